This is an optimization exercise on Yosys and OpenROAD, whose aim is small area, a short achievable clock period and few clock cycles, not a production implementation. RTL that was checked went through simulation tests only; none was proved equivalent to the original. Order is by start time. A run may have started before the one above it ended, and the first run may already hold edits. Some runs may be left out. An edit can pass the tests and still lose a function that they never use. Function not checked in run 2: the RTL went through the layout flow alone.

File: flow/run.sh
#!/bin/bash
# synth_recipe.tcl (not shown) runs the flow's synth.tcl, then flattens the netlist and writes it again
# the make line also repeats each setting of config.mk as NAME=value (left out here)
make -C /OpenROAD-flow-scripts/flow DESIGN_CONFIG=/design/flow/config.mk WORK_HOME=/design/flow/orfs CLKGATE_MAP_FILE= SYNTH_SCRIPT=/design/flow/synth_recipe.tcl finish
File: flow/config.mk
export PLATFORM = sky130hd
export DESIGN_NAME = rv32im_core
export DESIGN_NICKNAME = rv32im_core
export VERILOG_FILES = /design/flow/design.v
export SDC_FILE = /design/flow/constraint.sdc
export NUM_CORES = 8
export LEC_CHECK = 0
export CAP_MARGIN = 20
export CORE_MARGIN = 2
export CORE_UTILIZATION = 40
export SLEW_MARGIN = 20
File: flow/constraint.sdc
create_clock -name core_clock -period 20.0 [get_ports {clk}]
set_input_delay 4.0000 -clock core_clock [delete_from_list [all_inputs] [get_ports {clk}]]
set_output_delay 4.0000 -clock core_clock [all_outputs]
set_load 0.01 [all_outputs]
File: flow/design.v
module alu #(parameter WIDTH = 32)(
    input  logic [WIDTH-1:0] inA,
    input  logic [WIDTH-1:0] inB,
    input  logic [3:0]       alu_op,
    output logic             zero,
    output logic [WIDTH-1:0] result
);
    always @(*) begin
        case(alu_op)
            4'b0000: result = inA + inB;
            4'b1000: result = inA - inB;
            4'b0001: result = inA << inB[4:0];  
            4'b0010: result = ($signed(inA) < $signed(inB)) ? {{(WIDTH-1){1'b0}},{1'b1}} : {(WIDTH){1'b0}};    
            4'b0011: result = (inA < inB) ? {{(WIDTH-1){1'b0}},{1'b1}} : {(WIDTH){1'b0}};  
            4'b0100: result = inA ^ inB;
            4'b0101: result = inA >> inB[4:0];  
            4'b1101: result = $signed(inA) >>> inB[4:0];  
            4'b0110: result = inA | inB;
            4'b0111: result = inA & inB;
            4'b1010: result = inA * inB;                                           
            4'b1011: result = 32'((64'(($signed(inA))) * 64'(($signed(inB)))) >> 32);   
            4'b1100: result = 32'((64'(($signed(inA))) * 64'(inB)) >> 32);              
            4'b1001: result = 32'((64'(inA) * 64'(inB)) >> 32);
            default: result = {WIDTH{1'b0}};
        endcase
    end
    assign zero = ~(| result[WIDTH-1:0]);
endmodule
module alu_decoder(
    input  logic [1:0] aluOp,
    input  logic [2:0] funct3,
    input  logic       funct7_5,
    input  logic [6:0] opcode,        
    output logic [3:0] aluControl
);
    always_comb begin
        case (aluOp)
            2'b00: aluControl = 4'b0000;   
            2'b01: begin   
                case (funct3)
                    3'b000, 3'b001: aluControl = 4'b1000;   
                    3'b100, 3'b101: aluControl = 4'b0010;   
                    3'b110, 3'b111: aluControl = 4'b0011;   
                    default: aluControl = 4'b0000;
                endcase
            end
            2'b10: begin   
                case (funct3)
                    3'b000: begin
                        if (opcode == 7'b0110011 && funct7_5)
                            aluControl = 4'b1000;   
                        else
                            aluControl = 4'b0000;   
                    end
                    3'b001: aluControl = 4'b0001;   
                    3'b010: aluControl = 4'b0010;   
                    3'b011: aluControl = 4'b0011;   
                    3'b100: aluControl = 4'b0100;   
                    3'b101: begin
                        if (funct7_5)
                            aluControl = 4'b1101;   
                        else
                            aluControl = 4'b0101;   
                    end
                    3'b110: aluControl = 4'b0110;   
                    3'b111: aluControl = 4'b0111;   
                    default: aluControl = 4'b0000;
                endcase
            end
            2'b11:begin
                case (funct3)
                    3'b000: aluControl = 4'b1010;  
                    3'b001: aluControl = 4'b1011;  
                    3'b010: aluControl = 4'b1100;  
                    3'b011: aluControl = 4'b1001;  
                    3'b100: aluControl = 4'b1110;  
                    3'b101: aluControl = 4'b1111;  
                    3'b110: aluControl = 4'b0110;  
                    3'b111: aluControl = 4'b0111;  
                    default: aluControl = 4'b0000;
                endcase
            end
            default: aluControl = 4'b0000;
        endcase
    end
endmodule
module branch_comparator (
    input  logic        zero,           
    input  logic        alu_result_0,   
    input  logic [2:0]  branchType,
    input  logic        Branch,
    output logic        branch_taken
);
    typedef enum logic [2:0] {
        BEQ  = 3'b000,
        BNE  = 3'b001,
        BLT  = 3'b100,
        BGE  = 3'b101,
        BLTU = 3'b110,
        BGEU = 3'b111
    } branch_t;
    always_comb begin
        branch_taken = 1'b0;
        if (Branch) begin
            case (branchType)
                BEQ:  branch_taken = zero;            
                BNE:  branch_taken = ~zero;           
                BLT:  branch_taken = ~zero;           
                BGE:  branch_taken = zero;            
                BLTU: branch_taken = ~zero;           
                BGEU: branch_taken = zero;            
                default: branch_taken = 1'b0;
            endcase
        end
    end
endmodule
/*verilator lint_off UNUSED*/
module control_unit (
    input  logic [31:0] instr,
    output logic [3:0]  ALUControl,
    output logic        ALUSrcB,
    output logic        ALUSrcA,
    output logic        MemWrite,     
    output logic        RegWrite,     
    output logic [1:0]  ResultSrc,  
    output logic [2:0]  ImmSrc,
    output logic [1:0]  memSize,       
    output logic        mem_signed,    
    output logic        PCTargetSrc,   
    output logic        Branch,      
    output logic        Jump,        
    output logic [2:0]  branchType,   
    output logic        is_div
);
    logic [6:0] opcode;
    logic [2:0] funct3;
    logic       funct7_5;   
    assign opcode   = instr[6:0];
    assign funct3   = instr[14:12];
    assign funct7_5 = instr[30];
    logic [1:0] aluOp;
    logic branch_taken;
    always_comb begin
        RegWrite    = 1'b0;     
        ResultSrc   = 2'b00;    
        ALUSrcA     = 1'b0;      
        ALUSrcB     = 1'b0;     
        MemWrite    = 1'b0;     
        memSize     = 2'b10;    
        mem_signed  = 1'b0;     
        ImmSrc      = 3'b000;   
        Branch      = 1'b0;     
        Jump        = 1'b0;     
        branchType  = 3'b000;   
        aluOp       = 2'b00;    
        PCTargetSrc = 1'b0;     
        is_div      = 1'b0;
        case (opcode)
            7'b0110011: begin   
                RegWrite  = 1'b1;
                ResultSrc = 2'b00;   
                ALUSrcB   = 1'b0;    
                aluOp     = 2'b10;
                if (instr[31:25] == 7'b0000001) begin  
                    aluOp = 2'b11;
                    case (funct3)
                        3'b100, 3'b101, 3'b110, 3'b111: begin
                            is_div = 1'b1;
                        end
                        default: begin
                            is_div = 1'b0;
                        end
                    endcase
                end
            end
            7'b1100011: begin   
                Branch     = 1'b1;       
                ALUSrcB    = 1'b0;      
                ImmSrc     = 3'b010;     
                aluOp      = 2'b01;
                branchType = funct3;     
            end
            7'b0000011: begin  
                RegWrite  = 1'b1;
                ResultSrc = 2'b01;
                ALUSrcB   = 1'b1;
                case(funct3)
                    3'b000: begin
                        memSize    = 2'b00;
                        mem_signed = 1'b1;
                    end
                    3'b001: begin 
                        memSize    = 2'b01;
                        mem_signed = 1'b1;
                    end
                    3'b010: memSize = 2'b10;
                    3'b100: begin  
                        memSize     = 2'b00;
                    end
                    3'b101: begin  
                        memSize     = 2'b01;
                    end
                    default: ;  
                endcase
            end
            7'b0010011: begin  
                RegWrite  = 1'b1;
                ResultSrc = 2'b00;
                ALUSrcB   = 1'b1;
                ImmSrc    = 3'b000;
                aluOp     = 2'b10;
            end
            7'b0100011: begin  
                ImmSrc    = 3'b001;
                MemWrite  = 1'b1;
                ALUSrcB   = 1'b1;
                case(funct3)
                    3'b000: memSize = 2'b00;
                    3'b001: memSize = 2'b01;
                    3'b010: memSize = 2'b10;
                    default: ;  
                endcase
            end
            7'b0010111: begin  
                ImmSrc    = 3'b011;
                RegWrite  = 1'b1;
                ALUSrcA   = 1'b1;
                ALUSrcB   = 1'b1;
            end
            7'b0110111: begin  
                RegWrite  = 1'b1;    
                ResultSrc = 2'b00;   
                ALUSrcB   = 1'b1;    
                ImmSrc    = 3'b011;  
                aluOp     = 2'b00;
            end
            7'b1100111: begin  
                RegWrite    = 1'b1;
                ResultSrc   = 2'b10;
                ALUSrcB     = 1'b1;     
                Jump        = 1'b1;
                PCTargetSrc = 1'b1;  
            end
            7'b1101111: begin  
                RegWrite  = 1'b1;     
                ResultSrc = 2'b10;    
                ImmSrc    = 3'b100;   
                Jump      = 1'b1;   
            end
            default: ;  
        endcase
    end
    alu_decoder alu_dec (
        .aluOp(aluOp),
        .funct3(funct3),
        .funct7_5(funct7_5),
        .opcode(opcode),
        .aluControl(ALUControl)
    );
endmodule
module sign_extend (
    input logic [2:0] immSrc,
    /*verilator lint_off UNUSED*/
    input logic [31:0] instr,
    /*verilator lint_on UNUSED*/
    output logic [31:0] imm_ext
);
always_comb begin
    case (immSrc)
        3'b000: imm_ext = {{20{instr[31]}}, instr[31:20]};        
        3'b001: imm_ext = {{20{instr[31]}}, instr[31:25], instr[11:7]};                                  
        3'b010: imm_ext = {{19{instr[31]}}, instr[31], instr[7], instr[30:25], instr[11:8], 1'b0};                           
        3'b011: imm_ext = {instr[31:12], 12'b0};                        
        3'b100: imm_ext = {{11{instr[31]}}, instr[31], instr[19:12], instr[20], instr[30:21], 1'b0};                           
        default: imm_ext = 32'b0;
    endcase
end
endmodule
module regfile(
    input clk,
    input write_en,
    input rst,
    input logic [4:0] a1,
    input logic [4:0] a2,
    input logic [4:0] a3,
    input logic [31:0] din,
    output logic [31:0] rout1,
    output logic [31:0] rout2,
   output logic [31:0] a0
);
logic [31:0] register [31:0];
assign register[0] = 32'b0;
for (genvar g = 1; g < 32; g++) begin : entry
    always_ff @(posedge clk) begin
        if(rst) begin
            register[g] <= 32'b0;
        end
        else if(write_en && a3 == g) begin
            register[g] <= din;
        end
    end
end
assign rout1 = (a1 == 5'b0) ? 32'b0 : (write_en && a3 == a1) ? din : register[a1];
assign rout2 = (a2 == 5'b0) ? 32'b0 : (write_en && a3 == a2) ? din : register[a2];
assign a0 = register[10];
endmodule
module decode #(
    parameter DATA_WIDTH = 32
) (
    input  logic                   clk,
    input  logic                   rst,
    input  logic [DATA_WIDTH-1:0]  instr,
    input  logic [DATA_WIDTH-1:0]  data_in,
    input  logic                   wb_write_en,
    input  logic [4:0]             wb_rd,
    output logic                   PCTargetSrc,
    output logic                   RegWrite,
    output logic [1:0]             result_src,
    output logic                   mem_write,
    output logic [3:0]             alu_control,
    output logic                   alu_srcA,
    output logic                   alu_srcB,
    output logic                   sign_ext_flag,
    output logic                   Branch,
    output logic                   Jump,
    output logic [2:0]             branchType,
    output logic [DATA_WIDTH-1:0]  imm_ext,
    output logic [DATA_WIDTH-1:0]  r_out1,
    output logic [DATA_WIDTH-1:0]  r_out2,
    output logic [1:0]             type_control,
    output logic [4:0]             rs1,
    output logic [4:0]             rs2,
    output logic [4:0]             rd,
    output logic [6:0]             opcode,
    output logic [DATA_WIDTH-1:0]  a0,
    output logic                   is_div
);
    logic [2:0] imm_src;
    assign rs1 = instr[19:15];
    assign rs2 = instr[24:20];
    assign rd  = instr[11:7];
    assign opcode = instr[6:0];
    control_unit control_unit(
        .instr(instr),
        .ALUControl(alu_control),
        .ALUSrcB(alu_srcB),
        .ALUSrcA(alu_srcA),
        .MemWrite(mem_write),     
        .RegWrite(RegWrite),
        .ResultSrc(result_src),  
        .ImmSrc(imm_src),
        .memSize(type_control),    
        .mem_signed(sign_ext_flag),
        .Branch(Branch),
        .Jump(Jump),
        .branchType(branchType),
        .PCTargetSrc(PCTargetSrc),
        .is_div(is_div)
    );
    logic [4:0] rf_a1;
    assign rf_a1 = (opcode == 7'b0110111) ? 5'b0 : rs1;
    regfile regfile(
        .clk(clk),
        .write_en(wb_write_en),
        .rst(rst),
        .a1(rf_a1),
        .a2(rs2),
        .a3(wb_rd),
        .din(data_in),
        .rout1(r_out1),
        .rout2(r_out2),
        .a0(a0)
    );
    sign_extend sign_extend(
        .immSrc(imm_src),
        .instr(instr),
        .imm_ext(imm_ext)
    );
endmodule
module div #(
    parameter DATA_WIDTH = 32
)(
    input  logic clk,
    input  logic rst,
    input  logic [DATA_WIDTH-1:0] dividend,
    input  logic [DATA_WIDTH-1:0] divisor,
    output logic [DATA_WIDTH-1:0] quotient,
    output logic [DATA_WIDTH-1:0] remainder,
    output logic is_finished,
    input  logic is_unsigned,
    input  logic triggered
);
    logic                     is_running;
    logic [5:0]               cycle;
    logic [DATA_WIDTH-1:0]    dividend_register;
    logic [DATA_WIDTH-1:0]    divider_register;
    logic [DATA_WIDTH-1:0]    quotient_reg;
    logic [DATA_WIDTH-1:0]    remainder_reg;
    logic                     signed_result;
    logic                     signed_remainder;
    logic [DATA_WIDTH-1:0]    possible_remainder;
    assign possible_remainder = {remainder_reg[DATA_WIDTH-2:0], dividend_register[DATA_WIDTH-1]};
    always_ff @(posedge clk) begin
        if (rst) begin
            is_running  <= 0;
            is_finished <= 0;
        end
        else if (triggered && !is_running && !is_finished) begin
            if (divisor == 0) begin
                is_finished     <= 1;
                is_running   <= 0;
                quotient  <= 32'hFFFFFFFF;
                remainder <= dividend;
            end 
            else begin
                is_running <= 1;
                is_finished   <= 0;
                cycle <= 0;
                if (!is_unsigned) begin
                    signed_remainder    <= dividend[DATA_WIDTH-1];
                    signed_result <= dividend[DATA_WIDTH-1] ^ divisor[DATA_WIDTH-1];
                    dividend_register <= dividend[DATA_WIDTH-1] ? -dividend : dividend;
                    divider_register  <= divisor[DATA_WIDTH-1]  ? -divisor  : divisor;
                end 
                else begin
                    dividend_register <= dividend;
                    divider_register  <= divisor;
                    signed_remainder       <= 0;
                    signed_result    <= 0;
                end
                quotient_reg <= '0;
                remainder_reg <= '0;
            end
        end
        else if (is_running) begin
            if (cycle < 32) begin
                dividend_register <= {dividend_register[DATA_WIDTH-2:0], 1'b0};
                if (possible_remainder >= divider_register) begin
                    remainder_reg <= possible_remainder - divider_register;
                    quotient_reg <= {quotient_reg[DATA_WIDTH-2:0], 1'b1};
                end
                else begin
                    remainder_reg <= possible_remainder;
                    quotient_reg <= {quotient_reg[DATA_WIDTH-2:0], 1'b0};
                end
                cycle <= cycle + 1;
            end
            else begin
                is_running <= 0;
                is_finished   <= 1;
                if (!is_unsigned) begin
                    quotient  <= signed_result ? -quotient_reg : quotient_reg;
                    remainder <= signed_remainder    ? -remainder_reg : remainder_reg;
                end 
                else begin
                    quotient  <= quotient_reg;
                    remainder <= remainder_reg;
                end
            end
        end
        else if (is_finished) begin
            is_finished <= 0;
        end
    end
endmodule
module execute #(
    parameter DATA_WIDTH = 32
) (
    input  logic clk,
    input  logic rst,
    input  logic [3:0]            alu_control,
    input  logic                  ALUSrcA,
    input  logic                  ALUSrcB,
    input  logic                  PCTargetSrc,
    input  logic                  Branch,
    input  logic [2:0]            branchType,
    input  logic [DATA_WIDTH-1:0] PC,
    input  logic [DATA_WIDTH-1:0] rs1,
    input  logic [DATA_WIDTH-1:0] rs2,
    input  logic [DATA_WIDTH-1:0] imm_ext,
    input  logic                  is_div,
    output logic [DATA_WIDTH-1:0] ALUResult,
    output logic [DATA_WIDTH-1:0] PCTarget,
    output logic                  branch_taken,
    output logic                  div_stall_flag
);
    logic [DATA_WIDTH-1:0] op1;
    logic [DATA_WIDTH-1:0] op2;
    logic [DATA_WIDTH-1:0] PCoperand;
    logic                  ALUlsb;
    logic                  zero;
    logic [DATA_WIDTH-1:0] alu_out;
    logic [DATA_WIDTH-1:0] quotient;
    logic [DATA_WIDTH-1:0] remainder; 
    logic div_done;
    logic div_unsigned;
    always_comb begin : ALU_Operand_select
        op1 = ALUSrcA ? PC : rs1;
        op2 = ALUSrcB ? imm_ext : rs2;    
    end 
    alu alu(
        .inA(op1),
        .inB(op2),
        .alu_op(alu_control),
        .zero(zero),
        .result(alu_out)
    );
    assign ALUlsb = ALUResult[0];
    assign div_unsigned = alu_control[0];
    div div(
        .clk(clk),
        .rst(rst),
        .triggered(is_div),
        .dividend(op1),
        .divisor(op2),
        .is_unsigned(div_unsigned),
        .quotient(quotient),
        .remainder(remainder),
        .is_finished(div_done)
    );
    assign div_stall_flag = (is_div) && !div_done;
    always_comb begin
        ALUResult = alu_out;
        if (is_div) begin
            if (div_done) begin
                if (alu_control[3] == 1'b0) 
                    ALUResult = remainder;
                else
                    ALUResult = quotient;
            end
        end
    end
    branch_comparator branchComparator (
        .zero(zero),
        .alu_result_0(ALUlsb),
        .branchType(branchType),
        .Branch(Branch),
        .branch_taken(branch_taken)
    );
    always_comb begin : PC_target_adder
        PCoperand = PCTargetSrc ? rs1 : PC;
        PCTarget  = PCoperand + imm_ext;
    end
endmodule
module pc_reg #(
    parameter DATA_WIDTH = 32
) (
    input logic clk,
    input logic rst,
    input logic PC_en,
    input logic [DATA_WIDTH-1: 0] pc_next,
    output logic [DATA_WIDTH-1: 0] pc_out
);
    logic [DATA_WIDTH-1:0] PC; 
    always_ff @(posedge clk) begin
        if (rst) begin
            PC <= 32'b0;
        end
        else if(PC_en)begin
            PC <= pc_next;
        end
    end
    assign pc_out = PC;
endmodule
module fetch #(
    parameter DATA_WIDTH = 32
) (
    input logic clk,
    /*verilator lint_off UNUSED*/
    input logic rst,
    /*verilator lint_on UNUSED*/
    input logic                  PCSrc,
    input logic                  PC_en,
    input logic                  predict_taken,
    input logic [DATA_WIDTH-1:0] predict_target,
    input logic                  predict_valid,
    input logic [DATA_WIDTH-1:0] Hazard_target,
    input logic [DATA_WIDTH-1:0] imem_rdata,
    output logic [DATA_WIDTH-1:0] Instr,
    output logic [DATA_WIDTH-1:0] pc_out4,
    output logic [DATA_WIDTH-1:0] pc_out
);
    logic [DATA_WIDTH-1:0] PC_next;
    pc_reg PC_REG(
        .clk(clk),
        .rst(rst),
        .PC_en(PC_en),
        .pc_next(PC_next),
        .pc_out(pc_out)
    );
    always_comb begin
        pc_out4 = pc_out + 32'b100;
    end
    always_comb begin
        if (PCSrc)
            PC_next = Hazard_target;
        else if (predict_taken && predict_valid)
            PC_next = predict_target;
        else
            PC_next = pc_out4;
    end
    assign Instr = imem_rdata;
endmodule
module F_D_reg #(
    parameter DATA_WIDTH = 32
) (
    input  logic clk,
    input  logic rst,
    input  logic F_D_en,
    input  logic CTRL_Flush,
    input  logic [DATA_WIDTH-1:0] F_instr,
    input  logic [DATA_WIDTH-1:0] F_pc_out,
    input  logic [DATA_WIDTH-1:0] F_pc_out4,
    output logic [DATA_WIDTH-1:0] D_instr,
    output logic [DATA_WIDTH-1:0] D_pc_out,
    output logic [DATA_WIDTH-1:0] D_pc_out4,
    input   logic                  F_prediction_made,
    input   logic                  F_predicted_taken,
    input   logic [DATA_WIDTH-1:0] F_btb_PCtarget,
    output  logic                  D_prediction_made,
    output  logic                  D_predicted_taken,
    output  logic [DATA_WIDTH-1:0] D_btb_PCtarget
);
    always_ff @(posedge clk) begin
        if (rst || CTRL_Flush) begin
            D_instr <= 32'b0;
            D_pc_out <= 32'b0;
            D_pc_out4 <= 32'b0;
            D_predicted_taken <= 1'b0;
            D_prediction_made <= 1'b0;
            D_btb_PCtarget <= 32'b0;
        end else if (F_D_en) begin
            D_instr <= F_instr;
            D_pc_out <= F_pc_out;
            D_pc_out4 <= F_pc_out4;
            D_predicted_taken <= F_predicted_taken;
            D_prediction_made <= F_prediction_made;
            D_btb_PCtarget <= F_btb_PCtarget;
        end
    end
endmodule
module D_E_reg #(
    parameter DATA_WIDTH = 32
) (
    input  logic clk,
    input  logic rst,
    input  logic no_op,
    input  logic CTRL_Flush,
    input  logic D_E_en,
    input  logic D_RegWrite,
    input  logic D_PCTargetSrc,
    input  logic [1:0] D_result_src,
    input  logic D_mem_write,
    input  logic [3:0] D_alu_control,
    input  logic D_alu_srcA,
    input  logic D_alu_srcB,
    input  logic D_sign_ext_flag,
    input  logic D_Branch,
    input  logic D_Jump,
    input  logic [2:0] D_branchType,
    input  logic [DATA_WIDTH-1:0] D_pc_out,
    input  logic [DATA_WIDTH-1:0] D_pc_out4,
    input  logic [DATA_WIDTH-1:0] D_imm_ext,
    input  logic [DATA_WIDTH-1:0] D_r_out1,
    input  logic [DATA_WIDTH-1:0] D_r_out2,
    input  logic [1:0] D_type_control,
    input  logic [6:0] D_opcode,
    input  logic [4:0] D_rd,
    input  logic D_is_div,
    input  logic [4:0] D_ra,
    input  logic [4:0] D_rb,
    output logic E_RegWrite,
    output logic E_PCTargetSrc,
    output logic [1:0] E_result_src,
    output logic E_mem_write,
    output logic [3:0] E_alu_control,
    output logic E_alu_srcA,
    output logic E_alu_srcB,
    output logic E_sign_ext_flag,
    output logic E_Branch,
    output logic E_Jump,
    output logic [2:0] E_branchType,
    output logic [DATA_WIDTH-1:0] E_pc_out,
    output logic [DATA_WIDTH-1:0] E_pc_out4,
    output logic [DATA_WIDTH-1:0] E_imm_ext,
    output logic [DATA_WIDTH-1:0] E_r_out1,
    output logic [DATA_WIDTH-1:0] E_r_out2,
    output logic [1:0] E_type_control,
    output logic [6:0] E_opcode,
    output logic [4:0] E_rd,
    output logic E_is_div,
    output logic [4:0] E_ra,
    output logic [4:0] E_rb,
    input  logic                  D_prediction_made,
    input  logic                  D_predicted_taken,
    input  logic [DATA_WIDTH-1:0] D_btb_PCtarget,
    output logic                  E_prediction_made,
    output logic                  E_predicted_taken,
    output logic [DATA_WIDTH-1:0] E_btb_PCtarget
);
    always_ff @(posedge clk) begin
        if (rst) begin
            E_RegWrite <= 0;
            E_PCTargetSrc <= 0;
            E_result_src <= 0;
            E_mem_write <= 0;
            E_alu_control <= 0;
            E_alu_srcA <= 0;
            E_alu_srcB <= 0;
            E_sign_ext_flag <= 0;
            E_Branch <= 0;
            E_Jump <= 0;
            E_branchType <= 0;
            E_pc_out <= 0;
            E_pc_out4 <= 0;
            E_imm_ext <= 0;
            E_r_out1 <= 0;
            E_r_out2 <= 0;
            E_type_control <= 0;
            E_rd <= 0;
            E_ra <= 0;
            E_rb <= 0;
            E_opcode <= 0;
            E_predicted_taken <= 0;
            E_prediction_made <= 0;
            E_btb_PCtarget <= 0;
            E_is_div <= 0;
        end 
        else if (CTRL_Flush || no_op) begin
            E_RegWrite <= 0;
            E_PCTargetSrc <= 0;
            E_result_src <= 0;
            E_mem_write <= 0;
            E_alu_control <= 0;
            E_alu_srcA <= 0;
            E_alu_srcB <= 0;
            E_sign_ext_flag <= 0;
            E_Branch <= 0;
            E_Jump <= 0;
            E_branchType <= 0;
            E_pc_out <= 0;
            E_pc_out4 <= 0;
            E_imm_ext <= 0;
            E_r_out1 <= 0;
            E_r_out2 <= 0;
            E_type_control <= 0;
            E_rd <= 0;
            E_ra <= 0;
            E_rb <= 0;
            E_opcode <= 0;
            E_predicted_taken <= 0;
            E_prediction_made <= 0;
            E_btb_PCtarget <= 0;
            E_is_div <= 0;
        end
        else if (D_E_en)
        begin
            E_RegWrite <= D_RegWrite;
            E_PCTargetSrc <= D_PCTargetSrc;
            E_result_src <= D_result_src;
            E_mem_write <= D_mem_write;
            E_alu_control <= D_alu_control;
            E_alu_srcA <= D_alu_srcA;
            E_alu_srcB <= D_alu_srcB;
            E_sign_ext_flag <= D_sign_ext_flag;
            E_Branch <= D_Branch;
            E_Jump <= D_Jump;
            E_branchType <= D_branchType;
            E_pc_out <= D_pc_out;
            E_pc_out4 <= D_pc_out4;
            E_imm_ext <= D_imm_ext;
            E_r_out1 <= D_r_out1;
            E_r_out2 <= D_r_out2;
            E_type_control <= D_type_control;
            E_rd <= D_rd;
            E_ra <= D_ra;
            E_rb <= D_rb;
            E_opcode <= D_opcode;
            E_predicted_taken <= D_predicted_taken;
            E_prediction_made <= D_prediction_made;
            E_btb_PCtarget <= D_btb_PCtarget;
            E_is_div <= D_is_div;
        end
    end
endmodule
module E_M_reg #(
    parameter DATA_WIDTH = 32
) (
    input  logic clk,
    input  logic rst,
    input  logic E_M_en,
    input  logic E_RegWrite,
    input  logic E_mem_write,
    input  logic [1:0] E_type_control,
    input  logic E_sign_ext_flag,
    input  logic [1:0] E_result_src,
    input  logic [DATA_WIDTH-1:0] E_alu_result,
    input  logic [DATA_WIDTH-1:0] E_r_out2,
    input  logic [DATA_WIDTH-1:0] E_pc_out4,
    input  logic [4:0] E_rd,
    input  logic [6:0] E_opcode,
    output logic M_RegWrite,
    output logic M_mem_write,
    output logic [1:0] M_type_control,
    output logic M_sign_ext_flag,
    output logic [1:0] M_result_src,
    output logic [DATA_WIDTH-1:0] M_alu_result,
    output logic [DATA_WIDTH-1:0] M_write_data,
    output logic [DATA_WIDTH-1:0] M_pc_out4,
    output logic [4:0] M_rd,
    output logic [6:0] M_opcode
);
    always_ff @(posedge clk) begin
        if (rst) begin
            M_RegWrite <= 0;
            M_mem_write <= 0;
            M_type_control <= 0;
            M_sign_ext_flag <= 0;
            M_result_src <= 0;
            M_alu_result <= 0;
            M_write_data <= 0;
            M_pc_out4 <= 0;
            M_rd <= 0;
            M_opcode <= 0;
        end
        else if (E_M_en)
        begin
            M_RegWrite <= E_RegWrite;
            M_mem_write <= E_mem_write;
            M_type_control <= E_type_control;
            M_sign_ext_flag <= E_sign_ext_flag;
            M_result_src <= E_result_src;
            M_alu_result <= E_alu_result;
            M_write_data <= E_r_out2;
            M_pc_out4 <= E_pc_out4;
            M_rd <= E_rd;
            M_opcode <= E_opcode;
        end
    end
endmodule
module M_W_reg #(
    parameter DATA_WIDTH = 32
) (
    input  logic clk,
    input  logic rst,
    input  logic M_W_en,
    input  logic M_RegWrite,
    input  logic [1:0] M_result_src,
    input  logic [DATA_WIDTH-1:0] M_alu_result,
    input  logic [DATA_WIDTH-1:0] M_mem_data,
    input  logic [DATA_WIDTH-1:0] M_pc_out4,
    input  logic [4:0] M_rd,
    input  logic [6:0] M_opcode,
    output logic W_RegWrite,
    output logic [1:0] W_result_src,
    output logic [DATA_WIDTH-1:0] W_alu_result,
    output logic [DATA_WIDTH-1:0] W_mem_data,
    output logic [DATA_WIDTH-1:0] W_pc_out4,
    output logic [4:0] W_rd,
    output logic [6:0] W_opcode
);
    always_ff @(posedge clk) begin
        if (rst) begin
            W_RegWrite <= 0;
            W_result_src <= 0;
            W_alu_result <= 0;
            W_mem_data <= 0;
            W_pc_out4 <= 0;
            W_rd <= 0;
            W_opcode <= 0;
        end
        else if (M_W_en)
        begin
            W_RegWrite <= M_RegWrite;
            W_result_src <= M_result_src;
            W_alu_result <= M_alu_result;
            W_mem_data <= M_mem_data;
            W_pc_out4 <= M_pc_out4;
            W_rd <= M_rd;
            W_opcode <= M_opcode;
        end
    end
endmodule
typedef enum logic [1:0]{
    none = 2'b00,
    mem  = 2'b01,
    writeback = 2'b10
} forward_type;
module hazard_unit(
    input  logic    [4:0] d_reg_a,
    input  logic    [4:0] d_reg_b,
    input  logic    [6:0] d_opcode,
    input   logic   [4:0] ex_reg_a,
    input   logic   [4:0] ex_reg_b,
    input   logic   [4:0] ex_reg_d,
    input   logic   [6:0] E_opcode,
    input   logic   datamem_reg_write_enable,
    input   logic   [4:0] datamem_reg_write_addr,
    input   logic   [6:0] M_opcode,
    input   logic   wb_reg_write_enable,
    input   logic   [4:0] wb_reg_write_addr,
    input   logic   [6:0] W_opcode,
    input   logic   div_stall,    
    input   logic   cache_stall,  
    output  forward_type    reg_a,
    output  forward_type    reg_b,
    output logic            PC_en,
    output logic            F_D_en,
    output logic            D_E_en,
    output logic            E_M_en,
    output logic            M_W_en,
    output logic            no_op,
    input  logic            Branch,
    input  logic            branch_taken,
    input  logic            Jump,
    output logic            PCSrc,
    output logic            Flush,
    input  logic            E_prediction_made,
    input  logic            E_predicted_taken,
    input  logic   [31:0]   E_btb_PCtarget,
    input  logic   [31:0]   PCTarget,
    input  logic   [31:0]   E_pc_out4,
    output logic   [31:0]   Hazard_target
);
logic E_reg_1_valid;
logic E_reg_2_valid;
logic M_reg_c_valid;
logic W_reg_c_valid;
logic d_reg_1_valid;
logic d_reg_2_valid;
logic reg_en;
logic branch_mispredict;
logic target_mismatch;
logic M_rd_nz;
logic W_rd_nz;
assign M_rd_nz = (datamem_reg_write_addr != 5'b0);
assign W_rd_nz = (wb_reg_write_addr != 5'b0);
assign target_mismatch = (E_btb_PCtarget != PCTarget);
always_comb begin : opcode_check
    d_reg_1_valid = ~(d_opcode == 7'b0010111 | d_opcode == 7'b0110111 | d_opcode == 7'b1101111);
    d_reg_2_valid = ~(d_opcode == 7'b0010111 | d_opcode == 7'b0110111 | d_opcode == 7'b1100111 | d_opcode == 7'b1101111 | d_opcode == 7'b0000011 | d_opcode == 7'b0010011);
    E_reg_1_valid = ~(E_opcode == 7'b0010111 | E_opcode == 7'b0110111 | E_opcode == 7'b1101111 | E_opcode == 7'b0000000);
    E_reg_2_valid = ~(E_opcode == 7'b0010111 | E_opcode == 7'b0110111 | E_opcode == 7'b1100111 | E_opcode == 7'b1101111 | E_opcode == 7'b0000011 | E_opcode == 7'b0010011 | E_opcode == 7'b0000000);
    W_reg_c_valid = ~(W_opcode == 7'b0100011 | W_opcode == 7'b1100011 | ~wb_reg_write_enable);
    M_reg_c_valid = ~(M_opcode == 7'b0100011 | M_opcode == 7'b1100011 | ~datamem_reg_write_enable);
end
always_comb begin : reg_enables
    if (cache_stall) begin
        PC_en  = 1'b0;
        F_D_en = 1'b0;
        D_E_en = 1'b0;
        E_M_en = 1'b1;   
        M_W_en = 1'b1;   
        no_op  = 1'b1;
    end else if (branch_mispredict) begin
        PC_en  = 1'b1;
        F_D_en = 1'b1;
        D_E_en = 1'b1;
        E_M_en = 1'b1;
        M_W_en = 1'b1;
        no_op  = 1'b0;
    end else begin
        PC_en  = reg_en && !div_stall;
        F_D_en = reg_en && !div_stall;
        D_E_en = reg_en && !div_stall;
        E_M_en = 1'b1;
        M_W_en = 1'b1;
        no_op  = ~reg_en;
    end
end
logic A_L_haz;
assign A_L_haz = (E_opcode == 7'b0000011 && (((d_reg_a == ex_reg_d) && d_reg_1_valid) || ((d_reg_b == ex_reg_d) && d_reg_2_valid)));
assign reg_en = ~(A_L_haz || cache_stall);
always_comb begin
    reg_a = none;
    reg_b = none;
    if((ex_reg_a == datamem_reg_write_addr) && datamem_reg_write_enable && M_rd_nz && E_reg_1_valid && M_reg_c_valid && (M_opcode != 7'b0000011)) begin
        reg_a = mem;
    end
    else if((ex_reg_a == wb_reg_write_addr) && wb_reg_write_enable && W_rd_nz && E_reg_1_valid && W_reg_c_valid) begin
        reg_a = writeback;
    end
    if((ex_reg_b == datamem_reg_write_addr) && datamem_reg_write_enable && M_rd_nz && E_reg_2_valid && M_reg_c_valid && (M_opcode != 7'b0000011)) begin
        reg_b = mem;
    end
    else if((ex_reg_b == wb_reg_write_addr) && wb_reg_write_enable && W_rd_nz && E_reg_2_valid && W_reg_c_valid) begin
        reg_b = writeback;
    end
end
logic mispred_take;
logic mispred_not_take;
always_comb begin
    if (Branch) begin
        if (E_prediction_made) begin
            if (branch_taken) begin
                branch_mispredict = (~E_predicted_taken) || target_mismatch;
            end else begin
                branch_mispredict = E_predicted_taken;
            end
        end else begin
            branch_mispredict = branch_taken;
        end
    end
    else if (Jump) begin
        if (E_opcode == 7'b1100111) begin
            branch_mispredict = 1'b1;
        end else begin
            if (E_prediction_made) begin
                if (E_predicted_taken) begin
                    branch_mispredict = target_mismatch;
                end else begin
                    branch_mispredict = 1'b1;
                end
            end else begin
                branch_mispredict = 1'b1;
            end
        end
    end
    else begin
        branch_mispredict = 1'b0;
    end
    mispred_take     = Branch && branch_taken && !E_predicted_taken;
    mispred_not_take = Branch && !branch_taken && E_predicted_taken;
    if (Jump)
        Hazard_target = PCTarget;
    else if (mispred_take)
        Hazard_target = PCTarget;
    else if (mispred_not_take)
        Hazard_target = E_pc_out4;
    else if (Branch && branch_taken)
        Hazard_target = PCTarget;     
    else
        Hazard_target = E_pc_out4;
    PCSrc = Jump || mispred_take || mispred_not_take || (Branch && branch_taken && ~E_prediction_made);
    Flush = PCSrc;
end
endmodule
module writeback #(
    parameter DATA_WIDTH = 32
) (
    input  logic [1:0]            result_src,
    input  logic [DATA_WIDTH-1:0] alu_result,
    input  logic [DATA_WIDTH-1:0] mem_data,
    input  logic [DATA_WIDTH-1:0] pc4,
    output logic [DATA_WIDTH-1:0] result
);
    always_comb begin
        case(result_src)
            2'b00: result = alu_result;
            2'b01: result = mem_data;
            2'b10: result = pc4;
            default: result = alu_result;
        endcase
    end
endmodule
module rv32im_core #(
    parameter DATA_WIDTH = 32
) (
    input   logic clk,
    input   logic rst,
    output  logic [DATA_WIDTH-1:0] imem_addr,
    input   logic [DATA_WIDTH-1:0] imem_rdata,
    output  logic [DATA_WIDTH-1:0] dmem_addr,
    output  logic                  dmem_we,
    output  logic [1:0]            dmem_size,
    output  logic [DATA_WIDTH-1:0] dmem_wdata,
    input   logic [DATA_WIDTH-1:0] dmem_rdata,
    output  logic [DATA_WIDTH-1:0] a0
);
    logic PCSrc;
    logic [DATA_WIDTH-1:0] PCTarget;
    logic [DATA_WIDTH-1:0] F_instr;
    logic [DATA_WIDTH-1:0] F_pc_out;
    logic [DATA_WIDTH-1:0] F_pc_out4;
    logic [DATA_WIDTH-1:0] D_instr;
    logic [DATA_WIDTH-1:0] D_pc_out;
    logic [DATA_WIDTH-1:0] D_pc_out4;
    logic D_PCTargetSrc;
    logic D_RegWrite;
    logic [1:0] D_result_src;
    logic D_mem_write;
    logic [3:0] D_alu_control;
    logic D_alu_srcA;
    logic D_alu_srcB;
    logic D_sign_ext_flag;
    logic D_Branch;
    logic D_Jump;
    logic [2:0] D_branchType;
    logic [DATA_WIDTH-1:0] D_imm_ext;
    logic [DATA_WIDTH-1:0] D_r_out1;
    logic [DATA_WIDTH-1:0] D_r_out2;
    logic [1:0] D_type_control;
    logic [4:0] D_rs1;
    logic [4:0] D_rs2;
    logic [4:0] D_rd;
    logic D_is_div;
    logic E_PCTargetSrc;
    logic E_RegWrite;
    logic [1:0] E_result_src;
    logic E_mem_write;
    logic [3:0] E_alu_control;
    logic E_alu_srcA;
    logic E_alu_srcB;
    logic E_sign_ext_flag;
    logic E_Branch;
    logic E_Jump;
    logic [2:0] E_branchType;
    logic [DATA_WIDTH-1:0] E_pc_out;
    logic [DATA_WIDTH-1:0] E_pc_out4;
    logic [DATA_WIDTH-1:0] E_imm_ext;
    logic [DATA_WIDTH-1:0] E_r_out1;
    logic [DATA_WIDTH-1:0] E_r_out2;
    logic [DATA_WIDTH-1:0] E_forwarded_1;
    logic [DATA_WIDTH-1:0] E_forwarded_2;
    logic [1:0] E_type_control;
    logic [4:0] E_rd;
    logic [4:0] E_ra;
    logic [4:0] E_rb;
    logic E_is_div;
    logic [DATA_WIDTH-1:0] E_ALUResult;
    logic M_mem_write;
    logic M_RegWrite;
    logic [1:0] M_type_control;
    logic M_sign_ext_flag;
    logic [1:0] M_result_src;
    logic [DATA_WIDTH-1:0] M_alu_result;
    logic [DATA_WIDTH-1:0] M_write_data;
    logic [DATA_WIDTH-1:0] M_pc_out4;
    logic [4:0] M_rd;
    logic [DATA_WIDTH-1:0] M_mem_read_data;
    logic [DATA_WIDTH-1:0] M_alu_result_out;
    logic cache_stall;
    logic W_RegWrite;
    logic [1:0] W_result_src;
    logic [DATA_WIDTH-1:0] W_alu_result;
    logic [DATA_WIDTH-1:0] W_mem_data;
    logic [DATA_WIDTH-1:0] W_pc_out4;
    logic [4:0] W_rd;
    logic [DATA_WIDTH-1:0] W_result;
    logic [1:0] forwarding_sel_a;
    logic [1:0] forwarding_sel_b;
    logic [6:0] D_opcode;
    logic [6:0] E_opcode;
    logic [6:0] M_opcode;
    logic [6:0] W_opcode;
    logic F_D_en;
    logic D_E_en;
    logic E_M_en;
    logic M_W_en;
    logic PC_en;
    logic no_op;
    logic CTRL_Flush;
    logic branch_taken;
    logic div_stall_flag;
    logic bp_predict_taken;
    logic [DATA_WIDTH-1:0] bp_predict_target;
    logic bp_predict_valid;
    logic F_prediction_made;
    logic F_predicted_taken;
    logic D_prediction_made;
    logic D_predicted_taken;
    logic E_prediction_made;
    logic E_predicted_taken;
    logic [DATA_WIDTH-1:0] F_btb_PCtarget;
    logic [DATA_WIDTH-1:0] D_btb_PCtarget;
    logic [DATA_WIDTH-1:0] E_btb_PCtarget;
    assign F_prediction_made = bp_predict_valid;
    assign F_predicted_taken = bp_predict_taken;
    assign F_btb_PCtarget    = bp_predict_target;
    logic [DATA_WIDTH-1:0] Hazard_target;
    assign bp_predict_taken  = 1'b0;
    assign bp_predict_target = '0;
    assign bp_predict_valid  = 1'b0;
    fetch fetch_stage (
        .clk(clk),
        .rst(rst),
        .PCSrc(PCSrc),
        .imem_rdata(imem_rdata),
        .Instr(F_instr),
        .pc_out4(F_pc_out4),
        .pc_out(F_pc_out),
        .PC_en(PC_en),
        .predict_taken(bp_predict_taken),
        .predict_target(bp_predict_target),
        .predict_valid(bp_predict_valid),
        .Hazard_target(Hazard_target)
    );
    F_D_reg F_D (
        .clk(clk),
        .rst(rst),
        .CTRL_Flush(CTRL_Flush),
        .F_D_en(F_D_en),
        .F_instr(F_instr),
        .F_pc_out(F_pc_out),
        .F_pc_out4(F_pc_out4),
        .D_instr(D_instr),
        .D_pc_out(D_pc_out),
        .D_pc_out4(D_pc_out4),
        .F_prediction_made(F_prediction_made),
        .F_predicted_taken(F_predicted_taken),
        .D_prediction_made(D_prediction_made),
        .D_predicted_taken(D_predicted_taken),
        .F_btb_PCtarget(F_btb_PCtarget),
        .D_btb_PCtarget(D_btb_PCtarget)
    );
    decode decode_stage (
        .clk(clk),
        .rst(rst),
        .instr(D_instr),
        .data_in(W_result),
        .wb_write_en(W_RegWrite),
        .wb_rd(W_rd),
        .PCTargetSrc(D_PCTargetSrc),
        .RegWrite(D_RegWrite),
        .result_src(D_result_src),
        .mem_write(D_mem_write),
        .alu_control(D_alu_control),
        .alu_srcA(D_alu_srcA),
        .alu_srcB(D_alu_srcB),
        .sign_ext_flag(D_sign_ext_flag),
        .Branch(D_Branch),
        .Jump(D_Jump),
        .branchType(D_branchType),
        .imm_ext(D_imm_ext),
        .r_out1(D_r_out1),
        .r_out2(D_r_out2),
        .type_control(D_type_control),
        .rs1(D_rs1),
        .rs2(D_rs2),
        .rd(D_rd),
        .a0(a0),
        .opcode(D_opcode),
        .is_div(D_is_div)
    );
    D_E_reg D_E (
        .clk(clk),
        .rst(rst),
        .no_op(no_op),
        .D_E_en(D_E_en),
        .CTRL_Flush(CTRL_Flush),
        .D_RegWrite(D_RegWrite),
        .D_PCTargetSrc(D_PCTargetSrc),
        .D_result_src(D_result_src),
        .D_mem_write(D_mem_write),
        .D_alu_control(D_alu_control),
        .D_alu_srcA(D_alu_srcA),
        .D_alu_srcB(D_alu_srcB),
        .D_sign_ext_flag(D_sign_ext_flag),
        .D_Branch(D_Branch),
        .D_Jump(D_Jump),
        .D_branchType(D_branchType),
        .D_pc_out(D_pc_out),
        .D_pc_out4(D_pc_out4),
        .D_imm_ext(D_imm_ext),
        .D_r_out1(D_r_out1),
        .D_r_out2(D_r_out2),
        .D_type_control(D_type_control),
        .D_rd(D_rd),
        .D_ra(D_rs1),
        .D_rb(D_rs2),
        .D_opcode(D_opcode),
        .D_prediction_made(D_prediction_made),
        .D_predicted_taken(D_predicted_taken),
        .D_is_div(D_is_div),
        .E_RegWrite(E_RegWrite),
        .E_PCTargetSrc(E_PCTargetSrc),
        .E_result_src(E_result_src),
        .E_mem_write(E_mem_write),
        .E_alu_control(E_alu_control),
        .E_alu_srcA(E_alu_srcA),
        .E_alu_srcB(E_alu_srcB),
        .E_sign_ext_flag(E_sign_ext_flag),
        .E_Branch(E_Branch),
        .E_Jump(E_Jump),
        .E_branchType(E_branchType),
        .E_pc_out(E_pc_out),
        .E_pc_out4(E_pc_out4),
        .E_imm_ext(E_imm_ext),
        .E_r_out1(E_r_out1),
        .E_r_out2(E_r_out2),
        .E_type_control(E_type_control),
        .E_rd(E_rd),
        .E_ra(E_ra),
        .E_rb(E_rb),
        .E_opcode(E_opcode),
        .E_is_div(E_is_div),
        .E_prediction_made(E_prediction_made),
        .E_predicted_taken(E_predicted_taken),
        .D_btb_PCtarget(D_btb_PCtarget),
        .E_btb_PCtarget(E_btb_PCtarget)
    );
    always_comb begin
        case (forwarding_sel_a)
            2'b00: E_forwarded_1 = E_r_out1;
            2'b01: E_forwarded_1 = M_alu_result;
            2'b10: E_forwarded_1 = W_result;
            default: E_forwarded_1 = 32'b0;        
        endcase
        case (forwarding_sel_b)
            2'b00: E_forwarded_2 = E_r_out2;
            2'b01: E_forwarded_2 = M_alu_result;
            2'b10: E_forwarded_2 = W_result;
            default: E_forwarded_2 = 32'b0;        
        endcase
    end
    execute execute_stage (
        .clk(clk),
        .rst(rst),
        .is_div(E_is_div),
        .alu_control(E_alu_control),
        .ALUSrcA(E_alu_srcA),
        .ALUSrcB(E_alu_srcB),
        .PCTargetSrc(E_PCTargetSrc),
        .Branch(E_Branch),
        .branch_taken(branch_taken),
        .branchType(E_branchType),
        .PC(E_pc_out),
        .rs1(E_forwarded_1),
        .rs2(E_forwarded_2),
        .imm_ext(E_imm_ext),
        .ALUResult(E_ALUResult),
        .PCTarget(PCTarget),
        .div_stall_flag(div_stall_flag)
    );
    E_M_reg E_M (
        .clk(clk),
        .rst(rst),
        .E_M_en(E_M_en),
        .E_RegWrite(div_stall_flag ? 1'b0 : E_RegWrite),
        .E_mem_write(div_stall_flag ? 1'b0 : E_mem_write),
        .E_type_control(E_type_control),
        .E_sign_ext_flag(E_sign_ext_flag),
        .E_result_src(E_result_src),
        .E_alu_result(E_ALUResult),
        .E_r_out2(E_forwarded_2),
        .E_pc_out4(E_pc_out4),
        .E_rd(E_rd),
        .E_opcode(E_opcode),
        .M_RegWrite(M_RegWrite),
        .M_mem_write(M_mem_write),
        .M_type_control(M_type_control),
        .M_sign_ext_flag(M_sign_ext_flag),
        .M_result_src(M_result_src),
        .M_alu_result(M_alu_result),
        .M_write_data(M_write_data),
        .M_pc_out4(M_pc_out4),
        .M_rd(M_rd),
        .M_opcode(M_opcode)
    );
    assign imem_addr        = F_pc_out;
    assign dmem_addr        = M_alu_result;
    assign dmem_we          = M_mem_write;
    assign dmem_size        = M_type_control;
    assign dmem_wdata       = M_write_data;
    assign M_alu_result_out = M_alu_result;
    assign cache_stall      = 1'b0;
    always_comb begin
        case (M_type_control)
            2'b00:   M_mem_read_data = {{24{M_sign_ext_flag & dmem_rdata[7]}}, dmem_rdata[7:0]};
            2'b01:   M_mem_read_data = {{16{M_sign_ext_flag & dmem_rdata[15]}}, dmem_rdata[15:0]};
            2'b10:   M_mem_read_data = dmem_rdata;
            default: M_mem_read_data = 32'b0;
        endcase
    end
    M_W_reg M_W (
        .clk(clk),
        .rst(rst),
        .M_W_en(M_W_en),
        .M_RegWrite(M_RegWrite),
        .M_result_src(M_result_src),
        .M_alu_result(M_alu_result_out),
        .M_mem_data(M_mem_read_data),
        .M_pc_out4(M_pc_out4),
        .M_rd(M_rd),
        .M_opcode(M_opcode),
        .W_RegWrite(W_RegWrite),
        .W_result_src(W_result_src),
        .W_alu_result(W_alu_result),
        .W_mem_data(W_mem_data),
        .W_pc_out4(W_pc_out4),
        .W_rd(W_rd),
        .W_opcode(W_opcode)
    );
    writeback writeback_stage (
        .result_src(W_result_src),
        .alu_result(W_alu_result),
        .mem_data(W_mem_data),
        .pc4(W_pc_out4),
        .result(W_result)
    );
    hazard_unit h_u(
        .PC_en(PC_en),
        .F_D_en(F_D_en),
        .D_E_en(D_E_en),
        .E_M_en(E_M_en),
        .M_W_en(M_W_en),
        .E_opcode(E_opcode),
        .M_opcode(M_opcode),
        .W_opcode(W_opcode),
        .d_reg_a(D_rs1),
        .d_reg_b(D_rs2),
        .d_opcode(D_opcode),
        .ex_reg_a(E_ra),
        .ex_reg_b(E_rb),
        .ex_reg_d(E_rd),
        .datamem_reg_write_enable(M_RegWrite),
        .datamem_reg_write_addr(M_rd),
        .wb_reg_write_enable(W_RegWrite),
        .wb_reg_write_addr(W_rd),
        .reg_a(forwarding_sel_a),
        .reg_b(forwarding_sel_b),
        .no_op(no_op),
        .Branch(E_Branch),
        .Jump(E_Jump),
        .branch_taken(branch_taken),
        .Flush(CTRL_Flush),
        .E_prediction_made(E_prediction_made),
        .E_predicted_taken(E_predicted_taken),
        .PCSrc(PCSrc),
        .E_btb_PCtarget(E_btb_PCtarget),
        .PCTarget(PCTarget),
        .E_pc_out4(E_pc_out4),
        .Hazard_target(Hazard_target),
        .div_stall(div_stall_flag),
        .cache_stall(cache_stall)
    );
endmodule
==> flow_summary.toml, run 1 <==
[global_routing]
grt_usage_pct = 39.11
grt_antenna_before_repair = 74
total_global_routing_overflow = 0
largest_net_degree_at_the_start_of_global_routing = 156
first_pass_grt_wire_length_um = 1177000
number_of_global_route_vias_before_repair = 152700

[setup_path]
critPathCaptureType = "flip-flop"
worst_ep_arrival_time_ns = 19.58
worstReg2RegEnd = "D_E.E_imm_ext[17]"
timing.reg2reg.worst_path_depth = 46
reg2reg_setup_slack_ns = 1.22
peak_fanout_along_the_critical_path = 116
timing.critical_path.slowest_cell_delay_ns = 1.01
timing.critical_path.from = "M_W.W_rd[0]"
cp.required_ns = 20.80
cpMostUsedCell = "sky130_fd_sc_hd__fa_1"
critical_path_class = "flip-flop to flip-flop"
r2r_startpoint = "M_W.W_rd[0]"
start_kind = "flip-flop"
cp_slowest_cell = "sky130_fd_sc_hd__dfxtp_1"

[hold_path]
worstHoldPathType = "flip-flop to flip-flop"
worst_hold_path.endpoint = "M_W.W_rd[0]"
hold_crit_start = "E_M.M_rd[0]"
min_delay_path_depth = 1

[clocking]
cts_num_sinks = 1749
cts_root_buf = "sky130_fd_sc_hd__clkbuf_16"
clkSlewWorstSetupHoldPaths_ns = 0.06
worst_skew_pair.late_latency_ns = 1.07
cts_hold_repair.buffers = 0
cts_setup_buffers = 0
tritoncts = "done"
ctsLongestPathBuffers = 4
cts-resized-gates = 0
cts.htree.levels = 4
cts-buffers-inserted = 194

[place]
hpwl_um = 593800
globalplace.congestion = 1.073
io_buffer_count = 196
postPlaceCellArea_sq_um = 176900
place_ws_ns = 1.974

[final_layout]
layout_common_cells = "3006 x sky130_fd_sc_hd__nand2_1, 2972 x sky130_fd_sc_hd__inv_1, 2283 x sky130_fd_sc_hd__fa_1, 1543 x sky130_fd_sc_hd__dfxtp_1, 1451 x sky130_fd_sc_hd__a21oi_1"
layout.cell_area.non_filler_sq_um = 184000
layout_stage_area_growth_over_the_synthesis_result_pct = 9.912
largest_register_ff_count = 992
final_common_cell = "sky130_fd_sc_hd__nand2_1"
layout.nets = 22390
post_route_cells_drive_above_1_share_pct = 5.968

[timing]
tns_ns = 0
final-hold-violation-count = 0
hold-worst-slack_ns = 0.3732
worst_slack_ns = 1.218
unrepaired_setup_endpoints_after_global_routing = "false"
min_period_over_period_pct = 93.91
worst-slew-pin-transition_ns = 1.435
worst_clock_skew_ns = 0.2028
shortest_period_the_worst_path_allows_ns = 18.78
slew_headroom_pct = 3.569
maxSlewViolCount = 0
timing.fmax_ghz = 0.05324
setup_viol_count_final = 0

[logic_synthesis]
synth_async_sr_flop_share_pct = 0
synth_mux_area_share_pct = 2.482
simple_gate_portion_of_the_synthesized_area_pct = 14.57
synth-compound-area-share_pct = 15.82
synth_area_per_cell_sq_um = 8.534
post_synth_fa_ha_maj_area_fraction_pct = 33.44
syn_inst = 19620
yosysSeqAreaShare_pct = 22.11
yosys.cell_types.count = 99
synth-seq-cells = 1749
synth_top_family_by_area = "adder cells"
synth_edf_count = 200
post_synth_xor_area_fraction_pct = 1.904
synth_top_flop_cell = "sky130_fd_sc_hd__dfxtp_1"
synthesis.area_sq_um = 167400
synth.yosys.warnings = 18

[drt]
route.detailed.drc = 0
wirelength_um = 851500
wl_per_cell_um = 34.10
initialDrtViolationCount = 26200
num_vias = 157600
vias_per_cell = 6.313
drt-pass1-iter-count = 12
number_of_nets_with_antenna_violations_after_detailed_routing = 0

[status]
status = "complete, no violations"

[job]
maxCapViolations = 0

[die]
placementRows = 237
chipHeight_um = 650.9
die-area_sq_um = 423700
die_span_x_um = 650.9
pin_count = 197
starting_density_of_the_core_pct = 40.18
floorplan.core_area_sq_um = 416600
## worst max-delay path: cells and delay by family, from the launching register on
family | cells | cell delay (ns)
flops | 1 | 1.01
fa+ha+maj | 9 | 4.45
compound gates | 15 | 5.86
simple gates | 12 | 5.04
buf+inv | 9 | 1.48
mux | 1 | 0.50
## cell usage after synthesis (all sizes together) (117+ instances only)
cell type / count / area, sq um
a211oi: 192 / 1451
a21o: 131 / 983.4
a21oi: 1454 / 7277
a221oi: 277 / 2426
a22o: 206 / 1804
a22oi: 508 / 3814
buf: 213 / 917.1
clkbuf: 1062 / 3986
dfxtp: 1549 / 31010
edfxtp: 200 / 6006
fa: 2284 / 45720
ha: 820 / 10260
inv: 2994 / 11240
mux2i: 384 / 3847
nand2: 3029 / 11370
nand3: 269 / 1359
nand4: 184 / 1151
nor2: 1373 / 5156
nor2b: 187 / 1170
nor3: 192 / 970.9
o21ai: 458 / 2292
xnor2: 247 / 2163
xor2: 117 / 1025
## stage by stage
stage,instances,util (%)
after global placement,24510,42.43
final,24970,44.17
after CTS,24860,44.09
after floorplan,19620,-
after global routing,24900,44.12
after detailed placement,24510,42.46
## kinds of logic (layout without fill, tap and decap cells)
kind of cell    after synthesis  after routing
fa+ha+maj                  3104           3104
other cells                   0            105
flops                      1749           1749
xor+xnor                    364            364
simple gates               5699           5699
mux                         407            407
compound gates             4009           4009
buf+inv                    4286           4039
## per-layer routing
layer / track usage, % / wire [um] / vias up / share of wire [%]
met5: 1.868 / 1424 / - / 0.17
met2: 55.32 / 342700 / 12680 / 40
met1: 47.38 / 301300 / 77250 / 35
met3: 15.26 / 121200 / 3868 / 14
met4: 30.23 / 84870 / 82 / 10
li1: - / - / 63770 / -
## worst max-delay path by stage
stage	to	slack, ns	cells past startpoint
6_report	D_E.E_imm_ext[17]	1.22	46
5_1_grt	D_E.E_imm_ext[2]	1.01	43
4_1_cts	D_E.E_imm_ext[17]	1.91	43
3_5_place_dp	D_E.E_imm_ext[2]	1.97	45
3_3_place_gp	D_E.E_imm_ext[15]	0.94	44
2_1_floorplan	D_E.E_pc_out[10]	6.37	47
## layout make-up
| cell class | instances | area (sq um) |
|---|---|---|
| Tap cell | 5497 | 6878 |
| Inverter | 3011 | 11300 |
| Clock buffer | 265 | 5573 |
| Antenna cell | 105 | 262.8 |
| Timing Repair Buffer | 677 | 5756 |
| Fill cell | 40780 | 232600 |
| Clock inverter | 86 | 1212 |
| Multi-Input combinational cell | 13580 | 116000 |
| Sequential cell | 1749 | 37030 |
Testbench counts, summed over its fixed seeds: cycles 53,399.
Power of run 1 is not shown: the default activity estimate is doubtful for this run.
==> run 2: changes to the inputs <==
==> flow/design.v (replaced) <==
module regfile (
    input  logic        clk,
    input  logic        rst,
    input  logic        we,       
    input  logic [4:0]  wa,
    input  logic [31:0] wd,
    input  logic [4:0]  ra1,
    input  logic [4:0]  ra2,
    output logic [31:0] rd1,
    output logic [31:0] rd2,
    output logic [31:0] x10
);
    logic [31:0] r [0:31];
    logic [31:0] v;
    assign r[0] = 32'b0;
    for (genvar g = 1; g < 32; g++) begin : entry
        always_ff @(posedge clk) begin
            if (we && wa == g) r[g] <= wd;
        end
        always_ff @(posedge clk) begin
            if (rst) v[g] <= 1'b0;
            else if (we && wa == g) v[g] <= 1'b1;
        end
    end
    assign v[0] = 1'b0;
    assign rd1 = (we && wa == ra1) ? wd : (v[ra1] ? r[ra1] : 32'b0);
    assign rd2 = (we && wa == ra2) ? wd : (v[ra2] ? r[ra2] : 32'b0);
    assign x10 = v[10] ? r[10] : 32'b0;
endmodule
module muldiv (
    input  logic        clk,
    input  logic        rst,
    input  logic        start,
    input  logic [2:0]  f3,
    input  logic [31:0] a,
    input  logic [31:0] b,
    input  logic [4:0]  rd,
    input  logic        ack,      
    output logic        busy,
    output logic        done,
    output logic [4:0]  prd,
    output logic [31:0] result
);
    localparam logic [1:0] IDLE = 2'd0, NORM = 2'd1, RUN = 2'd2, DONE = 2'd3;
    logic [1:0]  state;
    logic [31:0] r1, r2, r3;    
    logic [4:0]  cnt;
    logic        is_div, sel_hi, neg;
    assign busy = (state != IDLE);
    assign done = (state == DONE);
    logic sa, sb;
    assign sa = a[31] & ((f3 == 3'd1) | (f3 == 3'd2) | (f3 == 3'd4) | (f3 == 3'd6));
    assign sb = b[31] & ((f3 == 3'd1) | (f3 == 3'd4) | (f3 == 3'd6));
    logic [31:0] ma, mb;
    assign ma = sa ? -a : a;
    assign mb = sb ? -b : b;
    function automatic logic [5:0] clz32(input logic [31:0] x);
        clz32 = 6'd32;
        for (int i = 0; i < 32; i++) if (x[i]) clz32 = 6'd31 - i[5:0];
    endfunction
    logic [5:0] z1, z3;
    logic [5:0] kdiff;
    assign z1 = clz32(r1);
    assign z3 = clz32(r3);
    assign kdiff = z3 - z1;
    logic [39:0] msum;
    assign msum = {8'b0, r1} + r3 * r2[7:0];
    logic [32:0] dsub;
    assign dsub = {1'b0, r1} - {1'b0, r3};
    logic [31:0] x;
    logic        cin;
    assign x = sel_hi ? r1 : r2;
    assign cin = (sel_hi & ~is_div) ? (r2 == 32'b0) : 1'b1;
    assign result = neg ? (~x + {31'b0, cin}) : x;
    always_ff @(posedge clk) begin
        if (rst) begin
            state <= IDLE;
        end else begin
            case (state)
                IDLE: if (start) begin
                    prd    <= rd;
                    is_div <= f3[2];
                    if (f3[2]) begin
                        r1     <= ma;
                        r2     <= 32'b0;
                        r3     <= mb;
                        sel_hi <= f3[1];
                        neg    <= f3[1] ? sa : (sa ^ sb);
                        state  <= NORM;
                    end else begin
                        r1     <= 32'b0;
                        r2     <= mb;
                        r3     <= ma;
                        sel_hi <= (f3[1:0] != 2'd0);
                        neg    <= sa ^ sb;
                        cnt    <= 5'd3;
                        state  <= RUN;
                    end
                end
                NORM: begin
                    if (r3 == 32'b0) begin
                        r2    <= 32'hFFFF_FFFF;
                        neg   <= neg & sel_hi;
                        state <= DONE;
                    end else if (z3 < z1) begin
                        state <= DONE;
                    end else begin
                        r3    <= r3 << kdiff[4:0];
                        cnt   <= kdiff[4:0];
                        state <= RUN;
                    end
                end
                RUN: begin
                    if (is_div) begin
                        if (!dsub[32]) r1 <= dsub[31:0];
                        r2 <= {r2[30:0], ~dsub[32]};
                        r3 <= {1'b0, r3[31:1]};
                    end else begin
                        r1 <= msum[39:8];
                        r2 <= {msum[7:0], r2[31:8]};
                    end
                    cnt <= cnt - 5'd1;
                    if (cnt == 5'd0) state <= DONE;
                end
                DONE: if (ack) state <= IDLE;
            endcase
        end
    end
endmodule
module rv32im_core #(
    parameter DATA_WIDTH = 32
) (
    input   logic clk,
    input   logic rst,
    output  logic [DATA_WIDTH-1:0] imem_addr,
    input   logic [DATA_WIDTH-1:0] imem_rdata,
    output  logic [DATA_WIDTH-1:0] dmem_addr,
    output  logic                  dmem_we,
    output  logic [1:0]            dmem_size,
    output  logic [DATA_WIDTH-1:0] dmem_wdata,
    input   logic [DATA_WIDTH-1:0] dmem_rdata,
    output  logic [DATA_WIDTH-1:0] a0
);
    logic [9:0]  pc_f;
    logic [31:0] ins_d;
    logic [9:0]  pc_d;
    logic        v_d;
    logic        we_e, ld_e, st_e, br_e, jalr_e, md_e, pred_e;
    logic [31:0] rv1_e, rv2_e, imm_e;
    logic [10:0] alt_e;
    logic [2:0]  f3_e;
    logic [4:0]  rd_e;
    logic        useimm_e, sub_e, sadd_e, sslt_e, ssltu_e, sxor_e, sor_e, sand_e, ssh_e, slink_e;
    logic        shl_e, sha_e;
    logic        fm1_e, fw1_e, fm2_e, fw2_e;
    logic        we_m, ld_m, st_m;
    logic [31:0] res_m, sd_m;
    logic [4:0]  rd_m;
    logic [2:0]  f3_m;
    logic        we_w, ld_w;
    logic [31:0] res_w;
    logic [4:0]  rd_w;
    logic [2:0]  f3_w;
    logic [31:0] wd_w;
    logic        redir_e;
    logic [9:0]  tgt_e;
    logic        stall_d;
    logic        u_busy, u_done;
    logic [4:0]  u_rd;
    logic [31:0] u_res;
    assign imem_addr = {20'b0, pc_f, 2'b00};
    logic [4:0] op;
    logic [2:0] f3;
    logic is_lui, is_auipc, is_jal, is_jalr, is_br, is_ld, is_st, is_opi, is_op;
    assign op  = ins_d[6:2];
    assign f3  = ins_d[14:12];
    assign is_lui   = (op == 5'b01101);
    assign is_auipc = (op == 5'b00101);
    assign is_jal   = (op == 5'b11011);
    assign is_jalr  = (op == 5'b11001);
    assign is_br    = (op == 5'b11000);
    assign is_ld    = (op == 5'b00000);
    assign is_st    = (op == 5'b01000);
    assign is_opi   = (op == 5'b00100);
    assign is_op    = (op == 5'b01100);
    logic [4:0] rs1, rs2, rd;
    assign rs1 = (is_lui | is_auipc | is_jal) ? 5'd0 : ins_d[19:15];
    assign rs2 = ins_d[24:20];
    assign rd  = ins_d[11:7];
    logic rd_nz, use2, wr_d, ld_d, md_d;
    assign rd_nz = (rd != 5'd0);
    assign use2  = is_br | is_st | is_op;
    assign md_d  = is_op & ins_d[25] & rd_nz;
    assign ld_d  = is_ld & rd_nz;
    assign wr_d  = (is_lui | is_auipc | is_jal | is_jalr | is_ld | is_opi | (is_op & ~ins_d[25])) & rd_nz;
    logic [31:0] rv1, rv2;
    regfile rf (
        .clk(clk), .rst(rst),
        .we(we_w), .wa(rd_w), .wd(wd_w),
        .ra1(rs1), .ra2(rs2),
        .rd1(rv1), .rd2(rv2),
        .x10(a0)
    );
    logic [10:0] pc1_d;
    logic [9:0]  off_d, tgt_d;
    logic        pred_d;
    assign pc1_d  = {1'b0, pc_d} + 11'd1;
    assign off_d  = is_jal ? {ins_d[20], ins_d[30:22]} : {ins_d[7], ins_d[30:25], ins_d[11:9]};
    assign tgt_d  = pc_d + off_d;
    assign pred_d = is_jal | (is_br & ins_d[31]);
    logic hz_late, hz_waw, hz_unit, hz_busy;
    assign hz_late = (ld_e | md_e) & ((rs1 == rd_e) | (use2 & (rs2 == rd_e)));
    assign hz_waw  = md_e & (wr_d | md_d) & (rd == rd_e);
    logic u_wait;     
    assign u_wait  = u_busy & ~(u_done & ~we_m);
    assign hz_busy = u_wait & ((rs1 == u_rd) | (use2 & (rs2 == u_rd)) | ((wr_d | md_d) & (rd == u_rd)));
    assign hz_unit = md_d & (u_wait | md_e);
    assign stall_d = v_d & (hz_late | hz_waw | hz_busy | hz_unit);
    logic go_d;       
    assign go_d = v_d & ~stall_d & ~redir_e;
    logic [31:0] imm_d;
    always_comb begin
        if (is_st)         imm_d = {{20{ins_d[31]}}, ins_d[31:25], ins_d[11:7]};
        else if (is_lui)   imm_d = {ins_d[31:12], 12'b0};
        else if (is_auipc) imm_d = {ins_d[31:12], pc_d, 2'b00};
        else if (is_jal)   imm_d = {19'b0, pc1_d, 2'b00};
        else               imm_d = {{20{ins_d[31]}}, ins_d[31:20]};
    end
    logic alu_rr, alu_ri;
    assign alu_rr = is_op & ~ins_d[25];
    assign alu_ri = is_opi;
    always_ff @(posedge clk) begin
        if (rst) begin
            pc_f <= 10'd0;
        end else if (redir_e) begin
            pc_f <= tgt_e;
        end else if (!stall_d) begin
            pc_f <= (v_d & pred_d) ? tgt_d : pc_f + 10'd1;
        end
    end
    always_ff @(posedge clk) begin
        if (rst | redir_e) v_d <= 1'b0;
        else if (!stall_d) v_d <= ~(v_d & pred_d);
        if (!stall_d) begin
            ins_d <= imem_rdata;
            pc_d  <= pc_f;
        end
    end
    always_ff @(posedge clk) begin
        if (rst | ~go_d) begin
            we_e <= 1'b0; ld_e <= 1'b0; st_e <= 1'b0; br_e <= 1'b0; jalr_e <= 1'b0; md_e <= 1'b0;
        end else begin
            we_e   <= wr_d;
            ld_e   <= ld_d;
            st_e   <= is_st;
            br_e   <= is_br;
            jalr_e <= is_jalr;
            md_e   <= md_d;
        end
        pred_e   <= pred_d;
        rv1_e    <= rv1;
        rv2_e    <= rv2;
        imm_e    <= imm_d;
        alt_e    <= (is_jalr | pred_d) ? pc1_d : {1'b0, tgt_d};
        f3_e     <= f3;
        rd_e     <= rd;
        useimm_e <= ~(is_op | is_br);
        sub_e    <= is_br | ((alu_rr | alu_ri) & ((f3 == 3'd2) | (f3 == 3'd3))) | (alu_rr & (f3 == 3'd0) & ins_d[30]);
        sadd_e   <= ~(alu_rr | alu_ri | is_jalr) | ((alu_rr | alu_ri) & (f3 == 3'd0));
        sslt_e   <= (alu_rr | alu_ri) & (f3 == 3'd2);
        ssltu_e  <= (alu_rr | alu_ri) & (f3 == 3'd3);
        sxor_e   <= (alu_rr | alu_ri) & (f3 == 3'd4);
        sor_e    <= (alu_rr | alu_ri) & (f3 == 3'd6);
        sand_e   <= (alu_rr | alu_ri) & (f3 == 3'd7);
        ssh_e    <= (alu_rr | alu_ri) & ((f3 == 3'd1) | (f3 == 3'd5));
        slink_e  <= is_jalr;
        shl_e    <= ~f3[2];
        sha_e    <= ins_d[30];
        fm1_e    <= we_e & (rs1 == rd_e);
        fw1_e    <= (we_m & (rs1 == rd_m)) | (u_done & ~we_m & (rs1 == u_rd));
        fm2_e    <= we_e & (rs2 == rd_e);
        fw2_e    <= (we_m & (rs2 == rd_m)) | (u_done & ~we_m & (rs2 == u_rd));
    end
    logic [31:0] a, b2, b;
    assign a  = fm1_e ? res_m : (fw1_e ? wd_w : rv1_e);
    assign b2 = fm2_e ? res_m : (fw2_e ? wd_w : rv2_e);
    assign b  = useimm_e ? imm_e : b2;
    logic [32:0] sum;
    assign sum = {1'b0, a} + {1'b0, sub_e ? ~b : b} + {32'b0, sub_e};
    logic eq, lt, ltu;
    assign eq  = (a == b2);
    assign ltu = ~sum[32];
    assign lt  = (a[31] ^ b[31]) ? a[31] : sum[31];
    logic [31:0] sh_in, sh_out, sh_rev;
    logic [4:0]  shamt;
    assign shamt = b[4:0];
    always_comb begin
        for (int i = 0; i < 32; i++) sh_in[i] = shl_e ? a[31 - i] : a[i];
    end
    assign sh_out = 32'($signed({sha_e & ~shl_e & a[31], sh_in}) >>> shamt);
    always_comb begin
        for (int i = 0; i < 32; i++) sh_rev[i] = shl_e ? sh_out[31 - i] : sh_out[i];
    end
    logic [31:0] res_e;
    assign res_e = ({32{sadd_e}}  & sum[31:0])
                 | ({32{sslt_e}}  & {31'b0, lt})
                 | ({32{ssltu_e}} & {31'b0, ltu})
                 | ({32{sxor_e}}  & (a ^ b))
                 | ({32{sor_e}}   & (a | b))
                 | ({32{sand_e}}  & (a & b))
                 | ({32{ssh_e}}   & sh_rev)
                 | ({32{slink_e}} & {19'b0, alt_e, 2'b00});
    logic taken;
    assign taken   = (f3_e[2] ? (f3_e[1] ? ltu : lt) : eq) ^ f3_e[0];
    assign redir_e = (br_e & (taken ^ pred_e)) | jalr_e;
    assign tgt_e   = jalr_e ? sum[11:2] : alt_e[9:0];
    muldiv mdu (
        .clk(clk), .rst(rst),
        .start(md_e), .f3(f3_e), .a(a), .b(b2), .rd(rd_e),
        .ack(u_done & ~we_m),
        .busy(u_busy), .done(u_done), .prd(u_rd), .result(u_res)
    );
    always_ff @(posedge clk) begin
        if (rst) begin
            we_m <= 1'b0; ld_m <= 1'b0; st_m <= 1'b0;
        end else begin
            we_m <= we_e; ld_m <= ld_e; st_m <= st_e;
        end
        res_m <= res_e;
        sd_m  <= b2;
        rd_m  <= rd_e;
        f3_m  <= f3_e;
    end
    assign dmem_addr  = res_m;
    assign dmem_we    = st_m;
    assign dmem_size  = f3_m[1:0];
    assign dmem_wdata = sd_m;
    logic inj;
    assign inj = u_done & ~we_m;
    always_ff @(posedge clk) begin
        if (rst) begin
            we_w <= 1'b0;
        end else begin
            we_w <= we_m | inj;
        end
        ld_w  <= ld_m & ~inj;
        res_w <= inj ? u_res : (ld_m ? dmem_rdata : res_m);
        rd_w  <= inj ? u_rd : rd_m;
        f3_w  <= f3_m;
    end
    always_comb begin
        wd_w = res_w;
        if (ld_w) begin
            case (f3_w)
                3'd0: wd_w = {{24{res_w[7]}}, res_w[7:0]};
                3'd1: wd_w = {{16{res_w[15]}}, res_w[15:0]};
                3'd4: wd_w = {24'b0, res_w[7:0]};
                3'd5: wd_w = {16'b0, res_w[15:0]};
                default: wd_w = res_w;
            endcase
        end
    end
endmodule
==> run 2 against run 1 <==
  * Routed wire length decreased by 53%
  * Fmax rose to 2.5 times the previous value
  * Sequential cell count decreased by 309
  * Die area shrank 50%
  * Worst setup slack better by 11 ns
  * Via count is 53% lower
  * Hold slack worse by 0.047 ns
  * Largest cell class is now flip-flops and latches
  * Highest routed layer unchanged
==> flow_summary.toml, run 2 <==
[timing]
shortest_period_the_worst_path_allows_ns = 7.368
unrepaired_setup_endpoints_after_global_routing = "false"
final-hold-violation-count = 0
timing.fmax_ghz = 0.1357
min_period_over_period_pct = 36.84
worst_slack_ns = 12.63
worst_clock_skew_ns = 0.05623
setup_viol_count_final = 0
tns_ns = 0
slew_headroom_pct = 10.09
worst-slew-pin-transition_ns = 1.338
maxSlewViolCount = 0

[logic_synthesis]
yosys.cell_types.count = 107
synth.yosys.warnings = 5
syn_inst = 7557
synth_area_per_cell_sq_um = 10.95
synthDominantAreaCellType = "sky130_fd_sc_hd__edfxtp_1"
ys_top_cells_by_count = "1141 x sky130_fd_sc_hd__edfxtp_1, 644 x sky130_fd_sc_hd__nand2_1, 477 x sky130_fd_sc_hd__nor2_1, 442 x sky130_fd_sc_hd__clkbuf_1, 406 x sky130_fd_sc_hd__inv_1"
synthesis.area_sq_um = 82710
synth_area_leaders = "sky130_fd_sc_hd__edfxtp_1 41%, sky130_fd_sc_hd__dfxtp_1 7.2%, sky130_fd_sc_hd__fa_1 5.2%"
yosysSeqAreaShare_pct = 48.66
synth.most_common_cell = "sky130_fd_sc_hd__edfxtp_1"
synth_edf_count = 1141
synth_top_flop_cell = "sky130_fd_sc_hd__edfxtp_1"
synth_async_sr_flop_share_pct = 0
synth.top_cell.area_share_pct = 41.42
synth-seq-cells = 1440

[clocking]
cts_setup_buffers = 0
cts_num_sinks = 1440
cts_hold_repair.buffers = 0
ctsLongestPathBuffers = 3
cts-resized-gates = 0
cts_root_buf = "sky130_fd_sc_hd__clkbuf_16"
cts-buffers-inserted = 155
cts.htree.levels = 4
clkSlewWorstSetupHoldPaths_ns = 0.07
tritoncts = "done"
worst_skew_pair.late_latency_ns = 0.85

[final_layout]
final_common_cell = "sky130_fd_sc_hd__edfxtp_1"
top_reg_by_flops = "rf.r"
fillCellCount = 18850
layout_common_cells = "1141 x sky130_fd_sc_hd__edfxtp_1, 643 x sky130_fd_sc_hd__nand2_1, 406 x sky130_fd_sc_hd__inv_1, 382 x sky130_fd_sc_hd__nor2_1, 354 x sky130_fd_sc_hd__a22oi_1"
layout_stage_area_growth_over_the_synthesis_result_pct = 13.45
largest_register_ff_count = 992
post_route_cells_drive_above_1_share_pct = 10.24
multiInputGateArea_sq_um = 39550
regArea_sq_um = 40250
layout.nets = 8141

[global_routing]
grt.busiest_layer = "met2"
total_global_routing_overflow = 0
first_pass_grt_wire_length_um = 551900
gr-usage-met2_pct = 54.51
grt_antenna_before_repair = 25
use_met3_pct = 13.85
grt_use_met1_pct = 44.52
number_of_global_route_vias_before_repair = 69770
grt_usage_pct = 37.09
largest_net_degree_at_the_start_of_global_routing = 71

[job]
maxCapViolations = 0

[die]
starting_density_of_the_core_pct = 40.35
floorplan.core_area_sq_um = 205000
chipHeight_um = 458.7
pin_count = 197
die-area_sq_um = 210400
die_span_x_um = 458.7
placementRows = 166

[drt]
initialDrtViolationCount = 14240
route.detailed.drc = 0
number_of_nets_with_antenna_violations_after_detailed_routing = 0
wl_per_cell_um = 38.42
wirelength_um = 402700
vias_per_cell = 7.013
drt-pass1-iter-count = 13
num_vias = 73510

[place]
io_buffer_count = 172
hpwl_um = 258000
place_ws_ns = 12.71
globalplace.congestion = 1.001

[setup_path]
peak_fanout_along_the_critical_path = 20
critPathCaptureType = "flip-flop"
start_kind = "flip-flop"
worst_ep_arrival_time_ns = 7.96
cp.required_ns = 20.59
critical_path_class = "flip-flop to flip-flop"

[hold_path]
worstHoldPathType = "flip-flop to flip-flop"

[status]
status = "complete, no violations"
[run 2: cell count changes after synthesis, moves of 149 or more]
| cell | previous run | this run |
|---|---|---|
| sky130_fd_sc_hd__a211oi_1 | 190 | 34 |
| sky130_fd_sc_hd__a21oi_1 | 1454 | 310 |
| sky130_fd_sc_hd__a22oi_1 | 508 | 354 |
| sky130_fd_sc_hd__clkbuf_1 | 1062 | 442 |
| sky130_fd_sc_hd__dfxtp_1 | 1549 | 299 |
| sky130_fd_sc_hd__edfxtp_1 | 200 | 1141 |
| sky130_fd_sc_hd__fa_1 | 2284 | 216 |
| sky130_fd_sc_hd__ha_1 | 820 | 214 |
| sky130_fd_sc_hd__inv_1 | 2985 | 406 |
| sky130_fd_sc_hd__mux2i_1 | 383 | 198 |
| sky130_fd_sc_hd__nand2_1 | 3029 | 644 |
| sky130_fd_sc_hd__nor2_1 | 1372 | 477 |
| sky130_fd_sc_hd__nor2b_1 | 187 | 38 |
[run 2: critical path, cell delays in order (launching register included)]
cell                        delay (ns)
sky130_fd_sc_hd__edfxtp_1         1.06
sky130_fd_sc_hd__buf_4            0.43
sky130_fd_sc_hd__nand2_1          0.12
sky130_fd_sc_hd__fa_1             0.58
sky130_fd_sc_hd__fa_1             0.45
sky130_fd_sc_hd__fa_1             0.50
sky130_fd_sc_hd__inv_1            0.05
sky130_fd_sc_hd__fa_1             0.44
sky130_fd_sc_hd__ha_1             0.36
sky130_fd_sc_hd__a21o_1           0.19
sky130_fd_sc_hd__a21o_1           0.18
sky130_fd_sc_hd__a21oi_1          0.13
sky130_fd_sc_hd__o31ai_1          0.08
sky130_fd_sc_hd__buf_4            0.17
sky130_fd_sc_hd__a2111oi_1        1.03
sky130_fd_sc_hd__o41a_1           0.40
sky130_fd_sc_hd__o31a_1           0.23
sky130_fd_sc_hd__o2111ai_1        0.18
sky130_fd_sc_hd__mux2i_1          0.18
sky130_fd_sc_hd__nor2_1           0.05
sky130_fd_sc_hd__a211o_1          0.29
[run 2: cells by family after synthesis]
group / count (synthesis) / share of synthesized area (%)
other: 1 / 0.004534
buffers and inverters: 963 / 4.615
muxes: 294 / 4.556
xor gates and xnor gates: 287 / 3.039
DFF: 1440 / 48.66
and+or+nand+nor: 1877 / 10.64
adders and majority gates: 430 / 8.465
AOI/OAI and AO/OA: 2265 / 20.01
[run 2: final cells by class]
type                       count  area share, %
timing repair buffer         454          4.151
multi-input combinational   5175          42.15
tap                         2688          3.584
inverter                     419          1.679
antenna                       23        0.06133
clock inverter                90         0.9867
clock buffer                 194          4.493
sequential                  1440          42.90
[run 2: final timing paths]
| kind | startpoint | endpoint | slack [ns] | cells past startpoint |
|---|---|---|---|---|
| worst max-delay path | mdu.r2[5] | mdu.r1[29] | 12.63 | 20 |
| worst max register to register | mdu.r2[5] | mdu.r1[29] | 12.63 | 20 |
| worst min-delay path | f3_m[2] | f3_w[2] | 0.33 | 0 |
| worst min register to register | f3_m[2] | f3_w[2] | 0.33 | 0 |
[run 2: metal layers]
metal  vias up  share of wire, %
met4        20               9.1
met5         -             0.076
met1     35780                34
li1      29050                 -
met2      6776                42
met3      1886                15
[run 2: stage by stage]
step / cells / hold WS (ns) / util, % / instance area (sq um)
finish: 10480 / 0.3267 / 45.77 / 93840
global route: 10460 / 0.3279 / 45.75 / 93780
CTS: 10460 / 0.3260 / 45.70 / 93690
detailed placement: 10170 / 0.3121 / 43.19 / 88540
global placement: 10170 / 0.3121 / 43.17 / 88500
floorplan: 7578 / 0.3096 / - / 82790
Power of run 2 is not shown: the default activity estimate is doubtful for this run.
==> run 3: changes to the inputs <==
==> flow/design.v (replaced) <==
module regfile (
    input  logic        clk,
    input  logic        rst,
    input  logic        we,       
    input  logic [4:0]  wa,
    input  logic [31:0] wd,
    input  logic [4:0]  ra1,
    input  logic [4:0]  ra2,
    output logic [31:0] rd1,
    output logic [31:0] rd2,
    output logic [31:0] x10
);
    logic [31:0] r [0:31];
    logic [31:0] v;
    assign r[0] = 32'b0;
    assign v[0] = 1'b0;
    assign v[10] = 1'b1;
    for (genvar g = 1; g < 32; g++) begin : entry
        if (g == 10) begin : a0reg
            always_ff @(posedge clk) begin
                if (rst) r[g] <= 32'b0;
                else if (we && wa == g) r[g] <= wd;
            end
        end else begin : plain
            always_ff @(posedge clk) begin
                if (we && wa == g) r[g] <= wd;
            end
            always_ff @(posedge clk) begin
                if (rst) v[g] <= 1'b0;
                else if (we && wa == g) v[g] <= 1'b1;
            end
        end
    end
    logic [31:0] o1, o2;
    always_comb begin
        o1 = 32'b0;
        o2 = 32'b0;
        for (int i = 1; i < 32; i++) begin
            o1 = o1 | (r[i] & {32{ra1 == i && v[i]}});
            o2 = o2 | (r[i] & {32{ra2 == i && v[i]}});
        end
    end
    assign rd1 = o1;
    assign rd2 = o2;
    assign x10 = r[10];
endmodule
module muldiv (
    input  logic        clk,
    input  logic        rst,
    input  logic        start,
    input  logic [2:0]  f3,
    input  logic [31:0] a,
    input  logic [31:0] b,
    input  logic [4:0]  rd,
    input  logic        slot,     
    output logic        busy,
    output logic        inj,      
    output logic        inj_r,    
    output logic [4:0]  prd,
    output logic [31:0] result
);
    localparam logic [1:0] IDLE = 2'd0, NORM = 2'd1, RUN = 2'd2, DONE = 2'd3;
    logic [1:0]  state;
    logic [31:0] r1;    
    logic [31:0] r4;    
    logic        ci;    
    logic [31:0] r2;    
    logic [31:0] r3;    
    logic [4:0]  cnt;
    logic        is_div, sel_hi, neg;
    assign busy = (state != IDLE);
    logic sa, sb;
    assign sa = a[31] & ((f3 == 3'd1) | (f3 == 3'd2) | (f3 == 3'd4) | (f3 == 3'd6));
    assign sb = b[31] & ((f3 == 3'd1) | (f3 == 3'd4) | (f3 == 3'd6));
    logic [32:0] ma_x, mb_x;
    assign ma_x = {a ^ {32{sa}}, 1'b1} + {32'b0, sa};
    assign mb_x = {b ^ {32{sb}}, 1'b1} + {32'b0, sb};
    logic [31:0] ma, mb;
    assign ma = ma_x[32:1];
    assign mb = mb_x[32:1];
    logic [5:0] za, zb, z1, z3;
    logic [5:0] kdiff;
    lzc32 lza (.x(ma), .z(za));
    lzc32 lzb (.x(mb), .z(zb));
    assign kdiff = z3 - z1;
    logic [39:0] pp [0:9];
    assign pp[0] = {8'b0, r1};
    assign pp[1] = {8'b0, r4};
    for (genvar i = 0; i < 8; i++) begin : g_pp
        assign pp[i + 2] = {8'b0, r3 & {32{r2[i]}}} << i;
    end
    function automatic logic [39:0] fa_s(input logic [39:0] x, input logic [39:0] y, input logic [39:0] z);
        fa_s = x ^ y ^ z;
    endfunction
    function automatic logic [39:0] fa_c(input logic [39:0] x, input logic [39:0] y, input logic [39:0] z);
        fa_c = {(x[38:0] & y[38:0]) | (x[38:0] & z[38:0]) | (y[38:0] & z[38:0]), 1'b0};
    endfunction
    logic [39:0] s1a, c1a, s1b, c1b, s1c, c1c, s2a, c2a, s2b, c2b, s3a, c3a, s4a, c4a, cx, cy;
    assign s1a = fa_s(pp[2], pp[3], pp[4]);  assign c1a = fa_c(pp[2], pp[3], pp[4]);
    assign s1b = fa_s(pp[5], pp[6], pp[7]);  assign c1b = fa_c(pp[5], pp[6], pp[7]);
    assign s1c = fa_s(pp[8], pp[9], pp[0]);  assign c1c = fa_c(pp[8], pp[9], pp[0]);
    assign s2a = fa_s(s1a, c1a, s1b);        assign c2a = fa_c(s1a, c1a, s1b);
    assign s2b = fa_s(c1b, s1c, c1c);        assign c2b = fa_c(c1b, s1c, c1c);
    assign s3a = fa_s(s2a, c2a, s2b);        assign c3a = fa_c(s2a, c2a, s2b);
    assign s4a = fa_s(s3a, c3a, c2b);        assign c4a = fa_c(s3a, c3a, c2b);
    assign cx  = fa_s(s4a, c4a, pp[1]);      assign cy  = fa_c(s4a, c4a, pp[1]);
    logic [9:0] lsum;       
    assign lsum = {1'b0, cx[7:0], 1'b1} + {1'b0, cy[7:0], ci};
    logic [33:0] dsub;
    assign dsub = {1'b0, r1, 1'b1} + {1'b0, ~r3, 1'b1};
    logic ge;               
    assign ge = dsub[33];
    logic direct, early;
    assign direct = (state == RUN) & ~is_div & ~sel_hi & (cnt == 5'd0);    
    assign early  = (state == NORM) & (z3[5] | (z3 < z1));                  
    assign inj    = slot & ((state == DONE) | direct | early);
    assign inj_r  = slot & ((state == DONE) | direct);      
    logic        mhi;
    logic [31:0] nmask, ra, rb;
    logic [1:0]  rk;
    assign mhi   = sel_hi & ~is_div;
    assign nmask = {32{neg}};
    assign ra    = (mhi ? r1 : (sel_hi ? r1 : r2)) ^ nmask;
    assign rb    = mhi ? (r4 ^ nmask) : 32'b0;
    assign rk    = mhi ? (neg ? {1'b0, ~ci} + {1'b0, r2 == 32'b0} : {1'b0, ci}) : {1'b0, neg};
    logic [31:0] rsum;
    assign rsum  = ra + rb + {30'b0, rk};
    always_comb begin
        if (state == DONE)      result = rsum;
        else if (state == NORM) result = sel_hi ? rsum : {32{z3[5]}};
        else                    result = {lsum[8:1], r2[31:8]};
    end
    always_ff @(posedge clk) begin
        if (rst) begin
            state <= IDLE;
        end else begin
            case (state)
                IDLE: if (start) begin
                    prd    <= rd;
                    is_div <= f3[2];
                    if (f3[2]) begin
                        r1     <= ma;
                        r2     <= 32'b0;
                        r3     <= mb;
                        z1     <= za;
                        z3     <= zb;
                        sel_hi <= f3[1];
                        neg    <= f3[1] ? sa : (sa ^ sb);
                        state  <= NORM;
                    end else begin
                        r1     <= 32'b0;
                        r4     <= 32'b0;
                        ci     <= 1'b0;
                        r2     <= mb;
                        r3     <= ma;
                        sel_hi <= (f3[1:0] != 2'd0);
                        neg    <= sa ^ sb;
                        cnt    <= 5'd3;
                        state  <= RUN;
                    end
                end
                NORM: begin
                    if (z3[5]) begin
                        r2    <= 32'hFFFF_FFFF;
                        neg   <= neg & sel_hi;
                        state <= slot ? IDLE : DONE;
                    end else if (z3 < z1) begin
                        state <= slot ? IDLE : DONE;
                    end else begin
                        r3    <= r3 << kdiff[4:0];
                        cnt   <= kdiff[4:0];
                        state <= RUN;
                    end
                end
                RUN: begin
                    if (is_div) begin
                        if (ge) r1 <= dsub[32:1];
                        r2 <= {r2[30:0], ge};
                        r3 <= {1'b0, r3[31:1]};
                    end else begin
                        r1 <= cx[39:8];
                        r4 <= cy[39:8];
                        ci <= lsum[9];
                        r2 <= {lsum[8:1], r2[31:8]};
                    end
                    cnt <= cnt - 5'd1;
                    if (cnt == 5'd0) state <= (direct & slot) ? IDLE : DONE;
                end
                DONE: if (slot) state <= IDLE;
            endcase
        end
    end
endmodule
module lzc32 (
    input  logic [31:0] x,
    output logic [5:0]  z
);
    logic [15:0] v1;  logic [0:0] c1 [0:15];
    logic [7:0]  v2;  logic [1:0] c2 [0:7];
    logic [3:0]  v3;  logic [2:0] c3 [0:3];
    logic [1:0]  v4;  logic [3:0] c4 [0:1];
    for (genvar i = 0; i < 16; i++) begin : l1
        assign v1[i] = x[2*i+1] | x[2*i];
        assign c1[i] = ~x[2*i+1];
    end
    for (genvar i = 0; i < 8; i++) begin : l2
        assign v2[i] = v1[2*i+1] | v1[2*i];
        assign c2[i] = v1[2*i+1] ? {1'b0, c1[2*i+1]} : {1'b1, c1[2*i]};
    end
    for (genvar i = 0; i < 4; i++) begin : l3
        assign v3[i] = v2[2*i+1] | v2[2*i];
        assign c3[i] = v2[2*i+1] ? {1'b0, c2[2*i+1]} : {1'b1, c2[2*i]};
    end
    for (genvar i = 0; i < 2; i++) begin : l4
        assign v4[i] = v3[2*i+1] | v3[2*i];
        assign c4[i] = v3[2*i+1] ? {1'b0, c3[2*i+1]} : {1'b1, c3[2*i]};
    end
    assign z = (v4[1] | v4[0]) ? {1'b0, v4[1] ? {1'b0, c4[1]} : {1'b1, c4[0]}} : 6'd32;
endmodule
module rv32im_core #(
    parameter DATA_WIDTH = 32
) (
    input   logic clk,
    input   logic rst,
    output  logic [DATA_WIDTH-1:0] imem_addr,
    input   logic [DATA_WIDTH-1:0] imem_rdata,
    output  logic [DATA_WIDTH-1:0] dmem_addr,
    output  logic                  dmem_we,
    output  logic [1:0]            dmem_size,
    output  logic [DATA_WIDTH-1:0] dmem_wdata,
    input   logic [DATA_WIDTH-1:0] dmem_rdata,
    output  logic [DATA_WIDTH-1:0] a0
);
    logic [9:0]  pc_f;
    logic [31:0] ins_d;
    logic [9:0]  pc_d;
    logic        v_d, pred_d;
    logic        v_e, we_e, ld_e, st_e, br_e, jalr_e, md_e;
    logic        c_eq_e, c_lt_e, c_ltu_e, c_inv_e;
    logic [4:0]  shamt_e;
    logic        we_ev, ld_ev, md_ev;       
    logic [31:0] rv1_e, rv2_e, bop_e;
    logic [10:0] alt_e;
    logic [2:0]  f3_e;
    logic [4:0]  rd_e;
    logic        sub_e, sadd_e, sslt_e, ssltu_e, sxor_e, sor_e, sand_e, ssh_e, slink_e;
    logic        shl_e, sha_e;
    logic        we_m, ld_m, st_m;
    logic [31:0] res_m, sd_m;
    logic [4:0]  rd_m;
    logic [2:0]  f3_m;
    logic [1:0]  sz_m;
    logic        we_rf;
    logic [31:0] wd_rf;
    logic [4:0]  wa_rf;
    logic        redir_e;
    logic [9:0]  tgt_e;
    logic        stall_d;
    logic [31:0] res_e, mres;
    logic        u_busy, u_inj, u_injr;
    logic [4:0]  u_rd;
    logic [31:0] u_res;
    assign imem_addr = {20'b0, pc_f, 2'b00};
    logic       f_jal, f_bb, f_pred;
    logic [9:0] f_tj, f_tb, f_inc, f_next;
    assign f_jal  = (imem_rdata[6:2] == 5'b11011);
    assign f_bb   = (imem_rdata[6:2] == 5'b11000) & imem_rdata[31];
    assign f_pred = f_jal | f_bb;
    add10 f_addj (.a(pc_f), .b({imem_rdata[20], imem_rdata[30:22]}), .s(f_tj));
    add10 f_addb (.a(pc_f), .b({imem_rdata[7], imem_rdata[30:25], imem_rdata[11:9]}), .s(f_tb));
    assign f_inc  = pc_f + 10'd1;
    assign f_next = f_jal ? f_tj : (f_bb ? f_tb : f_inc);
    always_ff @(posedge clk) begin
        if (rst) begin
            pc_f <= 10'd0;
        end else if (redir_e) begin
            pc_f <= tgt_e;
        end else if (!stall_d) begin
            pc_f <= f_next;
        end
    end
    always_ff @(posedge clk) begin
        if (rst | redir_e) v_d <= 1'b0;
        else if (!stall_d) v_d <= 1'b1;
        if (!stall_d) begin
            ins_d  <= imem_rdata;
            pc_d   <= pc_f;
            pred_d <= f_pred;
        end
    end
    logic [4:0] op;
    logic [2:0] f3;
    logic is_lui, is_auipc, is_jal, is_jalr, is_br, is_ld, is_st, is_opi, is_op;
    assign op  = ins_d[6:2];
    assign f3  = ins_d[14:12];
    assign is_lui   = (op == 5'b01101);
    assign is_auipc = (op == 5'b00101);
    assign is_jal   = (op == 5'b11011);
    assign is_jalr  = (op == 5'b11001);
    assign is_br    = (op == 5'b11000);
    assign is_ld    = (op == 5'b00000);
    assign is_st    = (op == 5'b01000);
    assign is_opi   = (op == 5'b00100);
    assign is_op    = (op == 5'b01100);
    logic [4:0] rs1, rs2, rd;
    assign rs1 = (is_lui | is_auipc | is_jal) ? 5'd0 : ins_d[19:15];
    assign rs2 = ins_d[24:20];
    assign rd  = ins_d[11:7];
    logic rd_nz, use2, wr_d, ld_d, md_d;
    assign rd_nz = (rd != 5'd0);
    assign use2  = is_br | is_st | is_op;
    assign md_d  = is_op & ins_d[25] & rd_nz;
    assign ld_d  = is_ld & rd_nz;
    assign wr_d  = (is_lui | is_auipc | is_jal | is_jalr | is_ld | is_opi | (is_op & ~ins_d[25])) & rd_nz;
    logic [31:0] rv1, rv2;
    regfile rf (
        .clk(clk), .rst(rst),
        .we(we_rf), .wa(wa_rf), .wd(wd_rf),
        .ra1(rs1), .ra2(rs2),
        .rd1(rv1), .rd2(rv2),
        .x10(a0)
    );
    logic fe1, fm1, fe2, fm2, fu1, fu2;
    assign we_ev = we_e & v_e;
    assign ld_ev = ld_e & v_e;
    assign md_ev = md_e & v_e;
    assign fe1 = we_ev & (rs1 == rd_e);
    assign fm1 = we_m & (rs1 == rd_m);
    assign fe2 = we_ev & (rs2 == rd_e);
    assign fm2 = we_m & (rs2 == rd_m);
    assign fu1 = u_inj & (rs1 == u_rd);
    assign fu2 = u_inj & (rs2 == u_rd);
    logic [31:0] o1, o2;
    assign o1 = fe1 ? res_e : (fm1 ? mres : (fu1 ? u_res : rv1));
    assign o2 = fe2 ? res_e : (fm2 ? mres : (fu2 ? u_res : rv2));
    logic hz_late, hz_waw, hz_unit, hz_busy;
    assign hz_late = (ld_ev | md_ev) & ((rs1 == rd_e) | (use2 & (rs2 == rd_e)));
    assign hz_waw  = md_ev & (wr_d | md_d) & (rd == rd_e);
    assign hz_busy = u_busy & ~u_injr & ((rs1 == u_rd) | (use2 & (rs2 == u_rd)) | ((wr_d | md_d) & (rd == u_rd)));
    assign hz_unit = md_d & ((u_busy & ~u_injr) | md_ev);
    assign stall_d = v_d & (hz_late | hz_waw | hz_busy | hz_unit);
    logic go_d;       
    assign go_d = v_d & ~stall_d & ~redir_e;
    logic [10:0] pc1_d;
    logic [9:0]  btgt_d;
    assign pc1_d  = {1'b0, pc_d} + 11'd1;
    assign btgt_d = pc_d + {ins_d[7], ins_d[30:25], ins_d[11:9]};
    logic [31:0] imm_d;
    always_comb begin
        if (is_st)         imm_d = {{20{ins_d[31]}}, ins_d[31:25], ins_d[11:7]};
        else if (is_lui)   imm_d = {ins_d[31:12], 12'b0};
        else if (is_auipc) imm_d = {ins_d[31:12], pc_d, 2'b00};
        else if (is_jal)   imm_d = {19'b0, pc1_d, 2'b00};
        else               imm_d = {{20{ins_d[31]}}, ins_d[31:20]};
    end
    logic alu_rr, alu_ri, alu, sub_d;
    assign alu_rr = is_op & ~ins_d[25];
    assign alu_ri = is_opi;
    assign alu    = alu_rr | alu_ri;
    assign sub_d  = is_br | (alu & ((f3 == 3'd2) | (f3 == 3'd3))) | (alu_rr & (f3 == 3'd0) & ins_d[30]);
    logic [31:0] b_d;
    assign b_d = (is_op | is_br) ? o2 : imm_d;
    always_ff @(posedge clk) begin
        if (rst) v_e <= 1'b0;
        else     v_e <= go_d;
        we_e    <= wr_d;
        ld_e    <= ld_d;
        st_e    <= is_st;
        br_e    <= is_br;
        jalr_e  <= is_jalr;
        md_e    <= md_d;
        c_eq_e  <= ~f3[2];
        c_lt_e  <= f3[2] & ~f3[1];
        c_ltu_e <= f3[2] & f3[1];
        c_inv_e <= f3[0] ^ pred_d;
        shamt_e <= b_d[4:0];
        rv1_e   <= o1;
        rv2_e   <= o2;
        bop_e   <= sub_d ? ~b_d : b_d;
        alt_e   <= (is_jalr | pred_d) ? pc1_d : {1'b0, btgt_d};
        f3_e    <= f3;
        rd_e    <= rd;
        sub_e   <= sub_d;
        sadd_e  <= ~(alu | is_jalr) | (alu & (f3 == 3'd0));
        sslt_e  <= alu & (f3 == 3'd2);
        ssltu_e <= alu & (f3 == 3'd3);
        sxor_e  <= alu & (f3 == 3'd4);
        sor_e   <= alu & (f3 == 3'd6);
        sand_e  <= alu & (f3 == 3'd7);
        ssh_e   <= alu & ((f3 == 3'd1) | (f3 == 3'd5));
        slink_e <= is_jalr;
        shl_e   <= ~f3[2];
        sha_e   <= ins_d[30];
    end
    logic [31:0] a, b;
    assign a = rv1_e;
    assign b = bop_e;
    logic [33:0] sumx;
    logic [32:0] sum;
    assign sumx = {1'b0, a, 1'b1} + {1'b0, b, sub_e};
    assign sum  = sumx[33:1];
    logic eq, lt, ltu;
    assign eq  = (rv1_e == rv2_e);
    assign ltu = ~sum[32];
    assign lt  = (a[31] ^ ~b[31]) ? a[31] : sum[31];
    logic [31:0] sh_in, sh_out, sh_rev;
    logic [4:0]  shamt;
    assign shamt = shamt_e;
    always_comb begin
        for (int i = 0; i < 32; i++) sh_in[i] = shl_e ? a[31 - i] : a[i];
    end
    assign sh_out = 32'($signed({sha_e & ~shl_e & a[31], sh_in}) >>> shamt);
    always_comb begin
        for (int i = 0; i < 32; i++) sh_rev[i] = shl_e ? sh_out[31 - i] : sh_out[i];
    end
    assign res_e = ({32{sadd_e}}  & sum[31:0])
                 | ({32{sslt_e}}  & {31'b0, lt})
                 | ({32{ssltu_e}} & {31'b0, ltu})
                 | ({32{sxor_e}}  & (a ^ b))
                 | ({32{sor_e}}   & (a | b))
                 | ({32{sand_e}}  & (a & b))
                 | ({32{ssh_e}}   & sh_rev)
                 | ({32{slink_e}} & {19'b0, alt_e, 2'b00});
    logic taken;
    assign taken   = (c_eq_e & eq) | (c_lt_e & lt) | (c_ltu_e & ltu);
    assign redir_e = v_e & ((br_e & (taken ^ c_inv_e)) | jalr_e);
    assign tgt_e   = jalr_e ? sum[11:2] : alt_e[9:0];
    muldiv mdu (
        .clk(clk), .rst(rst),
        .start(md_ev), .f3(f3_e), .a(rv1_e), .b(rv2_e), .rd(rd_e),
        .slot(~we_m),
        .busy(u_busy), .inj(u_inj), .inj_r(u_injr), .prd(u_rd), .result(u_res)
    );
    always_ff @(posedge clk) begin
        if (rst) begin
            we_m <= 1'b0; ld_m <= 1'b0; st_m <= 1'b0;
        end else begin
            we_m <= we_ev; ld_m <= ld_ev; st_m <= st_e & v_e;
        end
        res_m <= res_e;
        sd_m  <= rv2_e;
        rd_m  <= rd_e;
        f3_m  <= f3_e;
        sz_m  <= f3_e[1:0];
    end
    assign dmem_addr  = res_m;
    assign dmem_we    = st_m;
    assign dmem_size  = sz_m;
    assign dmem_wdata = sd_m;
    always_comb begin
        mres = res_m;
        if (ld_m) begin
            case (f3_m)
                3'd0: mres = {{24{dmem_rdata[7]}}, dmem_rdata[7:0]};
                3'd1: mres = {{16{dmem_rdata[15]}}, dmem_rdata[15:0]};
                3'd4: mres = {24'b0, dmem_rdata[7:0]};
                3'd5: mres = {16'b0, dmem_rdata[15:0]};
                default: mres = dmem_rdata;
            endcase
        end
    end
    assign we_rf = we_m | u_inj;
    assign wa_rf = u_inj ? u_rd : rd_m;
    assign wd_rf = u_inj ? u_res : mres;
endmodule
module add10 (
    input  logic [9:0] a,
    input  logic [9:0] b,
    output logic [9:0] s
);
    logic [9:0] g0, p0, g1, p1, g2, p2, g3, p3, g4;
    assign g0 = a & b;
    assign p0 = a ^ b;
    assign g1 = g0 | (p0 & {g0[8:0], 1'b0});
    assign p1 = p0 & {p0[8:0], 1'b0};
    assign g2 = g1 | (p1 & {g1[7:0], 2'b0});
    assign p2 = p1 & {p1[7:0], 2'b0};
    assign g3 = g2 | (p2 & {g2[5:0], 4'b0});
    assign p3 = p2 & {p2[5:0], 4'b0};
    assign g4 = g3 | (p3 & {g3[1:0], 8'b0});
    assign s  = p0 ^ {g4[8:0], 1'b0};
endmodule
==> flow/flow/run.sh (new file) <==
#!/bin/bash
# Layout flow: the standard layout (standard.sh, every ORFS step unchanged)
# with two settings changed:
#  * BUFFER_PORTS_ARGS: the buffers that global placement puts on every input
#    and output port are sky130_fd_sc_hd__buf_4 instead of the default choice
#    (a clkdlybuf4s50 delay cell).
# ORFS writes each step's full log under orfs/logs/; make's own output goes to
# standard.log in this folder.
set -euo pipefail
bash standard.sh SETUP_SLACK_MARGIN=14.6 "BUFFER_PORTS_ARGS=-buffer_cell sky130_fd_sc_hd__buf_4" finish > standard.log 2>&1
==> flow/standard.sh (new file) <==
#!/bin/bash
# synth_recipe.tcl (not shown) runs the flow's synth.tcl, then flattens the netlist and writes it again
# the make line also repeats each setting of config.mk as NAME=value (left out here)
make -C /OpenROAD-flow-scripts/flow DESIGN_CONFIG=/design/flow/config.mk WORK_HOME=/design/flow/orfs CLKGATE_MAP_FILE= SYNTH_SCRIPT=/design/flow/synth_recipe.tcl "${@:-finish}"
removed: flow/run.sh
==> run 3 against run 2 <==
  * First-iteration DRC count up 19%
  * Via count increased by 12%
  * Final cell count increased by 12%
  * Critical path type unchanged
  * Sequential share of layout area decreased by 3.3 points
  * Core utilization grew 1.1 points
  * Non-clock buffer count grew 173
  * Design area rose by 9.7%
  * Count of clock-buffer cells in the layout rose by 12
  * Global-route usage increased by 1.3 points
  * Synthesized cell count grew 13%
  * Die area grew 6.7%
  * Hold slack improved by 0.14 ns
==> flow_summary.toml, run 3 <==
[status]
status = "complete, no violations"

[timing]
worst_clock_skew_ns = 0.08727
tns_ns = 0
maxSlewViolCount = 0
slew_headroom_pct = 8.290
unrepaired_setup_endpoints_after_global_routing = "true"
worst-slew-pin-transition_ns = 1.373
timing.fmax_ghz = 0.1747
setup_viol_count_final = 0
final-hold-violation-count = 0
shortest_period_the_worst_path_allows_ns = 5.726
min_period_over_period_pct = 28.63

[drt]
wirelength_um = 447500
initialDrtViolationCount = 16940
route.detailed.drc = 0
num_vias = 82530
number_of_nets_with_antenna_violations_after_detailed_routing = 0
drt-pass1-iter-count = 12
wl_per_cell_um = 38.18
vias_per_cell = 7.041

[die]
chipHeight_um = 473.8
die_span_x_um = 473.8
pin_count = 197
floorplan.core_area_sq_um = 219500
die-area_sq_um = 224500
placementRows = 172
starting_density_of_the_core_pct = 40.22

[final_layout]
top_reg_by_flops = "rf.r"
layout_common_cells = "1155 x sky130_fd_sc_hd__edfxtp_1, 684 x sky130_fd_sc_hd__nand2_1, 601 x sky130_fd_sc_hd__a22oi_1, 600 x sky130_fd_sc_hd__inv_1, 534 x sky130_fd_sc_hd__buf_4"
layout_stage_area_growth_over_the_synthesis_result_pct = 16.61
regArea_sq_um = 40730
fillCellCount = 20160
layout.nets = 9244
final_common_cell = "sky130_fd_sc_hd__edfxtp_1"
post_route_cells_drive_above_1_share_pct = 17.21
multiInputGateArea_sq_um = 45440
largest_register_ff_count = 992

[logic_synthesis]
synth_area_leaders = "sky130_fd_sc_hd__edfxtp_1 39%, sky130_fd_sc_hd__dfxtp_1 6.6%, sky130_fd_sc_hd__fa_1 5.7%"
synthDominantAreaCellType = "sky130_fd_sc_hd__edfxtp_1"
syn_inst = 8546
synth_top_flop_cell = "sky130_fd_sc_hd__edfxtp_1"
synth_area_per_cell_sq_um = 10.33
synth.top_cell.area_share_pct = 39.29
yosysSeqAreaShare_pct = 45.86
yosys.cell_types.count = 101
synth_edf_count = 1155
synth-seq-cells = 1445
synth.yosys.warnings = 10
ys_top_cells_by_count = "1155 x sky130_fd_sc_hd__edfxtp_1, 699 x sky130_fd_sc_hd__nand2_1, 611 x sky130_fd_sc_hd__inv_1, 604 x sky130_fd_sc_hd__a22oi_1, 549 x sky130_fd_sc_hd__nor2_1"
synthesis.area_sq_um = 88280
synth_async_sr_flop_share_pct = 0
synth.most_common_cell = "sky130_fd_sc_hd__edfxtp_1"

[setup_path]
reg2reg_setup_slack_ns = 14.27
r2r_startpoint = "ins_d[19]"
worst_ep_arrival_time_ns = 6.44
critical_path_class = "flip-flop to flip-flop"
timing.reg2reg.worst_path_depth = 12
peak_fanout_along_the_critical_path = 25
worstReg2RegEnd = "rv1_e[2]"
cp.required_ns = 20.71
start_kind = "flip-flop"
critPathCaptureType = "flip-flop"

[global_routing]
grt_antenna_before_repair = 29
total_global_routing_overflow = 0
number_of_global_route_vias_before_repair = 77050
first_pass_grt_wire_length_um = 606300
largest_net_degree_at_the_start_of_global_routing = 60
grt_usage_pct = 38.42

[hold_path]
hold_crit_start = "rd_e[1]"
worst_hold_path.endpoint = "rd_m[1]"
min_delay_path_depth = 0
worstHoldPathType = "flip-flop to flip-flop"

[clocking]
ctsLongestPathBuffers = 3
cts_num_sinks = 1445
clkSlewWorstSetupHoldPaths_ns = 0.06
worst_skew_pair.late_latency_ns = 0.90
cts-buffers-inserted = 158
tritoncts = "done"
cts_root_buf = "sky130_fd_sc_hd__clkbuf_16"
cts.htree.levels = 4

[place]
hpwl_um = 287300
globalplace.congestion = 1.023
io_buffer_count = 172

[job]
maxCapViolations = 0
==> run 3: through the flow <==
step | hold slack (ns) | setup WS [ns] | instances | utilization [%] | area (sq um)
after floorplan | 0.3290 | 14.19 | 8567 | - | 89130
after global placement | 0.4402 | 12.75 | 11230 | 42.90 | 94170
after detailed placement | 0.4396 | 12.73 | 11230 | 42.90 | 94180
after CTS | 0.4615 | 14.46 | 11620 | 46.20 | 101400
after global routing | 0.4698 | 14.45 | 11700 | 46.88 | 102900
final | 0.4669 | 14.27 | 11720 | 46.90 | 102900
==> run 3: worst max-delay path: stages (launching register included) <==
cell and delay [ns]:
sky130_fd_sc_hd__edfxtp_1 0.32, sky130_fd_sc_hd__buf_4 0.39, sky130_fd_sc_hd__clkinv_1 0.82, sky130_fd_sc_hd__nor2_1 0.97, sky130_fd_sc_hd__nor4_2 0.13, sky130_fd_sc_hd__buf_4 0.34, sky130_fd_sc_hd__a221oi_1 0.40, sky130_fd_sc_hd__and3_1 0.21
sky130_fd_sc_hd__nand4_1 0.11, sky130_fd_sc_hd__a2111oi_2 1.20, sky130_fd_sc_hd__o22ai_1 0.27, sky130_fd_sc_hd__nand2_1 0.15, sky130_fd_sc_hd__o21ai_0 0.18
==> run 3: timing repair <==
| item | CTS | global route |
|---|---|---|
| pin swaps | 24 | 37 |
| setup buffers | 85 | 67 |
| setup endpoints to repair | 983 | 760 |
| hold buffers | 0 | 0 |
| gates resized for setup | 258 | 173 |
| cloned | 12 | 3 |
==> run 3: worst max path at each step <==
stage	start	end	slack (ns)	cells after the start
2_1_floorplan	rst	mdu.r3[0]	14.19	3
3_3_place_gp	rv1_e[4]	bop_e[0]	12.75	21
3_5_place_dp	rv1_e[4]	bop_e[0]	12.73	21
4_1_cts	rv1_e[8]	bop_e[0]	14.46	21
5_1_grt	mdu.r2[5]	rf.r[18][31]	14.45	26
6_report	ins_d[19]	rv1_e[2]	14.27	12
==> run 3: logic make-up (layout without fill, tap and decap cells) <==
group	after synthesis	after routing	synth area share, %
other	1	46	0.004248
muxes	266	271	4.075
buffers and inverters	1294	1542	5.629
adders and majority gates	487	487	9.034
DFF	1445	1445	45.86
and+or+nand+nor	2260	2263	12.46
AOI/OAI and AO/OA	2458	2461	19.61
xor gates and xnor gates	335	335	3.323
==> run 3: routing by layer <==
metal	global-route usage (%)	vias to the layer above	routed length [um]
met2	53.96	7812	179500
met1	46.26	40070	152600
li1	-	32340	-
met3	16.53	2277	71580
met4	28.76	31	43040
met5	2.077	-	862
==> run 3: layout make-up <==
class                           count  share of cell area, %
Timing Repair Buffer              627                  5.164
Inverter                          621                  2.296
Clock inverter                     88                  1.022
Sequential cell                  1445                  39.56
Tap cell                         2871                  3.489
Antenna cell                       24                0.05834
Clock buffer                      206                  4.270
Multi-Input combinational cell   5839                  44.14
Testbench counts for the RTL of run 3, summed over its fixed seeds: cycles 39,946.
Power of run 3 is not shown: the default activity estimate is doubtful for this run.
==> run 4: changes to the inputs <==
--- a/flow/design.v
+++ b/flow/design.v
@@ -32,14 +32,8 @@
         end
     end
     logic [31:0] o1, o2;
-    always_comb begin
-        o1 = 32'b0;
-        o2 = 32'b0;
-        for (int i = 1; i < 32; i++) begin
-            o1 = o1 | (r[i] & {32{ra1 == i && v[i]}});
-            o2 = o2 | (r[i] & {32{ra2 == i && v[i]}});
-        end
-    end
+    assign o1 = r[ra1] & {32{v[ra1]}};
+    assign o2 = r[ra2] & {32{v[ra2]}};
     assign rd1 = o1;
     assign rd2 = o2;
     assign x10 = r[10];
@@ -83,6 +77,12 @@
     lzc32 lza (.x(ma), .z(za));
     lzc32 lzb (.x(mb), .z(zb));
     assign kdiff = z3 - z1;
+    logic [6:0] zsum;
+    logic       mfirst, mhe, mnz;
+    assign zsum   = {1'b0, z1} + {1'b0, z3};
+    assign mfirst = (state == RUN) & ~is_div & (cnt == 5'd3);
+    assign mhe    = mfirst & sel_hi & (zsum[6] | zsum[5]);
+    assign mnz    = ~z1[5] & ~z3[5];       
     logic [39:0] pp [0:9];
     assign pp[0] = {8'b0, r1};
     assign pp[1] = {8'b0, r4};
@@ -106,15 +106,11 @@
     assign cx  = fa_s(s4a, c4a, pp[1]);      assign cy  = fa_c(s4a, c4a, pp[1]);
     logic [9:0] lsum;       
     assign lsum = {1'b0, cx[7:0], 1'b1} + {1'b0, cy[7:0], ci};
-    logic [33:0] dsub;
-    assign dsub = {1'b0, r1, 1'b1} + {1'b0, ~r3, 1'b1};
-    logic ge;               
-    assign ge = dsub[33];
     logic direct, early;
-    assign direct = (state == RUN) & ~is_div & ~sel_hi & (cnt == 5'd0);    
+    assign direct = 1'b0;    
     assign early  = (state == NORM) & (z3[5] | (z3 < z1));                  
-    assign inj    = slot & ((state == DONE) | direct | early);
-    assign inj_r  = slot & ((state == DONE) | direct);      
+    assign inj    = slot & ((state == DONE) | direct | early | mhe);
+    assign inj_r  = slot & ((state == DONE) | direct | mhe);      
     logic        mhi;
     logic [31:0] nmask, ra, rb;
     logic [1:0]  rk;
@@ -123,12 +119,16 @@
     assign ra    = (mhi ? r1 : (sel_hi ? r1 : r2)) ^ nmask;
     assign rb    = mhi ? (r4 ^ nmask) : 32'b0;
     assign rk    = mhi ? (neg ? {1'b0, ~ci} + {1'b0, r2 == 32'b0} : {1'b0, ci}) : {1'b0, neg};
-    logic [31:0] rsum;
-    assign rsum  = ra + rb + {30'b0, rk};
+    logic        divrun;
+    logic [32:0] rsum;
+    assign divrun = is_div & (state == RUN);
+    assign rsum   = {1'b0, divrun ? r1 : ra} + {1'b0, divrun ? ~r3 : rb} + {31'b0, divrun ? 2'd1 : rk};
+    logic ge;               
+    assign ge = rsum[32];
     always_comb begin
-        if (state == DONE)      result = rsum;
-        else if (state == NORM) result = sel_hi ? rsum : {32{z3[5]}};
-        else                    result = {lsum[8:1], r2[31:8]};
+        if (state == DONE)      result = rsum[31:0];
+        else if (state == NORM) result = sel_hi ? rsum[31:0] : {32{z3[5]}};
+        else                    result = {32{neg & mnz}};      
     end
     always_ff @(posedge clk) begin
         if (rst) begin
@@ -153,6 +153,8 @@
                         ci     <= 1'b0;
                         r2     <= mb;
                         r3     <= ma;
+                        z1     <= za;
+                        z3     <= zb;
                         sel_hi <= (f3[1:0] != 2'd0);
                         neg    <= sa ^ sb;
                         cnt    <= 5'd3;
@@ -174,9 +176,11 @@
                 end
                 RUN: begin
                     if (is_div) begin
-                        if (ge) r1 <= dsub[32:1];
+                        if (ge) r1 <= rsum[31:0];
                         r2 <= {r2[30:0], ge};
                         r3 <= {1'b0, r3[31:1]};
+                    end else if (mhe) begin
+                        r2 <= {31'b0, mnz};      
                     end else begin
                         r1 <= cx[39:8];
                         r4 <= cy[39:8];
@@ -184,7 +188,8 @@
                         r2 <= {lsum[8:1], r2[31:8]};
                     end
                     cnt <= cnt - 5'd1;
-                    if (cnt == 5'd0) state <= (direct & slot) ? IDLE : DONE;
+                    if (mhe) state <= slot ? IDLE : DONE;
+                    else if (cnt == 5'd0) state <= (direct & slot) ? IDLE : DONE;
                 end
                 DONE: if (slot) state <= IDLE;
             endcase
--- a/flow/flow/run.sh
+++ b/flow/flow/run.sh
@@ -7,4 +7,4 @@
 # ORFS writes each step's full log under orfs/logs/; make's own output goes to
 # standard.log in this folder.
 set -euo pipefail
-bash standard.sh SETUP_SLACK_MARGIN=14.6 "BUFFER_PORTS_ARGS=-buffer_cell sky130_fd_sc_hd__buf_4" finish > standard.log 2>&1
+bash standard.sh SETUP_SLACK_MARGIN=14.8 "BUFFER_PORTS_ARGS=-buffer_cell sky130_fd_sc_hd__buf_4" finish > standard.log 2>&1
--- a/flow/config.mk
+++ b/flow/config.mk
@@ -7,5 +7,7 @@
 export LEC_CHECK = 0
 export CAP_MARGIN = 20
 export CORE_MARGIN = 2
-export CORE_UTILIZATION = 40
+export CORE_UTILIZATION = 50
+export CTS_CLUSTER_DIAMETER = 60
+export CTS_CLUSTER_SIZE = 20
 export SLEW_MARGIN = 20
==> run 4 against run 3 <==
  * Critical path depth down 1
  * Die area down 19%
  * Design area up 0.35%
  * First-iteration DRC count down 3.0%
  * Fmax up 3.1%
  * Final cell count down 4.4%
  * Via count up 2.7%
  * Critical path type unchanged
  * Critical endpoint is now rv1_e[7]
  * Highest routed layer unchanged
==> flow_summary.toml, run 4 <==
[timing]
worst_clock_skew_ns = 0.07563
maxSlewViolCount = 0
slew_headroom_pct = 11.94
timing.fmax_ghz = 0.1801
shortest_period_the_worst_path_allows_ns = 5.551
tns_ns = 0
worst-slew-pin-transition_ns = 1.318
setup_viol_count_final = 0
worst_slack_ns = 14.45
final-hold-violation-count = 0
min_period_over_period_pct = 27.76
unrepaired_setup_endpoints_after_global_routing = "true"
hold-worst-slack_ns = 0.4265

[die]
die_span_x_um = 425.9
floorplan.core_area_sq_um = 176500
die-area_sq_um = 181400
pin_count = 197
starting_density_of_the_core_pct = 50.43
placementRows = 154
chipHeight_um = 425.9

[logic_synthesis]
syn_inst = 8556
synth_async_sr_flop_share_pct = 0
synth-seq-cells = 1445
synthesis.area_sq_um = 89020
synth_area_per_cell_sq_um = 10.40
ys_top_cells_by_count = "1155 x sky130_fd_sc_hd__edfxtp_1, 732 x sky130_fd_sc_hd__nand2_1, 622 x sky130_fd_sc_hd__a22oi_1, 578 x sky130_fd_sc_hd__inv_1, 539 x sky130_fd_sc_hd__clkbuf_1"
synth_top_flop_cell = "sky130_fd_sc_hd__edfxtp_1"
yosysSeqAreaShare_pct = 45.49
yosys.cell_types.count = 114
synth.most_common_cell = "sky130_fd_sc_hd__edfxtp_1"
synthDominantAreaCellType = "sky130_fd_sc_hd__edfxtp_1"
synth.top_cell.area_share_pct = 38.96
synth_edf_count = 1155
synth.yosys.warnings = 10
synth_area_leaders = "sky130_fd_sc_hd__edfxtp_1 39%, sky130_fd_sc_hd__dfxtp_1 6.5%, sky130_fd_sc_hd__fa_1 5.6%"

[job]
maxCapViolations = 0

[hold_path]
worstHoldPathType = "flip-flop to flip-flop"

[global_routing]
grt_usage_pct = 49.63
first_pass_grt_wire_length_um = 625100
number_of_global_route_vias_before_repair = 77850
total_global_routing_overflow = 0
largest_net_degree_at_the_start_of_global_routing = 67
grt_antenna_before_repair = 29

[drt]
route.detailed.drc = 0
vias_per_cell = 7.564
num_vias = 84780
initialDrtViolationCount = 16430
drt-pass1-iter-count = 13
number_of_nets_with_antenna_violations_after_detailed_routing = 0
wirelength_um = 467600
wl_per_cell_um = 41.71

[final_layout]
top_reg_by_flops = "rf.r"
post_route_cells_drive_above_1_share_pct = 18.84
layout_stage_area_growth_over_the_synthesis_result_pct = 16.06
final_common_cell = "sky130_fd_sc_hd__edfxtp_1"
layout_common_cells = "1155 x sky130_fd_sc_hd__edfxtp_1, 721 x sky130_fd_sc_hd__nand2_1, 621 x sky130_fd_sc_hd__a22oi_1, 568 x sky130_fd_sc_hd__inv_1, 529 x sky130_fd_sc_hd__buf_4"
layout.nets = 9270
post-route-util_pct = 58.53
largest_register_ff_count = 992

[clocking]
worst_skew_pair.late_latency_ns = 0.88
cts_num_sinks = 1445
tritoncts = "done"
clkSlewWorstSetupHoldPaths_ns = 0.08
ctsLongestPathBuffers = 3
cts.htree.levels = 3
cts_root_buf = "sky130_fd_sc_hd__clkbuf_16"
cts-buffers-inserted = 118

[setup_path]
worst_ep_arrival_time_ns = 6.32
reg2reg_setup_slack_ns = 14.45
critical_path_class = "flip-flop to flip-flop"
peak_fanout_along_the_critical_path = 20
start_kind = "flip-flop"
cp.required_ns = 20.77
critPathCaptureType = "flip-flop"

[place]
globalplace.congestion = 1.027
io_buffer_count = 172
hpwl_um = 299600
place_ws_ns = 12.76

[status]
status = "complete, no violations"
## run 4: layout make-up
cell class,count,area [sq um]
multi-input combinational,5872,46680
timing repair buffer,719,6556
clock buffer,150,3177
clock inverter,74,904.6
sequential,1445,40780
antenna,24,60.06
fill,14900,73190
tap,2340,2928
inverter,585,2218
## run 4: per-layer routing
| metal | global-route usage (%) | vias to the layer above | wire length (um) |
|---|---|---|---|
| li1 | - | 32770 | - |
| met4 | 41.38 | 32 | 52100 |
| met2 | 70.64 | 8459 | 189700 |
| met5 | 0 | - | 511 |
| met3 | 20.65 | 2684 | 74580 |
| met1 | 58.18 | 40840 | 150700 |
## run 4: logic make-up after synthesis
| group | Yosys count | share of synthesized area (%) |
|---|---|---|
| XOR/XNOR | 293 | 2.907 |
| buffers and inverters | 1284 | 5.632 |
| AO/OA/AOI/OAI | 2514 | 20.17 |
| flip-flops | 1445 | 45.49 |
| other | 1 | 0.004213 |
| adder cells (fa/ha/maj) | 463 | 8.616 |
| AND/OR/NAND/NOR | 2255 | 12.47 |
| multiplexers | 301 | 4.713 |
## run 4: per-stage QoR
step	std cells	instance area [sq um]
after floorplan	8577	89950
after global placement	10720	94480
after detailed placement	10720	94490
after CTS	11090	101500
after global routing	11190	103300
final	11210	103300
## run 4: worst max-delay path: stages (launching register included)
cell and delay (ns):
sky130_fd_sc_hd__edfxtp_1 0.63, sky130_fd_sc_hd__and4b_1 0.32, sky130_fd_sc_hd__o21ai_2 0.26, sky130_fd_sc_hd__buf_4 0.51
sky130_fd_sc_hd__nand3_2 0.72, sky130_fd_sc_hd__nor2_4 0.83, sky130_fd_sc_hd__buf_4 0.56, sky130_fd_sc_hd__a221o_1 0.25
sky130_fd_sc_hd__nor2_1 0.05, sky130_fd_sc_hd__a31oi_1 0.87, sky130_fd_sc_hd__o22ai_1 0.24, sky130_fd_sc_hd__o21ai_0 0.22
## run 4: what timing repair did
item / 4_1_cts / 5_1_grt
pin swaps: 61 / 78
setup endpoints to repair: 1272 / 1245
hold buffers: 0 / 0
buffers inserted: 127 / 85
resized for setup: 445 / 183
gates cloned: 18 / 13
## run 4: path summary, 6_finish.rpt
| check | start | end | cells after the start |
|---|---|---|---|
| max | ins_d[5] | rv1_e[7] | 11 |
| min | st_e | st_m | 1 |
| max reg2reg | ins_d[5] | rv1_e[7] | 11 |
| min reg2reg | st_e | st_m | 1 |
Testbench counts for the RTL of run 4, summed over its fixed seeds: cycles 38,201.
Power of run 4 is not shown: the default activity estimate is doubtful for this run.
==> run 5: changes to the inputs <==
--- a/flow/design.v
+++ b/flow/design.v
@@ -4,8 +4,10 @@
     input  logic        we,       
     input  logic [4:0]  wa,
     input  logic [31:0] wd,
-    input  logic [4:0]  ra1,
-    input  logic [4:0]  ra2,
+    input  logic [3:0]  ra1_lo,
+    input  logic [7:0]  ra1_hi,
+    input  logic [3:0]  ra2_lo,
+    input  logic [7:0]  ra2_hi,
     output logic [31:0] rd1,
     output logic [31:0] rd2,
     output logic [31:0] x10
@@ -32,8 +34,14 @@
         end
     end
     logic [31:0] o1, o2;
-    assign o1 = r[ra1] & {32{v[ra1]}};
-    assign o2 = r[ra2] & {32{v[ra2]}};
+    always_comb begin
+        o1 = 32'b0;
+        o2 = 32'b0;
+        for (int i = 1; i < 32; i++) begin
+            o1 = o1 | (r[i] & {32{ra1_lo[i % 4] & ra1_hi[i / 4] & v[i]}});
+            o2 = o2 | (r[i] & {32{ra2_lo[i % 4] & ra2_hi[i / 4] & v[i]}});
+        end
+    end
     assign rd1 = o1;
     assign rd2 = o2;
     assign x10 = r[10];
@@ -42,6 +50,8 @@
     input  logic        clk,
     input  logic        rst,
     input  logic        start,
+    input  logic        sga,      
+    input  logic        sgb,      
     input  logic [2:0]  f3,
     input  logic [31:0] a,
     input  logic [31:0] b,
@@ -64,8 +74,8 @@
     logic        is_div, sel_hi, neg;
     assign busy = (state != IDLE);
     logic sa, sb;
-    assign sa = a[31] & ((f3 == 3'd1) | (f3 == 3'd2) | (f3 == 3'd4) | (f3 == 3'd6));
-    assign sb = b[31] & ((f3 == 3'd1) | (f3 == 3'd4) | (f3 == 3'd6));
+    assign sa = a[31] & sga;
+    assign sb = b[31] & sgb;
     logic [32:0] ma_x, mb_x;
     assign ma_x = {a ^ {32{sa}}, 1'b1} + {32'b0, sa};
     assign mb_x = {b ^ {32{sb}}, 1'b1} + {32'b0, sb};
@@ -241,6 +251,7 @@
     logic [9:0]  pc_d;
     logic        v_d, pred_d;
     logic        v_e, we_e, ld_e, st_e, br_e, jalr_e, md_e;
+    logic        sga_e, sgb_e;      
     logic        c_eq_e, c_lt_e, c_ltu_e, c_inv_e;
     logic [4:0]  shamt_e;
     logic        we_ev, ld_ev, md_ev;       
@@ -275,15 +286,23 @@
     add10 f_addb (.a(pc_f), .b({imem_rdata[7], imem_rdata[30:25], imem_rdata[11:9]}), .s(f_tb));
     assign f_inc  = pc_f + 10'd1;
     assign f_next = f_jal ? f_tj : (f_bb ? f_tb : f_inc);
+    logic       pc_keep;
+    logic [9:0] pc_alt, next_d;
+    assign pc_keep = rst | redir_e | stall_d;
+    assign pc_alt  = rst ? 10'd0 : (redir_e ? tgt_e : next_d);
     always_ff @(posedge clk) begin
-        if (rst) begin
-            pc_f <= 10'd0;
-        end else if (redir_e) begin
-            pc_f <= tgt_e;
-        end else if (!stall_d) begin
-            pc_f <= f_next;
-        end
+        pc_f <= pc_keep ? pc_alt : f_next;
     end
+    logic       f_nors1;
+    logic [4:0] f_rs1;
+    logic [3:0] f_r1lo, f_r2lo, r1lo_d, r2lo_d;
+    logic [7:0] f_r1hi, f_r2hi, r1hi_d, r2hi_d;
+    assign f_nors1 = (imem_rdata[6:2] == 5'b01101) | (imem_rdata[6:2] == 5'b00101) | (imem_rdata[6:2] == 5'b11011);
+    assign f_rs1   = f_nors1 ? 5'd0 : imem_rdata[19:15];
+    assign f_r1lo  = 4'b0001 << f_rs1[1:0];
+    assign f_r1hi  = 8'b0000_0001 << f_rs1[4:2];
+    assign f_r2lo  = 4'b0001 << imem_rdata[21:20];
+    assign f_r2hi  = 8'b0000_0001 << imem_rdata[24:22];
     always_ff @(posedge clk) begin
         if (rst | redir_e) v_d <= 1'b0;
         else if (!stall_d) v_d <= 1'b1;
@@ -291,6 +310,10 @@
             ins_d  <= imem_rdata;
             pc_d   <= pc_f;
             pred_d <= f_pred;
+            r1lo_d <= f_r1lo;
+            r1hi_d <= f_r1hi;
+            r2lo_d <= f_r2lo;
+            r2hi_d <= f_r2hi;
         end
     end
     logic [4:0] op;
@@ -321,7 +344,7 @@
     regfile rf (
         .clk(clk), .rst(rst),
         .we(we_rf), .wa(wa_rf), .wd(wd_rf),
-        .ra1(rs1), .ra2(rs2),
+        .ra1_lo(r1lo_d), .ra1_hi(r1hi_d), .ra2_lo(r2lo_d), .ra2_hi(r2hi_d),
         .rd1(rv1), .rd2(rv2),
         .x10(a0)
     );
@@ -347,9 +370,11 @@
     logic go_d;       
     assign go_d = v_d & ~stall_d & ~redir_e;
     logic [10:0] pc1_d;
-    logic [9:0]  btgt_d;
+    logic [9:0]  btgt_d, jtgt_d;
     assign pc1_d  = {1'b0, pc_d} + 11'd1;
     assign btgt_d = pc_d + {ins_d[7], ins_d[30:25], ins_d[11:9]};
+    assign jtgt_d = pc_d + {ins_d[20], ins_d[30:22]};
+    assign next_d = pred_d ? (is_jal ? jtgt_d : btgt_d) : pc1_d[9:0];
     logic [31:0] imm_d;
     always_comb begin
         if (is_st)         imm_d = {{20{ins_d[31]}}, ins_d[31:25], ins_d[11:7]};
@@ -374,6 +399,8 @@
         br_e    <= is_br;
         jalr_e  <= is_jalr;
         md_e    <= md_d;
+        sga_e   <= (f3 == 3'd1) | (f3 == 3'd2) | (f3 == 3'd4) | (f3 == 3'd6);
+        sgb_e   <= (f3 == 3'd1) | (f3 == 3'd4) | (f3 == 3'd6);
         c_eq_e  <= ~f3[2];
         c_lt_e  <= f3[2] & ~f3[1];
         c_ltu_e <= f3[2] & f3[1];
@@ -432,7 +459,7 @@
     assign tgt_e   = jalr_e ? sum[11:2] : alt_e[9:0];
     muldiv mdu (
         .clk(clk), .rst(rst),
-        .start(md_ev), .f3(f3_e), .a(rv1_e), .b(rv2_e), .rd(rd_e),
+        .start(md_ev), .sga(sga_e), .sgb(sgb_e), .f3(f3_e), .a(rv1_e), .b(rv2_e), .rd(rd_e),
         .slot(~we_m),
         .busy(u_busy), .inj(u_inj), .inj_r(u_injr), .prd(u_rd), .result(u_res)
     );
@@ -446,7 +473,7 @@
         sd_m  <= rv2_e;
         rd_m  <= rd_e;
         f3_m  <= f3_e;
-        sz_m  <= f3_e[1:0];
+        sz_m  <= f3_e[1:0] & {2{st_e}};     
     end
     assign dmem_addr  = res_m;
     assign dmem_we    = st_m;
--- a/flow/config.mk
+++ b/flow/config.mk
@@ -7,7 +7,7 @@
 export LEC_CHECK = 0
 export CAP_MARGIN = 20
 export CORE_MARGIN = 2
-export CORE_UTILIZATION = 50
+export CORE_UTILIZATION = 55
 export CTS_CLUSTER_DIAMETER = 60
 export CTS_CLUSTER_SIZE = 20
 export SLEW_MARGIN = 20
==> run 5 against run 4 <==
  * Synthesized area down 0.36%
  * Non-clock buffer count shrank 101
  * Fmax is 3.3% higher
  * Still clean
  * Register-to-register slack gained 0.28 ns
  * Worst setup slack improved by 0.17 ns
  * Hold slack better by 0.038 ns
  * Clock skew up 0.026 ns
  * Die area is 9.3% lower
==> flow_summary.toml, run 5 <==
[setup_path]
r2r_startpoint = "rv1_e[31]"
worstReg2RegEnd = "mdu.z1[0]"
worstPathBufferInverterCount = 1
critPathCapture = "a0[28]"
cp_top_family = "flip-flops"
critical_path_class = "flip-flop to output pin"
worst_ep_arrival_time_ns = 1.38
timing.critical_path.slowest_cell_delay_ns = 0.45
crit_path_cell_trace = "buf_6"
critPathCaptureType = "output pin"
timing.reg2reg.worst_path_depth = 13
timing.critical_path.depth = 1
reg2reg_setup_slack_ns = 14.73
cp_slowest_cell = "sky130_fd_sc_hd__dfxtp_4"
cp.required_ns = 16.00
timing.critical_path.from = "rf.r[10][28]"
start_kind = "flip-flop"
peak_fanout_along_the_critical_path = 2

[drt]
wl_per_cell_um = 40.68
vias_per_cell = 7.748
initialDrtViolationCount = 17670
wirelength_um = 435400
drt-pass1-iter-count = 13
number_of_nets_with_antenna_violations_after_detailed_routing = 0
route.detailed.drc = 0
num_vias = 82930

[logic_synthesis]
synth_top_flop_cell = "sky130_fd_sc_hd__edfxtp_1"
synth.yosys.warnings = 10
synth_area_per_cell_sq_um = 10.62
synth_area_leaders = "sky130_fd_sc_hd__edfxtp_1 40%, sky130_fd_sc_hd__dfxtp_1 6.6%, sky130_fd_sc_hd__fa_1 5.7%"
syn_inst = 8351
ys_top_cells_by_count = "1179 x sky130_fd_sc_hd__edfxtp_1, 629 x sky130_fd_sc_hd__nand2_1, 584 x sky130_fd_sc_hd__clkbuf_1, 584 x sky130_fd_sc_hd__inv_1, 454 x sky130_fd_sc_hd__a22oi_1"
synth-seq-cells = 1473
yosysSeqAreaShare_pct = 46.55
synth_async_sr_flop_share_pct = 0
synth_edf_count = 1179
synth.most_common_cell = "sky130_fd_sc_hd__edfxtp_1"
synth.top_cell.area_share_pct = 39.91
synthesis.area_sq_um = 88700
yosys.cell_types.count = 112
synthDominantAreaCellType = "sky130_fd_sc_hd__edfxtp_1"

[final_layout]
layout.nets = 8949
largest_register_ff_count = 992
layout_stage_area_growth_over_the_synthesis_result_pct = 14.98
layout.cells.non_filler = 10700
fillCellCount = 12890
post_route_cells_drive_above_1_share_pct = 18.35
final_common_cell = "sky130_fd_sc_hd__edfxtp_1"
multiInputGateArea_sq_um = 45360
top_reg_by_flops = "rf.r"
layout_common_cells = "1179 x sky130_fd_sc_hd__edfxtp_1, 608 x sky130_fd_sc_hd__nand2_1, 573 x sky130_fd_sc_hd__inv_1, 449 x sky130_fd_sc_hd__a22oi_1, 447 x sky130_fd_sc_hd__buf_4"
regArea_sq_um = 41590

[global_routing]
total_global_routing_overflow = 0
number_of_global_route_vias_before_repair = 75690
first_pass_grt_wire_length_um = 589200
grt_antenna_before_repair = 25
largest_net_degree_at_the_start_of_global_routing = 68
grt_usage_pct = 51.26

[die]
placementRows = 147
die_span_x_um = 405.6
chipHeight_um = 405.6
starting_density_of_the_core_pct = 55.30
floorplan.core_area_sq_um = 160400
pin_count = 197
die-area_sq_um = 164500

[timing]
timing.fmax_ghz = 0.1860
final-hold-violation-count = 0
setup_viol_count_final = 0
slew_headroom_pct = 10.95
min_period_over_period_pct = 26.88
worst_clock_skew_ns = 0.1019
maxSlewViolCount = 0
hold-worst-slack_ns = 0.4648
shortest_period_the_worst_path_allows_ns = 5.376
unrepaired_setup_endpoints_after_global_routing = "true"
worst-slew-pin-transition_ns = 1.319
tns_ns = 0

[hold_path]
worstHoldPathType = "flip-flop to flip-flop"
min_delay_path_depth = 0

[clocking]
cts.htree.levels = 3
clkSlewWorstSetupHoldPaths_ns = 0.08
worst_skew_pair.late_latency_ns = 0.85
cts_num_sinks = 1473
cts-buffers-inserted = 117
ctsLongestPathBuffers = 3
cts_root_buf = "sky130_fd_sc_hd__clkbuf_16"
tritoncts = "done"

[place]
hpwl_um = 272700
numPlacedInstances = 10250
io_buffer_count = 172
globalplace.congestion = 1.024

[status]
status = "complete, no violations"

[job]
maxCapViolations = 0
[run 5: cell count changes in the layout (fill, tap and decap cells not counted), sizes merged, moves of 51 or more]
cell    before  now
a221oi     155  293
a22o       127  241
a22oi      622  454
buf        712  610
nand2      733  630
nand3      181  104
nand4      129  200
o221ai      63   12
[run 5: final cells by class]
class | count | share of cell area [%]
multi-input cells | 5613 | 44.48
flip-flops and latches | 1473 | 40.78
repair buffers | 618 | 5.619
clock buffers | 146 | 3.038
well taps | 2160 | 2.650
inverters | 593 | 2.224
clock inverters | 76 | 1.146
diodes | 25 | 0.06134
[run 5: stage by stage]
step | cell area (sq um) | util, % | worst slack (ns)
final | 102000 | 63.59 | 14.62
after global routing | 101900 | 63.56 | 14.57
after CTS | 100400 | 62.59 | 14.66
after detailed placement | 93120 | 58.06 | 12.65
after global placement | 93090 | 58.04 | 12.81
after floorplan | 89600 | - | 14.27
[run 5: cell families (layout without fill, tap and decap cells)]
| kind of cell | Yosys count | after routing | share of synthesized area, % |
|---|---|---|---|
| AOI/OAI and AO/OA | 2459 | 2471 | 20.05 |
| xor gates and xnor gates | 302 | 302 | 2.982 |
| adders and majority gates | 469 | 469 | 8.735 |
| buffers and inverters | 1305 | 1433 | 5.716 |
| DFF | 1473 | 1473 | 46.55 |
| muxes | 282 | 289 | 4.395 |
| other | 1 | 47 | 0.004228 |
| and+or+nand+nor | 2060 | 2060 | 11.57 |
[run 5: worst min path at each step]
stage / start / end / slack [ns]
finish: rd_e[2] / rd_m[2] / 0.46
global route: rv2_e[13] / sd_m[13] / 0.47
CTS: rv2_e[13] / sd_m[13] / 0.46
detailed placement: v_d / v_e / 0.46
global placement: v_d / v_e / 0.45
floorplan: rv2_e[19] / sd_m[19] / 0.33
[run 5: repair_timing]
item                                    4_1_cts  5_1_grt
hold buffers                                  0        0
setup buffers                               113       68
pin swaps                                    55       73
gates resized for setup                     487      151
endpoints found under the setup margin     1270      828
gates cloned                                 17        8
[run 5: per-layer routing]
layer / routed length [um] / vias up / part of all wire [%] / track usage (%)
met1: 142700 / 39910 / 33 / 61.79
met3: 72540 / 2659 / 17 / 22.16
li1: - / 31800 / - / -
met4: 45260 / 32 / 10 / 39.79
met2: 174300 / 8530 / 40 / 71.66
met5: 642 / - / 0.15 / 1.754
[run 5: worst reg2reg max path: cells and delay by family (launching register included)]
family | cells | cell delay, ns
xor+xnor | 1 | 1.03
buf+inv | 2 | 0.42
fa+ha+maj | 1 | 0.37
flops | 1 | 0.60
simple gates | 3 | 1.32
compound gates | 6 | 1.26
Testbench counts for the RTL of run 5, summed over its fixed seeds: cycles 38,201.
Power of run 5 is not shown: the default activity estimate is doubtful for this run.
==> run 6: changes to the inputs <==
==> flow/config.mk (replaced) <==
export PLATFORM = sky130hd
export DESIGN_NAME = rv32im_core
export DESIGN_NICKNAME = rv32im_core
export VERILOG_FILES = /design/flow/design.v
export SDC_FILE = /design/flow/constraint.sdc
export NUM_CORES = 8
export LEC_CHECK = 0
export CAP_MARGIN = 30
export CORE_MARGIN = 2
export CORE_UTILIZATION = 55
export CTS_CLUSTER_DIAMETER = 80
export CTS_CLUSTER_SIZE = 25
export SLEW_MARGIN = 30
==> run 6 against run 5 <==
  * Still clean on timing, DRC and antenna
  * Sequential share of layout area rose by 0.36 points
  * Synthesized cell count did not move
  * Non-clock buffer count fell by 8
  * Design area fell by 0.89%
  * First-iteration DRC count barely moved
  * Core utilization fell by 0.56 points
  * Routed wire length fell by 0.42%
  * Worst setup slack improved by 0.014 ns
  * Die area did not move
  * Register-to-register slack got worse by 0.05 ns
  * Critical path type is now primary input to flip-flop
  * Critical endpoint is now pc_f[6]
==> flow_summary.toml, run 6 <==
[status]
status = "complete, no violations"

[setup_path]
crit_path_cell_trace = "buf_12 > ha_4 > inv_2 > fa_2 > inv_2 > a21oi_2 > o21bai_2 > buf_4 > a22oi_2 > o21ai_1 > a221o_1 > o21ai_1 > a31o_2"
peak_fanout_along_the_critical_path = 3
timing.critical_path.slowest_cell_delay_ns = 0.41
worstPathBufferInverterCount = 4
critical_path_class = "primary input to flip-flop"
critPathCaptureType = "flip-flop"
cp.required_ns = 20.69
cp_top_family = "compound AO/OA/AOI/OAI gates"
reg2reg_setup_slack_ns = 14.68
start_kind = "primary input"
cp_slowest_cell = "sky130_fd_sc_hd__a221o_1"
worst_ep_arrival_time_ns = 6.05

[logic_synthesis]
synth_edf_count = 1179
synth_async_sr_flop_share_pct = 0
synth_area_per_cell_sq_um = 10.62
yosysSeqAreaShare_pct = 46.55
post_synth_xor_area_fraction_pct = 2.982
synthDominantAreaCellType = "sky130_fd_sc_hd__edfxtp_1"
synth_mux_area_share_pct = 4.395
post_synth_fa_ha_maj_area_fraction_pct = 8.735
simple_gate_portion_of_the_synthesized_area_pct = 11.57
syn_inst = 8351
synthesis.area_sq_um = 88700
yosys.cell_types.count = 112
synth-seq-cells = 1473
synth.most_common_cell = "sky130_fd_sc_hd__edfxtp_1"
ys_top_cells_by_count = "1179 x sky130_fd_sc_hd__edfxtp_1, 629 x sky130_fd_sc_hd__nand2_1, 584 x sky130_fd_sc_hd__clkbuf_1, 584 x sky130_fd_sc_hd__inv_1, 454 x sky130_fd_sc_hd__a22oi_1"
synth-compound-area-share_pct = 20.05
synth_top_flop_cell = "sky130_fd_sc_hd__edfxtp_1"
synth_top_family_by_area = "compound AO/OA/AOI/OAI gates"
synth_area_leaders = "sky130_fd_sc_hd__edfxtp_1 40%, sky130_fd_sc_hd__dfxtp_1 6.6%, sky130_fd_sc_hd__fa_1 5.7%"
synth.top_cell.area_share_pct = 39.91
synth.yosys.warnings = 10

[global_routing]
grt_usage_pct = 51.26
largest_net_degree_at_the_start_of_global_routing = 68
grt_antenna_before_repair = 29
first_pass_grt_wire_length_um = 589000
total_global_routing_overflow = 0
number_of_global_route_vias_before_repair = 75410

[timing]
hold-worst-slack_ns = 0.4734
worst_slack_ns = 14.64
setup_viol_count_final = 0
worst-slew-pin-transition_ns = 1.226
final-hold-violation-count = 0
maxSlewViolCount = 0
tns_ns = 0
unrepaired_setup_endpoints_after_global_routing = "true"
worst_clock_skew_ns = 0.1101
min_period_over_period_pct = 26.81
slew_headroom_pct = 16.98
shortest_period_the_worst_path_allows_ns = 5.362
timing.fmax_ghz = 0.1865

[drt]
route.met3.wl_um = 73150
wl_per_cell_um = 40.75
vias_per_cell = 7.723
num_vias = 82180
initialDrtViolationCount = 17660
wirelength_met1_um = 141300
number_of_nets_with_antenna_violations_after_detailed_routing = 0
wirelength_um = 433600
highest-signal-layer = "met5"
routed-wl-met2_um = 173500
route.detailed.drc = 0
drt-pass1-iter-count = 12

[final_layout]
multiInputGateArea_sq_um = 45550
layout.nets = 8916
layout_common_cells = "1179 x sky130_fd_sc_hd__edfxtp_1, 610 x sky130_fd_sc_hd__nand2_1, 574 x sky130_fd_sc_hd__inv_1, 449 x sky130_fd_sc_hd__a22oi_1, 435 x sky130_fd_sc_hd__buf_4"
layout.cells.non_filler = 10640
top_reg_by_flops = "rf.r"
final_common_cell = "sky130_fd_sc_hd__edfxtp_1"
regArea_sq_um = 41590
largest_register_ff_count = 992
fillCellCount = 12940
post_route_cells_drive_above_1_share_pct = 18.06
layout_stage_area_growth_over_the_synthesis_result_pct = 13.97

[job]
maxCapViolations = 0

[die]
die-area_sq_um = 164500
pin_count = 197
chipHeight_um = 405.6
die_span_x_um = 405.6
starting_density_of_the_core_pct = 55.30
placementRows = 147
floorplan.core_area_sq_um = 160400

[clocking]
cts-buffers-inserted = 92
worst_skew_pair.late_latency_ns = 0.81
ctsLongestPathBuffers = 3
cts_root_buf = "sky130_fd_sc_hd__clkbuf_16"
cts_num_sinks = 1473
cts.htree.levels = 3
clkSlewWorstSetupHoldPaths_ns = 0.10
tritoncts = "done"

[place]
globalplace.congestion = 1.024
hpwl_um = 272800
place_ws_ns = 12.62
io_buffer_count = 172
numPlacedInstances = 10250

[hold_path]
worstHoldPathType = "flip-flop to flip-flop"
run 6: area by class of cell:
cell class              instances  area share, %
diodes                         20        0.04951
clock buffers                 107          2.364
clock inverters                65         0.8206
inverters                     593          2.242
multi-input cells            5613          45.06
flip-flops and latches       1473          41.14
well taps                    2160          2.674
repair buffers                610          5.650
run 6: per-layer routing:
layer / vias to the layer above / GRT usage [%]
li1: 31680 / -
met1: 39360 / 61.64
met2: 8422 / 71.40
met3: 2664 / 22.62
met4: 43 / 39.97
met5: - / 1.695
run 6: worst reg2reg max path: cells and delay by family (launching register included):
family          cells  cell delay (ns)
xor+xnor            1             0.10
compound gates      8             2.61
mux                 1             0.15
fa+ha+maj           3             0.87
flops               1             0.55
simple gates        3             0.75
buf+inv             1             0.19
run 6: kinds of logic (layout without fill, tap and decap cells):
logic type / after synthesis / after routing
DFF: 1473 / 1473
AOI/OAI and AO/OA: 2459 / 2473
other: 1 / 42
muxes: 282 / 286
buffers and inverters: 1305 / 1375
adders and majority gates: 469 / 469
and+or+nand+nor: 2060 / 2061
xor gates and xnor gates: 302 / 302
run 6: worst paths after layout:
path,from,end,depth (start not counted)
worst max-delay path,imem_rdata[22],pc_f[6],13
worst max register to register,mdu.r2[23],rv1_e[10],17
worst min register to register,rd_e[3],rd_m[3],0
worst min-delay path,rd_e[3],rd_m[3],0
run 6: timing repair:
item | 4_1_cts | 5_1_grt
endpoints found under the hold margin | 0 | 0
setup endpoints to repair | 1278 | 750
resized for setup | 488 | 147
setup buffers | 122 | 49
cloned | 19 | 6
pin swaps | 64 | 55
hold buffers | 0 | 0
run 6: per-stage QoR:
stage | utilization, % | cell area [sq um]
2_1_floorplan | - | 89600
3_3_place_gp | 58.04 | 93090
3_5_place_dp | 58.17 | 93300
4_1_cts | 62.14 | 99670
5_1_grt | 63.00 | 101000
6_report | 63.03 | 101100
Power of run 6 is not shown: the default activity estimate is doubtful for this run.
==> run 7: changes to the inputs <==
--- a/flow/config.mk
+++ b/flow/config.mk
@@ -7,7 +7,7 @@
 export LEC_CHECK = 0
 export CAP_MARGIN = 30
 export CORE_MARGIN = 2
-export CORE_UTILIZATION = 55
-export CTS_CLUSTER_DIAMETER = 80
-export CTS_CLUSTER_SIZE = 25
+export CORE_UTILIZATION = 58
+export CTS_CLUSTER_DIAMETER = 60
+export CTS_CLUSTER_SIZE = 20
 export SLEW_MARGIN = 30
==> run 7 against run 6 <==
  * Synthesized area is the same
  * Fmax shrank 3.8%
  * Core utilization grew 4.4 points
  * Worst setup slack lost 0.21 ns
  * Critical endpoint is now bop_e[13]
  * Highest routed layer unchanged
==> flow_summary.toml, run 7 <==
[job]
maxCapViolations = 0

[logic_synthesis]
synth.yosys.warnings = 10
synth.most_common_cell = "sky130_fd_sc_hd__edfxtp_1"
synth_area_leaders = "sky130_fd_sc_hd__edfxtp_1 40%, sky130_fd_sc_hd__dfxtp_1 6.6%, sky130_fd_sc_hd__fa_1 5.7%"
synth_async_sr_flop_share_pct = 0
yosys.cell_types.count = 112
ys_top_cells_by_count = "1179 x sky130_fd_sc_hd__edfxtp_1, 629 x sky130_fd_sc_hd__nand2_1, 584 x sky130_fd_sc_hd__clkbuf_1, 584 x sky130_fd_sc_hd__inv_1, 454 x sky130_fd_sc_hd__a22oi_1"
synth.top_cell.area_share_pct = 39.91
synth-seq-cells = 1473
synth_top_flop_cell = "sky130_fd_sc_hd__edfxtp_1"
yosysSeqAreaShare_pct = 46.55
syn_inst = 8351
synth_edf_count = 1179
synth_area_per_cell_sq_um = 10.62
synthesis.area_sq_um = 88700
synthDominantAreaCellType = "sky130_fd_sc_hd__edfxtp_1"

[clocking]
cts_hold_repair.buffers = 0
cts_root_buf = "sky130_fd_sc_hd__clkbuf_16"
clkSlewWorstSetupHoldPaths_ns = 0.08
cts.htree.levels = 3
tritoncts = "done"
ctsLongestPathBuffers = 3
worst_skew_pair.late_latency_ns = 0.86
cts-buffers-inserted = 117
cts_num_sinks = 1473

[global_routing]
number_of_global_route_vias_before_repair = 76120
grt_usage_pct = 52.23
first_pass_grt_wire_length_um = 577600
grt_antenna_before_repair = 32
largest_net_degree_at_the_start_of_global_routing = 76
total_global_routing_overflow = 0

[setup_path]
worst_ep_arrival_time_ns = 6.23
cp_slowest_cell = "sky130_fd_sc_hd__or4b_4"
cp_top_family = "compound AO/OA/AOI/OAI gates"
worstPathBufferInverterCount = 3
timing.critical_path.from = "dmem_rdata[7]"
r2r_startpoint = "mdu.r2[18]"
crit_path_cell_trace = "buf_12 > or4b_4 > buf_4 > buf_8 > a31oi_4 > a21oi_2 > a2bb2oi_4 > a21oi_4 > xnor2_2"
timing.critical_path.slowest_cell_delay_ns = 0.58
critical_path_class = "primary input to flip-flop"
peak_fanout_along_the_critical_path = 5
critPathCaptureType = "flip-flop"
cp.required_ns = 20.66
start_kind = "primary input"

[timing]
timing.fmax_ghz = 0.1794
shortest_period_the_worst_path_allows_ns = 5.573
final-hold-violation-count = 0
worst-slew-pin-transition_ns = 1.349
min_period_over_period_pct = 27.87
unrepaired_setup_endpoints_after_global_routing = "true"
worst_clock_skew_ns = 0.1097
slew_headroom_pct = 9.322
tns_ns = 0
maxSlewViolCount = 0
setup_viol_count_final = 0

[drt]
wl_per_cell_um = 39.88
wirelength_um = 422700
initialDrtViolationCount = 18250
vias_per_cell = 7.814
number_of_nets_with_antenna_violations_after_detailed_routing = 0
route.detailed.drc = 0
drt-pass1-iter-count = 13
num_vias = 82830

[die]
die_span_x_um = 395.1
die-area_sq_um = 156100
floorplan.core_area_sq_um = 151900
pin_count = 197
chipHeight_um = 395.1
placementRows = 143
starting_density_of_the_core_pct = 58.39

[final_layout]
layout.nets = 8978
largest_register_ff_count = 992
final_common_cell = "sky130_fd_sc_hd__edfxtp_1"
layout_stage_area_growth_over_the_synthesis_result_pct = 15.45
top_reg_by_flops = "rf.r"
layout_common_cells = "1179 x sky130_fd_sc_hd__edfxtp_1, 607 x sky130_fd_sc_hd__nand2_1, 571 x sky130_fd_sc_hd__inv_1, 453 x sky130_fd_sc_hd__buf_4, 449 x sky130_fd_sc_hd__a22oi_1"
post_route_cells_drive_above_1_share_pct = 18.70

[place]
hpwl_um = 264100
io_buffer_count = 172
globalplace.congestion = 1.044

[hold_path]
worstHoldPathType = "flip-flop to flip-flop"
hold_crit_start = "v_d"

[status]
status = "complete, no violations"
## run 7: area by class of cell
cell class	instances	area, sq um
Fill cell	11410	49500
Multi-Input combinational cell	5615	45580
Sequential cell	1473	41590
Timing Repair Buffer	644	6101
Clock buffer	144	3060
Tap cell	2030	2540
Inverter	593	2277
Clock inverter	75	1182
Antenna cell	25	62.56
Timing Repair inverter	1	8.758
## run 7: cells by family (layout without fill, tap and decap cells)
group           Yosys count  after routing  share of synthesized area, %
xor+xnor                302            302                         2.982
other cells               1             47                      0.004228
compound gates         2459           2475                         20.05
flops                  1473           1473                         46.55
buf+inv                1305           1457                         5.716
simple gates           2060           2062                         11.57
fa+ha+maj               469            469                         8.735
mux                     282            285                         4.395
## run 7: path summary, 6_finish.rpt
path | end | slack (ns) | depth (start not counted)
min | v_e | 0.47 | 1
max reg2reg | bop_e[8] | 14.59 | 19
min reg2reg | v_e | 0.47 | 1
max | bop_e[13] | 14.43 | 9
## run 7: repair_timing
action,CTS,global route
cloned,20,7
setup buffers,131,89
pin swaps,60,67
setup endpoints to repair,1574,832
resized for setup,494,174
## run 7: metrics by stage
step	instances	setup WS, ns	instance area, sq um	util [%]	hold slack (ns)
after detailed placement	10100	13.04	92970	61.21	0.4533
after floorplan	8372	14.27	89600	-	0.3258
final	10600	14.43	102400	67.41	0.4669
after global routing	10580	14.51	102400	67.38	0.4664
after global placement	10100	13.12	92780	61.08	0.4449
after CTS	10470	14.51	100500	66.15	0.4627
## run 7: metal layers
layer  part of all wire, %  vias to the layer above  GRT usage (%)  wire [um]
met4                    10                       32          38.72      44140
met5                  0.29                        -          3.325       1218
li1                      -                    31860              -          -
met1                    32                    39570          62.81     136000
met2                    40                     8659          72.71     168100
met3                    17                     2706          24.23      73260
Power of run 7 is not shown: the default activity estimate is doubtful for this run.
==> run 8: changes to the inputs <==
--- a/flow/config.mk
+++ b/flow/config.mk
@@ -7,7 +7,7 @@
 export LEC_CHECK = 0
 export CAP_MARGIN = 30
 export CORE_MARGIN = 2
-export CORE_UTILIZATION = 58
-export CTS_CLUSTER_DIAMETER = 60
-export CTS_CLUSTER_SIZE = 20
+export CORE_UTILIZATION = 55
+export CTS_CLUSTER_DIAMETER = 90
+export CTS_CLUSTER_SIZE = 22
 export SLEW_MARGIN = 30
==> run 8 against run 7 <==
  * Sequential share of layout area rose by 0.69 points
  * First-iteration DRC count decreased by 2.9%
  * Critical path depth grew 4
  * Worst setup slack gained 0.18 ns
  * Hold slack lost 0.015 ns
  * Global-route usage is 1.1 points lower
  * Design area shrank 1.7%
  * Die area increased by 5.4%
  * Clock skew increased by 0.0038 ns
  * Count of clock-buffer cells in the layout down 16
  * Synthesized cell count unchanged
  * Non-clock buffer count shrank 26
==> flow_summary.toml, run 8 <==
[logic_synthesis]
synth.top_cell.area_share_pct = 39.91
synth_top_flop_cell = "sky130_fd_sc_hd__edfxtp_1"
yosysSeqAreaShare_pct = 46.55
synth_area_per_cell_sq_um = 10.62
synth.most_common_cell = "sky130_fd_sc_hd__edfxtp_1"
syn_inst = 8351
synth_area_leaders = "sky130_fd_sc_hd__edfxtp_1 40%, sky130_fd_sc_hd__dfxtp_1 6.6%, sky130_fd_sc_hd__fa_1 5.7%"
yosys.cell_types.count = 112
synth_edf_count = 1179
synth.yosys.warnings = 10
synth-seq-cells = 1473
synthDominantAreaCellType = "sky130_fd_sc_hd__edfxtp_1"
synth_async_sr_flop_share_pct = 0
synthesis.area_sq_um = 88700
ys_top_cells_by_count = "1179 x sky130_fd_sc_hd__edfxtp_1, 629 x sky130_fd_sc_hd__nand2_1, 584 x sky130_fd_sc_hd__clkbuf_1, 584 x sky130_fd_sc_hd__inv_1, 454 x sky130_fd_sc_hd__a22oi_1"

[setup_path]
cp_slowest_cell = "sky130_fd_sc_hd__a221o_1"
timing.reg2reg.worst_path_depth = 17
cp_top_family = "compound AO/OA/AOI/OAI gates"
worst_ep_arrival_time_ns = 6.08
critPathCapture = "pc_f[6]"
cp.required_ns = 20.69
worstReg2RegEnd = "rv1_e[10]"
peak_fanout_along_the_critical_path = 3
worstPathBufferInverterCount = 3
timing.critical_path.depth = 13
timing.critical_path.from = "imem_rdata[9]"
start_kind = "primary input"
timing.critical_path.slowest_cell_delay_ns = 0.42
r2r_startpoint = "mdu.r2[18]"
critical_path_class = "primary input to flip-flop"
reg2reg_setup_slack_ns = 14.65
crit_path_cell_trace = "buf_8 > ha_4 > inv_2 > fa_2 > nor2b_4 > o21ai_2 > nand2b_1 > buf_4 > a22oi_2 > o21ai_1 > a221o_1 > o21ai_1 > a31o_2"
cpMostUsedCell = "sky130_fd_sc_hd__o21ai_1"
critPathCaptureType = "flip-flop"

[place]
globalplace.congestion = 1.024
hpwl_um = 272800
place_ws_ns = 12.62
io_buffer_count = 172

[global_routing]
grt_usage_pct = 51.17
gr-usage-met2_pct = 71.58
first_pass_grt_wire_length_um = 588300
total_global_routing_overflow = 0
grt.busiest_layer = "met2"
grt_antenna_before_repair = 23
use_met3_pct = 22.72
largest_net_degree_at_the_start_of_global_routing = 68
grt_use_met1_pct = 61.43
number_of_global_route_vias_before_repair = 75200

[final_layout]
post_route_cells_drive_above_1_share_pct = 17.60
layout.nets = 8917
top_reg_by_flops = "rf.r"
layout_common_cells = "1179 x sky130_fd_sc_hd__edfxtp_1, 607 x sky130_fd_sc_hd__nand2_1, 573 x sky130_fd_sc_hd__inv_1, 449 x sky130_fd_sc_hd__a22oi_1, 447 x sky130_fd_sc_hd__buf_4"
post-route-util_pct = 62.76
largest_register_ff_count = 992
layout_stage_area_growth_over_the_synthesis_result_pct = 13.48
final_common_cell = "sky130_fd_sc_hd__edfxtp_1"

[clocking]
cts_num_sinks = 1473
cts-buffers-inserted = 83
clkSlewWorstSetupHoldPaths_ns = 0.09
worst_skew_pair.late_latency_ns = 0.82
tritoncts = "done"
ctsLongestPathBuffers = 3
cts.htree.levels = 3
cts_hold_repair.buffers = 0
cts_root_buf = "sky130_fd_sc_hd__clkbuf_16"

[die]
starting_density_of_the_core_pct = 55.30
die-area_sq_um = 164500
floorplan.core_area_sq_um = 160400
chipHeight_um = 405.6
die_span_x_um = 405.6
pin_count = 197
placementRows = 147

[drt]
wl_per_cell_um = 40.87
wirelength_um = 434300
drt-pass1-iter-count = 17
num_vias = 81960
route.detailed.drc = 0
initialDrtViolationCount = 17710
number_of_nets_with_antenna_violations_after_detailed_routing = 0
vias_per_cell = 7.712

[job]
maxCapViolations = 0

[timing]
min_period_over_period_pct = 26.94
worst_slack_ns = 14.61
unrepaired_setup_endpoints_after_global_routing = "true"
tns_ns = 0
shortest_period_the_worst_path_allows_ns = 5.389
timing.fmax_ghz = 0.1856
setup_viol_count_final = 0
worst_clock_skew_ns = 0.1135
worst-slew-pin-transition_ns = 1.231
slew_headroom_pct = 17.15
maxSlewViolCount = 0
final-hold-violation-count = 0

[status]
status = "complete, no violations"

[hold_path]
worstHoldPathType = "flip-flop to flip-flop"
[run 8: how the worst min path moves through the flow]
| stage | cells past startpoint | to | slack (ns) | start |
|---|---|---|---|---|
| final | 0 | rd_m[3] | 0.45 | rd_e[3] |
| after global routing | 0 | rd_m[3] | 0.45 | rd_e[3] |
| after CTS | 0 | rd_m[3] | 0.44 | rd_e[3] |
| after detailed placement | 0 | rd_m[3] | 0.46 | rd_e[3] |
| after global placement | 1 | v_e | 0.45 | v_d |
| after floorplan | 0 | sd_m[19] | 0.33 | rv2_e[19] |
[run 8: through the flow]
stage | hold WS [ns] | instances | area (sq um)
4_1_cts | 0.4423 | 10530 | 98880
6_report | 0.4517 | 10630 | 100700
2_1_floorplan | 0.3258 | 8372 | 89600
5_1_grt | 0.4538 | 10610 | 100600
3_3_place_gp | 0.4456 | 10250 | 93090
3_5_place_dp | 0.4585 | 10250 | 93300
[run 8: cells by family (layout without fill, tap and decap cells)]
group | after synthesis | in the layout | share of synthesized area [%]
adder cells (fa/ha/maj) | 469 | 469 | 8.735
XOR/XNOR | 302 | 302 | 2.982
AO/OA/AOI/OAI | 2459 | 2474 | 20.05
multiplexers | 282 | 286 | 4.395
buffers and inverters | 1305 | 1360 | 5.716
other | 1 | 42 | 0.004228
flip-flops | 1473 | 1473 | 46.55
AND/OR/NAND/NOR | 2060 | 2062 | 11.57
[run 8: cell type report]
cell class / instances / area, sq um
fill: 13040 / 59730
inverter: 593 / 2271
timing repair buffer: 618 / 5751
antenna: 20 / 50.05
sequential: 1473 / 41570
tap: 2160 / 2703
clock inverter: 21 / 351.6
multi-input combinational: 5615 / 45690
clock buffer: 128 / 2266
[run 8: repair_timing]
item	4_1_cts	5_1_grt
resized for setup	474	167
setup buffers	108	72
pin swaps	62	75
setup endpoints to repair	1246	668
gates cloned	19	7
[run 8: routing by layer]
metal  routed length [um]  up-vias
met1               141800    39540
met2               174500     8249
li1                     -    31630
met5                  848        -
met3                73120     2513
met4                44060       30
Power of run 8 is not shown: the default activity estimate is doubtful for this run.

afterwards: timing with drivers on the ports:
Ports are ideal in the flow. The routed layouts listed here were re-timed in OpenROAD. Step 1 assumes that a clkbuf_16 drives the clock port and a buf_2 every other input. Step 2, shift: input delay + t, output delay - t, t = (earliest + latest rising clock arrival at the registers) / 2. This alone moves slack from input paths to output paths. a / b / c = no drivers / after step 1 / after step 2; a / b = the first two.
run	t (ns)	setup slack, ns	hold slack, ns
run 1	1.097	1.218 / 1.218 / 1.218	0.373 / 0.373 / 0.373
run 2	0.914	12.632 / 12.632 / 12.632	0.327 / 0.327 / 0.327
run 3	0.951	14.274 / 14.274 / 13.642	0.467 / 0.467 / 0.467
run 4	0.934	14.449 / 14.449 / 13.600	0.427 / 0.427 / 0.427
run 5	0.896	14.624 / 14.528 / 13.788	0.465 / 0.465 / 0.465
run 6	0.854	14.638 / 14.549 / 13.830	0.473 / 0.473 / 0.473
run 7	0.892	14.427 / 14.447 / 13.554	0.467 / 0.467 / 0.467
run 8	0.852	14.611 / 14.557 / 13.802	0.452 / 0.452 / 0.452
After both steps setup and hold are still met in every run listed. The setup slack of run 7, which loses most, moves by +0.020 ns with the drivers and by -0.873 ns with both steps.
